Context: an optimization exercise on an open-source flow, tuned for small area. The choices shown serve that exercise and are no tape-out recipe. In this exercise RTL edits were held to simulation tests only and were not proved equivalent to the original. Order is by start time. A run may have started before the one above it ended, and the first run may already hold edits. Some runs may be left out. An edit can pass the tests and still lose a function that they never use. The clock port is modelled as an ideal driver; clocking choices that lean on that would not hold on a real chip.

--- run.sh ---
#!/bin/bash
# synth_recipe.tcl (not shown) runs the flow's synth.tcl, then flattens the netlist and writes it again
# the make line also repeats each setting of config.mk as NAME=value (left out here)
make -C /OpenROAD-flow-scripts/flow DESIGN_CONFIG=/design/flow/config.mk WORK_HOME=/design/flow/orfs CLKGATE_MAP_FILE= SYNTH_SCRIPT=/design/flow/synth_recipe.tcl finish
--- config.mk ---
export PLATFORM = sky130hd
export DESIGN_NAME = firp
export DESIGN_NICKNAME = firp
export VERILOG_FILES = /design/flow/design.v
export SDC_FILE = /design/flow/constraint.sdc
export NUM_CORES = 4
export LEC_CHECK = 0
export CAP_MARGIN = 20
export CORE_MARGIN = 2
export CORE_UTILIZATION = 40
export SLEW_MARGIN = 20
--- constraint.sdc ---
create_clock -name core_clock -period 20.0 [get_ports {clock}]
set_input_delay 4.0000 -clock core_clock [delete_from_list [all_inputs] [get_ports {clock}]]
set_output_delay 4.0000 -clock core_clock [all_outputs]
set_load 0.01 [all_outputs]
--- design.v ---
`timescale 1ns / 1ps
module firp(
  input clock,
  input reset,
  output done,
  input start,
  input wire[15:0] input_sample,
  output [15:0] output_sample2);
parameter N = 19;
wire [15:0] coeffs[18:0];
reg [15:0] holderBefore[18:0];
integer i;
wire signed [16:0] saveSum;
wire signed [15:0] a,b;
wire [15:0] coeff;
wire signed [32:0] savemulti;
reg signed [32:0] final_acc;
wire signed [32:0] output_sample;
reg [3:0] j;
reg busy;
reg done_r;
reg [15:0] out_r;
wire [32:0] tmp;
    assign coeffs[0]=26;
    assign coeffs[1]=270;
    assign coeffs[2]=963;
    assign coeffs[3]=2424;
    assign coeffs[4]=4869;
    assign coeffs[5]=8259;
    assign coeffs[6]=12194;
    assign coeffs[7]=15948;
    assign coeffs[8]=18666;
    assign coeffs[9]=19660;
    assign coeffs[10]=18666;
    assign coeffs[11]=15948;
    assign coeffs[12]=12194;
	 assign coeffs[13]=8259;
	 assign coeffs[14]=4869;
	 assign coeffs[15]=2424;
	 assign coeffs[16]=963;
	 assign coeffs[17]=270;
	 assign coeffs[18]=26;
assign a = holderBefore[j];
assign b = (j == 4'd9) ? 16'd0 : holderBefore[5'd18 - j];
assign coeff = coeffs[j];
Adder A(.a(a),.b(b),.s(saveSum));
Adder2 B(.a(savemulti),.b(final_acc),.s(output_sample));
multiplier M(.b(saveSum),.a(coeff),.p(savemulti));
assign done = done_r;
always @(posedge clock or posedge reset)
begin
    if(reset)
        begin
				for(i=0;i<19;i=i+1) begin
					holderBefore[i] <= 0;
				end
				final_acc <= 0;
				j <= 0;
				busy <= 0;
				done_r <= 0;
				out_r <= 0;
        end
    else begin
        done_r <= 0;
        if(!busy) begin
            if(start) begin  
				for(i=18;i>0;i=i-1) begin
					holderBefore[i] <= holderBefore[i-1];
				end
                holderBefore[0]     <= input_sample;
                busy <= 1;
                j <= 0;
                final_acc <= 0;
            end
        end
		else begin
            final_acc <= output_sample;
            j <= j + 4'd1;
            if(j == 4'd9) begin
                busy <= 0;
                done_r <= 1;
                out_r <= tmp[32:17];
            end
		end
    end
end
assign tmp=RoundOuput(output_sample[32:0]);
assign output_sample2 = out_r;
function [32:0] RoundOuput;
		input reg [32:0] din;
		RoundOuput= ( din + 33'b0_0000_0000_0000_0001_0000_0000_0000_0000);
endfunction
endmodule
`timescale 1ns / 1ps
module Adder(input signed [15:0] a, input signed [15:0] b, output signed [16:0] s);
    assign s = a + b;
endmodule
module Adder2(input signed [32:0] a, input signed [32:0] b, output signed [32:0] s);
    assign s = a + b;
endmodule
module multiplier(input signed [16:0] b, input [15:0] a, output signed [32:0] p);
    assign p = b * $signed({1'b0, a});
endmodule
==> summary.md, run 1 <==
The destination of the worst register-to-register timing path was out_r[12]. The initial detailed-routing violation count is 2481. Entering global routing, the biggest net connects 215 pins. The height of the die works out to 277 µm. The delay of the slowest critical-path stage works out to 0.93 ns. Data arrives at the worst endpoint at 14.37 ns.

For this run, the total global-route usage over all layers was measured as 24.4%. After synthesis, the cell types taking the most area are dfrtp_1, fa_1, mux2_2, inv_1, ha_1. In the final design database the tool counted 3340 nets. Detailed placement finished with a half-perimeter wire length of 65300 µm. The run finished with no timing, DRC or antenna violations.

Clock tree synthesis inserted a total of 43 buffers. After detailed routing, the number of vias per cell comes to 5.95. The synthesized design contains 359 register bits. The biggest area consumer among synthesized cells is dfrtp_1. In this run the post-CTS setup repair buffer count came out at 0. The fraction of layout instances using a drive strength above 1 is 16.5%. The most frequent cell after synthesis was inv_1.

Final sum of negative setup slack: 0 ns. The number of hold buffers added after CTS is 0, and the actual transition at the worst max-transition pin is 1.33 ns. For the remaining global-route overflow, the log shows 0. The reg-to-reg startpoint was j[3]. TritonCTS built the clock tree. 36 I/O pins were placed. The most used flip-flop cell after synthesis is dfrtp_1. The hold violation total from the final report was 0; the share of the cycle needed by the critical path after routing was 69.4%. The end of the critical path is out_r[12]. The layout overhead on the synthesized area is 10.3%. STA classifies the critical path endpoint as a flip-flop. The first-pass detailed-route iteration total came out at 6. On the critical path, the stage with the largest delay is an instance of nor2b_1. Each instance of the synthesized netlist takes up on average 10.1 µm². The tools report the startpoint class of the critical path as a flip-flop. The setup check on the worst reg-to-reg path leaves a slack of 6.12 ns. After synthesis, flip-flops and latches occupy 30.2% of the total area. The synthesized design devotes to its leading area cell type 30.2% of total area. In the final routed layout, each cell accounts on average for 23.7 µm.

The critical path's most frequent cell was fa_1. The tools report the startpoint of the tightest hold check path as out_r[9]. At the placement stage, the worst setup path has a slack of 6.53 ns. The biggest fanout along the worst timing path is 33, and the shortest period the worst path allows is 13.88 ns.

The number of max-slew violations in the final report was 0. The critical path starts at j[3]. For this block, the routed nets add up to 92900 µm of wire. Die footprint: 76600 µm².

The first global-routing pass estimated 146000 µm of wire. The clock drives 359 sinks. In this run the worst hold path is classified as reg2reg. Of all flip-flops after synthesis, the portion carrying an async set or reset was 100%. The number of flops mapped to enable cells by yosys came out at 0. For the upper clock frequency limit, the log shows 0.0721 GHz.

In the synthesized netlist, the cells that appear most often are inv_1, dfrtp_1, mux2_2. For the layout filler cell count, the log shows 7044. The area of the placeable core is 74100 µm², and the number of distinct standard cells referenced by the synthesized netlist is 79. Floorplan die width: 277 µm. The total nets after synthesis is 3379, and the number of warnings issued by yosys is 2. The logs give 3 for the maximum number of buffers from clock root to sink and 2 for the level count of the clock H-tree.

The synthesized cell area was 29800 µm². The setup path with the least slack is of type reg2reg. Once placement completed, the tool counted placed cells totaling 3834.

After layout, the worst setup slack is 6.12 ns. The routed layout has 23300 vias. The tools report the final-report setup violation count as 0. In this run the tool buffered the top-level ports with 35 buffer cells. Number of global-route vias before repair: 24200.

The logs give 3916 for the filler-free cell count of the finished design and 0 for the initial antenna violation count. The tightest hold path in the finished design has a slack of 0.480 ns. At the end of routability-driven placement, the weighted congestion stood at 0.907.

Setup repair after global routing left no endpoint under its margin. For this configuration, the core starts out at a cell density of 40.2%. The clock reaches the later pin of the worst-skew pair after 0.61 ns.

The remaining routing DRC violations is 0, and the number of cells upsized or downsized after cts is 0. The tree is rooted in a clkbuf_16. In this run the remaining antenna-violating nets after routing total 0. The clock transition at the register clock pins on the worst setup and hold paths after CTS was 0.06 ns; the clock tree skew after final layout was 0.0234 ns.

The depth of the worst register-to-register path was 46; the required arrival time at the worst endpoint was 20.49 ns. The worst slew margin relative to its limit was 11.1%; the cell count after synthesis was 2951. In this run the core area contains 100 standard-cell rows. The count of maximum capacitance violations came out at 0.
## placed cells by master, fill, tap and decap left out, types with 9 or more instances in the layout
cell type,instances
a41oi_1,13
a222oi_1,44
xor2_1,16
a21oi_1,54
nand3_1,47
buf_4,56
and3_1,19
nor3_1,50
a2111oi_0,18
xnor2_1,46
and2_1,25
a211oi_1,9
or3_1,14
o21ai_0,51
a21o_1,18
a22oi_1,123
nor2_1,191
nand4_1,16
nor2b_1,16
mux2_2,309
nand2b_1,17
or2_2,9
o31ai_1,18
fa_1,292
a31oi_1,21
a221oi_1,28
ha_1,117
clkbuf_16,43
clkdlybuf4s50_1,35
inv_1,408
dfrtp_1,359
a22o_1,46
nand2_1,247
## through the flow
stage                     instance area (µm²)  utilization (%)
final                                   32800             44.3
after CTS                               32700             44.2
after detailed placement                31200             42.1
after floorplan                         29800                -
after global routing                    32800             44.3
after global placement                  31200             42.1
## state kept, by name, summed over array words and instances (netlist names)
register / count
holderBefore: 304
busy: 1
done_r: 1
out_r: 16
final_acc: 33
j: 4
## final cells by class
type	instances	area, µm²	area share, %
Antenna cell	1	2.50	0.00763
Clock buffer	55	1200	3.66
Clock inverter	24	349	1.06
Inverter	411	1550	4.73
Multi-Input combinational cell	2001	18600	56.8
Sequential cell	359	8980	27.4
Tap cell	969	1210	3.70
Timing Repair Buffer	96	877	2.67
## worst min path at each step
stage / slack (ns) / end / cells after the start
2_1_floorplan: 0.47 / final_acc[0] / 1
3_3_place_gp: 0.46 / out_r[2] / 2
3_5_place_dp: 0.47 / out_r[11] / 2
4_1_cts: 0.48 / out_r[11] / 2
5_1_grt: 0.51 / out_r[2] / 2
6_report: 0.48 / out_r[9] / 2
## layer usage
metal  GRT usage, %  vias to the layer above  routed length [µm]
met5              0                        -                   0
met1           33.3                    11800               39100
li1               -                    10100                   -
met4           9.04                        0                3850
met3           5.07                      278                7990
met2           38.5                     1116               42000
## worst max-delay path: cells and delay by family (launching register included)
| kind | cells | cell delay [ns] |
|---|---|---|
| AOI/OAI and AO/OA | 18 | 4.79 |
| xor gates and xnor gates | 1 | 0.13 |
| adders and majority gates | 9 | 3.94 |
| buffers and inverters | 6 | 0.86 |
| DFF | 1 | 0.33 |
| muxes | 1 | 0.28 |
| and+or+nand+nor | 11 | 3.39 |
## logic make-up (layout without fill, tap and decap cells)
family	after synthesis	count (layout)	share of synthesized area, %
and+or+nand+nor	689	689	10.5
buffers and inverters	591	586	7.46
AOI/OAI and AO/OA	528	528	13.6
adders and majority gates	409	409	24.6
DFF	359	359	30.2
muxes	312	312	11.8
xor gates and xnor gates	63	63	1.88
other	0	1	0
Power of run 1 is not shown: default switching activity piles up to over one toggle a cycle in this logic, so the estimate is an artifact.
==> run 2, diff against run 1 <==
==> design.v (replaced) <==
`timescale 1ns / 1ps
module firp(
  input clock,
  input reset,
  output done,
  input start,
  input wire [15:0] input_sample,
  output [15:0] output_sample2);
reg  [3:0]  ph;
reg         pend;      
reg         act;       
reg         last;      
reg         fresh;     
reg  [15:0] C;         
reg  [15:0] W [0:17];  
reg  [8:0]  cy;        
reg  [16:0] acc;       
wire win   = act | (pend & (ph == 4'd0));
wire ready = ~pend & ~act;
wire take  = start & ready;
wire is15  = (ph == 4'd15);
wire en = win & ~fresh;
wire z  = win & fresh & is15;
wire [17:0] t;
wire        c0 = win & C[ph];
genvar k;
generate
  for (k = 0; k < 18; k = k + 1) begin : g_tap
    assign t[k] = (W[k][0] & en) | z;
  end
endgenerate
wire [8:0] pa = {t[7:0], c0};
wire [8:0] pb = {t[9], t[10], t[11], t[12], t[13], t[14], t[15], t[16], t[17]};
wire [8:0] ps, pc;
genvar p;
generate
  for (p = 0; p < 9; p = p + 1) begin : g_pre
    fa3 u_pre (.a(pa[p]), .b(pb[p]), .c(cy[p]), .s(ps[p]), .co(pc[p]));
  end
endgenerate
wire       mid = t[8];
wire s1, c2;
ha2 u_s1 (.a(acc[1]), .b(ps[0]), .s(s1), .co(c2));
wire s3, c4;
fa3 u_s3 (.a(s1), .b(~ps[1]), .c(ps[5]), .s(s3), .co(c4));
wire s5, c6;
fa3 u_s5 (.a(acc[2]), .b(ps[2]), .c(ps[4]), .s(s5), .co(c6));
wire s7, c8;
ha2 u_s7 (.a(~ps[7]), .b(mid), .s(s7), .co(c8));
wire s9, c10;
fa3 u_s9 (.a(acc[3]), .b(ps[0]), .c(~ps[3]), .s(s9), .co(c10));
wire s11, c12;
fa3 u_s11 (.a(ps[8]), .b(mid), .c(last), .s(s11), .co(c12));
wire s13, c14;
fa3 u_s13 (.a(acc[4]), .b(ps[0]), .c(ps[1]), .s(s13), .co(c14));
wire s15, c16;
ha2 u_s15 (.a(ps[7]), .b(last), .s(s15), .co(c16));
wire s17, c18;
fa3 u_s17 (.a(acc[5]), .b(ps[6]), .c(~ps[8]), .s(s17), .co(c18));
wire s19, c20;
fa3 u_s19 (.a(acc[6]), .b(~ps[2]), .c(ps[5]), .s(s19), .co(c20));
wire s21, c22;
ha2 u_s21 (.a(acc[7]), .b(~ps[3]), .s(s21), .co(c22));
wire s23, c24;
ha2 u_s23 (.a(acc[8]), .b(ps[1]), .s(s23), .co(c24));
wire s25, c26;
fa3 u_s25 (.a(acc[9]), .b(ps[3]), .c(ps[4]), .s(s25), .co(c26));
wire s27, c28;
ha2 u_s27 (.a(acc[11]), .b(ps[3]), .s(s27), .co(c28));
wire s29, c30;
ha2 u_s29 (.a(acc[12]), .b(ps[4]), .s(s29), .co(c30));
wire s31, c32;
ha2 u_s31 (.a(acc[14]), .b(ps[6]), .s(s31), .co(c32));
wire s33, c34;
ha2 u_s33 (.a(acc[0]), .b(~ps[2]), .s(s33), .co(c34));
wire s35, c36;
fa3 u_s35 (.a(s3), .b(ps[6]), .c(ps[8]), .s(s35), .co(c36));
wire s37, c38;
fa3 u_s37 (.a(s5), .b(s7), .c(c2), .s(s37), .co(c38));
wire s39, c40;
fa3 u_s39 (.a(s9), .b(s11), .c(c6), .s(s39), .co(c40));
wire s41, c42;
fa3 u_s41 (.a(s13), .b(s15), .c(c10), .s(s41), .co(c42));
wire s43, c44;
fa3 u_s43 (.a(s17), .b(last), .c(c14), .s(s43), .co(c44));
wire s45, c46;
fa3 u_s45 (.a(s19), .b(ps[7]), .c(mid), .s(s45), .co(c46));
wire s47, c48;
fa3 u_s47 (.a(s21), .b(~ps[6]), .c(mid), .s(s47), .co(c48));
wire s49, c50;
fa3 u_s49 (.a(s23), .b(ps[4]), .c(ps[8]), .s(s49), .co(c50));
wire s51, c52;
fa3 u_s51 (.a(s25), .b(~ps[7]), .c(last), .s(s51), .co(c52));
wire s53, c54;
fa3 u_s53 (.a(acc[10]), .b(ps[2]), .c(mid), .s(s53), .co(c54));
wire s55, c56;
fa3 u_s55 (.a(s27), .b(ps[8]), .c(mid), .s(s55), .co(c56));
wire s57, c58;
fa3 u_s57 (.a(s29), .b(~ps[6]), .c(last), .s(s57), .co(c58));
wire s59, c60;
fa3 u_s59 (.a(acc[13]), .b(ps[5]), .c(last), .s(s59), .co(c60));
wire s61, c62;
fa3 u_s61 (.a(s31), .b(ps[7]), .c(ps[8]), .s(s61), .co(c62));
wire s63, c64;
ha2 u_s63 (.a(acc[15]), .b(last), .s(s63), .co(c64));
wire s65, c66;
ha2 u_s65 (.a(s33), .b(ps[4]), .s(s65), .co(c66));
wire s67, c68;
fa3 u_s67 (.a(s35), .b(last), .c(c34), .s(s67), .co(c68));
wire s69, c70;
fa3 u_s69 (.a(s37), .b(c4), .c(c36), .s(s69), .co(c70));
wire s71, c72;
fa3 u_s71 (.a(s39), .b(c8), .c(c38), .s(s71), .co(c72));
wire s73, c74;
fa3 u_s73 (.a(s41), .b(c12), .c(c40), .s(s73), .co(c74));
wire s75, c76;
fa3 u_s75 (.a(s43), .b(c16), .c(c42), .s(s75), .co(c76));
wire s77, c78;
fa3 u_s77 (.a(s45), .b(c18), .c(c44), .s(s77), .co(c78));
wire s79, c80;
fa3 u_s79 (.a(s47), .b(c20), .c(c46), .s(s79), .co(c80));
wire s81, c82;
fa3 u_s81 (.a(s49), .b(c22), .c(c48), .s(s81), .co(c82));
wire s83, c84;
fa3 u_s83 (.a(s51), .b(c24), .c(c50), .s(s83), .co(c84));
wire s85, c86;
fa3 u_s85 (.a(s53), .b(c26), .c(c52), .s(s85), .co(c86));
wire s87, c88;
fa3 u_s87 (.a(s55), .b(last), .c(c54), .s(s87), .co(c88));
wire s89, c90;
fa3 u_s89 (.a(s57), .b(c28), .c(c56), .s(s89), .co(c90));
wire s91, c92;
fa3 u_s91 (.a(s59), .b(c30), .c(c58), .s(s91), .co(c92));
wire s93, c94;
fa3 u_s93 (.a(s61), .b(mid), .c(c60), .s(s93), .co(c94));
wire s95, c96;
fa3 u_s95 (.a(s63), .b(c32), .c(c62), .s(s95), .co(c96));
wire s97, c98;
ha2 u_s97 (.a(acc[16]), .b(c64), .s(s97), .co(c98));
wire s99, c100;
ha2 u_s99 (.a(s65), .b(ps[5]), .s(s99), .co(c100));
wire s101, c102;
fa3 u_s101 (.a(s67), .b(c66), .c(c100), .s(s101), .co(c102));
wire s103, c104;
fa3 u_s103 (.a(s69), .b(c68), .c(c102), .s(s103), .co(c104));
wire s105, c106;
fa3 u_s105 (.a(s71), .b(c70), .c(c104), .s(s105), .co(c106));
wire s107, c108;
fa3 u_s107 (.a(s73), .b(c72), .c(c106), .s(s107), .co(c108));
wire s109, c110;
fa3 u_s109 (.a(s75), .b(c74), .c(c108), .s(s109), .co(c110));
wire s111, c112;
fa3 u_s111 (.a(s77), .b(c76), .c(c110), .s(s111), .co(c112));
wire s113, c114;
fa3 u_s113 (.a(s79), .b(c78), .c(c112), .s(s113), .co(c114));
wire s115, c116;
fa3 u_s115 (.a(s81), .b(c80), .c(c114), .s(s115), .co(c116));
wire s117, c118;
fa3 u_s117 (.a(s83), .b(c82), .c(c116), .s(s117), .co(c118));
wire s119, c120;
fa3 u_s119 (.a(s85), .b(c84), .c(c118), .s(s119), .co(c120));
wire s121, c122;
fa3 u_s121 (.a(s87), .b(c86), .c(c120), .s(s121), .co(c122));
wire s123, c124;
fa3 u_s123 (.a(s89), .b(c88), .c(c122), .s(s123), .co(c124));
wire s125, c126;
fa3 u_s125 (.a(s91), .b(c90), .c(c124), .s(s125), .co(c126));
wire s127, c128;
fa3 u_s127 (.a(s93), .b(c92), .c(c126), .s(s127), .co(c128));
wire s129, c130;
fa3 u_s129 (.a(s95), .b(c94), .c(c128), .s(s129), .co(c130));
wire s131, c132;
fa3 u_s131 (.a(s97), .b(c96), .c(c130), .s(s131), .co(c132));
wire s133, c134;
ha2 u_s133 (.a(c98), .b(c132), .s(s133), .co(c134));
wire [17:0] s = {s133, s131, s129, s127, s125, s123, s121, s119, s117, s115, s113, s111, s109, s107, s105, s103, s101, s99};
assign output_sample2 = s[16:1];
assign done = last;
integer i;
always @(posedge clock) begin
  for (i = 0; i < 18; i = i + 1)
    W[i] <= {win ? (i == 0 ? c0 : t[i-1]) : W[i][0], W[i][15:1]};
  cy  <= pc;
  acc <= win ? s[17:1] : 17'd4975;
  if (take) C <= {~input_sample[15], input_sample[14:0]};
end
always @(posedge clock or posedge reset) begin
  if (reset) begin
    ph    <= 4'd0;
    pend  <= 1'b0;
    act   <= 1'b0;
    last  <= 1'b0;
    fresh <= 1'b1;
  end else begin
    ph    <= ph + 4'd1;
    pend  <= take | (pend & (ph != 4'd0));
    act   <= win & ~is15;
    last  <= win & is15;
    if (win & is15) fresh <= 1'b0;
  end
end
endmodule
`timescale 1ns / 1ps
module fa3(input a, input b, input c, output s, output co);
    assign s  = a ^ b ^ c;
    assign co = (a & b) | (a & c) | (b & c);
endmodule
module ha2(input a, input b, output s, output co);
    assign s  = a ^ b;
    assign co = a & b;
endmodule
--- a/config.mk
+++ b/config.mk
@@ -10,2 +10,4 @@
 export CORE_UTILIZATION = 40
 export SLEW_MARGIN = 20
+export SYNTH_HIERARCHICAL = 1
+export SYNTH_MINIMUM_KEEP_SIZE = 0
==> summary.md, run 2 <==
The flow ran to the end and the layout has no timing, DRC or antenna violations. The remaining global-route overflow was 0 (unchanged). The run gives 11.80 ns (-2.57 ns) as the arrival time reported for the critical path endpoint. The register with the most flip-flops in the final layout is W. The biggest fanout along the worst timing path came out at 7 (-79%). The number of flops mapped to enable cells by yosys is 16 (+16). The flip-flop count of the largest register, all copies and words added works out to 288 (-5.3%). The initial detailed-routing violation count is 162 (-93%). The actual transition at the worst max-transition pin works out to 0.873 ns (-0.460 ns). The maximum number of buffers from clock root to sink was 3 (unchanged); the HPWL reported at the end of detailed placement was 8130 µm (-88%). The startpoint class of the critical path was a flip-flop.

The cell count after synthesis was 534 (-82%). Mean post-synth cell area: 17.5 µm² (+73%). The number of hold buffers added after CTS came out at 0 (unchanged). The compound-gate portion of the synthesized area works out to 3.73% (-9.8 points). For the number of warnings issued by yosys, the log shows 8 (+6). Combinational family with the most area after synthesis: adder cells.

The xor and xnor fraction of the mapped netlist area came out at 0.188% (-1.7 points). By area the synthesized netlist is led by dfxtp_1, fa_1, edfxtp_1, ha_1, dfrtp_1. On the critical path, the stage with the largest delay is an instance of fa_1. For the number of distinct standard cells referenced by the synthesized netlist, the log shows 29 (-63%).

Level count of the clock H-tree: 1 (-1). The count of maximum capacitance violations was 0 (unchanged). The number of ports placed on the die boundary is 36 (unchanged). The first-pass detailed-route iteration total was 4 (-2); the number of global-route vias before repair was 4121 (-83%). The detailed-route wire length is 12700 µm (-86%), and the fraction of layout instances using a drive strength above 1 is 12.5% (-4.0 points). The tools report the later-pin clock latency in the skew report as 0.56 ns (-0.05 ns).

The final sum of negative setup slack came out at 0 ns (unchanged). The share of flip-flops with an asynchronous set or reset after synthesis was 2.37% (-98 points). In the layout the commonest cells are dfxtp_1, fa_1, clkdlybuf4s50_1, clkbuf_16, a21o_1. The mux share of post-synthesis cell area is 1.29% (-11 points).

The number of antenna diodes is 0 (-1), and the number of buffer cells added on primary ports is 35 (unchanged). TritonCTS built the clock tree. The run gives 11000 µm² (-67%) as the post-route standard cell area excluding fillers.

The placed cell area is 9890 µm² (-68%). The tools report the clock tree skew after final layout as 0.0149 ns (-0.00847 ns). In this design, the largest share of critical-path delay is due to adder cells. The shortest period the worst path allows was 15.80 ns (+1.92 ns). The run gives 0 (unchanged) as the number of cells upsized or downsized after cts. The remaining routing DRC violations is 0 (unchanged), and the number of logic stages on the critical path including buffering is 26 (-43%). Worst slew margin relative to its limit: 41.7% (+31 points). Setup repair after global routing left no endpoint under its margin. Part of the Yosys area used for sequential elements: 74.7% (+45 points). Yosys instantiated no cell more often than dfxtp_1. Depth of the worst register-to-register path: 27 (-41%).

The largest registers in the layout are W x288, acc x17, C x16. By count the netlist is led by dfxtp_1, fa_1, a21o_1. The count of nets left with antenna violations after detail routing is 0 (unchanged). The total nets after synthesis came out at 631 (-81%).

The library cell used most frequently in the layout, excluding fill and tap cells, is dfxtp_1. The upper clock frequency limit was 0.0633 GHz (-12%). The initial antenna violation count was 0 (unchanged). The run gives 0.737 (-19%) as the final RePlAce weighted congestion.

The tools report the die footprint as 24500 µm² (-68%). The area fraction in and, or, nand and nor cells after synthesis is 1.81% (-8.7 points), and the fraction of post-synthesis cell area in the top cell type by area is 67.4% (+37 points). The number of storage elements in the synthesis netlist is 338 (-5.8%).

The number of nets in the layout is 672 (-80%). The height of the die came out at 157 µm (-43%). The run gives 0 (unchanged) as the count of buffers added by post-CTS timing repair for setup. The root buffer selected by CTS is clkbuf_16. For the required arrival time at the worst endpoint, the log shows 16.00 ns (-4.49 ns).

For the CTS buffer count, the log shows 31 (-28%). Critical path's most frequent cell: fa_1. The primary flip-flop cell chosen by synthesis mapping is dfxtp_1. The hold-critical path depth was 0 (-2); the hold violation total from the final report was 0 (unchanged). Number of max-slew violations in the final report: 0 (unchanged).

The clock transition at the register clock pins on the worst setup and hold paths after CTS works out to 0.06 ns (about the same). The worst setup path is of the reg2out kind. The share of synthesized cell area in full adder, half adder and majority cells was 15.5% (-9.1 points). The floorplan die width is 157 µm (-43%), and the maximum number of pins on one net before global-route repair is 38 (-82%).

Of all cell types, the one taking the most synthesized area is dfxtp_1. The routed wirelength normalized by instance count is 13.9 µm (-41%). Type of the most critical hold path: reg2reg. The overall track demand over capacity in global routing was 10.9% (-13 points). The synthesized cell area was 9320 µm² (-69%). Worst path buffer plus inverter count: 1 (-5).

The share of the cycle needed by the critical path after routing was 79.0% (+9.6 points). The tools report the kind of end point of the critical path as an output pin. The starting density of the core is 40.9% (+0.76 points). The run gives 3775 (-84%) as the vias after detailed routing. The run gives 22800 µm² (-69%) as the area of the placeable core. The tools report the floorplan row count as 55 (-45%).

The final-report setup violation count was 0 (unchanged); the first-pass GRT wire length was 21000 µm (-86%). The run gives 338 (-5.8%) as the number of sinks handled by clock tree synthesis. Relative to the synthesized area, the layout overhead comes to 17.7%. The delay of the slowest critical-path stage is 0.71 ns (-0.22 ns), and the final hold slack is 0.319 ns (-0.161 ns). The average via count per standard cell is 4.14 (-30%).
run 2: cell types whose count changed after synthesis, sizes merged, moves of 101 or more:
cell | before | now
inv | 410 | 11
dfrtp | 359 | 7
dfxtp | 0 | 314
mux2 | 309 | 1
nand2 | 247 | 1
fa | 292 | 62
nor2 | 195 | 3
clkbuf | 176 | 0
a22oi | 123 | 0
ha | 117 | 16
run 2: per-layer routing:
layer	wire length, µm	part of all wire (%)	up-vias	GRT usage (%)
met5	0	0	-	0
met4	334	2.6	0	3.54
met3	555	4.4	31	2.66
met2	5290	42	78	16.0
met1	6480	51	1859	16.0
li1	-	-	1807	-
run 2: logic make-up after synthesis:
kind of cell / after synthesis
flip-flops: 338
AO/OA/AOI/OAI: 40
adder cells (fa/ha/maj): 78
AND/OR/NAND/NOR: 28
multiplexers: 7
XOR/XNOR: 2
buffers and inverters: 41
run 2: area by class of cell:
type	instances	area (µm²)
clock inverters	19	198
inverters	11	41.3
clock buffers	38	883
flip-flops and latches	338	6970
well taps	313	392
repair buffers	38	373
fillers	1937	11800
multi-input cells	155	2120
run 2: worst paths after layout:
| kind | to | slack, ns | start |
|---|---|---|---|
| min reg2reg | W[2][3] | 0.32 | W[2][4] |
| min in group asynchronous | last | 3.73 | reset |
| max reg2reg | acc[16] | 8.91 | ph[0] |
| max | output_sample2[15] | 4.20 | ph[0] |
| max in group asynchronous | fresh | 15.99 | reset |
| min | W[2][3] | 0.32 | W[2][4] |
run 2: per-stage QoR:
stage               utilization, %  std cells  setup WS, ns
floorplan                        -        534          5.73
global placement              43.4        855          4.81
detailed placement            43.4        855          4.72
CTS                           48.2        912          4.10
global route                  48.2        912          3.73
finish                        48.2        912          4.20
run 2: modules after synthesis (local to each module, per instance):
| module | cells inside | cell area (µm²) | copies in the design | flops+latches |
|---|---|---|---|---|
| fa3 | 1 | 20.0 | 62 | 0 |
| firp | 458 | 7910 | 1 | 338 |
| ha2 | 1 | 12.5 | 14 | 0 |
Power of run 2 is not shown: the default activity estimate is doubtful for this run.
==> run 3, diff against run 2 <==
==> design.v (replaced) <==
`timescale 1ns / 1ps
module firp(
  input clock,
  input reset,
  output done,
  input start,
  input wire [15:0] input_sample,
  output [15:0] output_sample2);
reg  [3:0]  ph;
reg         pend;      
reg         act;       
reg         last;      
reg         fresh;     
reg  [15:0] C;         
reg  [15:0] W [0:17];  
reg  [8:0]  cy;        
reg  [16:0] acc;       
wire win   = act | (pend & (ph == 4'd0));
wire ready = ~pend & ~act;
wire take  = start & ready;
wire is15  = (ph == 4'd15);
wire en = win & ~fresh;
wire z  = win & fresh & is15;
wire [17:0] t;
wire        c0 = win & C[ph];
genvar k;
generate
  for (k = 0; k < 18; k = k + 1) begin : g_tap
    assign t[k] = (W[k][0] & en) | z;
  end
endgenerate
wire [8:0] pa = {t[7:0], c0};
wire [8:0] pb = {t[9], t[10], t[11], t[12], t[13], t[14], t[15], t[16], t[17]};
wire [8:0] ps, pc;
genvar p;
generate
  for (p = 0; p < 9; p = p + 1) begin : g_pre
    fa3 u_pre (.a(pa[p]), .b(pb[p]), .c(cy[p]), .s(ps[p]), .co(pc[p]));
  end
endgenerate
wire       mid = t[8];
wire s4, c4;
fa3 u_4 (.a(acc[0]), .b(~ps[2]), .c(ps[4]), .s(s4), .co(c4));
wire s7, c7;
ha2 u_7 (.a(~ps[5]), .b(s4), .s(s7), .co(c7));
wire s14, c14;
fa3 u_14 (.a(acc[1]), .b(ps[0]), .c(~ps[1]), .s(s14), .co(c14));
wire s17, c17;
fa3 u_17 (.a(ps[6]), .b(ps[8]), .c(c4), .s(s17), .co(c17));
wire s20, c20;
fa3 u_20 (.a(s14), .b(c7), .c(s17), .s(s20), .co(c20));
wire s29, c29;
fa3 u_29 (.a(acc[2]), .b(ps[2]), .c(ps[4]), .s(s29), .co(c29));
wire s32, c32;
fa3 u_32 (.a(ps[5]), .b(~ps[7]), .c(~mid), .s(s32), .co(c32));
wire s35, c35;
fa3 u_35 (.a(c14), .b(s29), .c(s32), .s(s35), .co(c35));
wire s38, c38;
fa3 u_38 (.a(c17), .b(s35), .c(c20), .s(s38), .co(c38));
wire s45, c45;
fa3 u_45 (.a(acc[3]), .b(~ps[0]), .c(~ps[3]), .s(s45), .co(c45));
wire s48, c48;
fa3 u_48 (.a(ps[8]), .b(c29), .c(c32), .s(s48), .co(c48));
wire s51, c51;
fa3 u_51 (.a(s45), .b(c35), .c(s48), .s(s51), .co(c51));
wire s54, c54;
ha2 u_54 (.a(s51), .b(c38), .s(s54), .co(c54));
wire s60, c60;
fa3 u_60 (.a(acc[4]), .b(ps[1]), .c(ps[7]), .s(s60), .co(c60));
wire s63, c63;
fa3 u_63 (.a(mid), .b(c45), .c(s60), .s(s63), .co(c63));
wire s66, c66;
fa3 u_66 (.a(c48), .b(s63), .c(c51), .s(s66), .co(c66));
wire s69, c69;
ha2 u_69 (.a(s66), .b(c54), .s(s69), .co(c69));
wire s76, c76;
fa3 u_76 (.a(acc[5]), .b(ps[0]), .c(ps[6]), .s(s76), .co(c76));
wire s79, c79;
fa3 u_79 (.a(~ps[8]), .b(last), .c(c60), .s(s79), .co(c79));
wire s82, c82;
fa3 u_82 (.a(s76), .b(c63), .c(s79), .s(s82), .co(c82));
wire s85, c85;
fa3 u_85 (.a(s82), .b(c66), .c(c69), .s(s85), .co(c85));
wire s93, c93;
fa3 u_93 (.a(acc[6]), .b(~ps[2]), .c(ps[5]), .s(s93), .co(c93));
wire s96, c96;
fa3 u_96 (.a(ps[7]), .b(~mid), .c(c76), .s(s96), .co(c96));
wire s99, c99;
fa3 u_99 (.a(s93), .b(c79), .c(s96), .s(s99), .co(c99));
wire s102, c102;
fa3 u_102 (.a(c82), .b(s99), .c(c85), .s(s102), .co(c102));
wire s109, c109;
fa3 u_109 (.a(acc[7]), .b(~ps[3]), .c(~ps[6]), .s(s109), .co(c109));
wire s112, c112;
fa3 u_112 (.a(last), .b(c93), .c(s109), .s(s112), .co(c112));
wire s115, c115;
fa3 u_115 (.a(c96), .b(s112), .c(c99), .s(s115), .co(c115));
wire s118, c118;
ha2 u_118 (.a(s115), .b(c102), .s(s118), .co(c118));
wire s126, c126;
fa3 u_126 (.a(acc[8]), .b(ps[1]), .c(ps[4]), .s(s126), .co(c126));
wire s129, c129;
fa3 u_129 (.a(ps[8]), .b(mid), .c(last), .s(s129), .co(c129));
wire s132, c132;
fa3 u_132 (.a(c109), .b(s126), .c(s129), .s(s132), .co(c132));
wire s135, c135;
fa3 u_135 (.a(c112), .b(s132), .c(c115), .s(s135), .co(c135));
wire s138, c138;
ha2 u_138 (.a(s135), .b(c118), .s(s138), .co(c138));
wire s144, c144;
fa3 u_144 (.a(acc[9]), .b(ps[3]), .c(ps[4]), .s(s144), .co(c144));
wire s147, c147;
fa3 u_147 (.a(~ps[7]), .b(c126), .c(c129), .s(s147), .co(c147));
wire s150, c150;
fa3 u_150 (.a(s144), .b(c132), .c(s147), .s(s150), .co(c150));
wire s153, c153;
fa3 u_153 (.a(s150), .b(c135), .c(c138), .s(s153), .co(c153));
wire s159, c159;
fa3 u_159 (.a(acc[10]), .b(ps[2]), .c(~mid), .s(s159), .co(c159));
wire s162, c162;
fa3 u_162 (.a(c144), .b(s159), .c(c147), .s(s162), .co(c162));
wire s165, c165;
fa3 u_165 (.a(c150), .b(s162), .c(c153), .s(s165), .co(c165));
wire s171, c171;
fa3 u_171 (.a(acc[11]), .b(ps[3]), .c(ps[8]), .s(s171), .co(c171));
wire s174, c174;
fa3 u_174 (.a(c159), .b(s171), .c(c162), .s(s174), .co(c174));
wire s177, c177;
ha2 u_177 (.a(s174), .b(c165), .s(s177), .co(c177));
wire s184, c184;
fa3 u_184 (.a(acc[12]), .b(ps[4]), .c(~ps[6]), .s(s184), .co(c184));
wire s187, c187;
fa3 u_187 (.a(mid), .b(last), .c(c171), .s(s187), .co(c187));
wire s190, c190;
fa3 u_190 (.a(s184), .b(s187), .c(c174), .s(s190), .co(c190));
wire s193, c193;
ha2 u_193 (.a(s190), .b(c177), .s(s193), .co(c193));
wire s198, c198;
fa3 u_198 (.a(acc[13]), .b(ps[5]), .c(last), .s(s198), .co(c198));
wire s201, c201;
fa3 u_201 (.a(c184), .b(s198), .c(c187), .s(s201), .co(c201));
wire s204, c204;
fa3 u_204 (.a(s201), .b(c190), .c(c193), .s(s204), .co(c204));
wire s212, c212;
fa3 u_212 (.a(acc[14]), .b(ps[6]), .c(ps[7]), .s(s212), .co(c212));
wire s215, c215;
fa3 u_215 (.a(ps[8]), .b(mid), .c(c198), .s(s215), .co(c215));
wire s218, c218;
fa3 u_218 (.a(s212), .b(s215), .c(c201), .s(s218), .co(c218));
wire s221, c221;
ha2 u_221 (.a(s218), .b(c204), .s(s221), .co(c221));
wire s225, c225;
fa3 u_225 (.a(acc[15]), .b(last), .c(c212), .s(s225), .co(c225));
wire s228, c228;
fa3 u_228 (.a(c215), .b(s225), .c(c218), .s(s228), .co(c228));
wire s231, c231;
ha2 u_231 (.a(s228), .b(c221), .s(s231), .co(c231));
wire s234, c234;
fa3 u_234 (.a(acc[16]), .b(c225), .c(c228), .s(s234), .co(c234));
wire s237, c237;
ha2 u_237 (.a(s234), .b(c231), .s(s237), .co(c237));
wire s239 = c234 ^ c237;
wire [17:0] s = {s239, s237, s231, s221, s204, s193, s177, s165, s153, s138, s118, s102, s85, s69, s54, s38, s20, s7};
assign output_sample2 = s[16:1];
assign done = last;
integer i;
always @(posedge clock) begin
  for (i = 0; i < 18; i = i + 1)
    W[i] <= {win ? (i == 0 ? c0 : t[i-1]) : W[i][0], W[i][15:1]};
  cy  <= pc;
  acc <= win ? s[17:1] : 17'd6076;
  if (take) C <= {~input_sample[15], input_sample[14:0]};
end
always @(posedge clock or posedge reset) begin
  if (reset) begin
    ph    <= 4'd0;
    pend  <= 1'b0;
    act   <= 1'b0;
    last  <= 1'b0;
    fresh <= 1'b1;
  end else begin
    ph    <= ph + 4'd1;
    pend  <= take | (pend & (ph != 4'd0));
    act   <= win & ~is15;
    last  <= win & is15;
    if (win & is15) fresh <= 1'b0;
  end
end
endmodule
`timescale 1ns / 1ps
module fa3(input a, input b, input c, output s, output co);
    assign s  = a ^ b ^ c;
    assign co = (a & b) | (a & c) | (b & c);
endmodule
module ha2(input a, input b, output s, output co);
    assign s  = a ^ b;
    assign co = a & b;
endmodule
--- a/config.mk
+++ b/config.mk
@@ -8,5 +8,8 @@
 export CAP_MARGIN = 20
 export CORE_MARGIN = 2
-export CORE_UTILIZATION = 40
+export CORE_UTILIZATION = 65
+export CTS_BUF_LIST = sky130_fd_sc_hd__clkbuf_16
+export CTS_CLUSTER_DIAMETER = 150
+export CTS_CLUSTER_SIZE = 32
 export SLEW_MARGIN = 20
 export SYNTH_HIERARCHICAL = 1
==> summary.md, run 3 <==
The cell count after synthesis was 531 (-0.56%). The combinational family with the most area after synthesis was adder cells. Endpoint with the worst hold slack: W[10][9]. The number of buffer cells added on primary ports was 35 (unchanged); the overall track demand over capacity in global routing was 17.9% (+6.9 points). The delay of the slowest critical-path stage works out to 0.80 ns (+0.09 ns). The run gives 20200 µm (-3.7%) as the first-pass GRT wire length. The number of hold buffers added after CTS came out at 0 (unchanged).

The worst hold path begins at W[10][10]. The CTS buffer count came out at 14 (-55%). The tools report the initial antenna violation count as 0 (unchanged). The worst path buffer plus inverter count is 4 (+3). The number of storage elements in the synthesis netlist works out to 338 (unchanged).

Number of nets in the layout: 644 (-4.2%). Synthesized cell area: 9200 µm² (-1.4%). The setup slack of the most critical reg-to-reg path was 11.32 ns (+2.41 ns).

The run gives 36 (unchanged) as the number of ports placed on the die boundary. The logs give 13800 µm² (-39%) for the area of the placeable core and 1 (unchanged) for the level count of the clock H-tree. Hold-critical path depth: 0 (unchanged). The largest total area in the synthesized netlist belongs to dfxtp_1. The tools report the startpoint class of the critical path as a flip-flop.

The run gives 0.0744 GHz (+18%) as the upper clock frequency limit. The mux share of post-synthesis cell area works out to 1.21% (-0.077 points). TritonCTS built the clock tree. Clock transition at the register clock pins on the worst setup and hold paths after CTS: 0.11 ns (+0.05 ns). First-pass detailed-route iteration total: 4 (unchanged). The vias after detailed routing is 3612 (-4.3%), and the HPWL reported at the end of detailed placement is 7990 µm (-1.8%). The flip-flop count of the largest register, all copies and words added is 288 (unchanged).

The clock tree skew after final layout came out at 0.0148 ns (-0.000148 ns). The critical setup path kind is reg2out. The actual transition at the worst max-transition pin was 1.02 ns (+0.149 ns); the maximum number of pins on one net before global-route repair was 39 (+2.6%).

The top register by number of flip-flops was W. The share of the cycle needed by the critical path after routing works out to 67.2% (-12 points). Count of nets left with antenna violations after detail routing: 0 (unchanged). The tightest min-delay check is of the reg2reg type. Routed wirelength normalized by instance count: 16.9 µm (+22%). The library cell used most frequently in the layout, excluding fill and tap cells, is dfxtp_1. The share of synthesized cell area in full adder, half adder and majority cells works out to 14.5% (-0.98 points).

The run gives 163 (+0.62%) as the initial detailed-routing violation count. For the total nets after synthesis, the log shows 621 (-1.6%). The run finished with no timing, DRC or antenna violations. The mean post-synth cell area is 17.3 µm² (-0.81%), and the number of antenna diodes is 0 (unchanged). The count of maximum capacitance violations was 0 (unchanged).

The tools report the final-report setup violation count as 0 (unchanged). From synthesis to final layout, the design area changed by 9.02%. The height of the die was 123 µm (-22%); the later-pin clock latency in the skew report was 0.48 ns (-0.08 ns). The required arrival time at the worst endpoint was 16.00 ns (about the same).

Among all cell types in the netlist, the one instantiated most often is dfxtp_1. For the floorplan row count, the log shows 43 (-22%). The part of the Yosys area used for sequential elements is 75.8% (+1.0 points). Setup repair after global routing left no endpoint under its margin. The xor and xnor fraction of the mapped netlist area was 0.286% (+0.098 points); the floorplan die width was 123 µm (-22%). The number of flops mapped to enable cells by yosys is 16 (unchanged). The compound-gate portion of the synthesized area is 3.81% (+0.079 points), and the layout filler cell count is 823 (-58%). The tools report the number of max-slew violations in the final report as 0 (unchanged). Dominant delay contributor by cell family on the critical path: adder cells. The largest registers in the layout are W x288, acc x17, C x16.

Number of distinct standard cells referenced by the synthesized netlist: 32 (+10%). The worst setup path is captured at an output pin. Sorting the synthesized cells by area gives the leading types as dfxtp_1, fa_1, edfxtp_1, dfrtp_1, a221o_1. The tools report the reg-to-reg startpoint as ph[0].

The arrival time reported for the critical path endpoint was 9.43 ns (-2.37 ns); the fraction of post-synthesis cell area in the top cell type by area was 68.4% (+0.94 points). The remaining global-route overflow is 0 (unchanged). The run gives 0 ns (unchanged) as the final sum of negative setup slack. The number of global-route vias before repair is 3872 (-6.0%). The shortest period the worst path allows is 13.43 ns (-2.37 ns), and the die footprint is 15100 µm² (-38%). Ranked by instance count, the synthesized netlist is headed by dfxtp_1, fa_1, a21o_1. Root buffer selected by CTS: clkbuf_16. The starting density of the core came out at 66.5% (+26 points). The detailed-route wire length was 12500 µm (-1.4%). The tools report the remaining routing DRC violations as 0 (unchanged).

The library cells used most frequently in the layout, excluding fill and tap cells, are dfxtp_1, fa_1, clkdlybuf4s50_1, a21o_1. The average via count per standard cell came out at 4.89 (+18%). The number of cells upsized or downsized after cts is 0 (unchanged). The share of flip-flops with an asynchronous set or reset after synthesis is 2.37% (unchanged), and the final hold slack is 0.324 ns (+0.00464 ns). The cell with the largest stage delay on the worst path was a31oi_4. The hold violation total from the final report is 0 (unchanged), and the biggest fanout along the worst timing path is 38 (+31).

The area fraction in and, or, nand and nor cells after synthesis works out to 1.80% (-0.016 points). The count of buffers added by post-CTS timing repair for setup was 0 (unchanged); the maximum number of buffers from clock root to sink was 3 (unchanged). The depth of the worst register-to-register path came out at 27 (unchanged). In the synthesized netlist the dominant register cell turns out to be dfxtp_1. Number of sinks handled by clock tree synthesis: 338 (unchanged). The fraction of layout instances using a drive strength above 1 came out at 6.63% (-5.9 points). The run gives 72.5% (+24 points) as the post-route core utilization. The final RePlAce weighted congestion came out at 0.847 (+15%). In this run the critical register-to-register path is captured at acc[15]. The number of warnings issued by yosys is 8 (unchanged), and the worst slew margin relative to its limit is 31.9% (-9.8 points).
## run 3: cell count changes in the layout (fill, tap and decap cells not counted), sizes merged, moves of 2 or more
cell | before | now
clkbuf | 38 | 15
clkinv | 8 | 0
ha | 16 | 12
fa | 62 | 59
bufinv | 2 | 0
mux2 | 1 | 3
mux2i | 3 | 1
o22ai | 0 | 2
## run 3: worst max path at each step
| stage | slack [ns] | endpoint | cells after the start | startpoint |
|---|---|---|---|---|
| after global placement | 7.20 | output_sample2[15] | 27 | ph[0] |
| after CTS | 6.47 | output_sample2[15] | 26 | ph[0] |
| after floorplan | 8.54 | output_sample2[15] | 28 | ph[1] |
| after detailed placement | 7.06 | output_sample2[15] | 26 | ph[0] |
| final | 6.57 | output_sample2[15] | 27 | ph[0] |
| after global routing | 6.01 | output_sample2[15] | 26 | ph[0] |
## run 3: final cells by class
type                       count  area (µm²)  share of cell area (%)
sequential                   338        6970                    69.5
multi-input combinational    150        2010                    20.1
clock buffer                  15         375                    3.74
timing repair buffer          37         365                    3.64
tap                          180         225                    2.25
inverter                      13        48.8                   0.487
clock inverter                 5        31.3                   0.312
## run 3: per-stage QoR
| stage | instance area (µm²) | setup WS (ns) | instances |
|---|---|---|---|
| 3_5_place_dp | 9610 | 7.06 | 718 |
| 6_report | 10000 | 6.57 | 738 |
| 3_3_place_gp | 9610 | 7.20 | 718 |
| 2_1_floorplan | 9200 | 8.54 | 531 |
| 5_1_grt | 10000 | 6.01 | 738 |
| 4_1_cts | 10000 | 6.47 | 738 |
## run 3: worst register-to-register path: stages, from the launching register on
cell	delay, ns
dfrtp_1	0.57
inv_1	0.11
ha_1	0.26
a31oi_4	0.80
nor2_2	0.03
buf_4	0.28
a21o_1	0.24
fa_1	0.65
inv_1	0.12
fa_1	0.43
fa_1	0.46
fa_1	0.39
fa_1	0.38
ha_1	0.19
ha_1	0.19
fa_1	0.39
fa_1	0.38
ha_1	0.19
ha_1	0.19
fa_1	0.39
fa_1	0.38
ha_1	0.19
ha_1	0.19
fa_1	0.37
ha_1	0.20
ha_1	0.18
ha_1	0.28
nor2b_1	0.13
## run 3: kinds of logic (layout without fill, tap and decap cells)
kind of cell / after synthesis / after routing
xor+xnor: 3 / 3
simple gates: 27 / 27
compound gates: 42 / 42
mux: 7 / 7
fa+ha+maj: 71 / 71
flops: 338 / 338
buf+inv: 43 / 70
## run 3: per-layer routing
| layer | GRT usage, % | up-vias | part of all wire (%) |
|---|---|---|---|
| met5 | 0 | - | 0 |
| met4 | 3.74 | 0 | 1.2 |
| met3 | 2.35 | 16 | 2.3 |
| met2 | 29.4 | 43 | 49 |
| met1 | 25.9 | 1818 | 48 |
| li1 | - | 1735 | - |
## run 3: modules after synthesis (local to each module, per instance)
module | area (µm²) | cells inside
firp | 7890 | 462
fa3 | 20.0 | 1
ha2 | 12.5 | 1
Power of run 3 is not shown: the default activity estimate is doubtful for this run.
==> run 4, diff against run 3 <==
--- a/config.mk
+++ b/config.mk
@@ -9,7 +9,7 @@
 export CORE_MARGIN = 2
 export CORE_UTILIZATION = 65
-export CTS_BUF_LIST = sky130_fd_sc_hd__clkbuf_16
-export CTS_CLUSTER_DIAMETER = 150
-export CTS_CLUSTER_SIZE = 32
+export CTS_BUF_LIST = sky130_fd_sc_hd__clkbuf_8
+export CTS_CLUSTER_DIAMETER = 100
+export CTS_CLUSTER_SIZE = 17
 export SLEW_MARGIN = 20
 export SYNTH_HIERARCHICAL = 1
==> summary.md, run 4 <==
For the number of max-slew violations in the final report, the log shows 0 (unchanged). The biggest area consumer among synthesized cells is dfxtp_1. The biggest fanout along the worst timing path is 38 (unchanged).

The root buffer selected by CTS is clkbuf_8. The layout filler cell count was 855 (+3.9%). Initial antenna violation count: 0 (unchanged).

The startpoint identified for the worst hold timing path is W[17][9]. Fraction of post-synthesis cell area in the top cell type by area: 68.4% (unchanged). The count of buffers added by post-CTS timing repair for setup came out at 0 (unchanged). For the count of maximum capacitance violations, the log shows 0 (unchanged).

The destination of the worst register-to-register timing path is acc[15]. For the maximum number of pins on one net before global-route repair, the log shows 39 (unchanged). Number of distinct standard cells referenced by the synthesized netlist: 32 (unchanged). The number of nets in the layout is 653 (+1.4%).

The number of buffer cells added on primary ports was 35 (unchanged). The most frequent cell after synthesis was dfxtp_1. The most common library cell in the layout ignoring fill and taps was dfxtp_1.

The remaining routing DRC violations was 0 (unchanged). The share of flip-flops with an asynchronous set or reset after synthesis is 2.37% (unchanged). For the CTS buffer count, the log shows 23 (+9).

The number of hold buffers added after CTS was 0 (unchanged); the number of flops mapped to enable cells by yosys was 16 (unchanged). For the number of sinks handled by clock tree synthesis, the log shows 338 (unchanged). The initial detailed-routing violation count was 140 (-14%). Delay of the slowest critical-path stage: 0.81 ns (about the same). TritonCTS built the clock tree. Setup repair after global routing left no endpoint under its margin. The run gives 6.55 ns (-0.0193 ns) as the post-route worst setup slack.

The top register by number of flip-flops is W. Among all flip-flop cells after synthesis, the most frequent one is dfxtp_1. The run gives 9.45 ns (+0.02 ns) as the arrival time reported for the critical path endpoint. The final-report setup violation count is 0 (unchanged). Depth of the worst register-to-register path: 26 (-3.7%). The run gives 13800 µm² (unchanged) as the area of the placeable core. STA classifies the critical path startpoint as a flip-flop. The vias after detailed routing is 3636 (+0.66%), and the overall track demand over capacity in global routing is 17.1% (-0.74 points). The hold violation total from the final report was 0 (unchanged).

The first-pass detailed-route iteration total was 4 (unchanged). The routed wirelength normalized by instance count is 15.8 µm (-6.7%). The required arrival time at the worst endpoint was 16.00 ns (about the same); the upper clock frequency limit was 0.0743 GHz (-0.14%). The remaining global-route overflow is 0 (unchanged). The startpoint identified for the worst register-to-register timing path is ph[0]. The tightest min-delay check is of the reg2reg type. The run gives 15100 µm² (unchanged) as the die footprint. Starting density of the core: 66.5% (unchanged).

Dominant delay contributor by cell family on the critical path: adder cells. The height of the die works out to 123 µm (unchanged). The average via count per standard cell was 4.86 (-0.68%).

Relative to the synthesized area, the layout overhead comes to 8.48%. Worst slack after detailed placement: 7.06 ns (unchanged). The tools report the level count of the clock H-tree as 1 (unchanged). The clock transition at the register clock pins on the worst setup and hold paths after CTS works out to 0.12 ns (about the same). Endpoint with the worst hold slack: W[17][8].

The floorplan die width came out at 123 µm (unchanged). Among the stages of the critical path, the cell type that occurs most often is fa_1. The logs give 11.35 ns (+0.03 ns) for the setup slack of the most critical reg-to-reg path and 9200 µm² (unchanged) for the synthesized cell area.

The number of antenna diodes was 0 (unchanged). STA classifies the critical path endpoint as an output pin. In the final layout, the registers with the most flip-flops are W x288, acc x17, C x16. The clock tree skew after final layout came out at 0.0263 ns (+0.0116 ns).

Share of the cycle needed by the critical path after routing: 67.3% (+0.097 points). The actual transition at the worst max-transition pin was 1.03 ns (+0.00810 ns); the cell count after synthesis was 531 (unchanged). For the number of cells upsized or downsized after cts, the log shows 0 (unchanged). For the first-pass GRT wire length, the log shows 19500 µm (-3.9%). The fraction of layout instances using a drive strength above 1 is 8.10% (+1.5 points), and the part of the Yosys area used for sequential elements is 75.8% (unchanged).

The library cells used most frequently in the layout, excluding fill and tap cells, are dfxtp_1, fa_1, clkdlybuf4s50_1, clkbuf_8, a21o_1. The slowest stage of the critical path belongs to the cell a31oi_4. The mean post-synth cell area is 17.3 µm² (unchanged), and the number of storage elements in the synthesis netlist is 338 (unchanged). The final sum of negative setup slack is 0 ns (unchanged). The logs give 7990 µm (unchanged) for the HPWL reported at the end of detailed placement and 31.4% (-0.54 points) for the worst slew margin relative to its limit.

After synthesis, the most frequently instantiated cells are dfxtp_1, fa_1, a21o_1. Sorting the synthesized cells by area gives the leading types as dfxtp_1, fa_1, edfxtp_1, dfrtp_1, a221o_1. Hold-critical path depth: 0 (unchanged). For the final RePlAce weighted congestion, the log shows 0.847 (unchanged). The shortest period the worst path allows is 13.45 ns (+0.0193 ns). The floorplan row count is 43 (unchanged), and the flip-flop count of the largest register, all copies and words added is 288 (unchanged).

The number of global-route vias before repair was 3831 (-1.1%). For the detailed-route wire length, the log shows 11800 µm (-5.4%). The run gives 0 (unchanged) as the count of nets left with antenna violations after detail routing.

The worst path buffer plus inverter count was 4 (unchanged). The tools report the later-pin clock latency in the skew report as 0.54 ns (+0.06 ns). The tools report the maximum number of buffers from clock root to sink as 3 (unchanged). The flow ran to the end and the layout has no timing, DRC or antenna violations. The run gives 621 (unchanged) as the total nets after synthesis. Number of warnings issued by yosys: 8 (unchanged). The critical path is of the reg2out type. The run gives 36 (unchanged) as the number of ports placed on the die boundary.
==> run 4: logic make-up (layout without fill, tap and decap cells) <==
| logic type | count (synthesis) | in the layout | synth area share [%] |
|---|---|---|---|
| DFF | 338 | 338 | 75.8 |
| adders and majority gates | 71 | 71 | 14.5 |
| muxes | 7 | 7 | 1.21 |
| and+or+nand+nor | 27 | 27 | 1.80 |
| buffers and inverters | 43 | 80 | 2.64 |
| xor gates and xnor gates | 3 | 3 | 0.286 |
| AOI/OAI and AO/OA | 42 | 42 | 3.81 |
==> run 4: cell type report <==
| cell class | instances | area, µm² | area share (%) |
|---|---|---|---|
| Clock buffer | 24 | 330 | 3.31 |
| Clock inverter | 6 | 26.3 | 0.263 |
| Inverter | 13 | 48.8 | 0.489 |
| Multi-Input combinational cell | 150 | 2010 | 20.2 |
| Sequential cell | 338 | 6970 | 69.9 |
| Tap cell | 180 | 225 | 2.26 |
| Timing Repair Buffer | 37 | 365 | 3.66 |
==> run 4: worst max-delay path by stage <==
stage	startpoint	slack (ns)	cells past startpoint	endpoint
5_1_grt	ph[0]	5.94	26	output_sample2[15]
3_5_place_dp	ph[0]	7.06	26	output_sample2[15]
2_1_floorplan	ph[1]	8.54	28	output_sample2[15]
4_1_cts	ph[0]	6.42	26	output_sample2[15]
6_report	ph[0]	6.55	26	output_sample2[15]
3_3_place_gp	ph[0]	7.20	27	output_sample2[15]
==> run 4: modules after synthesis (local to each module, per instance) <==
module / copies in the design / cell area [µm²] / flip-flops and latches / cells inside
fa3: 59 / 20.0 / 0 / 1
firp: 1 / 7890 / 338 / 462
ha2: 10 / 12.5 / 0 / 1
==> run 4: per-layer routing <==
metal | track usage, % | wire length, µm | vias up
li1 | - | - | 1749
met1 | 24.8 | 5750 | 1804
met2 | 26.8 | 5400 | 58
met3 | 2.95 | 348 | 25
met4 | 5.32 | 300 | 0
met5 | 0 | 0 | -
==> run 4: worst register-to-register path: stages (launching register included) <==
cell and delay [ns]:
dfrtp_1 0.54, inv_1 0.11, ha_1 0.25, a31oi_4 0.81, nor2_2 0.03, buf_4 0.28
a21o_1 0.24, fa_1 0.67, inv_1 0.14, fa_1 0.50, fa_1 0.40, fa_1 0.43
fa_1 0.45, ha_1 0.22, fa_1 0.38, fa_1 0.38, ha_1 0.19, ha_1 0.19
fa_1 0.39, fa_1 0.38, ha_1 0.19, ha_1 0.19, fa_1 0.37, ha_1 0.20
ha_1 0.18, ha_1 0.28, nor2b_1 0.13
==> run 4: stage by stage <==
stage	cells	hold slack, ns	utilization (%)	instance area [µm²]
after CTS	748	0.312	72.1	9970
after global routing	748	0.322	72.1	9970
final	748	0.319	72.1	9970
after detailed placement	718	0.312	69.5	9610
after global placement	718	0.310	69.5	9610
after floorplan	531	0.310	-	9200
Power of run 4 is not shown: the default activity estimate is doubtful for this run.
==> run 5, diff against run 4 <==
==> flow/run.sh (new file) <==
#!/bin/bash
# The standard layout (bash standard.sh) with two changes:
#  - ports get the smallest buffer (buf_1) instead of the delay buffer that
#    buffer_ports picks by default; every port is still buffered;
#  - clock tree: clkbuf_8 buffers, sink clusters of at most 17 flip-flops,
#    and no dummy loads.
# make's full output goes to flow_make.log here; each ORFS step also keeps its
# own log under orfs/logs/.
set -euo pipefail
export BUFFER_PORTS_ARGS="-buffer_cell sky130_fd_sc_hd__buf_1"
export CTS_ARGS="-sink_clustering_enable -repair_clock_nets -sink_clustering_size 17 -sink_clustering_max_diameter 100 -buf_list sky130_fd_sc_hd__clkbuf_8 -dont_use_dummy_load"
bash standard.sh > flow_make.log 2>&1
==> standard.sh (new file) <==
#!/bin/bash
# synth_recipe.tcl (not shown) runs the flow's synth.tcl, then flattens the netlist and writes it again
# the make line also repeats each setting of config.mk as NAME=value (left out here)
make -C /OpenROAD-flow-scripts/flow DESIGN_CONFIG=/design/flow/config.mk WORK_HOME=/design/flow/orfs CLKGATE_MAP_FILE= SYNTH_SCRIPT=/design/flow/synth_recipe.tcl "${@:-finish}"
--- a/config.mk
+++ b/config.mk
@@ -9,7 +9,4 @@
 export CORE_MARGIN = 2
 export CORE_UTILIZATION = 65
-export CTS_BUF_LIST = sky130_fd_sc_hd__clkbuf_8
-export CTS_CLUSTER_DIAMETER = 100
-export CTS_CLUSTER_SIZE = 17
 export SLEW_MARGIN = 20
 export SYNTH_HIERARCHICAL = 1
removed: run.sh
==> summary.md, run 5 <==
The floorplan row count was 43 (unchanged); the actual transition at the worst max-transition pin was 0.980 ns (-0.0499 ns). The starting density of the core is 66.5% (unchanged), and the floorplan die width is 123 µm (unchanged). The tools report the count of buffers added by post-CTS timing repair for setup as 0 (unchanged). After synthesis, the largest family of logic cells by area is adder cells. The tools report the final-report setup violation count as 0 (unchanged). The flow ran to the end and the layout has no timing, DRC or antenna violations.

Setup repair after global routing left no endpoint under its margin. The logs give 1 (unchanged) for the level count of the clock H-tree and 0 (unchanged) for the number of antenna diodes. Leaving out fill and tap cells, the most frequent cell in the layout is dfxtp_1. The mean post-synth cell area was 17.3 µm² (unchanged); the number of max-slew violations in the final report was 0 (unchanged).

Part of the Yosys area used for sequential elements: 75.8% (unchanged). After synthesis, the cell types taking the most area are dfxtp_1, fa_1, edfxtp_1, dfrtp_1, a221o_1. The number of sinks handled by clock tree synthesis is 338 (unchanged), and the upper clock frequency limit is 0.0767 GHz (+3.2%). The run gives 16.5% (-0.68 points) as the overall track demand over capacity in global routing.

The final RePlAce weighted congestion came out at 0.820 (-3.2%). For the die footprint, the log shows 15100 µm² (unchanged). The fraction of layout instances using a drive strength above 1 came out at 7.84% (-0.26 points). For the clock tree skew after final layout, the log shows 0.0250 ns (-0.00134 ns). The critical path in this run is classified as reg2out. The logs give 11400 µm (-3.2%) for the detailed-route wire length and 0 (unchanged) for the hold violation total from the final report. The routed wirelength normalized by instance count works out to 15.4 µm (-2.3%).

The count of nets left with antenna violations after detail routing was 0 (unchanged); the initial detailed-routing violation count was 172 (+23%). The fraction of post-synthesis cell area in the top cell type by area came out at 68.4% (unchanged). Leaving out fill and tap cells, the most frequent cells in the layout are dfxtp_1, fa_1, buf_1, clkbuf_8, a21o_1. The tree is rooted in a clkbuf_8. The area fraction in and, or, nand and nor cells after synthesis is 1.80% (unchanged). For the total nets after synthesis, the log shows 621 (unchanged). The commonest cells after synthesis are dfxtp_1, fa_1, a21o_1. The logs give 741 (-0.94%) for the filler-free cell count of the finished design and 18700 µm (-3.8%) for the first-pass GRT wire length. The number of flops mapped to enable cells by yosys is 16 (unchanged).

The worst setup path is launched from a flip-flop. For the HPWL reported at the end of detailed placement, the log shows 7680 µm (-3.9%). The primary flip-flop cell chosen by synthesis mapping is dfxtp_1. For the worst slew margin relative to its limit, the log shows 34.7% (+3.3 points).

Placed cell count: 718 (unchanged). The type of the most critical hold path is reg2reg. For the number of distinct standard cells referenced by the synthesized netlist, the log shows 32 (unchanged). CTS buffer count: 23 (unchanged). The share of the cycle needed by the critical path after routing was 65.2% (-2.1 points). The shortest period the worst path allows works out to 13.04 ns (-0.412 ns). The run gives 3681 (-3.9%) as the number of global-route vias before repair.

The synthesized cell area is 9200 µm² (unchanged). The arrival time reported for the critical path endpoint came out at 9.04 ns (-0.41 ns). The average via count per standard cell came out at 4.87 (+0.25%). In the final layout, the registers with the most flip-flops are W x288, acc x17, C x16. For the post-route core utilization, the log shows 70.3% (-1.9 points).

The tools report the remaining routing DRC violations as 0 (unchanged). The synthesized design spends more area on one cell type than any other, namely dfxtp_1. The most frequent cell after synthesis is dfxtp_1. The final hold slack is 0.318 ns (-0.000960 ns), and the number of hold buffers added after CTS is 0 (unchanged). The logs give 0 (unchanged) for the initial antenna violation count and 8 (unchanged) for the number of warnings issued by yosys.

For the vias after detailed routing, the log shows 3611 (-0.69%). First-pass detailed-route iteration total: 4 (unchanged). The compound-gate portion of the synthesized area came out at 3.81% (unchanged). The tools report the maximum number of buffers from clock root to sink as 3 (unchanged). The number of storage elements in the synthesis netlist was 338 (unchanged). The height of the die came out at 123 µm (unchanged). Mux share of post-synthesis cell area: 1.21% (unchanged). The worst setup path is captured at an output pin. The logs give 0 (unchanged) for the number of cells upsized or downsized after cts and 876 (+2.5%) for the layout filler cell count. Number of ports placed on the die boundary: 36 (unchanged). The clock transition at the register clock pins on the worst setup and hold paths after CTS works out to 0.12 ns (about the same). The layout overhead on the synthesized area was 5.66%. The maximum number of pins on one net before global-route repair came out at 39 (unchanged). The cell count after synthesis came out at 531 (unchanged).

Number of buffer cells added on primary ports: 35 (unchanged). The later-pin clock latency in the skew report was 0.52 ns (-0.02 ns). The area of the placeable core is 13800 µm² (unchanged), and the share of synthesized cell area in full adder, half adder and majority cells is 14.5% (unchanged). TritonCTS built the clock tree.

The remaining global-route overflow was 0 (unchanged). The biggest fanout along the worst timing path is 38 (unchanged), and the final sum of negative setup slack is 0 ns (unchanged). The tools report the count of maximum capacitance violations as 0 (unchanged). The number of nets in the layout is 653 (unchanged), and the xor and xnor fraction of the mapped netlist area is 0.286% (unchanged). The run gives 16.00 ns (about the same) as the required arrival time at the worst endpoint.

The share of flip-flops with an asynchronous set or reset after synthesis is 2.37% (unchanged). The flip-flop count of the largest register, all copies and words added is 288 (unchanged). The top register by number of flip-flops is W.
==> run 5: changes by cell type in the layout (fill, tap and decap cells not counted), sizes merged <==
cell and delta:
clkbuf -1, clkinvlp -1, inv -5, buf +35, clkdlybuf4s50 -35
==> run 5: per-stage QoR <==
stage               setup slack (ns)  instance area [µm²]
global route                    6.42                 9720
global placement                7.59                 9390
floorplan                       8.54                 9200
finish                          6.96                 9720
detailed placement              7.43                 9390
CTS                             6.85                 9710
==> run 5: path summary, 6_finish.rpt <==
kind / end / cells after the start / slack (ns) / startpoint
max: output_sample2[15] / 27 / 6.96 / ph[0]
min: W[3][0] / 0 / 0.32 / W[3][1]
max reg2reg: acc[16] / 28 / 11.37 / ph[0]
min reg2reg: W[3][0] / 0 / 0.32 / W[3][1]
max in group asynchronous: fresh / 2 / 16.30 / reset
min in group asynchronous: ph[1] / 2 / 3.41 / reset
==> run 5: worst max-delay path, stage by stage, from the launching register on <==
cell and delay [ns]:
dfrtp_1 0.55, inv_1 0.12, ha_1 0.26, a31oi_4 0.77
nor2_2 0.03, buf_4 0.28, a21o_1 0.24, fa_1 0.64
inv_1 0.12, fa_1 0.43, fa_1 0.47, fa_1 0.40
fa_1 0.37, ha_1 0.19, ha_1 0.19, fa_1 0.38
fa_1 0.38, ha_1 0.19, ha_1 0.20, fa_1 0.38
fa_1 0.37, ha_1 0.20, ha_1 0.19, fa_1 0.36
ha_1 0.19, ha_1 0.18, ha_1 0.28, buf_1 0.16
==> run 5: layout make-up <==
class	count	area, µm²	share of cell area (%)
Multi-Input combinational cell	150	2010	20.7
Tap cell	180	225	2.32
Sequential cell	338	6970	71.7
Clock buffer	23	317	3.26
Inverter	13	48.8	0.502
Timing Repair Buffer	37	146	1.51
==> run 5: modules after synthesis, one instance, submodules excluded <==
module	times used	cells
fa3	59	1
firp	1	462
ha2	10	1
==> run 5: routing by layer <==
| layer | track usage [%] | wire length (µm) | vias up |
|---|---|---|---|
| met1 | 24.1 | 5580 | 1784 |
| met5 | 0 | 0 | - |
| li1 | - | - | 1744 |
| met4 | 4.96 | 255 | 0 |
| met2 | 25.5 | 5200 | 60 |
| met3 | 3.04 | 391 | 23 |
==> run 5: logic make-up (layout without fill, tap and decap cells) <==
| kind of cell | Yosys count | in the layout |
|---|---|---|
| muxes | 7 | 7 |
| AOI/OAI and AO/OA | 42 | 42 |
| and+or+nand+nor | 27 | 27 |
| DFF | 338 | 338 |
| buffers and inverters | 43 | 73 |
| xor gates and xnor gates | 3 | 3 |
| adders and majority gates | 71 | 71 |
Power of run 5 is not shown: the default activity estimate is doubtful for this run.
==> run 6, diff against run 5 <==
==> flow/run.sh (replaced) <==
#!/bin/bash
# The standard layout (bash standard.sh) with two changes:
#  - ports get the smallest buffer (buf_1) instead of the delay buffer that
#    buffer_ports picks by default; every port is still buffered;
#  - clock tree: clkbuf_8 buffers, sink clusters of at most 20 flip-flops,
#    and no dummy loads.
# make's full output goes to flow_make.log here; each ORFS step also keeps its
# own log under orfs/logs/.
set -euo pipefail
export BUFFER_PORTS_ARGS="-buffer_cell sky130_fd_sc_hd__buf_1"
export CTS_ARGS="-sink_clustering_enable -repair_clock_nets -sink_clustering_size 20 -sink_clustering_max_diameter 100 -buf_list sky130_fd_sc_hd__clkbuf_8 -dont_use_dummy_load"
bash standard.sh > flow_make.log 2>&1
--- a/config.mk
+++ b/config.mk
@@ -8,5 +8,5 @@
 export CAP_MARGIN = 20
 export CORE_MARGIN = 2
-export CORE_UTILIZATION = 65
+export CORE_UTILIZATION = 85
 export SLEW_MARGIN = 20
 export SYNTH_HIERARCHICAL = 1
==> summary.md, run 6 <==
The first error in the log reads "Error: detail_place.tcl, 38 bad optional access". Height of the die: 108 µm (-12%). The commonest cells after synthesis are dfxtp_1, fa_1, a21o_1. In the synthesized netlist the dominant register cell turns out to be dfxtp_1. For the number of ports placed on the die boundary, the log shows 36 (unchanged). The number of buffer cells added on primary ports works out to 35 (unchanged). For the total nets after synthesis, the log shows 621 (unchanged). It got as far as detailed placement and failed there. The logs give 0.798 (-2.7%) for the final RePlAce weighted congestion and 32 (unchanged) for the number of distinct standard cells referenced by the synthesized netlist.

The synthesized cell area was 9200 µm² (unchanged). The number of flops mapped to enable cells by yosys was 16 (unchanged). Of all cell types, the one taking the most synthesized area is dfxtp_1. The starting density of the core was 88.3% (+22 points); the number of warnings issued by yosys was 8 (unchanged).

The share of flip-flops with an asynchronous set or reset after synthesis came out at 2.37% (unchanged). The floorplan die width came out at 108 µm (-12%). For the floorplan row count, the log shows 37 (-14%). The most common cell in the synthesized netlist is dfxtp_1. Fraction of post-synthesis cell area in the top cell type by area: 68.4% (unchanged). The part of the Yosys area used for sequential elements came out at 75.8% (unchanged). The run stopped with a tool error. The cell count after synthesis was 531 (unchanged). The number of storage elements in the synthesis netlist was 338 (unchanged); the mean post-synth cell area was 17.3 µm² (unchanged).

By area the synthesized netlist is led by dfxtp_1, fa_1, edfxtp_1, dfrtp_1, a221o_1.
-- run 6: cell counts after synthesis --
No cell type changed its count.
-- run 6: Yosys stat by module (local to each module, per instance) --
| module | flip-flops and latches | cells | cell area, µm² |
|---|---|---|---|
| ha2 | 0 | 1 | 12.5 |
| firp | 338 | 462 | 7890 |
| fa3 | 0 | 1 | 20.0 |
-- run 6: through the flow --
stage	hold WS [ns]	setup WS, ns	cell area (µm²)	cells
floorplan	0.310	8.54	9200	531
global placement	0.311	7.65	9340	674
-- run 6: how the worst min path moves through the flow --
stage / end / slack, ns / depth (start not counted)
2_1_floorplan: W[0][0] / 0.31 / 0
3_3_place_gp: W[5][0] / 0.31 / 0
-- run 6: logic make-up after synthesis --
family | after synthesis | synth area share (%)
adders and majority gates | 71 | 14.5
buffers and inverters | 43 | 2.64
xor gates and xnor gates | 3 | 0.286
AOI/OAI and AO/OA | 42 | 3.81
and+or+nand+nor | 27 | 1.80
DFF | 338 | 75.8
muxes | 7 | 1.21
==> run 7, diff against run 6 <==
==> flow/run.sh (replaced) <==
#!/bin/bash
# The standard layout (bash standard.sh) with two changes:
#  - ports get the smallest buffer (buf_1) instead of the delay buffer that
#    buffer_ports picks by default; every port is still buffered;
#  - clock tree: clkbuf_4 and clkbuf_8 buffers, sink clusters of at most 12 flip-flops,
#    and no dummy loads.
# make's full output goes to flow_make.log here; each ORFS step also keeps its
# own log under orfs/logs/.
set -euo pipefail
export BUFFER_PORTS_ARGS="-buffer_cell sky130_fd_sc_hd__buf_1"
export CTS_ARGS='-sink_clustering_enable -repair_clock_nets -sink_clustering_size 12 -sink_clustering_max_diameter 60 -buf_list {sky130_fd_sc_hd__clkbuf_4 sky130_fd_sc_hd__clkbuf_8} -dont_use_dummy_load'
bash standard.sh > flow_make.log 2>&1
--- a/config.mk
+++ b/config.mk
@@ -8,5 +8,5 @@
 export CAP_MARGIN = 20
 export CORE_MARGIN = 2
-export CORE_UTILIZATION = 85
+export CORE_UTILIZATION = 75
 export SLEW_MARGIN = 20
 export SYNTH_HIERARCHICAL = 1
==> summary.md, run 7 <==
The first routing iteration left 288 violations. The share of the cycle needed by the critical path after routing came out at 64.9%. Initial antenna violation count: 0.

Destination of the worst register-to-register timing path: acc[16]. The worst setup path is captured at an output pin. Dividing the detail-routed via count by the number of cells gives 5.43. Critical path's most frequent cell: fa_1. In the final layout, the share of cells above drive strength 1 is 9.77%. The height of the die was 115 µm (+6.2%). Grouping stages by cell kind, the critical path spends the most delay in adder cells.

The final sum of negative setup slack came out at 0 ns. The routed design has 16100 µm of wire. The number of buffer cells added on primary ports is 35 (unchanged).

The top cell types in the final layout, fill and taps aside, are dfxtp_1, fa_1, buf_1, clkbuf_8, a21o_1. Along the worst path, the maximum fanout reaches 36. Yosys attributes the largest share of cell area to dfxtp_1, fa_1, edfxtp_1, dfrtp_1, a221o_1. The die footprint was 13200 µm². The largest registers in the layout are W x288, acc x17, C x16. After detailed routing, the average wire length per cell comes to 22.3 µm. The fraction of post-synthesis cell area in the top cell type by area works out to 68.4% (unchanged). At the pin with the least slew margin, the transition time is 0.850 ns. The cell count after synthesis came out at 531 (unchanged). Setup repair after global routing left no endpoint under its margin. The shortest period the worst path allows is 12.99 ns. The flip-flop count of the largest register, all copies and words added was 288; the share of flip-flops with an asynchronous set or reset after synthesis was 2.37% (unchanged).

Cell with the largest stage delay on the worst path: fa_1. The area growth from synthesis to layout is 7.16%. For the number of cells upsized or downsized after cts, the log shows 0. Post-CTS timing repair inserted 0 buffers for setup.

TritonCTS built the clock tree. The root buffer selected by CTS is clkbuf_8. The most frequent cell after synthesis is dfxtp_1.

The number of hold buffers added after CTS was 0; the delay of the slowest critical-path stage was 0.71 ns. The run finished with no timing, DRC or antenna violations. The setup slack of the most critical reg-to-reg path is 11.32 ns, and the final-report setup violation count is 0. For the worst setup path, the data required time is 16.00 ns. The number of flops mapped to enable cells by yosys works out to 16 (unchanged). Across the run, the number of max-cap violations was 0. The run gives 32 (unchanged) as the number of distinct standard cells referenced by the synthesized netlist. The tools report the final RePlAce weighted congestion as 0.827 (+3.6%).

The vias after detailed routing is 3909. Endpoint with the worst hold slack: W[11][4]. Remaining routing DRC violations: 0. The part of the Yosys area used for sequential elements came out at 75.8% (unchanged). For the maximum number of buffers from clock root to sink, the log shows 3. Later-pin clock latency in the skew report: 0.51 ns. The worst hold path begins at W[11][5]. The pre-antenna-repair detailed-routing pass consisted of 4 iterations. The number of nets in the layout was 665; the floorplan row count was 40 (+8.1%).

By count the netlist is led by dfxtp_1, fa_1, a21o_1. The number of warnings issued by yosys is 8 (unchanged), and the clock transition at the register clock pins on the worst setup and hold paths after CTS is 0.08 ns. The floorplan die width works out to 115 µm (+6.2%). More flip-flops sit in one register than any other, and that register is W. For the CTS buffer count, the log shows 34. For this run, the total global-route usage over all layers was measured as 26.3%. Data on the critical path arrives at its endpoint at 8.99 ns.

Between clock sinks in the finished design, the worst skew comes to 0.0236 ns. The tools report the number of antenna diodes as 0. The setup path with the least slack is of type reg2out. The path class of the tightest hold or removal check is reg2reg. The primary flip-flop cell chosen by synthesis mapping was dfxtp_1. Summed over all instances, the cell type with the most area after synthesis is dfxtp_1. The number of cells on the worst reg-to-reg path is 27. In this run the remaining antenna-violating nets after routing total 0. The first-pass GRT wire length was 25000 µm. For the remaining global-route overflow, the log shows 0. The number of global-route vias before repair came out at 4348.

Entering global routing, the biggest net connects 39 pins. For the number of ports placed on the die boundary, the log shows 36 (unchanged). The core region is 12000 µm². The number of max-slew violations in the final report was 0. The number of sinks handled by clock tree synthesis was 338; the number of storage elements in the synthesis netlist was 338 (unchanged).

The hold violation total from the final report is 0. For the starting density of the core, the log shows 76.6% (-12 points). The synthesized cell area came out at 9200 µm² (unchanged). The worst hold path was traced through 0 stages. Based on the critical path, the design can be clocked at up to 0.0770 GHz. The worst slew margin relative to its limit is 43.3%, and the worst path buffer plus inverter count is 4.

Mean post-synth cell area: 17.3 µm² (unchanged). Most common library cell in the layout ignoring fill and taps: dfxtp_1. Once detailed placement completed, the half-perimeter wirelength came to 9640 µm. The worst setup path is launched from a flip-flop. The startpoint identified for the worst register-to-register timing path is ph[0].

The level count of the clock H-tree was 2. The total nets after synthesis was 621 (unchanged).
## run 7: cell counts after synthesis
Identical to the previous run, type by type.
## run 7: cell families (layout without fill, tap and decap cells)
| family | count (synthesis) | in the layout | synth area share (%) |
|---|---|---|---|
| buffers and inverters | 43 | 85 | 2.64 |
| adders and majority gates | 71 | 71 | 14.5 |
| AOI/OAI and AO/OA | 42 | 42 | 3.81 |
| and+or+nand+nor | 27 | 27 | 1.80 |
| xor gates and xnor gates | 3 | 3 | 0.286 |
| muxes | 7 | 7 | 1.21 |
| DFF | 338 | 338 | 75.8 |
## run 7: worst max-delay path by stage
| stage | startpoint | endpoint | slack, ns | cells after the start |
|---|---|---|---|---|
| after floorplan | ph[1] | output_sample2[15] | 8.54 | 28 |
| after global placement | ph[0] | output_sample2[15] | 7.60 | 26 |
| after detailed placement | ph[0] | output_sample2[15] | 7.23 | 26 |
| after CTS | ph[0] | output_sample2[15] | 6.59 | 26 |
| after global routing | ph[0] | output_sample2[15] | 6.68 | 26 |
| final | ph[0] | output_sample2[15] | 7.01 | 26 |
## run 7: cell type report
type	count	area (µm²)
multi-input combinational	150	2010
clock buffer	34	468
inverter	13	48.8
tap	147	184
fill	519	2160
sequential	338	6970
timing repair buffer	38	174
## run 7: through the flow
stage               hold WS [ns]  utilization [%]  cells  setup WS [ns]  cell area [µm²]
floorplan                  0.310                -    531           8.54             9200
global placement           0.310             77.9    685           7.60             9350
detailed placement         0.312             77.9    685           7.23             9350
CTS                        0.318             81.8    719           6.59             9820
global route               0.309             82.0    720           6.68             9850
finish                     0.318             82.0    720           7.01             9850
## run 7: worst register-to-register path, stage by stage, from the launching register on
cell and delay (ns):
dfrtp_1 0.60, inv_1 0.12, ha_1 0.26, a31oi_4 0.45
nor2_2 0.07, buf_4 0.27, a21o_1 0.25, fa_1 0.71
inv_1 0.15, fa_1 0.49, fa_1 0.40, fa_1 0.44
fa_1 0.45, ha_1 0.22, fa_1 0.39, fa_1 0.38
ha_1 0.19, ha_1 0.20, fa_1 0.38, fa_1 0.38
ha_1 0.20, ha_1 0.21, fa_1 0.39, ha_1 0.22
ha_1 0.21, ha_1 0.24, xnor2_1 0.24, nor2_1 0.07
## run 7: per-layer routing
| metal | vias up | global-route usage (%) | share of wire, % |
|---|---|---|---|
| met5 | - | 0 | 0 |
| met4 | 0 | 7.31 | 2.2 |
| met3 | 26 | 5.35 | 5.3 |
| met2 | 141 | 45.5 | 53 |
| met1 | 1972 | 34.5 | 40 |
| li1 | 1770 | - | - |
## run 7: modules after synthesis (local to each module, per instance)
module / flip-flops and latches / cells
ha2: 0 / 1
fa3: 0 / 1
firp: 338 / 462
Power of run 7 is not shown: the default activity estimate is doubtful for this run.
==> run 8, diff against run 7 <==
==> design.v (replaced) <==
`timescale 1ns / 1ps
module firp(
  input clock,
  input reset,
  output done,
  input start,
  input wire [15:0] input_sample,
  output [15:0] output_sample2);
reg  [3:0]  ph;
reg         pend;      
reg         act;       
reg         last;      
reg         fresh;     
reg  [15:0] C;         
reg  [15:0] W [0:17];  
reg  [8:0]  cy;        
reg  [16:0] acc;       
wire win   = act | (pend & (ph == 4'd0));
wire ready = ~pend & ~act;
wire take  = start & ready;
wire is15  = (ph == 4'd15);
wire en = win & ~fresh;
wire z  = win & fresh & is15;
wire [17:0] t;
wire        c0 = win & C[ph];
genvar k;
generate
  for (k = 0; k < 18; k = k + 1) begin : g_tap
    assign t[k] = (W[k][0] & en) | z;
  end
endgenerate
wire [8:0] pa = {t[7:0], c0};
wire [8:0] pb = {t[9], t[10], t[11], t[12], t[13], t[14], t[15], t[16], t[17]};
wire [8:0] ps, pc;
genvar p;
generate
  for (p = 0; p < 9; p = p + 1) begin : g_pre
    fa3 u_pre (.a(pa[p]), .b(pb[p]), .c(cy[p]), .s(ps[p]), .co(pc[p]));
  end
endgenerate
wire       mid = t[8];
wire s4, c4;
fa3 u_4 (.a(acc[0]), .b(~ps[2]), .c(ps[4]), .s(s4), .co(c4));
wire s7, c7;
ha2 u_7 (.a(~ps[5]), .b(s4), .s(s7), .co(c7));
wire s14, c14;
fa3 u_14 (.a(acc[1]), .b(ps[0]), .c(~ps[1]), .s(s14), .co(c14));
wire s17, c17;
fa3 u_17 (.a(ps[6]), .b(ps[8]), .c(c4), .s(s17), .co(c17));
wire s20, c20;
fa3 u_20 (.a(s14), .b(c7), .c(s17), .s(s20), .co(c20));
wire s29, c29;
fa3 u_29 (.a(acc[2]), .b(ps[2]), .c(ps[4]), .s(s29), .co(c29));
wire s32, c32;
fa3 u_32 (.a(ps[5]), .b(~ps[7]), .c(~mid), .s(s32), .co(c32));
wire s35, c35;
fa3 u_35 (.a(c14), .b(s29), .c(s32), .s(s35), .co(c35));
wire s38, c38;
fa3 u_38 (.a(c17), .b(s35), .c(c20), .s(s38), .co(c38));
wire s45, c45;
fa3 u_45 (.a(acc[3]), .b(ps[0]), .c(~ps[3]), .s(s45), .co(c45));
wire s48, c48;
fa3 u_48 (.a(~ps[8]), .b(c29), .c(c32), .s(s48), .co(c48));
wire s51, c51;
fa3 u_51 (.a(s45), .b(c35), .c(s48), .s(s51), .co(c51));
wire s54, c54;
ha2 u_54 (.a(s51), .b(c38), .s(s54), .co(c54));
wire s62, c62;
fa3 u_62 (.a(acc[4]), .b(ps[0]), .c(ps[1]), .s(s62), .co(c62));
wire s65, c65;
fa3 u_65 (.a(ps[7]), .b(~ps[8]), .c(mid), .s(s65), .co(c65));
wire s68, c68;
fa3 u_68 (.a(c45), .b(s62), .c(s65), .s(s68), .co(c68));
wire s71, c71;
fa3 u_71 (.a(c48), .b(s68), .c(c51), .s(s71), .co(c71));
wire s74, c74;
ha2 u_74 (.a(s71), .b(c54), .s(s74), .co(c74));
wire s78, c78;
fa3 u_78 (.a(acc[5]), .b(~ps[6]), .c(c62), .s(s78), .co(c78));
wire s81, c81;
fa3 u_81 (.a(c65), .b(c68), .c(s78), .s(s81), .co(c81));
wire s84, c84;
fa3 u_84 (.a(s81), .b(c71), .c(c74), .s(s84), .co(c84));
wire s93, c93;
fa3 u_93 (.a(acc[6]), .b(~ps[2]), .c(ps[5]), .s(s93), .co(c93));
wire s96, c96;
fa3 u_96 (.a(~ps[6]), .b(ps[7]), .c(~mid), .s(s96), .co(c96));
wire s99, c99;
fa3 u_99 (.a(s93), .b(s96), .c(c78), .s(s99), .co(c99));
wire s102, c102;
fa3 u_102 (.a(c81), .b(s99), .c(c84), .s(s102), .co(c102));
wire s107, c107;
fa3 u_107 (.a(acc[7]), .b(~ps[3]), .c(c93), .s(s107), .co(c107));
wire s110, c110;
fa3 u_110 (.a(c96), .b(s107), .c(c99), .s(s110), .co(c110));
wire s113, c113;
ha2 u_113 (.a(s110), .b(c102), .s(s113), .co(c113));
wire s120, c120;
fa3 u_120 (.a(acc[8]), .b(ps[1]), .c(~ps[4]), .s(s120), .co(c120));
wire s123, c123;
fa3 u_123 (.a(ps[8]), .b(mid), .c(s120), .s(s123), .co(c123));
wire s126, c126;
fa3 u_126 (.a(c107), .b(s123), .c(c110), .s(s126), .co(c126));
wire s129, c129;
ha2 u_129 (.a(s126), .b(c113), .s(s129), .co(c129));
wire s134, c134;
fa3 u_134 (.a(acc[9]), .b(ps[3]), .c(~ps[7]), .s(s134), .co(c134));
wire s137, c137;
fa3 u_137 (.a(c120), .b(s134), .c(c123), .s(s137), .co(c137));
wire s140, c140;
fa3 u_140 (.a(s137), .b(c126), .c(c129), .s(s140), .co(c140));
wire s147, c147;
fa3 u_147 (.a(acc[10]), .b(ps[2]), .c(ps[4]), .s(s147), .co(c147));
wire s150, c150;
fa3 u_150 (.a(~mid), .b(c134), .c(s147), .s(s150), .co(c150));
wire s153, c153;
fa3 u_153 (.a(s150), .b(c137), .c(c140), .s(s153), .co(c153));
wire s159, c159;
fa3 u_159 (.a(acc[11]), .b(~ps[3]), .c(ps[8]), .s(s159), .co(c159));
wire s162, c162;
fa3 u_162 (.a(c147), .b(s159), .c(c150), .s(s162), .co(c162));
wire s165, c165;
ha2 u_165 (.a(s162), .b(c153), .s(s165), .co(c165));
wire s172, c172;
fa3 u_172 (.a(acc[12]), .b(ps[3]), .c(ps[4]), .s(s172), .co(c172));
wire s175, c175;
fa3 u_175 (.a(ps[6]), .b(mid), .c(c159), .s(s175), .co(c175));
wire s178, c178;
fa3 u_178 (.a(s172), .b(s175), .c(c162), .s(s178), .co(c178));
wire s181, c181;
ha2 u_181 (.a(s178), .b(c165), .s(s181), .co(c181));
wire s186, c186;
fa3 u_186 (.a(acc[13]), .b(ps[5]), .c(~ps[6]), .s(s186), .co(c186));
wire s189, c189;
fa3 u_189 (.a(c172), .b(s186), .c(c175), .s(s189), .co(c189));
wire s192, c192;
fa3 u_192 (.a(s189), .b(c178), .c(c181), .s(s192), .co(c192));
wire s200, c200;
fa3 u_200 (.a(acc[14]), .b(~ps[6]), .c(ps[7]), .s(s200), .co(c200));
wire s203, c203;
fa3 u_203 (.a(ps[8]), .b(mid), .c(c186), .s(s203), .co(c203));
wire s206, c206;
fa3 u_206 (.a(s200), .b(s203), .c(c189), .s(s206), .co(c206));
wire s209, c209;
ha2 u_209 (.a(s206), .b(c192), .s(s209), .co(c209));
wire s213, c213;
fa3 u_213 (.a(acc[15]), .b(ps[6]), .c(c200), .s(s213), .co(c213));
wire s216, c216;
fa3 u_216 (.a(c203), .b(s213), .c(c206), .s(s216), .co(c216));
wire s219, c219;
ha2 u_219 (.a(s216), .b(c209), .s(s219), .co(c219));
wire s222, c222;
fa3 u_222 (.a(acc[16]), .b(c213), .c(c216), .s(s222), .co(c222));
wire s225, c225;
ha2 u_225 (.a(s222), .b(c219), .s(s225), .co(c225));
wire s227 = c222 ^ c225;
wire [17:0] s = {s227, s225, s219, s209, s192, s181, s165, s153, s140, s129, s113, s102, s84, s74, s54, s38, s20, s7};
assign output_sample2 = s[16:1];
assign done = last;
integer i;
always @(posedge clock) begin
  for (i = 0; i < 18; i = i + 1)
    W[i] <= {win ? (i == 0 ? c0 : t[i-1]) : W[i][0], W[i][15:1]};
  cy  <= pc;
  acc <= win ? s[17:1] : 17'd28812;
  if (take) C <= {~input_sample[15], input_sample[14:0]};
end
always @(posedge clock or posedge reset) begin
  if (reset) begin
    ph    <= 4'd0;
    pend  <= 1'b0;
    act   <= 1'b0;
    last  <= 1'b0;
    fresh <= 1'b1;
  end else begin
    ph    <= ph + 4'd1;
    pend  <= take | (pend & (ph != 4'd0));
    act   <= win & ~is15;
    last  <= win & is15;
    if (win & is15) fresh <= 1'b0;
  end
end
endmodule
`timescale 1ns / 1ps
module fa3(input a, input b, input c, output s, output co);
    assign s  = a ^ b ^ c;
    assign co = (a & b) | (a & c) | (b & c);
endmodule
module ha2(input a, input b, output s, output co);
    assign s  = a ^ b;
    assign co = a & b;
endmodule
==> flow/run.sh (replaced) <==
#!/bin/bash
# The standard layout (bash standard.sh) with two changes:
#  - ports get the smallest buffer (buf_1) instead of the delay buffer that
#    buffer_ports picks by default; every port is still buffered;
#  - clock tree: clkbuf_8 buffers, sink clusters of at most 17 flip-flops,
#    and no dummy loads.
# make's full output goes to flow_make.log here; each ORFS step also keeps its
# own log under orfs/logs/.
set -euo pipefail
export BUFFER_PORTS_ARGS="-buffer_cell sky130_fd_sc_hd__buf_1"
export CTS_ARGS="-sink_clustering_enable -repair_clock_nets -sink_clustering_size 17 -sink_clustering_max_diameter 100 -buf_list sky130_fd_sc_hd__clkbuf_8 -dont_use_dummy_load"
bash standard.sh > flow_make.log 2>&1
--- a/config.mk
+++ b/config.mk
@@ -8,5 +8,5 @@
 export CAP_MARGIN = 20
 export CORE_MARGIN = 2
-export CORE_UTILIZATION = 75
+export CORE_UTILIZATION = 65
 export SLEW_MARGIN = 20
 export SYNTH_HIERARCHICAL = 1
==> summary.md, run 8 <==
The run finished with no timing, DRC or antenna violations. The run gives 66.1% (-10 points) as the starting density of the core. Part of the Yosys area used for sequential elements: 76.3% (+0.50 points). The critical setup path kind was reg2out.

The number of buffer cells added on primary ports was 35 (unchanged); the actual transition at the worst max-transition pin was 1.04 ns (+0.187 ns). The library cells used most frequently in the layout, excluding fill and tap cells, are dfxtp_1, fa_1, buf_1, clkbuf_8, a21o_1. The required arrival time at the worst endpoint was 16.00 ns (about the same); the global-route met2 utilization was 24.2% (-21 points). The maximum number of buffers from clock root to sink is 3 (unchanged). The root buffer cell chosen for the clock tree is clkbuf_8.

The number of global-route vias before repair was 3682 (-15%); the mean post-synth cell area was 17.3 µm² (about the same). The tools report the final hold slack as 0.324 ns (+0.00665 ns). The logs give 0 (unchanged) for the initial antenna violation count and 8 (unchanged) for the number of warnings issued by yosys. The total nets after synthesis is 615 (-0.97%). The number of nets in the layout was 647 (-2.7%). The count of nets left with antenna violations after detail routing is 0 (unchanged), and the number of sinks handled by clock tree synthesis is 338 (unchanged). The number of flops mapped to enable cells by yosys works out to 16 (unchanged). The area growth from synthesis to layout is 5.70%. The HPWL reported at the end of detailed placement is 7570 µm (-21%), and the die footprint is 15000 µm² (+14%). The most used flip-flop cell after synthesis is dfxtp_1. The first-pass detailed-route iteration total came out at 6 (+2). Of all cell types, the one taking the most synthesized area is dfxtp_1. The library cell used most frequently in the layout, excluding fill and tap cells, is dfxtp_1. The run gives 9330 µm² (-0.20%) as the placed cell area. In the post-synthesis netlist, the cell with the most instances is dfxtp_1.

For the number of cells upsized or downsized after cts, the log shows 0 (unchanged). The height of the die was 123 µm (+6.8%). Ranked by instance count, the synthesized netlist is headed by dfxtp_1, fa_1, a21o_1. The number of hold buffers added after CTS was 0 (unchanged). The run gives 11200 µm (-31%) as the detailed-route wire length. The share of the cycle needed by the critical path after routing is 65.2% (+0.30 points), and the share of flip-flops with an asynchronous set or reset after synthesis is 2.37% (unchanged). The tools report the post-route standard cell area excluding fillers as 9660 µm² (-2.0%). The tools report the final RePlAce weighted congestion as 0.787 (-4.9%). The clock tree skew after final layout was 0.0173 ns (-0.00623 ns); the final sum of negative setup slack was 0 ns (unchanged). The number of antenna diodes came out at 0 (unchanged). The tools report the synthesized cell area as 9140 µm² (-0.65%).

The logs give 140 (-51%) for the initial detailed-routing violation count and 16.0% (-10 points) for the overall track demand over capacity in global routing. The biggest fanout along the worst timing path is 38 (+5.6%), and the number of ports placed on the die boundary is 36 (unchanged). The area of the placeable core came out at 13800 µm² (+15%). The tools report the later-pin clock latency in the skew report as 0.52 ns (about the same).

The fraction of post-synthesis cell area in the top cell type by area works out to 68.8% (+0.45 points). The flip-flop count of the largest register, all copies and words added works out to 288 (unchanged). The cell count after synthesis came out at 528 (-0.56%). The hold violation total from the final report is 0 (unchanged). The shortest period the worst path allows was 13.05 ns (+0.0605 ns).

More flip-flops sit in one register than any other, and that register is W. The CTS buffer count is 23 (-32%). The post-route worst setup slack was 6.95 ns (-0.0605 ns). The highest-utilization routing layer at the global route stage is met2.

Average via count per standard cell: 4.83 (-11%). In the final layout, the registers with the most flip-flops are W x288, acc x17, C x16. The number of storage elements in the synthesis netlist was 338 (unchanged).

The run gives 7.44 ns (+0.217 ns) as the worst slack after detailed placement. The logs give 0.0767 GHz (-0.46%) for the upper clock frequency limit and 0 (unchanged) for the remaining global-route overflow. Final-report setup violation count: 0 (unchanged). The worst setup path is launched from a flip-flop. Floorplan row count: 43 (+7.5%). The global routing usage on met1 came out at 23.8% (-11 points). First-pass GRT wire length: 18300 µm (-27%). Routed wirelength normalized by instance count: 15.1 µm (-32%).

The tools report the kind of end point of the critical path as an output pin. Clock transition at the register clock pins on the worst setup and hold paths after CTS: 0.09 ns (about the same). The remaining routing DRC violations is 0 (unchanged).

The run gives 3567 (-8.7%) as the vias after detailed routing. The run gives 32 (unchanged) as the number of distinct standard cells referenced by the synthesized netlist. The count of maximum capacitance violations is 0 (unchanged). The min-delay analysis places its worst path in the category reg2reg. The number of max-slew violations in the final report is 0 (unchanged), and the global-route met3 utilization is 3.07% (-2.3 points). The maximum number of pins on one net before global-route repair was 39 (unchanged); the fraction of layout instances using a drive strength above 1 was 7.35% (-2.4 points). For the count of buffers added by post-CTS timing repair for setup, the log shows 0 (unchanged). TritonCTS built the clock tree.

The floorplan die width came out at 123 µm (+6.8%). Setup repair after global routing left no endpoint under its margin. The worst slew margin relative to its limit came out at 30.8% (-12 points). After synthesis, the cell types taking the most area are dfxtp_1, fa_1, edfxtp_1, dfrtp_1, a221o_1.

Arrival time reported for the critical path endpoint: 9.05 ns (+0.06 ns). Level count of the clock H-tree: 1 (-1).
run 8: cell count changes in the layout (fill, tap and decap cells not counted):
cell	delta
fa_1	-3
buf_16	-1
clkbuf_8	-11
nor2b_1	+3
or2_2	-3
run 8: final timing paths:
kind / from / endpoint / slack (ns) / depth (start not counted)
max: ph[0] / output_sample2[15] / 6.95 / 26
min: W[7][11] / W[7][10] / 0.32 / 0
max reg2reg: ph[0] / acc[16] / 11.31 / 27
min reg2reg: W[7][11] / W[7][10] / 0.32 / 0
max in group asynchronous: reset / fresh / 16.32 / 2
min in group asynchronous: reset / ph[2] / 3.39 / 2
run 8: critical path, stage by stage, from the launching register on:
cell     delay (ns)
dfrtp_1        0.53
inv_1          0.11
ha_1           0.26
a31oi_4        0.81
nor2_2         0.02
buf_4          0.27
a21o_1         0.24
fa_1           0.70
inv_1          0.14
fa_1           0.49
fa_1           0.40
fa_1           0.42
fa_1           0.44
ha_1           0.22
fa_1           0.39
fa_1           0.38
ha_1           0.20
ha_1           0.19
fa_1           0.37
fa_1           0.37
ha_1           0.19
ha_1           0.19
fa_1           0.36
ha_1           0.19
ha_1           0.18
ha_1           0.28
buf_1          0.16
run 8: final cells by class:
class / instances / area, µm²
Clock buffer: 23 / 317
Fill cell: 900 / 4170
Inverter: 13 / 48.8
Multi-Input combinational cell: 147 / 1950
Sequential cell: 338 / 6970
Tap cell: 180 / 225
Timing Repair Buffer: 37 / 146
run 8: logic make-up after synthesis:
group / synth area share [%]
buffers and inverters: 2.66
muxes: 1.22
and+or+nand+nor: 1.81
adders and majority gates: 13.9
AOI/OAI and AO/OA: 3.84
DFF: 76.3
xor gates and xnor gates: 0.288
run 8: per-layer routing:
metal | vias up | wire length, µm
met2 | 55 | 5090
met5 | - | 0
met1 | 1757 | 5460
met3 | 20 | 393
met4 | 0 | 226
li1 | 1735 | -
run 8: Yosys stat by module, one instance, submodules excluded:
module / cells inside / area, µm² / flip-flops and latches
firp: 462 / 7890 / 338
fa3: 1 / 20.0 / 0
ha2: 1 / 12.5 / 0
run 8: stage by stage:
step | util (%) | instances
2_1_floorplan | - | 528
3_3_place_gp | 67.5 | 715
3_5_place_dp | 67.5 | 715
4_1_cts | 69.8 | 738
5_1_grt | 69.8 | 738
6_report | 69.8 | 738
Power of run 8 is not shown: the default activity estimate is doubtful for this run.
==> run 9, diff against run 8 <==
==> flow/run.sh (replaced) <==
#!/bin/bash
# The standard layout (bash standard.sh) with two changes:
#  - ports get the smallest buffer (buf_1) instead of the delay buffer that
#    buffer_ports picks by default; every port is still buffered;
#  - clock tree: clkbuf_8 buffers, sink clusters of at most 18 flip-flops,
#    and no dummy loads.
# make's full output goes to flow_make.log here; each ORFS step also keeps its
# own log under orfs/logs/.
set -euo pipefail
export BUFFER_PORTS_ARGS="-buffer_cell sky130_fd_sc_hd__buf_1"
export CTS_ARGS="-sink_clustering_enable -repair_clock_nets -sink_clustering_size 18 -sink_clustering_max_diameter 100 -buf_list sky130_fd_sc_hd__clkbuf_8 -dont_use_dummy_load"
bash standard.sh > flow_make.log 2>&1
--- a/config.mk
+++ b/config.mk
@@ -8,5 +8,5 @@
 export CAP_MARGIN = 20
 export CORE_MARGIN = 2
-export CORE_UTILIZATION = 65
+export CORE_UTILIZATION = 70
 export SLEW_MARGIN = 20
 export SYNTH_HIERARCHICAL = 1
==> summary.md, run 9 <==
The flow ran to the end and the layout has no timing, DRC or antenna violations. The share of flip-flops with an asynchronous set or reset after synthesis is 2.37% (unchanged). The delay of the slowest critical-path stage was 0.81 ns (about the same); the count of buffers added by post-CTS timing repair for setup was 0 (unchanged).

The tools report the kind of end point of the critical path as an output pin. For the starting density of the core, the log shows 72.1% (+6.0 points). The number of buffer cells added on primary ports is 35 (unchanged), and the worst slew margin relative to its limit is 30.9% (+0.033 points). For the detailed-route wire length, the log shows 11800 µm (+5.6%).

For the number of distinct standard cells referenced by the synthesized netlist, the log shows 32 (unchanged). The height of the die came out at 118 µm (-3.5%). In the final layout, the registers with the most flip-flops are W x288, acc x17, C x16.

The run gives 7790 µm (+2.8%) as the HPWL reported at the end of detailed placement. The count of maximum capacitance violations was 0 (unchanged); the filler-free cell count of the finished design was 729 (-1.2%). The clock transition at the register clock pins on the worst setup and hold paths after CTS came out at 0.10 ns (about the same).

For the setup slack of the most critical reg-to-reg path, the log shows 11.25 ns (-0.06 ns). The count of nets left with antenna violations after detail routing was 0 (unchanged). The mux share of post-synthesis cell area is 1.22% (unchanged), and the average via count per standard cell is 4.88 (+0.87%). The critical path is of the reg2out type. Xor and xnor fraction of the mapped netlist area: 0.288% (unchanged). The flip-flop count of the largest register, all copies and words added came out at 288 (unchanged). The required arrival time at the worst endpoint is 16.00 ns (about the same). The tools report the upper clock frequency limit as 0.0758 GHz (-1.1%). The most frequent cell after synthesis is dfxtp_1. The run gives 76.3% (unchanged) as the part of the Yosys area used for sequential elements. Remaining routing DRC violations: 0 (unchanged). Fraction of layout instances using a drive strength above 1: 7.18% (-0.17 points). The startpoint class of the critical path was a flip-flop. The initial detailed-routing violation count is 203 (+45%), and the arrival time reported for the critical path endpoint is 9.19 ns (+0.14 ns). Area of the placeable core: 12700 µm² (-8.4%). The area fraction in and, or, nand and nor cells after synthesis is 1.81% (unchanged).

CTS buffer count: 22 (-4.3%). TritonCTS built the clock tree. The first-pass detailed-route iteration total was 4 (-2).

The number of cells upsized or downsized after cts was 0 (unchanged). The run gives 0.862 (+9.5%) as the final RePlAce weighted congestion. The depth of the worst register-to-register path came out at 26 (-3.7%).

The number of storage elements in the synthesis netlist was 338 (unchanged); the initial antenna violation count was 0 (unchanged). The floorplan row count is 41 (-4.7%), and the number of global-route vias before repair is 3826 (+3.9%). The tools report the total nets after synthesis as 615 (unchanged). The actual transition at the worst max-transition pin came out at 1.04 ns (-0.000497 ns). The hold violation total from the final report is 0 (unchanged), and the hold-critical path depth is 0 (unchanged). The run gives 0.0363 ns (+0.0190 ns) as the clock tree skew after final layout.

The tools report the startpoint of the tightest hold check path as W[11][2]. The level count of the clock H-tree was 1 (unchanged); the number of flops mapped to enable cells by yosys was 16 (unchanged). Ranked by total cell area, the synthesized netlist is headed by dfxtp_1, fa_1, edfxtp_1, dfrtp_1, a221o_1. The routed wirelength normalized by instance count is 16.2 µm (+6.9%). The number of nets in the layout is 646 (-0.15%). The slowest stage of the critical path is the a31oi_4 cell. The floorplan die width was 118 µm (-3.5%); the final-report setup violation count was 0 (unchanged). The tools report the number of max-slew violations in the final report as 0 (unchanged). The tools report the placed cell count as 707 (-1.1%).

Number of hold buffers added after CTS: 0 (unchanged). The shortest period the worst path allows was 13.19 ns (+0.148 ns); the later-pin clock latency in the skew report was 0.53 ns (about the same). Root buffer selected by CTS: clkbuf_8.

The fraction of post-synthesis cell area in the top cell type by area came out at 68.8% (unchanged). The maximum number of pins on one net before global-route repair is 39 (unchanged), and the remaining global-route overflow is 0 (unchanged). For the vias after detailed routing, the log shows 3554 (-0.36%). In the synthesized netlist, the cells that appear most often are dfxtp_1, fa_1, a21o_1. The layout filler cell count came out at 750 (-17%). The mean post-synth cell area is 17.3 µm² (unchanged). Combinational family with the most area after synthesis: adder cells.

For the number of sinks handled by clock tree synthesis, the log shows 338 (unchanged). Primary flip-flop cell chosen by synthesis mapping: dfxtp_1. For the number of antenna diodes, the log shows 0 (unchanged).

The logs give 0 ns (unchanged) for the final sum of negative setup slack and 19700 µm (+8.0%) for the first-pass GRT wire length. The library cells used most frequently in the layout, excluding fill and tap cells, are dfxtp_1, fa_1, buf_1, clkbuf_8, a21o_1. The most common library cell in the layout ignoring fill and taps is dfxtp_1. The tools report the endpoint with the worst hold slack as W[11][1]. The biggest fanout along the worst timing path works out to 38 (unchanged). The worst register-to-register path begins at ph[0]. The share of synthesized cell area in full adder, half adder and majority cells came out at 13.9% (unchanged). The run gives 9140 µm² (unchanged) as the synthesized cell area. On the critical path the largest part of the delay comes from adder cells. Setup repair after global routing left no endpoint under its margin. Overall track demand over capacity in global routing: 18.3% (+2.3 points). For the maximum number of buffers from clock root to sink, the log shows 3 (unchanged). The layout overhead on the synthesized area was 5.44%.

The share of the cycle needed by the critical path after routing was 66.0% (+0.74 points). The cell that appears most often on the critical path is fa_1. The worst register-to-register path ends at acc[15].

The type of the most critical hold path is reg2reg. The number of ports placed on the die boundary came out at 36 (unchanged). The die footprint was 14000 µm² (-6.9%); the worst path buffer plus inverter count was 4 (unchanged).

The top register by number of flip-flops is W. The biggest area consumer among synthesized cells is dfxtp_1. The number of warnings issued by yosys is 8 (unchanged), and the cell count after synthesis is 528 (unchanged). The compound-gate portion of the synthesized area is 3.84% (unchanged).
run 9: cell counts after synthesis:
No cell type changed its count.
run 9: cell families after synthesis:
logic type | Yosys count
flip-flops | 338
adder cells (fa/ha/maj) | 68
buffers and inverters | 43
AO/OA/AOI/OAI | 42
AND/OR/NAND/NOR | 27
multiplexers | 7
XOR/XNOR | 3
run 9: how the worst max path moves through the flow:
stage	startpoint	endpoint	slack, ns	depth (start not counted)
detailed placement	ph[0]	output_sample2[15]	7.30	26
global placement	ph[0]	output_sample2[15]	7.52	26
floorplan	ph[1]	output_sample2[15]	8.54	28
finish	ph[0]	output_sample2[15]	6.81	26
global route	ph[0]	output_sample2[15]	6.22	26
CTS	ph[0]	output_sample2[15]	6.70	26
run 9: final cells by class:
type | instances | area [µm²] | area share (%)
Sequential cell | 338 | 6970 | 72.3
Tap cell | 172 | 215 | 2.23
Inverter | 13 | 48.8 | 0.507
Timing Repair Buffer | 37 | 146 | 1.52
Clock buffer | 22 | 303 | 3.14
Multi-Input combinational cell | 147 | 1950 | 20.3
run 9: stage by stage:
| stage | setup slack, ns | hold WS [ns] | instance area, µm² | utilization (%) |
|---|---|---|---|---|
| finish | 6.81 | 0.315 | 9630 | 76.0 |
| global route | 6.22 | 0.314 | 9630 | 76.0 |
| detailed placement | 7.30 | 0.312 | 9320 | 73.6 |
| CTS | 6.70 | 0.315 | 9630 | 76.0 |
| floorplan | 8.54 | 0.310 | 9140 | - |
| global placement | 7.52 | 0.310 | 9320 | 73.6 |
run 9: modules after synthesis (local to each module, per instance):
module  cell area [µm²]  flip-flops and latches
fa3                20.0                       0
firp               7890                     338
ha2                12.5                       0
run 9: layer usage:
metal | vias to the layer above | part of all wire [%] | global-route usage [%]
met1 | 1754 | 47 | 26.1
met4 | 0 | 2.0 | 6.25
met5 | - | 0 | 0
met2 | 53 | 48 | 28.8
li1 | 1729 | - | -
met3 | 18 | 3.6 | 3.33
Power of run 9 is not shown: the default activity estimate is doubtful for this run.
==> run 10, diff against run 9 <==
--- a/design.v
+++ b/design.v
@@ -10,12 +10,13 @@
 reg         pend;      
 reg         act;       
-reg         last;      
 reg         fresh;     
 reg  [15:0] C;         
 reg  [15:0] W [0:17];  
-reg  [8:0]  cy;        
+reg  [8:0]  cyn;       
 reg  [16:0] acc;       
-wire win   = act | (pend & (ph == 4'd0));
-wire ready = ~pend & ~act;
+wire ph0   = (ph == 4'd0);
+wire last  = act & ph0;                   
+wire win   = (act & ~ph0) | (pend & ph0);
+wire ready = ~pend & (~act | ph0);
 wire take  = start & ready;
 wire is15  = (ph == 4'd15);
@@ -30,20 +31,24 @@
   end
 endgenerate
-wire [8:0] pa = {t[7:0], c0};
-wire [8:0] pb = {t[9], t[10], t[11], t[12], t[13], t[14], t[15], t[16], t[17]};
-wire [8:0] ps, pc;
+wire [17:0] tn  = ~t;
+wire        c0n = ~c0;
+wire [8:0] pa = {tn[7:0], c0n};
+wire [8:0] pb = {tn[9], tn[10], tn[11], tn[12], tn[13], tn[14], tn[15], tn[16], tn[17]};
+wire [8:0] psn, pcn;
 genvar p;
 generate
   for (p = 0; p < 9; p = p + 1) begin : g_pre
-    fa3 u_pre (.a(pa[p]), .b(pb[p]), .c(cy[p]), .s(ps[p]), .co(pc[p]));
+    fa3 u_pre (.a(pa[p]), .b(pb[p]), .c(cyn[p]), .s(psn[p]), .co(pcn[p]));
   end
 endgenerate
-wire       mid = t[8];
+wire [8:0] ps   = ~psn;
+wire       midn = tn[8];
+wire       mid  = ~midn;
 wire s4, c4;
-fa3 u_4 (.a(acc[0]), .b(~ps[2]), .c(ps[4]), .s(s4), .co(c4));
+fa3 u_4 (.a(acc[0]), .b(psn[2]), .c(ps[4]), .s(s4), .co(c4));
 wire s7, c7;
-ha2 u_7 (.a(~ps[5]), .b(s4), .s(s7), .co(c7));
+ha2 u_7 (.a(psn[5]), .b(s4), .s(s7), .co(c7));
 wire s14, c14;
-fa3 u_14 (.a(acc[1]), .b(ps[0]), .c(~ps[1]), .s(s14), .co(c14));
+fa3 u_14 (.a(acc[1]), .b(ps[0]), .c(psn[1]), .s(s14), .co(c14));
 wire s17, c17;
 fa3 u_17 (.a(ps[6]), .b(ps[8]), .c(c4), .s(s17), .co(c17));
@@ -53,5 +58,5 @@
 fa3 u_29 (.a(acc[2]), .b(ps[2]), .c(ps[4]), .s(s29), .co(c29));
 wire s32, c32;
-fa3 u_32 (.a(ps[5]), .b(~ps[7]), .c(~mid), .s(s32), .co(c32));
+fa3 u_32 (.a(ps[5]), .b(psn[7]), .c(midn), .s(s32), .co(c32));
 wire s35, c35;
 fa3 u_35 (.a(c14), .b(s29), .c(s32), .s(s35), .co(c35));
@@ -59,7 +64,7 @@
 fa3 u_38 (.a(c17), .b(s35), .c(c20), .s(s38), .co(c38));
 wire s45, c45;
-fa3 u_45 (.a(acc[3]), .b(ps[0]), .c(~ps[3]), .s(s45), .co(c45));
+fa3 u_45 (.a(acc[3]), .b(ps[0]), .c(psn[3]), .s(s45), .co(c45));
 wire s48, c48;
-fa3 u_48 (.a(~ps[8]), .b(c29), .c(c32), .s(s48), .co(c48));
+fa3 u_48 (.a(psn[8]), .b(c29), .c(c32), .s(s48), .co(c48));
 wire s51, c51;
 fa3 u_51 (.a(s45), .b(c35), .c(s48), .s(s51), .co(c51));
@@ -69,5 +74,5 @@
 fa3 u_62 (.a(acc[4]), .b(ps[0]), .c(ps[1]), .s(s62), .co(c62));
 wire s65, c65;
-fa3 u_65 (.a(ps[7]), .b(~ps[8]), .c(mid), .s(s65), .co(c65));
+fa3 u_65 (.a(ps[7]), .b(psn[8]), .c(mid), .s(s65), .co(c65));
 wire s68, c68;
 fa3 u_68 (.a(c45), .b(s62), .c(s65), .s(s68), .co(c68));
@@ -77,5 +82,5 @@
 ha2 u_74 (.a(s71), .b(c54), .s(s74), .co(c74));
 wire s78, c78;
-fa3 u_78 (.a(acc[5]), .b(~ps[6]), .c(c62), .s(s78), .co(c78));
+fa3 u_78 (.a(acc[5]), .b(psn[6]), .c(c62), .s(s78), .co(c78));
 wire s81, c81;
 fa3 u_81 (.a(c65), .b(c68), .c(s78), .s(s81), .co(c81));
@@ -83,7 +88,7 @@
 fa3 u_84 (.a(s81), .b(c71), .c(c74), .s(s84), .co(c84));
 wire s93, c93;
-fa3 u_93 (.a(acc[6]), .b(~ps[2]), .c(ps[5]), .s(s93), .co(c93));
+fa3 u_93 (.a(acc[6]), .b(psn[2]), .c(ps[5]), .s(s93), .co(c93));
 wire s96, c96;
-fa3 u_96 (.a(~ps[6]), .b(ps[7]), .c(~mid), .s(s96), .co(c96));
+fa3 u_96 (.a(psn[6]), .b(ps[7]), .c(midn), .s(s96), .co(c96));
 wire s99, c99;
 fa3 u_99 (.a(s93), .b(s96), .c(c78), .s(s99), .co(c99));
@@ -91,5 +96,5 @@
 fa3 u_102 (.a(c81), .b(s99), .c(c84), .s(s102), .co(c102));
 wire s107, c107;
-fa3 u_107 (.a(acc[7]), .b(~ps[3]), .c(c93), .s(s107), .co(c107));
+fa3 u_107 (.a(acc[7]), .b(psn[3]), .c(c93), .s(s107), .co(c107));
 wire s110, c110;
 fa3 u_110 (.a(c96), .b(s107), .c(c99), .s(s110), .co(c110));
@@ -97,5 +102,5 @@
 ha2 u_113 (.a(s110), .b(c102), .s(s113), .co(c113));
 wire s120, c120;
-fa3 u_120 (.a(acc[8]), .b(ps[1]), .c(~ps[4]), .s(s120), .co(c120));
+fa3 u_120 (.a(acc[8]), .b(ps[1]), .c(psn[4]), .s(s120), .co(c120));
 wire s123, c123;
 fa3 u_123 (.a(ps[8]), .b(mid), .c(s120), .s(s123), .co(c123));
@@ -105,5 +110,5 @@
 ha2 u_129 (.a(s126), .b(c113), .s(s129), .co(c129));
 wire s134, c134;
-fa3 u_134 (.a(acc[9]), .b(ps[3]), .c(~ps[7]), .s(s134), .co(c134));
+fa3 u_134 (.a(acc[9]), .b(ps[3]), .c(psn[7]), .s(s134), .co(c134));
 wire s137, c137;
 fa3 u_137 (.a(c120), .b(s134), .c(c123), .s(s137), .co(c137));
@@ -113,9 +118,9 @@
 fa3 u_147 (.a(acc[10]), .b(ps[2]), .c(ps[4]), .s(s147), .co(c147));
 wire s150, c150;
-fa3 u_150 (.a(~mid), .b(c134), .c(s147), .s(s150), .co(c150));
+fa3 u_150 (.a(midn), .b(c134), .c(s147), .s(s150), .co(c150));
 wire s153, c153;
 fa3 u_153 (.a(s150), .b(c137), .c(c140), .s(s153), .co(c153));
 wire s159, c159;
-fa3 u_159 (.a(acc[11]), .b(~ps[3]), .c(ps[8]), .s(s159), .co(c159));
+fa3 u_159 (.a(acc[11]), .b(psn[3]), .c(ps[8]), .s(s159), .co(c159));
 wire s162, c162;
 fa3 u_162 (.a(c147), .b(s159), .c(c150), .s(s162), .co(c162));
@@ -131,5 +136,5 @@
 ha2 u_181 (.a(s178), .b(c165), .s(s181), .co(c181));
 wire s186, c186;
-fa3 u_186 (.a(acc[13]), .b(ps[5]), .c(~ps[6]), .s(s186), .co(c186));
+fa3 u_186 (.a(acc[13]), .b(ps[5]), .c(psn[6]), .s(s186), .co(c186));
 wire s189, c189;
 fa3 u_189 (.a(c172), .b(s186), .c(c175), .s(s189), .co(c189));
@@ -137,5 +142,5 @@
 fa3 u_192 (.a(s189), .b(c178), .c(c181), .s(s192), .co(c192));
 wire s200, c200;
-fa3 u_200 (.a(acc[14]), .b(~ps[6]), .c(ps[7]), .s(s200), .co(c200));
+fa3 u_200 (.a(acc[14]), .b(psn[6]), .c(ps[7]), .s(s200), .co(c200));
 wire s203, c203;
 fa3 u_203 (.a(ps[8]), .b(mid), .c(c186), .s(s203), .co(c203));
@@ -162,5 +167,5 @@
   for (i = 0; i < 18; i = i + 1)
     W[i] <= {win ? (i == 0 ? c0 : t[i-1]) : W[i][0], W[i][15:1]};
-  cy  <= pc;
+  cyn <= pcn;
   acc <= win ? s[17:1] : 17'd28812;
   if (take) C <= {~input_sample[15], input_sample[14:0]};
@@ -171,11 +176,9 @@
     pend  <= 1'b0;
     act   <= 1'b0;
-    last  <= 1'b0;
     fresh <= 1'b1;
   end else begin
     ph    <= ph + 4'd1;
-    pend  <= take | (pend & (ph != 4'd0));
-    act   <= win & ~is15;
-    last  <= win & is15;
+    pend  <= take | (pend & ~ph0);
+    act   <= win;
     if (win & is15) fresh <= 1'b0;
   end
==> summary.md, run 10 <==
The startpoint class of the critical path is a flip-flop. The tools report the final sum of negative setup slack as 0 ns (unchanged). The critical setup path kind is reg2out. The run gives 0 (unchanged) as the initial antenna violation count. The level count of the clock H-tree is 1 (unchanged), and the part of the Yosys area used for sequential elements is 76.2% (-0.12 points). The remaining global-route overflow was 0 (unchanged). The area of the placeable core came out at 12700 µm² (unchanged).

The share of the cycle needed by the critical path after routing is 64.9% (-1.1 points), and the number of storage elements in the synthesis netlist is 337 (-0.30%). The average via count per standard cell works out to 4.98 (+2.2%). The count of buffers added by post-CTS timing repair for setup is 0 (unchanged), and the number of buffer cells added on primary ports is 35 (unchanged). The largest registers in the layout are W x288, acc x17, C x16. In the post-synthesis netlist, the cell with the most instances is dfxtp_1. Kind of end point of the critical path: an output pin. The run gives 193 (-4.9%) as the initial detailed-routing violation count. The post-route worst setup slack was 7.02 ns (+0.215 ns). The logs give 8560 µm (+10%) for the HPWL reported at the end of detailed placement and 16.00 ns (about the same) for the required arrival time at the worst endpoint. The final-report setup violation count was 0 (unchanged).

Setup repair after global routing left no endpoint under its margin. The share of flip-flops with an asynchronous set or reset after synthesis is 2.08% (-0.29 points). Flip-flop count of the largest register, all copies and words added: 288 (unchanged). The remaining routing DRC violations was 0 (unchanged).

The mean post-synth cell area came out at 17.3 µm² (about the same). Leaving out fill and tap cells, the most frequent cell in the layout is dfxtp_1. The vias after detailed routing came out at 3648 (+2.6%). More flip-flops sit in one register than any other, and that register is W. The shortest period the worst path allows came out at 12.98 ns (-0.215 ns). The logs give 3 (unchanged) for the maximum number of buffers from clock root to sink and 614 (-0.16%) for the total nets after synthesis.

After synthesis, the most frequently instantiated cells are dfxtp_1, fa_1, a21oi_1. TritonCTS built the clock tree. Synthesized cell area: 9120 µm² (-0.21%).

The number of flops mapped to enable cells by yosys came out at 16 (unchanged). The actual transition at the worst max-transition pin works out to 0.758 ns (-0.279 ns). For the number of nets in the layout, the log shows 649 (+0.46%).

The number of sinks handled by clock tree synthesis is 337 (-0.30%). The synthesized design spends more area on one cell type than any other, namely dfxtp_1. The worst slew margin relative to its limit is 49.4% (+19 points). Leaving out fill and tap cells, the most frequent cells in the layout are dfxtp_1, fa_1, buf_1, clkbuf_8, a21oi_1. The maximum number of pins on one net before global-route repair was 37 (-5.1%); the biggest fanout along the worst timing path was 36 (-5.3%). Die footprint: 14000 µm² (-0.19%). The starting density of the core came out at 71.9% (-0.15 points). The number of warnings issued by yosys was 8 (unchanged). The run gives 75.8% (-0.20 points) as the post-route core utilization. The tools report the number of ports placed on the die boundary as 36 (unchanged). The routed wirelength normalized by instance count came out at 17.3 µm (+7.1%).

The clock tree skew after final layout is 0.0501 ns (+0.0138 ns). The height of the die came out at 118 µm (about the same). The floorplan row count is 41 (unchanged), and the CTS buffer count is 22 (unchanged). The root buffer selected by CTS was clkbuf_8. The later-pin clock latency in the skew report was 0.55 ns (+0.02 ns). The fraction of post-synthesis cell area in the top cell type by area works out to 69.0% (+0.14 points).

The cell count after synthesis came out at 527 (-0.19%). The logs give 0 (unchanged) for the hold violation total from the final report and 12700 µm (+7.5%) for the detailed-route wire length. Yosys attributes the largest share of cell area to dfxtp_1, fa_1, edfxtp_1, a221o_1, dfrtp_1.

The flow ran to the end and the layout has no timing, DRC or antenna violations. The tools report the number of hold buffers added after CTS as 0 (unchanged). Type of the most critical hold path: reg2reg.

The primary flip-flop cell chosen by synthesis mapping was dfxtp_1. The clock transition at the register clock pins on the worst setup and hold paths after CTS works out to 0.10 ns (about the same). The layout overhead on the synthesized area was 5.38% (about the same); the upper clock frequency limit was 0.0770 GHz (+1.7%). Number of global-route vias before repair: 4075 (+6.5%). The tools report the worst slack after detailed placement as 7.14 ns (-0.156 ns). Overall track demand over capacity in global routing: 19.8% (+1.5 points).

The fraction of layout instances using a drive strength above 1 was 7.50% (+0.32 points); the number of antenna diodes was 0 (unchanged). The first-pass GRT wire length is 21100 µm (+6.8%). The arrival time reported for the critical path endpoint was 8.98 ns (-0.21 ns). The logs give 0 (unchanged) for the count of nets left with antenna violations after detail routing and 0 (unchanged) for the count of maximum capacitance violations. First-pass detailed-route iteration total: 4 (unchanged).

The number of max-slew violations in the final report is 0 (unchanged). For the number of distinct standard cells referenced by the synthesized netlist, the log shows 32 (unchanged). The number of cells upsized or downsized after cts was 0 (unchanged); the floorplan die width was 118 µm (about the same). The final RePlAce weighted congestion was 0.826 (-4.2%).
-- run 10: area by class of cell --
class                           instances  area (µm²)
Clock buffer                           22         303
Fill cell                             755        3060
Inverter                               16        60.1
Multi-Input combinational cell        147        1910
Sequential cell                       337        6940
Tap cell                              172         215
Timing Repair Buffer                   38         174
-- run 10: logic make-up after synthesis --
group	share of synthesized area [%]
xor gates and xnor gates	0.288
AOI/OAI and AO/OA	3.29
and+or+nand+nor	1.95
adders and majority gates	13.9
muxes	1.47
buffers and inverters	2.90
DFF	76.2
-- run 10: modules after synthesis, one instance, submodules excluded --
module | cell area [µm²] | times used | flops+latches | cells
fa3 | 20.0 | 56 | 0 | 1
firp | 7870 | 1 | 337 | 461
ha2 | 12.5 | 10 | 0 | 1
-- run 10: routing by layer --
| metal | wire length, µm | global-route usage (%) | vias up |
|---|---|---|---|
| met5 | 0 | 0 | - |
| met4 | 328 | 6.17 | 0 |
| met3 | 483 | 3.97 | 26 |
| met2 | 6040 | 31.6 | 77 |
| met1 | 5840 | 27.8 | 1809 |
| li1 | - | - | 1736 |
-- run 10: final timing paths --
check	startpoint	endpoint	slack, ns	cells past startpoint
max	ph[1]	output_sample2[15]	7.02	26
min	W[0][8]	W[0][7]	0.31	0
max reg2reg	ph[1]	acc[14]	11.47	25
min reg2reg	W[0][8]	W[0][7]	0.31	0
max in group asynchronous	reset	fresh	16.40	2
min in group asynchronous	reset	ph[2]	3.33	2
-- run 10: metrics by stage --
stage,std cells,hold slack (ns),cell area (µm²)
global placement,709,0.310,9280
global route,732,0.322,9610
detailed placement,709,0.312,9280
floorplan,527,0.310,9120
CTS,731,0.312,9580
finish,732,0.312,9610
-- run 10: worst max-delay path, stage by stage, from the launching register on --
cell and delay (ns):
dfrtp_1 0.56, inv_1 0.08, ha_1 0.19, nor3b_4 0.17
mux2i_4 0.28, nor2_4 0.62, a21oi_1 0.21, fa_1 0.66
inv_1 0.11, fa_1 0.50, fa_1 0.43, fa_1 0.41
fa_1 0.44, ha_1 0.22, fa_1 0.38, fa_1 0.40
ha_1 0.19, ha_1 0.19, fa_1 0.41, fa_1 0.38
ha_1 0.20, ha_1 0.20, fa_1 0.37, ha_1 0.20
ha_1 0.19, ha_1 0.28, buf_1 0.15
Power of run 10 is not shown: the default activity estimate is doubtful for this run.
==> run 11, diff against run 10 <==
==> flow/run.sh (replaced) <==
#!/bin/bash
# The standard layout (bash standard.sh) with three changes:
#  - ports get the smallest buffer (buf_1) instead of the delay buffer that
#    buffer_ports picks by default; every port is still buffered;
#  - clock tree: clkbuf_8 buffers, sink clusters of at most 19 flip-flops,
#    and no dummy loads;
#  - after global routing, repair_timing -recover_power 100 downsizes gates
#    that have timing slack to spare (ORFS's RECOVER_POWER knob).
# make's full output goes to flow_make.log here; each ORFS step also keeps its
# own log under orfs/logs/.
set -euo pipefail
export BUFFER_PORTS_ARGS="-buffer_cell sky130_fd_sc_hd__buf_1"
export CTS_ARGS="-sink_clustering_enable -repair_clock_nets -sink_clustering_size 19 -sink_clustering_max_diameter 100 -buf_list sky130_fd_sc_hd__clkbuf_8 -dont_use_dummy_load"
export RECOVER_POWER=100
bash standard.sh > flow_make.log 2>&1
==> summary.md, run 11 <==
For the CTS buffer count, the log shows 21 (-4.5%). The mean post-synth cell area is 17.3 µm² (unchanged). Number of flops mapped to enable cells by yosys: 16 (unchanged). The worst setup path is of the reg2out kind. After detailed routing, no signal wire sits above met4. The maximum number of pins on one net before global-route repair is 37 (unchanged). TritonCTS built the clock tree. Ranked by instance count, the synthesized netlist is headed by dfxtp_1, fa_1, a21oi_1. The final RePlAce weighted congestion is 0.826 (unchanged), and the floorplan die width is 118 µm (unchanged). Fraction of post-synthesis cell area in the top cell type by area: 69.0% (unchanged).

Initial antenna violation count: 0 (unchanged). The run did not pass the layout checks because of capacitance limit, slew limit. Relative to the synthesized area, the layout overhead comes to 4.84%. Cell with the largest stage delay on the worst path: nor2_1. The root buffer selected by CTS was clkbuf_8. The routed wirelength normalized by instance count was 16.9 µm (-2.2%); the number of hold buffers added after CTS was 0 (unchanged).

The height of the die is 118 µm (unchanged), and the cell count after synthesis is 527 (unchanged). The run gives 402 µm (-17%) as the detailed-routed wire length on met3. For the number of distinct standard cells referenced by the synthesized netlist, the log shows 32 (unchanged). The die footprint came out at 14000 µm² (unchanged). STA classifies the critical path endpoint as an output pin. The startpoint class of the critical path is a flip-flop. The dominant delay contributor by cell family on the critical path was adder cells. Worst slew margin relative to its limit: -44.1% (-93 points). The clock tree skew after final layout is 0.0410 ns (-0.00916 ns).

The vias after detailed routing was 3592 (-1.5%); the first-pass detailed-route iteration total was 5 (+1). The remaining global-route overflow was 0 (unchanged); the number of nets in the layout was 648 (-0.15%). Actual transition at the worst max-transition pin: 2.15 ns (+1.40 ns). The run gives 76.2% (unchanged) as the part of the Yosys area used for sequential elements. For the first-pass GRT wire length, the log shows 20900 µm (-0.75%). Leaving out fill and tap cells, the most frequent cells in the layout are dfxtp_1, fa_1, buf_1, clkbuf_8, a21oi_1.

The maximum number of buffers from clock root to sink is 3 (unchanged). Number of ports placed on the die boundary: 36 (unchanged). The count of maximum capacitance violations is 1 (+1), and the final sum of negative setup slack is 0 ns (unchanged).

The tools report the number of warnings issued by yosys as 8 (unchanged). In the final layout, the registers with the most flip-flops are W x288, acc x17, C x16. The run gives 337 (unchanged) as the number of sinks handled by clock tree synthesis. The hold violation total from the final report is 0 (unchanged), and the upper clock frequency limit is 0.0689 GHz (-11%). The number of buffer cells added on primary ports was 35 (unchanged); the fraction of layout instances using a drive strength above 1 was 6.62% (-0.88 points). The average via count per standard cell is 4.91 (-1.4%), and the count of buffers added by post-CTS timing repair for setup is 0 (unchanged).

The share of flip-flops with an asynchronous set or reset after synthesis is 2.08% (unchanged). The share of the cycle needed by the critical path after routing is 72.6% (+7.7 points), and the detailed-route wire length is 12400 µm (-2.4%). For the floorplan row count, the log shows 41 (unchanged). The delay of the slowest critical-path stage was 1.71 ns (+1.05 ns); the number of max-slew violations in the final report was 37 (+37). Synthesized cell area: 9120 µm² (unchanged).

In the synthesized netlist the dominant register cell turns out to be dfxtp_1. Setup repair after global routing left no endpoint under its margin. The cell that appears most often on the critical path is fa_1. Level count of the clock H-tree: 1 (unchanged).

The worst path buffer plus inverter count was 3 (unchanged); the overall track demand over capacity in global routing was 19.5% (-0.28 points). The tightest min-delay check is of the reg2reg type. The run finished, with violations left. The later-pin clock latency in the skew report is 0.53 ns (-0.02 ns), and the shortest period the worst path allows is 14.52 ns (+1.54 ns). The tools report the remaining routing DRC violations as 0 (unchanged). The clock transition at the register clock pins on the worst setup and hold paths after CTS is 0.10 ns (about the same). Biggest area consumer among synthesized cells: dfxtp_1.

The initial detailed-routing violation count was 225 (+17%). For the count of nets left with antenna violations after detail routing, the log shows 0 (unchanged). The tools report the layout filler cell count as 766 (+1.5%). The area of the placeable core was 12700 µm² (unchanged).

The number of antenna diodes is 0 (unchanged), and the HPWL reported at the end of detailed placement is 8560 µm (unchanged). The number of storage elements in the synthesis netlist was 337 (unchanged); the number of cells upsized or downsized after cts was 0 (unchanged). The required arrival time at the worst endpoint is 16.00 ns (about the same), and the biggest fanout along the worst timing path is 36 (unchanged). Total nets after synthesis: 614 (unchanged).

Leaving out fill and tap cells, the most frequent cell in the layout is dfxtp_1. The met2 wire length is 5820 µm (-3.7%). For the starting density of the core, the log shows 71.9% (unchanged). The arrival time reported for the critical path endpoint is 10.52 ns (+1.54 ns), and the number of global-route vias before repair is 4025 (-1.2%). Sorting the synthesized cells by area gives the leading types as dfxtp_1, fa_1, edfxtp_1, a221o_1, dfrtp_1.

For the final-report setup violation count, the log shows 0 (unchanged). The most frequent cell after synthesis was dfxtp_1. W holds more flip-flops than any other register. The met1 wire length is 5870 µm (+0.43%). The flip-flop count of the largest register, all copies and words added is 288 (unchanged).
## run 11: worst register-to-register path: stages (launching register included)
cell     delay [ns]
dfrtp_1        0.44
inv_1          0.16
ha_1           0.17
nor3b_1        0.41
mux2i_1        0.42
nor2_1         1.71
a21oi_1        0.32
fa_1           0.72
inv_1          0.12
fa_1           0.50
fa_1           0.43
fa_1           0.41
fa_1           0.44
ha_1           0.22
fa_1           0.38
fa_1           0.40
ha_1           0.19
ha_1           0.19
fa_1           0.41
fa_1           0.38
ha_1           0.20
ha_1           0.20
fa_1           0.37
ha_1           0.20
ha_1           0.29
or2_2          0.29
## run 11: final timing paths
check / to / depth (start not counted) / slack (ns) / start
min in group asynchronous: ph[1] / 2 / 3.36 / reset
max in group asynchronous: fresh / 2 / 16.36 / reset
max: output_sample2[15] / 26 / 5.48 / ph[0]
min: W[14][2] / 0 / 0.32 / W[14][3]
min reg2reg: W[14][2] / 0 / 0.32 / W[14][3]
max reg2reg: acc[14] / 25 / 9.91 / ph[0]
## run 11: kinds of logic after synthesis
kind of cell / Yosys count / share of synthesized area [%]
XOR/XNOR: 3 / 0.288
multiplexers: 8 / 1.47
AO/OA/AOI/OAI: 41 / 3.29
buffers and inverters: 43 / 2.90
AND/OR/NAND/NOR: 27 / 1.95
adder cells (fa/ha/maj): 68 / 13.9
flip-flops: 337 / 76.2
## run 11: layer usage
metal | up-vias | track usage, %
met3 | 24 | 3.29
met1 | 1762 | 28.1
met4 | 0 | 4.89
met5 | - | 0
met2 | 72 | 31.5
li1 | 1734 | -
## run 11: Yosys stat by module (local to each module, per instance)
module  cells inside  area [µm²]  times used
firp             461        7870           1
ha2                1        12.5          10
fa3                1        20.0          56
## run 11: area by class of cell
class,count,area (µm²),share of cell area [%]
clock buffer,21,289,3.02
inverter,16,60.1,0.628
tap,172,215,2.25
timing repair buffer,38,170,1.78
multi-input combinational,147,1880,19.7
sequential,337,6940,72.6
## run 11: per-stage QoR
stage	area, µm²	setup slack, ns	hold WS, ns	cells	utilization (%)
final	9560	5.48	0.319	731	75.4
after global routing	9560	4.77	0.315	731	75.4
after floorplan	9120	8.31	0.310	527	-
after global placement	9280	7.35	0.310	709	73.2
after detailed placement	9280	7.14	0.312	709	73.2
after CTS	9570	6.53	0.310	730	75.5
Power of run 11 is not shown: the default activity estimate is doubtful for this run.
==> run 12, diff against run 11 <==
==> flow/run.sh (replaced) <==
#!/bin/bash
# The standard layout (bash standard.sh) with two changes:
#  - ports get the smallest buffer (buf_1) instead of the delay buffer that
#    buffer_ports picks by default; every port is still buffered;
#  - clock tree: clkbuf_8 buffers, sink clusters of at most 19 flip-flops,
#    and no dummy loads.
# make's full output goes to flow_make.log here; each ORFS step also keeps its
# own log under orfs/logs/.
set -euo pipefail
export BUFFER_PORTS_ARGS="-buffer_cell sky130_fd_sc_hd__buf_1"
export CTS_ARGS="-sink_clustering_enable -repair_clock_nets -sink_clustering_size 19 -sink_clustering_max_diameter 100 -buf_list sky130_fd_sc_hd__clkbuf_8 -dont_use_dummy_load"
bash standard.sh > flow_make.log 2>&1
==> summary.md, run 12 <==
The height of the die is 118 µm (unchanged), and the area fraction in and, or, nand and nor cells after synthesis is 1.95% (unchanged). The number of flops mapped to enable cells by yosys was 16 (unchanged). The fraction of layout instances using a drive strength above 1 was 7.33% (+0.72 points). Startpoint class of the critical path: a flip-flop. The fraction of post-synthesis cell area in the top cell type by area works out to 69.0% (unchanged). By count the netlist is led by dfxtp_1, fa_1, a21oi_1. The run gives 0 (unchanged) as the hold violation total from the final report.

Setup repair after global routing left no endpoint under its margin. The cell count after synthesis came out at 527 (unchanged). Shortest period the worst path allows: 12.96 ns (-1.56 ns). The tools report the count of nets left with antenna violations after detail routing as 0 (unchanged). For the final RePlAce weighted congestion, the log shows 0.826 (unchanged). The largest registers in the layout are W x288, acc x17, C x16. Leaving out fill and tap cells, the most frequent cells in the layout are dfxtp_1, fa_1, buf_1, clkbuf_8, a21oi_1. The final sum of negative setup slack is 0 ns (unchanged), and the part of the Yosys area used for sequential elements is 76.2% (unchanged).

The required arrival time at the worst endpoint was 16.00 ns (about the same). Most common library cell in the layout ignoring fill and taps: dfxtp_1. Floorplan die width: 118 µm (unchanged). The remaining routing DRC violations was 0 (unchanged).

The flow ran to the end and the layout has no timing, DRC or antenna violations. Following the worst setup path forward leads to its endpoint at output_sample2[15]. The average via count per standard cell was 4.93 (+0.31%). Top register by number of flip-flops: W.

For the setup slack of the most critical reg-to-reg path, the log shows 11.47 ns (+1.56 ns). In the post-synthesis netlist, the biggest area contributors are dfxtp_1, fa_1, edfxtp_1, a221o_1, dfrtp_1. Number of antenna diodes: 0 (unchanged). The xor and xnor fraction of the mapped netlist area is 0.288% (unchanged), and the number of distinct standard cells referenced by the synthesized netlist is 32 (unchanged). The clock transition at the register clock pins on the worst setup and hold paths after CTS came out at 0.10 ns (about the same). Final-report setup violation count: 0 (unchanged). The number of max-slew violations in the final report was 0 (-100%); the overall track demand over capacity in global routing was 19.5% (unchanged).

The kind of end point of the critical path was an output pin. For the first-pass detailed-route iteration total, the log shows 5 (unchanged). The critical setup path kind is reg2out.

Cell with the largest stage delay on the worst path: fa_1. The share of flip-flops with an asynchronous set or reset after synthesis came out at 2.08% (unchanged). The initial antenna violation count was 0 (unchanged). The count of buffers added by post-CTS timing repair for setup is 0 (unchanged), and the routed wirelength normalized by instance count is 16.9 µm (-0.19%). The later-pin clock latency in the skew report is 0.53 ns (about the same), and the depth of the worst register-to-register path is 25 (unchanged). For the CTS buffer count, the log shows 21 (unchanged). The number of ports placed on the die boundary came out at 36 (unchanged).

Clock tree skew after final layout: 0.0430 ns (+0.00206 ns). The floorplan row count was 41 (unchanged); the mean post-synth cell area was 17.3 µm² (unchanged). Remaining global-route overflow: 0 (unchanged). The primary flip-flop cell chosen by synthesis mapping is dfxtp_1. The HPWL reported at the end of detailed placement came out at 8560 µm (unchanged). The tools report the beginning of the critical path as ph[1].

For the total nets after synthesis, the log shows 614 (unchanged). The area of the placeable core is 12700 µm² (unchanged), and the layout overhead on the synthesized area is 5.23%. Clock tree synthesis selected as its root buffer the cell clkbuf_8. The maximum number of pins on one net before global-route repair came out at 37 (unchanged). The reg-to-reg startpoint was ph[1]. The number of buffer cells added on primary ports was 35 (unchanged). Combinational family with the most area after synthesis: adder cells. The vias after detailed routing was 3603 (+0.31%); the arrival time reported for the critical path endpoint was 8.96 ns (-1.56 ns). The compound-gate portion of the synthesized area came out at 3.29% (unchanged). The number of storage elements in the synthesis netlist was 337 (unchanged). The biggest fanout along the worst timing path is 36 (unchanged), and the upper clock frequency limit is 0.0772 GHz (+12%). The run gives 1 (unchanged) as the level count of the clock H-tree. The run gives 0 (unchanged) as the number of hold buffers added after CTS. The type of the most critical hold path is reg2reg.

Flip-flop count of the largest register, all copies and words added: 288 (unchanged). The destination of the worst register-to-register timing path is acc[14]. The number of sinks handled by clock tree synthesis is 337 (unchanged). Biggest area consumer among synthesized cells: dfxtp_1. The delay of the slowest critical-path stage works out to 0.66 ns (-1.05 ns). The worst slew margin relative to its limit came out at 49.1% (+93 points). The most frequent cell after synthesis is dfxtp_1. The initial detailed-routing violation count is 238 (+5.8%).

Counting stages on the worst path, the most repeated cell is fa_1. The share of synthesized cell area in full adder, half adder and majority cells was 13.9% (unchanged); the maximum number of buffers from clock root to sink was 3 (unchanged). The first-pass GRT wire length is 20900 µm (unchanged). The die footprint was 14000 µm² (unchanged); the synthesized cell area was 9120 µm² (unchanged). The run gives 71.9% (unchanged) as the starting density of the core.

The number of cells upsized or downsized after cts was 0 (unchanged). The detailed-route wire length is 12400 µm (-0.19%), and the actual transition at the worst max-transition pin is 0.762 ns (-1.39 ns). The number of warnings issued by yosys came out at 8 (unchanged). The mux share of post-synthesis cell area is 1.47% (unchanged).

The count of maximum capacitance violations came out at 0 (-1). The share of the cycle needed by the critical path after routing is 64.8% (-7.8 points). For the number of nets in the layout, the log shows 648 (unchanged). TritonCTS built the clock tree.

The number of global-route vias before repair was 4025 (unchanged).
==> run 12: cell types whose count changed in the layout (fill, tap and decap cells not counted), sizes merged <==
cell / delta
clkbuf: -1
buf: +1
==> run 12: per-stage QoR <==
step	setup WS [ns]	utilization, %	instance area, µm²	hold WS, ns	cells
after floorplan	8.31	-	9120	0.310	527
after global placement	7.35	73.2	9280	0.310	709
after detailed placement	7.14	73.2	9280	0.312	709
after CTS	6.53	75.5	9570	0.310	730
after global routing	6.56	75.7	9590	0.315	731
final	7.04	75.7	9590	0.318	731
==> run 12: final cells by class <==
cell class / instances / area, µm²
clock buffers: 21 / 289
well taps: 172 / 215
fillers: 759 / 3080
inverters: 16 / 60.1
repair buffers: 38 / 174
flip-flops and latches: 337 / 6940
multi-input cells: 147 / 1910
==> run 12: cell families after synthesis <==
family,Yosys count
compound gates,41
xor+xnor,3
fa+ha+maj,68
buf+inv,43
flops,337
mux,8
simple gates,27
==> run 12: worst min path at each step <==
stage                   from  slack (ns)       end  cells after the start
detailed placement  W[3][15]        0.31  W[3][14]                      0
finish              W[14][3]        0.32  W[14][2]                      0
global route         W[0][8]        0.32   W[0][7]                      0
floorplan            W[0][1]        0.31   W[0][0]                      0
global placement    W[14][1]        0.31  W[14][0]                      0
CTS                  W[4][7]        0.31   W[4][6]                      0
==> run 12: layer usage <==
| metal | track usage (%) | wire, µm | up-vias | share of wire, % |
|---|---|---|---|---|
| li1 | - | - | 1734 | - |
| met1 | 28.1 | 5830 | 1776 | 47 |
| met4 | 4.89 | 303 | 0 | 2.5 |
| met2 | 31.5 | 5810 | 71 | 47 |
| met3 | 3.29 | 425 | 22 | 3.4 |
| met5 | 0 | 0 | - | 0 |
==> run 12: Yosys stat by module, one instance, submodules excluded <==
| module | flip-flops and latches | times used |
|---|---|---|
| fa3 | 0 | 56 |
| firp | 337 | 1 |
| ha2 | 0 | 10 |
==> run 12: worst max-delay path: cells and delay by family, from the launching register on <==
kind	cells	cell delay (ns)
AOI/OAI and AO/OA	1	0.21
adders and majority gates	19	6.25
and+or+nand+nor	2	0.79
muxes	1	0.27
buffers and inverters	3	0.34
DFF	1	0.55
Power of run 12 is not shown: the default activity estimate is doubtful for this run.
==> run 13, diff against run 12 <==
--- a/config.mk
+++ b/config.mk
@@ -6,8 +6,8 @@
 export NUM_CORES = 4
 export LEC_CHECK = 0
-export CAP_MARGIN = 20
+export CAP_MARGIN = 0
 export CORE_MARGIN = 2
 export CORE_UTILIZATION = 70
-export SLEW_MARGIN = 20
+export SLEW_MARGIN = 0
 export SYNTH_HIERARCHICAL = 1
 export SYNTH_MINIMUM_KEEP_SIZE = 0
==> summary.md, run 13 <==
The logs give 12400 µm (about the same) for the detailed-route wire length and 8560 µm (unchanged) for the HPWL reported at the end of detailed placement. The vias after detailed routing is 3588 (-0.42%), and the area of the placeable core is 12700 µm² (unchanged). The critical path is of the reg2out type. TritonCTS built the clock tree. The run gives 76.2% (unchanged) as the part of the Yosys area used for sequential elements. The overall track demand over capacity in global routing was 19.5% (unchanged); the storage element area was 6940 µm² (unchanged). The number of cells upsized or downsized after cts was 0 (unchanged). The routed wirelength normalized by instance count is 16.9 µm (+0.15%). The number of antenna diodes was 0 (unchanged). The delay of the slowest critical-path stage was 0.98 ns (+0.32 ns); the shortest period the worst path allows was 13.44 ns (+0.483 ns). The flip-flop count of the largest register, all copies and words added works out to 288 (unchanged). The tools report the number of ports placed on the die boundary as 36 (unchanged).

The worst slack after detailed placement is 7.14 ns (unchanged), and the level count of the clock H-tree is 1 (unchanged). The cell with the largest stage delay on the worst path was mux2i_4. The post-route worst setup slack was 6.56 ns (-0.483 ns).

The run gives 0.0744 GHz (-3.6%) as the upper clock frequency limit. The logs give 21 (unchanged) for the CTS buffer count and 730 (-0.14%) for the filler-free cell count of the finished design. The tools report the die footprint as 14000 µm² (unchanged). The final hold slack came out at 0.316 ns (-0.00218 ns). The tools report the kind of end point of the critical path as an output pin.

Yosys instantiated no cell more often than dfxtp_1. The tools report the number of max-slew violations in the final report as 0 (unchanged). CTS placed an instance of clkbuf_8 at the clock tree root. The number of hold buffers added after CTS is 0 (unchanged). The arrival time reported for the critical path endpoint was 9.44 ns (+0.48 ns); the layout filler cell count was 765 (+0.79%).

The tools report the required arrival time at the worst endpoint as 16.00 ns (about the same). The run gives 1910 µm² (unchanged) as the combined area of the multi-input logic cells. The most used flip-flop cell after synthesis is dfxtp_1. The later-pin clock latency in the skew report is 0.53 ns (about the same), and the actual transition at the worst max-transition pin is 1.14 ns (+0.376 ns).

The count of nets left with antenna violations after detail routing is 0 (unchanged), and the average via count per standard cell is 4.92 (-0.28%). The final-report setup violation count was 0 (unchanged). The clock tree skew after final layout is 0.0417 ns (-0.00133 ns), and the height of the die is 118 µm (unchanged). The floorplan die width was 118 µm (unchanged). Yosys attributes the largest share of cell area to dfxtp_1, fa_1, edfxtp_1, a221o_1, dfrtp_1. The number of buffer cells added on primary ports is 35 (unchanged). Counting instances in the post-synthesis netlist gives the leading cell types as dfxtp_1, fa_1, a21oi_1. The initial antenna violation count came out at 0 (unchanged).

The number of global-route vias before repair is 4025 (unchanged). The hold violation total from the final report came out at 0 (unchanged). The total nets after synthesis was 614 (unchanged). Top register by number of flip-flops: W. The largest registers in the layout are W x288, acc x17, C x16. The number of storage elements in the synthesis netlist is 337 (unchanged).

In the layout the commonest cells are dfxtp_1, fa_1, buf_1, clkbuf_8, a21oi_1. Leaving out fill and tap cells, the most frequent cell in the layout is dfxtp_1. The critical path's most frequent cell is fa_1. The run gives 4 (-1) as the first-pass detailed-route iteration total.

For the synthesized cell area, the log shows 9120 µm² (unchanged). The share of flip-flops with an asynchronous set or reset after synthesis was 2.08% (unchanged). The tools report the maximum number of pins on one net before global-route repair as 37 (unchanged). The biggest area consumer among synthesized cells is dfxtp_1. Setup repair after global routing left no endpoint under its margin. The maximum number of buffers from clock root to sink is 3 (unchanged), and the initial detailed-routing violation count is 223 (-6.3%). The cell count after synthesis was 527 (unchanged); the number of warnings issued by yosys was 8 (unchanged).

The tools report the final RePlAce weighted congestion as 0.826 (unchanged). The run gives 0 ns (unchanged) as the final sum of negative setup slack. First-pass GRT wire length: 20900 µm (unchanged). The type of the most critical hold path is reg2reg. The starting density of the core came out at 71.9% (unchanged). The fraction of layout instances using a drive strength above 1 is 7.17% (-0.17 points). Number of sinks handled by clock tree synthesis: 337 (unchanged).

The run gives 0 (unchanged) as the remaining global-route overflow. The count of maximum capacitance violations was 0 (unchanged); the share of the cycle needed by the critical path after routing was 67.2% (+2.4 points). The mean post-synth cell area was 17.3 µm² (unchanged). Startpoint class of the critical path: a flip-flop. The placed cell count is 709 (unchanged), and the number of flops mapped to enable cells by yosys is 16 (unchanged).

The remaining routing DRC violations was 0 (unchanged); the count of buffers added by post-CTS timing repair for setup was 0 (unchanged). The worst slew margin relative to its limit was 22.5% (-27 points); the floorplan row count was 41 (unchanged). Number of nets in the layout: 647 (-0.15%).

The flow ran to the end and the layout has no timing, DRC or antenna violations. Compared with the post-synthesis result, the final layout area differs by 4.93%. Fraction of post-synthesis cell area in the top cell type by area: 69.0% (unchanged).

The biggest fanout along the worst timing path was 36 (unchanged); the number of distinct standard cells referenced by the synthesized netlist was 32 (unchanged). The clock transition at the register clock pins on the worst setup and hold paths after CTS is 0.10 ns (about the same).
[run 13: cell count changes in the layout (fill, tap and decap cells not counted), sizes merged]
| cell | previous run | this run |
|---|---|---|
| buf | 38 | 37 |
[run 13: worst max-delay path: cells and delay by family (launching register included)]
family / cells / cell delay (ns)
mux: 1 / 0.98
simple gates: 2 / 0.63
compound gates: 1 / 0.31
fa+ha+maj: 19 / 6.05
flops: 1 / 0.45
buf+inv: 3 / 0.51
[run 13: path summary, 6_finish.rpt]
check,from,to,slack [ns],cells after the start
worst max-delay path,ph[0],output_sample2[15],6.56,26
worst min-delay path,W[14][3],W[14][2],0.32,0
worst max register to register,ph[0],acc[16],10.96,27
worst min register to register,W[14][3],W[14][2],0.32,0
max in group asynchronous,reset,fresh,16.35,2
min in group asynchronous,reset,ph[1],3.36,2
[run 13: routing by layer]
layer,routed length [µm],part of all wire [%],vias up,global-route usage [%]
met5,0,0,-,0
met4,271,2.2,0,4.89
met3,407,3.3,20,3.29
met2,5820,47,61,31.5
met1,5870,47,1775,28.1
li1,-,-,1732,-
[run 13: area by class of cell]
type	count	share of cell area [%]
Tap cell	172	2.25
Inverter	16	0.628
Sequential cell	337	72.6
Multi-Input combinational cell	147	20.0
Timing Repair Buffer	37	1.53
Clock buffer	21	3.02
[run 13: kinds of logic after synthesis]
logic type	count (synthesis)	share of synthesized area, %
compound gates	41	3.29
xor+xnor	3	0.288
fa+ha+maj	68	13.9
buf+inv	43	2.90
flops	337	76.2
mux	8	1.47
simple gates	27	1.95
[run 13: through the flow]
step / util (%) / area (µm²)
after detailed placement: 73.2 / 9280
final: 75.5 / 9570
after global routing: 75.5 / 9570
after CTS: 75.5 / 9570
after floorplan: - / 9120
after global placement: 73.2 / 9280
[run 13: Yosys stat by module (local to each module, per instance)]
module,flops+latches,cells
ha2,0,1
fa3,0,1
firp,337,461
Power of run 13 is not shown: the default activity estimate is doubtful for this run.
==> run 14, diff against run 13 <==
--- a/design.v
+++ b/design.v
@@ -46,45 +46,44 @@
 wire       mid  = ~midn;
 wire s4, c4;
-fa3 u_4 (.a(acc[0]), .b(psn[2]), .c(ps[4]), .s(s4), .co(c4));
-wire s7, c7;
-ha2 u_7 (.a(psn[5]), .b(s4), .s(s7), .co(c7));
-wire s14, c14;
-fa3 u_14 (.a(acc[1]), .b(ps[0]), .c(psn[1]), .s(s14), .co(c14));
-wire s17, c17;
-fa3 u_17 (.a(ps[6]), .b(ps[8]), .c(c4), .s(s17), .co(c17));
-wire s20, c20;
-fa3 u_20 (.a(s14), .b(c7), .c(s17), .s(s20), .co(c20));
-wire s29, c29;
-fa3 u_29 (.a(acc[2]), .b(ps[2]), .c(ps[4]), .s(s29), .co(c29));
-wire s32, c32;
-fa3 u_32 (.a(ps[5]), .b(psn[7]), .c(midn), .s(s32), .co(c32));
-wire s35, c35;
-fa3 u_35 (.a(c14), .b(s29), .c(s32), .s(s35), .co(c35));
-wire s38, c38;
-fa3 u_38 (.a(c17), .b(s35), .c(c20), .s(s38), .co(c38));
-wire s45, c45;
-fa3 u_45 (.a(acc[3]), .b(ps[0]), .c(psn[3]), .s(s45), .co(c45));
-wire s48, c48;
-fa3 u_48 (.a(psn[8]), .b(c29), .c(c32), .s(s48), .co(c48));
-wire s51, c51;
-fa3 u_51 (.a(s45), .b(c35), .c(s48), .s(s51), .co(c51));
-wire s54, c54;
-ha2 u_54 (.a(s51), .b(c38), .s(s54), .co(c54));
-wire s62, c62;
-fa3 u_62 (.a(acc[4]), .b(ps[0]), .c(ps[1]), .s(s62), .co(c62));
-wire s65, c65;
-fa3 u_65 (.a(ps[7]), .b(psn[8]), .c(mid), .s(s65), .co(c65));
-wire s68, c68;
-fa3 u_68 (.a(c45), .b(s62), .c(s65), .s(s68), .co(c68));
-wire s71, c71;
-fa3 u_71 (.a(c48), .b(s68), .c(c51), .s(s71), .co(c71));
-wire s74, c74;
-ha2 u_74 (.a(s71), .b(c54), .s(s74), .co(c74));
+fa3 u_4 (.a(acc[0]), .b(ps[2]), .c(ps[4]), .s(s4), .co(c4));
+wire c7 = ps[5] & s4;
+wire s16, c16;
+fa3 u_16 (.a(acc[1]), .b(ps[0]), .c(psn[1]), .s(s16), .co(c16));
+wire s19, c19;
+fa3 u_19 (.a(ps[2]), .b(ps[5]), .c(ps[6]), .s(s19), .co(c19));
+wire s22, c22;
+fa3 u_22 (.a(psn[8]), .b(c4), .c(s16), .s(s22), .co(c22));
+wire s25, c25;
+fa3 u_25 (.a(s19), .b(c7), .c(s22), .s(s25), .co(c25));
+wire s33, c33;
+fa3 u_33 (.a(acc[2]), .b(ps[4]), .c(psn[7]), .s(s33), .co(c33));
+wire s36, c36;
+fa3 u_36 (.a(psn[8]), .b(mid), .c(c16), .s(s36), .co(c36));
+wire s39, c39;
+fa3 u_39 (.a(c19), .b(s33), .c(c22), .s(s39), .co(c39));
+wire s42, c42;
+fa3 u_42 (.a(s36), .b(c25), .c(s39), .s(s42), .co(c42));
+wire s49, c49;
+fa3 u_49 (.a(acc[3]), .b(psn[0]), .c(psn[3]), .s(s49), .co(c49));
+wire s52, c52;
+fa3 u_52 (.a(mid), .b(c33), .c(s49), .s(s52), .co(c52));
+wire s55, c55;
+fa3 u_55 (.a(c36), .b(s52), .c(c39), .s(s55), .co(c55));
+wire s58, c58;
+ha2 u_58 (.a(c42), .b(s55), .s(s58), .co(c58));
+wire s64, c64;
+fa3 u_64 (.a(acc[4]), .b(ps[1]), .c(ps[7]), .s(s64), .co(c64));
+wire s67, c67;
+fa3 u_67 (.a(psn[8]), .b(c49), .c(s64), .s(s67), .co(c67));
+wire s70, c70;
+fa3 u_70 (.a(c52), .b(s67), .c(c55), .s(s70), .co(c70));
+wire s73, c73;
+ha2 u_73 (.a(c58), .b(s70), .s(s73), .co(c73));
 wire s78, c78;
-fa3 u_78 (.a(acc[5]), .b(psn[6]), .c(c62), .s(s78), .co(c78));
+fa3 u_78 (.a(acc[5]), .b(ps[0]), .c(psn[6]), .s(s78), .co(c78));
 wire s81, c81;
-fa3 u_81 (.a(c65), .b(c68), .c(s78), .s(s81), .co(c81));
+fa3 u_81 (.a(c64), .b(s78), .c(c67), .s(s81), .co(c81));
 wire s84, c84;
-fa3 u_84 (.a(s81), .b(c71), .c(c74), .s(s84), .co(c84));
+fa3 u_84 (.a(s81), .b(c70), .c(c73), .s(s84), .co(c84));
 wire s93, c93;
 fa3 u_93 (.a(acc[6]), .b(psn[2]), .c(ps[5]), .s(s93), .co(c93));
@@ -92,11 +91,11 @@
 fa3 u_96 (.a(psn[6]), .b(ps[7]), .c(midn), .s(s96), .co(c96));
 wire s99, c99;
-fa3 u_99 (.a(s93), .b(s96), .c(c78), .s(s99), .co(c99));
+fa3 u_99 (.a(c78), .b(s93), .c(s96), .s(s99), .co(c99));
 wire s102, c102;
-fa3 u_102 (.a(c81), .b(s99), .c(c84), .s(s102), .co(c102));
+fa3 u_102 (.a(s99), .b(c81), .c(c84), .s(s102), .co(c102));
 wire s107, c107;
 fa3 u_107 (.a(acc[7]), .b(psn[3]), .c(c93), .s(s107), .co(c107));
 wire s110, c110;
-fa3 u_110 (.a(c96), .b(s107), .c(c99), .s(s110), .co(c110));
+fa3 u_110 (.a(c96), .b(c99), .c(s107), .s(s110), .co(c110));
 wire s113, c113;
 ha2 u_113 (.a(s110), .b(c102), .s(s113), .co(c113));
@@ -116,29 +115,29 @@
 fa3 u_140 (.a(s137), .b(c126), .c(c129), .s(s140), .co(c140));
 wire s147, c147;
-fa3 u_147 (.a(acc[10]), .b(ps[2]), .c(ps[4]), .s(s147), .co(c147));
+fa3 u_147 (.a(acc[10]), .b(ps[2]), .c(psn[4]), .s(s147), .co(c147));
 wire s150, c150;
-fa3 u_150 (.a(midn), .b(c134), .c(s147), .s(s150), .co(c150));
+fa3 u_150 (.a(mid), .b(c134), .c(s147), .s(s150), .co(c150));
 wire s153, c153;
 fa3 u_153 (.a(s150), .b(c137), .c(c140), .s(s153), .co(c153));
-wire s159, c159;
-fa3 u_159 (.a(acc[11]), .b(psn[3]), .c(ps[8]), .s(s159), .co(c159));
-wire s162, c162;
-fa3 u_162 (.a(c147), .b(s159), .c(c150), .s(s162), .co(c162));
-wire s165, c165;
-ha2 u_165 (.a(s162), .b(c153), .s(s165), .co(c165));
-wire s172, c172;
-fa3 u_172 (.a(acc[12]), .b(ps[3]), .c(ps[4]), .s(s172), .co(c172));
-wire s175, c175;
-fa3 u_175 (.a(ps[6]), .b(mid), .c(c159), .s(s175), .co(c175));
-wire s178, c178;
-fa3 u_178 (.a(s172), .b(s175), .c(c162), .s(s178), .co(c178));
-wire s181, c181;
-ha2 u_181 (.a(s178), .b(c165), .s(s181), .co(c181));
+wire s161, c161;
+fa3 u_161 (.a(acc[11]), .b(ps[3]), .c(psn[4]), .s(s161), .co(c161));
+wire s164, c164;
+fa3 u_164 (.a(ps[8]), .b(mid), .c(c147), .s(s164), .co(c164));
+wire s167, c167;
+fa3 u_167 (.a(s161), .b(c150), .c(s164), .s(s167), .co(c167));
+wire s170, c170;
+ha2 u_170 (.a(s167), .b(c153), .s(s170), .co(c170));
+wire s174, c174;
+fa3 u_174 (.a(acc[12]), .b(ps[6]), .c(c161), .s(s174), .co(c174));
+wire s177, c177;
+fa3 u_177 (.a(c164), .b(s174), .c(c167), .s(s177), .co(c177));
+wire s180, c180;
+ha2 u_180 (.a(s177), .b(c170), .s(s180), .co(c180));
 wire s186, c186;
-fa3 u_186 (.a(acc[13]), .b(ps[5]), .c(psn[6]), .s(s186), .co(c186));
+fa3 u_186 (.a(acc[13]), .b(ps[4]), .c(ps[5]), .s(s186), .co(c186));
 wire s189, c189;
-fa3 u_189 (.a(c172), .b(s186), .c(c175), .s(s189), .co(c189));
+fa3 u_189 (.a(psn[6]), .b(s186), .c(c174), .s(s189), .co(c189));
 wire s192, c192;
-fa3 u_192 (.a(s189), .b(c178), .c(c181), .s(s192), .co(c192));
+fa3 u_192 (.a(s189), .b(c177), .c(c180), .s(s192), .co(c192));
 wire s200, c200;
 fa3 u_200 (.a(acc[14]), .b(psn[6]), .c(ps[7]), .s(s200), .co(c200));
@@ -160,5 +159,5 @@
 ha2 u_225 (.a(s222), .b(c219), .s(s225), .co(c225));
 wire s227 = c222 ^ c225;
-wire [17:0] s = {s227, s225, s219, s209, s192, s181, s165, s153, s140, s129, s113, s102, s84, s74, s54, s38, s20, s7};
+wire [17:0] s = {s227, s225, s219, s209, s192, s180, s170, s153, s140, s129, s113, s102, s84, s73, s58, s42, s25, 1'b0};
 assign output_sample2 = s[16:1];
 assign done = last;
==> summary.md, run 14 <==
The run gives 613 (-0.16%) as the total nets after synthesis. The tools report the number of ports placed on the die boundary as 36 (unchanged). Dominant delay contributor by cell family on the critical path: adder cells. The cell with the largest stage delay on the worst path is mux2i_4. The worst path buffer plus inverter count was 3 (unchanged). The shortest period the worst path allows was 13.48 ns (+0.0346 ns); the final RePlAce weighted congestion was 0.844 (+2.3%). The run gives 11100 µm (-10%) as the detailed-route wire length.

For the die footprint, the log shows 13900 µm² (about the same). The biggest fanout along the worst timing path was 36 (unchanged). The depth of the worst register-to-register path was 27 (unchanged). Ranked by total cell area, the synthesized netlist is headed by dfxtp_1, fa_1, edfxtp_1, a221o_1, dfrtp_1. The actual transition at the worst max-transition pin came out at 1.06 ns (-0.0756 ns).

The most frequent cell after synthesis is dfxtp_1. The root buffer cell chosen for the clock tree is clkbuf_8. In the final layout, the registers with the most flip-flops are W x288, acc x17, C x16. In this run the critical register-to-register path is captured at acc[15]. The initial detailed-routing violation count was 139 (-38%); the remaining routing DRC violations was 0 (unchanged). The number of antenna diodes was 0 (unchanged); the fraction of layout instances using a drive strength above 1 was 7.17% (unchanged). The routed wirelength normalized by instance count was 15.2 µm (-10%). The average via count per standard cell is 4.90 (-0.33%), and the maximum number of buffers from clock root to sink is 3 (unchanged).

The maximum number of pins on one net before global-route repair came out at 37 (unchanged). The mean post-synth cell area came out at 17.3 µm² (about the same). The most used flip-flop cell after synthesis is dfxtp_1. Ranked by instance count, the synthesized netlist is headed by dfxtp_1, fa_1, a21oi_1. The run gives 0 (unchanged) as the remaining global-route overflow. Leaving out fill and tap cells, the most frequent cells in the layout are dfxtp_1, fa_1, buf_1, clkbuf_8, a21oi_1.

The post-route core utilization is 75.4% (about the same), and the delay of the slowest critical-path stage is 0.92 ns (-0.06 ns). The final sum of negative setup slack was 0 ns (unchanged). The CTS buffer count was 21 (unchanged); the number of buffer cells added on primary ports was 35 (unchanged). The vias after detailed routing is 3576 (-0.33%). The xor and xnor fraction of the mapped netlist area was 0.288% (about the same). The critical setup path kind is reg2out. The reg-to-reg startpoint was ph[1]. The number of cells upsized or downsized after cts came out at 0 (unchanged).

By area, the combinational part of the netlist is dominated by adder cells. The later-pin clock latency in the skew report is 0.54 ns (about the same), and the number of flops mapped to enable cells by yosys is 16 (unchanged). The run gives 10.90 ns (-0.06 ns) as the setup slack of the most critical reg-to-reg path.

Height of the die: 118 µm (about the same). The floorplan row count is 41 (unchanged). The share of synthesized cell area in full adder, half adder and majority cells is 13.8% (-0.13 points). The worst slew margin relative to its limit was 27.7% (+5.2 points); the first-pass GRT wire length was 18700 µm (-11%). The tightest min-delay check is of the reg2reg type. Share of flip-flops with an asynchronous set or reset after synthesis: 2.08% (unchanged).

For the synthesized cell area, the log shows 9110 µm² (about the same). The logs give 12700 µm² (unchanged) for the area of the placeable core and 0 (unchanged) for the count of buffers added by post-CTS timing repair for setup. The final-report setup violation count came out at 0 (unchanged). The number of max-slew violations in the final report was 0 (unchanged); the arrival time reported for the critical path endpoint was 9.48 ns (+0.04 ns). The biggest area consumer among synthesized cells is dfxtp_1. The tools report the number of sinks handled by clock tree synthesis as 337 (unchanged). The logs give 0 (unchanged) for the initial antenna violation count and 3785 (-6.0%) for the number of global-route vias before repair.

The number of nets in the layout was 646 (-0.15%); the fraction of post-synthesis cell area in the top cell type by area was 69.0% (about the same). The tools report the count of nets left with antenna violations after detail routing as 0 (unchanged). Upper clock frequency limit: 0.0742 GHz (-0.26%). The hold-critical path depth was 0 (unchanged); the part of the Yosys area used for sequential elements was 76.2% (about the same). Hold violation total from the final report: 0 (unchanged). Setup repair after global routing left no endpoint under its margin. TritonCTS built the clock tree. The number of storage elements in the synthesis netlist is 337 (unchanged). The number of distinct standard cells referenced by the synthesized netlist was 32 (unchanged); the share of the cycle needed by the critical path after routing was 67.4% (+0.17 points). The count of maximum capacitance violations is 0 (unchanged). The clock tree skew after final layout is 0.0518 ns (+0.0101 ns), and the starting density of the core is 71.9% (about the same). The path with the worst hold slack has its endpoint at W[10][2].

The overall track demand over capacity in global routing is 17.1% (-2.4 points), and the number of hold buffers added after CTS is 0 (unchanged). The HPWL reported at the end of detailed placement was 7570 µm (-12%); the floorplan die width was 118 µm (about the same). The area fraction in and, or, nand and nor cells after synthesis is 2.02% (+0.070 points).

The flip-flop count of the largest register, all copies and words added is 288 (unchanged), and the compound-gate portion of the synthesized area is 3.30% (about the same). The cell count after synthesis was 527 (unchanged); the required arrival time at the worst endpoint was 16.00 ns (about the same). The layout overhead on the synthesized area is 4.93% (about the same).

The tools report the first-pass detailed-route iteration total as 4 (unchanged). The number of warnings issued by yosys came out at 8 (unchanged). The most common library cell in the layout ignoring fill and taps was dfxtp_1. The tools report the level count of the clock H-tree as 1 (unchanged).

W holds more flip-flops than any other register. The kind of end point of the critical path was an output pin. The clock transition at the register clock pins on the worst setup and hold paths after CTS came out at 0.11 ns (about the same).

The run finished with no timing, DRC or antenna violations. The worst setup path is launched from a flip-flop. The mux share of post-synthesis cell area was 1.47% (about the same). The worst hold path begins at W[10][3]. Among the stages of the critical path, the cell type that occurs most often is fa_1.
==> run 14: changes by cell type in the layout (fill, tap and decap cells not counted), sizes merged <==
cell   previous run  this run
nor2b            10        11
ha               12        11
==> run 14: area by class of cell <==
type                       instances  area (µm²)
sequential                       337        6940
fill                             821        3110
multi-input combinational        147        1910
clock buffer                      21         289
tap                              172         215
timing repair buffer              37         146
inverter                          16        60.1
==> run 14: kinds of logic (layout without fill, tap and decap cells) <==
kind of cell	count (synthesis)	count (layout)
AO/OA/AOI/OAI	41	41
XOR/XNOR	3	3
AND/OR/NAND/NOR	28	28
buffers and inverters	43	74
flip-flops	337	337
multiplexers	8	8
adder cells (fa/ha/maj)	67	67
==> run 14: Yosys stat by module, one instance, submodules excluded <==
module	copies in the design	cells
fa3	56	1
firp	1	462
ha2	9	1
==> run 14: worst reg2reg max path, stage by stage (launching register included) <==
cell and delay [ns]:
dfrtp_1 0.51, inv_1 0.10, ha_1 0.15, nor3b_4 0.26, mux2i_4 0.92, nor2_4 0.34, a21oi_1 0.30, fa_1 0.49
inv_1 0.14, fa_1 0.46, fa_1 0.40, fa_1 0.39, fa_1 0.40, fa_1 0.44, ha_1 0.20, fa_1 0.37
fa_1 0.38, ha_1 0.19, ha_1 0.18, fa_1 0.39, fa_1 0.38, ha_1 0.19, ha_1 0.19, fa_1 0.37
ha_1 0.21, ha_1 0.19, ha_1 0.28, nor2b_1 0.13
==> run 14: metal layers <==
metal,global-route usage (%),wire length (µm)
met5,0,0
met4,4.82,230
met3,3.29,449
met2,26.1,4880
met1,25.6,5540
==> run 14: per-stage QoR <==
step	std cells	cell area, µm²	setup slack (ns)	hold slack (ns)
global placement	709	9270	7.19	0.310
floorplan	527	9110	8.09	0.310
finish	730	9560	6.52	0.298
global route	730	9560	5.94	0.295
CTS	730	9560	6.43	0.299
detailed placement	709	9270	7.04	0.312
==> run 14: how the worst max path moves through the flow <==
stage                     slack, ns  start  cells past startpoint                 end
after detailed placement       7.04  ph[1]                     27  output_sample2[15]
final                          6.52  ph[1]                     27  output_sample2[15]
after CTS                      6.43  ph[1]                     27  output_sample2[15]
after global placement         7.19  ph[1]                     27  output_sample2[15]
after global routing           5.94  ph[1]                     27  output_sample2[15]
after floorplan                8.09  ph[1]                     29  output_sample2[15]
Power of run 14 is not shown: the default activity estimate is doubtful for this run.
==> run 15, diff against run 14 <==
==> flow/run.sh (replaced) <==
#!/bin/bash
# The standard layout (bash standard.sh) with two changes:
#  - ports get the smallest buffer (buf_1) instead of the delay buffer that
#    buffer_ports picks by default; every port is still buffered;
#  - clock tree: clkbuf_8 buffers, sink clusters of at most 21 flip-flops within 45 um,
#    and no dummy loads.
# make's full output goes to flow_make.log here; each ORFS step also keeps its
# own log under orfs/logs/.
set -euo pipefail
export BUFFER_PORTS_ARGS="-buffer_cell sky130_fd_sc_hd__buf_1"
export CTS_ARGS="-sink_clustering_enable -repair_clock_nets -sink_clustering_size 21 -sink_clustering_max_diameter 45 -buf_list sky130_fd_sc_hd__clkbuf_8 -dont_use_dummy_load"
bash standard.sh > flow_make.log 2>&1
==> summary.md, run 15 <==
The number of max-slew violations in the final report is 0 (unchanged), and the routed wirelength normalized by instance count is 15.3 µm (+0.68%). The critical path in this run is classified as reg2out. The run gives 0.0743 GHz (+0.18%) as the upper clock frequency limit. Sorting the synthesized cells by area gives the leading types as dfxtp_1, fa_1, edfxtp_1, a221o_1, dfrtp_1. The logs give 16.00 ns (about the same) for the required arrival time at the worst endpoint and 28.6% (+0.91 points) for the worst slew margin relative to its limit. Fraction of layout instances using a drive strength above 1: 7.66% (+0.50 points).

The logs give 733 (+0.41%) for the filler-free cell count of the finished design and 0 (unchanged) for the number of cells upsized or downsized after cts. The HPWL reported at the end of detailed placement was 7570 µm (unchanged). In the synthesized netlist the dominant register cell turns out to be dfxtp_1.

The level count of the clock H-tree was 1 (unchanged); the height of the die was 118 µm (unchanged). The number of flops mapped to enable cells by yosys came out at 16 (unchanged). The number of distinct standard cells referenced by the synthesized netlist came out at 32 (unchanged). The number of ports placed on the die boundary is 36 (unchanged). The library cell used most frequently in the layout, excluding fill and tap cells, is dfxtp_1. The post-route worst setup slack was 6.55 ns (+0.0247 ns); the number of sinks handled by clock tree synthesis was 337 (unchanged).

The hold violation total from the final report was 0 (unchanged); the average via count per standard cell was 4.94 (+0.93%). The count of buffers added by post-CTS timing repair for setup is 0 (unchanged), and the remaining routing DRC violations is 0 (unchanged). The worst path buffer plus inverter count came out at 3 (unchanged). The tools report the later-pin clock latency in the skew report as 0.56 ns (+0.02 ns).

The mean post-synth cell area was 17.3 µm² (unchanged); the depth of the worst register-to-register path was 27 (unchanged). Setup repair after global routing left no endpoint under its margin. The overall track demand over capacity in global routing is 17.3% (+0.18 points), and the biggest fanout along the worst timing path is 36 (unchanged).

The initial antenna violation count is 0 (unchanged). The share of flip-flops with an asynchronous set or reset after synthesis is 2.08% (unchanged). Compared with the post-synthesis result, the final layout area differs by 5.38%. The arrival time reported for the critical path endpoint was 9.45 ns (-0.03 ns); the share of the cycle needed by the critical path after routing was 67.3% (-0.12 points). The clock transition at the register clock pins on the worst setup and hold paths after CTS was 0.09 ns (-0.02 ns). The initial detailed-routing violation count is 167 (+20%), and the synthesized cell area is 9110 µm² (unchanged). The number of storage elements in the synthesis netlist is 337 (unchanged). For the maximum number of buffers from clock root to sink, the log shows 3 (unchanged). The tools report the cell count after synthesis as 527 (unchanged). In the final layout, the registers with the most flip-flops are W x288, acc x17, C x16. The run gives 0 (unchanged) as the number of hold buffers added after CTS. The number of nets in the layout is 649 (+0.46%), and the fraction of post-synthesis cell area in the top cell type by area is 69.0% (unchanged).

The tools report the end of the critical path as output_sample2[15]. The actual transition at the worst max-transition pin was 1.05 ns (-0.0133 ns). The tools report the CTS buffer count as 24 (+14%). dfxtp_1 is the most common cell in the netlist.

The delay of the slowest critical-path stage came out at 0.91 ns (about the same). Kind of end point of the critical path: an output pin. Root buffer selected by CTS: clkbuf_8.

The number of antenna diodes came out at 0 (unchanged). The floorplan die width is 118 µm (unchanged), and the setup slack of the most critical reg-to-reg path is 10.95 ns (+0.05 ns). The min-delay analysis places its worst path in the category reg2reg. The number of buffer cells added on primary ports was 35 (unchanged).

Leaving out fill and tap cells, the most frequent cells in the layout are dfxtp_1, fa_1, buf_1, clkbuf_8, a21oi_1. The number of warnings issued by yosys was 8 (unchanged). The shortest period the worst path allows was 13.45 ns (-0.0247 ns). The tools report the first-pass GRT wire length as 18700 µm (+0.33%). The starting density of the core was 71.9% (unchanged); the vias after detailed routing was 3624 (+1.3%). The count of nets left with antenna violations after detail routing came out at 0 (unchanged). The first-pass detailed-route iteration total was 4 (unchanged). For the final sum of negative setup slack, the log shows 0 ns (unchanged). The final-report setup violation count came out at 0 (unchanged). The run gives 0.844 (unchanged) as the final RePlAce weighted congestion.

Top register by number of flip-flops: W. The area of the placeable core was 12700 µm² (unchanged); the clock tree skew after final layout was 0.0906 ns (+0.0388 ns). The placed cell count came out at 709 (unchanged). The dominant delay contributor by cell family on the critical path is adder cells. The worst setup path is launched from a flip-flop. For the remaining global-route overflow, the log shows 0 (unchanged). The reg-to-reg startpoint is ph[1]. The floorplan row count was 41 (unchanged). The largest total area in the synthesized netlist belongs to dfxtp_1. The die footprint was 13900 µm² (unchanged). The worst slack after detailed placement is 7.04 ns (unchanged). The run gives 3766 (-0.50%) as the number of global-route vias before repair. The beginning of the critical path was ph[1]. The tools report the total nets after synthesis as 613 (unchanged). The flip-flop count of the largest register, all copies and words added was 288 (unchanged); the count of maximum capacitance violations was 0 (unchanged).

The run finished with no timing, DRC or antenna violations. The commonest cells after synthesis are dfxtp_1, fa_1, a21oi_1. TritonCTS built the clock tree. The maximum number of pins on one net before global-route repair is 37 (unchanged), and the number of logic stages on the critical path including buffering is 27 (unchanged). Destination of the worst register-to-register timing path: acc[15]. Part of the Yosys area used for sequential elements: 76.2% (unchanged). The slowest stage of the critical path is the mux2i_4 cell.

Counting stages on the worst path, the most repeated cell is fa_1. The run gives 11200 µm (+1.1%) as the detailed-route wire length.
-- run 15: changes by cell type in the layout (fill, tap and decap cells not counted), sizes merged --
| cell | previous run | this run |
|---|---|---|
| clkbuf | 21 | 24 |
-- run 15: metrics by stage --
stage	hold slack, ns	utilization (%)	area, µm²
after floorplan	0.310	-	9110
after global placement	0.310	73.2	9270
after detailed placement	0.312	73.2	9270
after CTS	0.281	75.8	9600
after global routing	0.289	75.8	9600
final	0.290	75.8	9600
-- run 15: logic make-up after synthesis --
kind of cell               synth area share [%]
AOI/OAI and AO/OA                          3.30
and+or+nand+nor                            2.02
xor gates and xnor gates                  0.288
DFF                                        76.2
adders and majority gates                  13.8
buffers and inverters                      2.90
muxes                                      1.47
-- run 15: worst min path at each step --
stage                          end  slack (ns)  startpoint  depth (start not counted)
final                     W[13][1]        0.29    W[13][2]                          0
after global routing      W[13][1]        0.29    W[13][2]                          0
after CTS                 W[13][1]        0.28    W[13][2]                          0
after detailed placement  W[6][12]        0.31    W[6][13]                          0
after global placement    W[13][3]        0.31    W[13][4]                          0
after floorplan            W[0][0]        0.31     W[0][1]                          0
-- run 15: layout make-up --
type	count	area, µm²
fillers	807	3070
multi-input cells	147	1910
clock buffers	24	330
inverters	16	60.1
flip-flops and latches	337	6940
repair buffers	37	146
well taps	172	215
-- run 15: modules after synthesis (local to each module, per instance) --
module	times used	cell area [µm²]	flops+latches
fa3	56	20.0	0
ha2	9	12.5	0
firp	1	7880	337
-- run 15: per-layer routing --
metal,track usage (%),wire [µm],vias up
met2,26.2,5040,77
met3,3.49,436,27
met5,0,0,-
li1,-,-,1735
met1,25.6,5410,1785
met4,5.72,337,0
Power of run 15 is not shown: the default activity estimate is doubtful for this run.
==> run 16, diff against run 15 <==
==> flow/run.sh (replaced) <==
#!/bin/bash
# The standard layout (bash standard.sh) with two changes:
#  - ports get the smallest buffer (buf_1) instead of the delay buffer that
#    buffer_ports picks by default; every port is still buffered;
#  - clock tree: clkbuf_16 at the sink clusters (at most 34 flip-flops), clkbuf_4 above,
#    and no dummy loads.
# make's full output goes to flow_make.log here; each ORFS step also keeps its
# own log under orfs/logs/.
set -euo pipefail
export BUFFER_PORTS_ARGS="-buffer_cell sky130_fd_sc_hd__buf_1"
export CTS_ARGS='-sink_clustering_enable -repair_clock_nets -sink_clustering_size 34 -sink_clustering_max_diameter 100 -buf_list {sky130_fd_sc_hd__clkbuf_16} -sink_clustering_buffer sky130_fd_sc_hd__clkbuf_16 -root_buf sky130_fd_sc_hd__clkbuf_4 -tree_buf sky130_fd_sc_hd__clkbuf_4 -dont_use_dummy_load'
bash standard.sh > flow_make.log 2>&1
==> summary.md, run 16 <==
The first-pass GRT wire length came out at 19100 µm (+1.8%). The biggest area contributor in the post-synthesis netlist is dfxtp_1. The biggest fanout along the worst timing path is 36 (unchanged), and the number of hold buffers added after CTS is 0 (unchanged). Overall track demand over capacity in global routing: 17.7% (+0.41 points).

For the layout filler cell count, the log shows 812 (+0.62%). The run finished with no timing, DRC or antenna violations. The upper clock frequency limit is 0.0736 GHz (-1.0%), and the combined area of the multi-input logic cells is 1910 µm² (unchanged).

For the required arrival time at the worst endpoint, the log shows 16.00 ns (about the same). The library cells used most frequently in the layout, excluding fill and tap cells, are dfxtp_1, fa_1, buf_1, a21oi_1, a221o_1. The logs give 76.2% (unchanged) for the part of the Yosys area used for sequential elements and 11800 µm (+4.9%) for the detailed-route wire length.

The worst path buffer plus inverter count is 3 (unchanged). The number of storage elements in the synthesis netlist is 337 (unchanged), and the count of maximum capacitance violations is 0 (unchanged). The run gives 0.844 (unchanged) as the final RePlAce weighted congestion. The number of flops mapped to enable cells by yosys came out at 16 (unchanged). The tools report the startpoint class of the critical path as a flip-flop. The library cell used most frequently in the layout, excluding fill and tap cells, is dfxtp_1. The routed wirelength normalized by instance count was 16.3 µm (+6.5%).

The number of cells upsized or downsized after cts came out at 0 (unchanged). The logs give 0 ns (unchanged) for the final sum of negative setup slack and 0 (unchanged) for the remaining global-route overflow. The maximum number of pins on one net before global-route repair was 37 (unchanged); the clock tree skew after final layout was 0.0695 ns (-0.0211 ns). The number of ports placed on the die boundary was 36 (unchanged). The initial detailed-routing violation count is 140 (-16%), and the die footprint is 13900 µm² (unchanged). The depth of the worst register-to-register path is 27 (unchanged). For the total nets after synthesis, the log shows 613 (unchanged).

Placed cell area: 9270 µm² (unchanged). The storage element area was 6940 µm² (unchanged); the level count of the clock H-tree was 1 (unchanged). For the number of global-route vias before repair, the log shows 3730 (-0.96%). Critical path's most frequent cell: fa_1.

The initial antenna violation count is 0 (unchanged), and the count of buffers added by post-CTS timing repair for setup is 0 (unchanged). The flip-flop count of the largest register, all copies and words added was 288 (unchanged); the clock transition at the register clock pins on the worst setup and hold paths after CTS was 0.11 ns (+0.02 ns). On the critical path, the stage with the largest delay is an instance of mux2i_4. STA classifies the critical path endpoint as an output pin. Number of logic stages on the critical path including buffering: 27 (unchanged).

The dominant delay contributor by cell family on the critical path is adder cells. The tools report the cell count after synthesis as 527 (unchanged). By area the synthesized netlist is led by dfxtp_1, fa_1, edfxtp_1, a221o_1, dfrtp_1.

The CTS buffer count came out at 13 (-46%). The logs give 8 (unchanged) for the number of warnings issued by yosys and 0 (unchanged) for the hold violation total from the final report. The count of nets left with antenna violations after detail routing was 0 (unchanged); the height of the die was 118 µm (unchanged). The actual transition at the worst max-transition pin was 1.06 ns (+0.0138 ns).

The most frequent cell after synthesis is dfxtp_1. The number of nets in the layout was 638 (-1.7%); the number of antenna diodes was 0 (unchanged). The type of the most critical hold path was reg2reg. The run gives 0 (unchanged) as the remaining routing DRC violations. Number of max-slew violations in the final report: 0 (unchanged).

The floorplan die width was 118 µm (unchanged). The run gives 4 (unchanged) as the first-pass detailed-route iteration total. The average via count per standard cell was 4.95 (+0.21%); the synthesized cell area was 9110 µm² (unchanged). Arrival time reported for the critical path endpoint: 9.59 ns (+0.14 ns). The number of buffer cells added on primary ports came out at 35 (unchanged). The root buffer cell chosen for the clock tree is clkbuf_4.

Critical setup path kind: reg2out. The number of sinks handled by clock tree synthesis came out at 337 (unchanged). The tools report the later-pin clock latency in the skew report as 0.62 ns (+0.06 ns). The tools report the HPWL reported at the end of detailed placement as 7570 µm (unchanged).

Maximum number of buffers from clock root to sink: 3 (unchanged). From synthesis to final layout, the design area changed by 4.75%. Hold-critical path depth: 0 (unchanged).

Ranked by flip-flop count, first place goes to W. Setup repair after global routing left no endpoint under its margin. The share of flip-flops with an asynchronous set or reset after synthesis was 2.08% (unchanged). The fraction of layout instances using a drive strength above 1 was 5.82% (-1.8 points).

TritonCTS built the clock tree. The tools report the post-route standard cell area excluding fillers as 9540 µm² (-0.60%). Fraction of post-synthesis cell area in the top cell type by area: 69.0% (unchanged).

Share of the cycle needed by the critical path after routing: 68.0% (+0.70 points). The worst slew margin relative to its limit came out at 27.6% (-0.94 points). The delay of the slowest critical-path stage was 0.92 ns (about the same). The primary flip-flop cell chosen by synthesis mapping is dfxtp_1. The mean post-synth cell area is 17.3 µm² (unchanged), and the final-report setup violation count is 0 (unchanged). The tools report the number of distinct standard cells referenced by the synthesized netlist as 32 (unchanged). The starting density of the core is 71.9% (unchanged), and the shortest period the worst path allows is 13.59 ns (+0.140 ns).

The logs give 3577 (-1.3%) for the vias after detailed routing and 12700 µm² (unchanged) for the area of the placeable core. The floorplan row count was 41 (unchanged). The largest registers in the layout are W x288, acc x17, C x16. Ranked by instance count, the synthesized netlist is headed by dfxtp_1, fa_1, a21oi_1.
## run 16: cell counts after synthesis
Identical to the previous run, type by type.
## run 16: metal layers
layer	global-route usage [%]	vias up	routed length [µm]
met2	28.5	61	5470
met3	2.52	14	356
met4	3.77	0	198
met5	0	-	0
li1	-	1720	-
met1	26.2	1782	5750
## run 16: per-module statistics from Yosys, one instance, submodules excluded
module	area (µm²)	flops+latches	cells inside	times used
fa3	20.0	0	1	56
firp	7880	337	462	1
ha2	12.5	0	1	9
## run 16: per-stage QoR
stage	hold slack, ns	utilization, %	instances	worst slack (ns)
after global routing	0.290	75.3	722	5.84
after detailed placement	0.312	73.2	709	7.04
after CTS	0.279	75.3	722	6.32
final	0.284	75.3	722	6.41
after floorplan	0.310	-	527	8.09
after global placement	0.310	73.2	709	7.19
## run 16: worst register-to-register path: stages, from the launching register on
cell and delay, ns:
dfrtp_1 0.52, inv_1 0.10, ha_1 0.15, nor3b_4 0.26, mux2i_4 0.92, nor2_4 0.35, a21oi_1 0.30, fa_1 0.49
inv_1 0.14, fa_1 0.46, fa_1 0.40, fa_1 0.39, fa_1 0.40, fa_1 0.44, ha_1 0.20, fa_1 0.37
fa_1 0.38, ha_1 0.19, ha_1 0.18, fa_1 0.39, fa_1 0.38, ha_1 0.19, ha_1 0.19, fa_1 0.37
ha_1 0.21, ha_1 0.19, ha_1 0.28, nor2b_1 0.13
## run 16: cells by family (layout without fill, tap and decap cells)
group | count (synthesis) | count (layout) | share of synthesized area [%]
AO/OA/AOI/OAI | 41 | 41 | 3.30
XOR/XNOR | 3 | 3 | 0.288
adder cells (fa/ha/maj) | 67 | 67 | 13.8
buffers and inverters | 43 | 66 | 2.90
flip-flops | 337 | 337 | 76.2
multiplexers | 8 | 8 | 1.47
AND/OR/NAND/NOR | 28 | 28 | 2.02
## run 16: path summary, 6_finish.rpt
kind	from	endpoint	slack [ns]
max in group asynchronous	reset	fresh	16.39
worst max-delay path	ph[1]	output_sample2[15]	6.41
min in group asynchronous	reset	ph[2]	3.27
worst min-delay path	W[13][5]	W[13][4]	0.28
worst min register to register	W[13][5]	W[13][4]	0.28
worst max register to register	ph[1]	acc[15]	10.87
## run 16: area by class of cell
class                   count  area share, %
clock buffers              13           2.86
repair buffers             37           1.53
well taps                 172           2.26
inverters                  16          0.629
flip-flops and latches    337           72.8
multi-input cells         147           20.0
Power of run 16 is not shown: the default activity estimate is doubtful for this run.
==> run 17, diff against run 16 <==
--- a/flow/run.sh
+++ b/flow/run.sh
@@ -9,4 +9,4 @@
 set -euo pipefail
 export BUFFER_PORTS_ARGS="-buffer_cell sky130_fd_sc_hd__buf_1"
-export CTS_ARGS='-sink_clustering_enable -repair_clock_nets -sink_clustering_size 34 -sink_clustering_max_diameter 100 -buf_list {sky130_fd_sc_hd__clkbuf_16} -sink_clustering_buffer sky130_fd_sc_hd__clkbuf_16 -root_buf sky130_fd_sc_hd__clkbuf_4 -tree_buf sky130_fd_sc_hd__clkbuf_4 -dont_use_dummy_load'
+export CTS_ARGS='-sink_clustering_enable -repair_clock_nets -sink_clustering_size 34 -sink_clustering_max_diameter 70 -buf_list {sky130_fd_sc_hd__clkbuf_16} -sink_clustering_buffer sky130_fd_sc_hd__clkbuf_16 -root_buf sky130_fd_sc_hd__clkbuf_4 -tree_buf sky130_fd_sc_hd__clkbuf_4 -dont_use_dummy_load'
 bash standard.sh > flow_make.log 2>&1
==> summary.md, run 17 <==
Delay of the slowest critical-path stage: 0.91 ns (about the same). Leaving out fill and tap cells, the most frequent cell in the layout is dfxtp_1. The clock transition at the register clock pins on the worst setup and hold paths after CTS works out to 0.11 ns (about the same).

The remaining routing DRC violations came out at 0 (unchanged). After synthesis, the largest family of logic cells by area is adder cells. The remaining global-route overflow is 0 (unchanged), and the shortest period the worst path allows is 13.59 ns (-0.000160 ns).

The number of warnings issued by yosys was 8 (unchanged). The detailed-route wire length was 11500 µm (-2.7%). Relative to the synthesized area, the layout overhead comes to 5.03%. The flow ran to the end and the layout has no timing, DRC or antenna violations.

The layout filler cell count was 804 (-0.99%). The beginning of the critical path was ph[1]. For the die footprint, the log shows 13900 µm² (unchanged).

The type of the most critical hold path is reg2reg. Starting density of the core: 71.9% (unchanged). In this run the clock root is driven by a clkbuf_4. The setup path with the least slack is of type reg2out. In the layout the commonest cells are dfxtp_1, fa_1, buf_1, a21oi_1, a221o_1.

The compound-gate portion of the synthesized area works out to 3.30% (unchanged). Mean post-synth cell area: 17.3 µm² (unchanged). CTS buffer count: 14 (+1). The storage element area is 6940 µm² (unchanged). Setup repair after global routing left no endpoint under its margin. The average via count per standard cell works out to 4.90 (-1.0%). The tools report the startpoint of the tightest hold check path as W[8][10]. The worst slew margin relative to its limit was 28.7% (+1.0 points). In this run the critical register-to-register path is launched from ph[1].

The run gives 0 (unchanged) as the count of buffers added by post-CTS timing repair for setup. The cell count after synthesis is 527 (unchanged), and the placed cell count is 709 (unchanged). The run gives 37 (unchanged) as the maximum number of pins on one net before global-route repair. The HPWL reported at the end of detailed placement was 7570 µm (unchanged); the share of flip-flops with an asynchronous set or reset after synthesis was 2.08% (unchanged). The run gives 723 (+0.14%) as the filler-free cell count of the finished design. Number of cells upsized or downsized after cts: 0 (unchanged).

Floorplan row count: 41 (unchanged). The number of buffer cells added on primary ports was 35 (unchanged). Counting instances in the post-synthesis netlist gives the leading cell types as dfxtp_1, fa_1, a21oi_1. The number of flops mapped to enable cells by yosys is 16 (unchanged), and the number of antenna diodes is 0 (unchanged). The run gives 0.63 ns (about the same) as the later-pin clock latency in the skew report. The fraction of layout instances using a drive strength above 1 is 5.99% (+0.17 points). Routed wirelength normalized by instance count: 15.8 µm (-2.8%).

The run gives 1 (unchanged) as the level count of the clock H-tree. For the initial detailed-routing violation count, the log shows 146 (+4.3%). The fraction of post-synthesis cell area in the top cell type by area was 69.0% (unchanged). Final hold slack: 0.303 ns (+0.0190 ns). The worst setup path is captured at an output pin. For the number of max-slew violations in the final report, the log shows 0 (unchanged).

Global-route met2 utilization: 27.9% (-0.54 points). The share of the cycle needed by the critical path after routing is 68.0% (about the same), and the mux share of post-synthesis cell area is 1.47% (unchanged). The initial antenna violation count is 0 (unchanged), and the height of the die is 118 µm (unchanged).

The final RePlAce weighted congestion was 0.844 (unchanged); the global-route met3 utilization was 2.66% (+0.15 points). Maximum number of buffers from clock root to sink: 3 (unchanged). The critical path's most frequent cell was fa_1. The run gives 12700 µm² (unchanged) as the area of the placeable core. The top register by number of flip-flops is W. Xor and xnor fraction of the mapped netlist area: 0.288% (unchanged). The required arrival time at the worst endpoint is 16.00 ns (about the same), and the share of synthesized cell area in full adder, half adder and majority cells is 13.8% (unchanged).

Synthesized cell area: 9110 µm² (unchanged). The largest registers in the layout are W x288, acc x17, C x16. The biggest fanout along the worst timing path was 36 (unchanged); the number of storage elements in the synthesis netlist was 337 (unchanged). The startpoint class of the critical path was a flip-flop. The vias after detailed routing is 3545 (-0.89%). The global routing stage identified its most utilized layer as met2. The actual transition at the worst max-transition pin was 1.05 ns (-0.0153 ns). The flip-flop count of the largest register, all copies and words added is 288 (unchanged), and the clock tree skew after final layout is 0.0532 ns (-0.0162 ns). The upper clock frequency limit came out at 0.0736 GHz (about the same).

Ranked by total cell area, the synthesized netlist is headed by dfxtp_1, fa_1, edfxtp_1, a221o_1, dfrtp_1. The number of sinks handled by clock tree synthesis came out at 337 (unchanged). The biggest area consumer among synthesized cells is dfxtp_1. The combined area of the multi-input logic cells is 1910 µm² (unchanged).

The overall track demand over capacity in global routing was 17.6% (-0.15 points). Number of ports placed on the die boundary: 36 (unchanged). The first-pass detailed-route iteration total was 4 (unchanged).

The run gives 613 (unchanged) as the total nets after synthesis. Arrival time reported for the critical path endpoint: 9.59 ns (about the same). The count of maximum capacitance violations was 0 (unchanged); the final sum of negative setup slack was 0 ns (unchanged). The global routing usage on met1 is 25.9% (-0.30 points). The number of hold buffers added after CTS is 0 (unchanged), and the first-pass GRT wire length is 19000 µm (-0.10%).

The primary flip-flop cell chosen by synthesis mapping was dfxtp_1. The hold violation total from the final report is 0 (unchanged), and the floorplan die width is 118 µm (unchanged). The count of nets left with antenna violations after detail routing is 0 (unchanged), and the area fraction in and, or, nand and nor cells after synthesis is 2.02% (unchanged).

The logs give 76.2% (unchanged) for the part of the Yosys area used for sequential elements and 3756 (+0.70%) for the number of global-route vias before repair. By instance count, the leading cell after synthesis is dfxtp_1. The number of distinct standard cells referenced by the synthesized netlist came out at 32 (unchanged).

The cell with the largest stage delay on the worst path was mux2i_4. TritonCTS built the clock tree. The run gives 639 (+0.16%) as the number of nets in the layout. For the final-report setup violation count, the log shows 0 (unchanged).
## run 17: cell counts after synthesis
No cell type changed its count.
## run 17: modules after synthesis (local to each module, per instance)
module,flops+latches,cells inside,copies in the design,cell area [µm²]
ha2,0,1,9,12.5
firp,337,462,1,7880
fa3,0,1,56,20.0
## run 17: metal layers
layer	vias up	routed length, µm
met1	1758	5560
met5	-	0
li1	1718	-
met2	53	5310
met4	0	246
met3	16	338
## run 17: path summary, 6_finish.rpt
check,endpoint,slack [ns],cells past startpoint
setup / recovery,output_sample2[15],6.41,27
hold / removal,W[8][9],0.30,0
setup reg to reg,acc[15],10.87,27
hold reg to reg,W[8][9],0.30,0
max in group asynchronous,fresh,16.44,2
min in group asynchronous,ph[2],3.27,2
## run 17: worst max-delay path: cells and delay by family (launching register included)
| kind | cells | cell delay, ns |
|---|---|---|
| adder cells (fa/ha/maj) | 20 | 6.25 |
| multiplexers | 1 | 0.91 |
| AND/OR/NAND/NOR | 2 | 0.59 |
| flip-flops | 1 | 0.52 |
| buffers and inverters | 3 | 0.39 |
| AO/OA/AOI/OAI | 1 | 0.30 |
## run 17: kinds of logic (layout without fill, tap and decap cells)
| kind of cell | count (synthesis) | count (layout) |
|---|---|---|
| adder cells (fa/ha/maj) | 67 | 67 |
| XOR/XNOR | 3 | 3 |
| flip-flops | 337 | 337 |
| buffers and inverters | 43 | 67 |
| AND/OR/NAND/NOR | 28 | 28 |
| AO/OA/AOI/OAI | 41 | 41 |
| multiplexers | 8 | 8 |
## run 17: cell type report
class                      count  share of cell area (%)
clock buffer                  14                    3.11
timing repair buffer          37                    1.53
multi-input combinational    147                    19.9
inverter                      16                   0.628
sequential                   337                    72.6
tap                          172                    2.25
## run 17: through the flow
| step | util [%] | area [µm²] | setup slack, ns |
|---|---|---|---|
| 2_1_floorplan | - | 9110 | 8.09 |
| 3_3_place_gp | 73.2 | 9270 | 7.19 |
| 3_5_place_dp | 73.2 | 9270 | 7.04 |
| 4_1_cts | 75.5 | 9570 | 6.30 |
| 5_1_grt | 75.5 | 9570 | 5.82 |
| 6_report | 75.5 | 9570 | 6.41 |
Power of run 17 is not shown: the default activity estimate is doubtful for this run.
==> run 18, diff against run 17 <==
--- a/flow/run.sh
+++ b/flow/run.sh
@@ -9,4 +9,4 @@
 set -euo pipefail
 export BUFFER_PORTS_ARGS="-buffer_cell sky130_fd_sc_hd__buf_1"
-export CTS_ARGS='-sink_clustering_enable -repair_clock_nets -sink_clustering_size 34 -sink_clustering_max_diameter 70 -buf_list {sky130_fd_sc_hd__clkbuf_16} -sink_clustering_buffer sky130_fd_sc_hd__clkbuf_16 -root_buf sky130_fd_sc_hd__clkbuf_4 -tree_buf sky130_fd_sc_hd__clkbuf_4 -dont_use_dummy_load'
+export CTS_ARGS='-sink_clustering_enable -repair_clock_nets -sink_clustering_size 34 -sink_clustering_max_diameter 100 -buf_list {sky130_fd_sc_hd__clkbuf_16} -sink_clustering_buffer sky130_fd_sc_hd__clkbuf_16 -root_buf sky130_fd_sc_hd__clkbuf_4 -tree_buf sky130_fd_sc_hd__clkbuf_4 -dont_use_dummy_load'
 bash standard.sh > flow_make.log 2>&1
--- a/config.mk
+++ b/config.mk
@@ -8,5 +8,5 @@
 export CAP_MARGIN = 0
 export CORE_MARGIN = 2
-export CORE_UTILIZATION = 70
+export CORE_UTILIZATION = 75
 export SLEW_MARGIN = 0
 export SYNTH_HIERARCHICAL = 1
==> summary.md, run 18 <==
The flow ran to the end and the layout has no timing, DRC or antenna violations. The floorplan die width works out to 114 µm (-3.3%). The maximum number of buffers from clock root to sink was 3 (unchanged); the detailed-route wire length was 12900 µm (+13%). Yosys instantiated no cell more often than dfxtp_1. Critical path's most frequent cell: fa_1.

The flip-flop count of the largest register, all copies and words added came out at 288 (unchanged). The shortest period the worst path allows came out at 13.83 ns (+0.238 ns). The starting density of the core is 76.5% (+4.6 points), and the number of sinks handled by clock tree synthesis is 337 (unchanged). The storage element area was 6940 µm² (unchanged); the hold-critical path depth was 0 (unchanged). The overall track demand over capacity in global routing was 21.5% (+3.9 points).

The tools report the final-report setup violation count as 0 (unchanged). Setup repair after global routing left no endpoint under its margin. Maximum number of pins on one net before global-route repair: 37 (unchanged). The run gives 3922 (+4.4%) as the number of global-route vias before repair. The top cell types in the final layout, fill and taps aside, are dfxtp_1, fa_1, buf_1, a21oi_1, a221o_1.

The tools report the filler-free cell count of the finished design as 698 (-3.5%). The level count of the clock H-tree is 1 (unchanged). Clock transition at the register clock pins on the worst setup and hold paths after CTS: 0.12 ns (about the same). The hold violation total from the final report is 0 (unchanged), and the number of distinct standard cells referenced by the synthesized netlist is 32 (unchanged).

The tools report the HPWL reported at the end of detailed placement as 8750 µm (+16%). The CTS buffer count is 13 (-1), and the delay of the slowest critical-path stage is 0.96 ns (+0.05 ns). The number of warnings issued by yosys is 8 (unchanged).

The cell with the largest stage delay on the worst path is mux2i_4. The logs give 142 (-2.7%) for the initial detailed-routing violation count and 1 (+1) for the initial antenna violation count. The number of nets in the layout is 638 (-0.16%). The logs give 0 (unchanged) for the count of maximum capacitance violations and 36 (unchanged) for the number of ports placed on the die boundary.

The upper clock frequency limit was 0.0723 GHz (-1.7%). The height of the die was 114 µm (-3.3%). The area fraction in and, or, nand and nor cells after synthesis was 2.02% (unchanged). The worst setup path is of the reg2out kind. The clock tree skew after final layout is 0.0603 ns (+0.00708 ns).

The combined area of the multi-input logic cells was 1910 µm² (unchanged). Ranked by total cell area, the synthesized netlist is headed by dfxtp_1, fa_1, edfxtp_1, a221o_1, dfrtp_1. In this run the clock root is driven by a clkbuf_4. The layout filler cell count was 650 (-19%); the compound-gate portion of the synthesized area was 3.30% (unchanged). The number of hold buffers added after CTS is 0 (unchanged), and the actual transition at the worst max-transition pin is 1.10 ns (+0.0553 ns). The share of synthesized cell area in full adder, half adder and majority cells came out at 13.8% (unchanged). The tools report the startpoint class of the critical path as a flip-flop. First-pass GRT wire length: 21000 µm (+10%). The mean post-synth cell area was 17.3 µm² (unchanged).

The average via count per standard cell works out to 5.21 (+6.3%). The type of the most critical hold path is reg2reg. The mux share of post-synthesis cell area works out to 1.47% (unchanged).

The part of the Yosys area used for sequential elements is 76.2% (unchanged). The later-pin clock latency in the skew report is 0.61 ns (-0.02 ns). The logs give 684 (-3.5%) for the placed cell count and 24.9% (-3.8 points) for the worst slew margin relative to its limit.

For the floorplan row count, the log shows 40 (-2.4%). Of all cell types, the one taking the most synthesized area is dfxtp_1. The largest registers in the layout are W x288, acc x17, C x16. The run gives 527 (unchanged) as the cell count after synthesis. The synthesized cell area was 9110 µm² (unchanged). The share of flip-flops with an asynchronous set or reset after synthesis came out at 2.08% (unchanged).

Among all flip-flop cells after synthesis, the most frequent one is dfxtp_1. The post-route standard cell area excluding fillers is 9510 µm² (-0.56%). The routed wirelength normalized by instance count was 18.5 µm (+17%). STA classifies the critical path endpoint as an output pin. The remaining routing DRC violations is 0 (unchanged), and the final sum of negative setup slack is 0 ns (unchanged). The number of cells upsized or downsized after cts is 0 (unchanged), and the number of max-slew violations in the final report is 0 (unchanged). The biggest fanout along the worst timing path was 36 (unchanged).

By count the netlist is led by dfxtp_1, fa_1, a21oi_1. The placed cell area is 9240 µm² (-0.34%), and the vias after detailed routing is 3639 (+2.7%). The number of buffer cells added on primary ports came out at 35 (unchanged). The count of buffers added by post-CTS timing repair for setup was 0 (unchanged); the remaining global-route overflow was 0 (unchanged).

The setup slack of the most critical reg-to-reg path came out at 10.61 ns (-0.26 ns). The library cell used most frequently in the layout, excluding fill and tap cells, is dfxtp_1. The layout overhead on the synthesized area is 4.44%, and the post-route core utilization is 79.9% (+4.4 points). The number of flops mapped to enable cells by yosys came out at 16 (unchanged). The number of storage elements in the synthesis netlist is 337 (unchanged).

The depth of the worst register-to-register path came out at 27 (unchanged). TritonCTS built the clock tree. For the arrival time reported for the critical path endpoint, the log shows 9.83 ns (+0.24 ns). The share of the cycle needed by the critical path after routing was 69.1% (+1.2 points); the first-pass detailed-route iteration total was 4 (unchanged). Total nets after synthesis: 613 (unchanged). The required arrival time at the worst endpoint is 16.00 ns (about the same). For the final RePlAce weighted congestion, the log shows 0.821 (-2.8%).

The fraction of post-synthesis cell area in the top cell type by area was 69.0% (unchanged). The count of nets left with antenna violations after detail routing came out at 0 (unchanged). After synthesis, the largest family of logic cells by area is adder cells. The top register by number of flip-flops is W. The fraction of layout instances using a drive strength above 1 was 5.82% (-0.17 points); the die footprint was 13000 µm² (-6.4%). The tools report the area of the placeable core as 11900 µm² (-6.0%). The xor and xnor fraction of the mapped netlist area is 0.288% (unchanged).
==> run 18: stage by stage <==
stage | hold WS (ns) | setup slack (ns)
3_5_place_dp | 0.312 | 6.82
5_1_grt | 0.289 | 5.74
4_1_cts | 0.282 | 6.10
6_report | 0.289 | 6.17
3_3_place_gp | 0.310 | 7.22
2_1_floorplan | 0.310 | 8.09
==> run 18: cell families after synthesis <==
group                      after synthesis
AOI/OAI and AO/OA                       41
muxes                                    8
xor gates and xnor gates                 3
buffers and inverters                   43
adders and majority gates               67
and+or+nand+nor                         28
DFF                                    337
==> run 18: per-layer routing <==
metal,routed length [µm],vias to the layer above,track usage (%)
met2,6610,67,36.9
met1,5710,1837,29.6
met4,252,0,4.96
li1,-,1717,-
met5,0,-,0
met3,364,18,3.07
==> run 18: worst paths after layout <==
check | start | to
worst max-delay path | ph[1] | output_sample2[15]
worst min-delay path | W[2][2] | W[2][1]
worst max register to register | ph[1] | acc[15]
worst min register to register | W[2][2] | W[2][1]
max in group asynchronous | reset | fresh
min in group asynchronous | reset | ph[1]
==> run 18: worst max-delay path: cells and delay by family (launching register included) <==
kind,cells,cell delay (ns)
buffers and inverters,3,0.43
DFF,1,0.54
muxes,1,0.96
AOI/OAI and AO/OA,1,0.31
and+or+nand+nor,2,0.65
adders and majority gates,20,6.33
==> run 18: final cells by class <==
class                      count  area share (%)
inverter                      16           0.631
clock buffer                  13            2.87
antenna                        1          0.0263
multi-input combinational    147            20.0
timing repair buffer          37            1.54
sequential                   337            73.0
tap                          147            1.93
==> run 18: modules after synthesis, one instance, submodules excluded <==
module  flops+latches  times used  area, µm²  cells inside
ha2                 0           9       12.5             1
firp              337           1       7880           462
fa3                 0          56       20.0             1
Power of run 18 is not shown: the default activity estimate is doubtful for this run.
==> run 19, diff against run 18 <==
==> flow/run.sh (replaced) <==
#!/bin/bash
# The standard layout (bash standard.sh) with two changes:
#  - ports get the smallest buffer (buf_1) instead of the delay buffer that
#    buffer_ports picks by default; every port is still buffered;
#  - clock tree: clkbuf_16 at the sink clusters (at most 34 flip-flops), clkbuf_2 above,
#    and no dummy loads.
# make's full output goes to flow_make.log here; each ORFS step also keeps its
# own log under orfs/logs/.
set -euo pipefail
export BUFFER_PORTS_ARGS="-buffer_cell sky130_fd_sc_hd__buf_1"
export CTS_ARGS='-sink_clustering_enable -repair_clock_nets -sink_clustering_size 34 -sink_clustering_max_diameter 100 -buf_list {sky130_fd_sc_hd__clkbuf_16} -sink_clustering_buffer sky130_fd_sc_hd__clkbuf_16 -root_buf sky130_fd_sc_hd__clkbuf_2 -tree_buf sky130_fd_sc_hd__clkbuf_2 -dont_use_dummy_load'
bash standard.sh > flow_make.log 2>&1
==> summary.md, run 19 <==
HPWL reported at the end of detailed placement: 8750 µm (unchanged). The depth of the worst register-to-register path came out at 27 (unchanged). The number of hold buffers added after CTS came out at 0 (unchanged).

The final RePlAce weighted congestion was 0.821 (unchanged). The tools report the layout filler cell count as 654 (+0.62%). The storage element area is 6940 µm² (unchanged), and the number of warnings issued by yosys is 8 (unchanged). The overall track demand over capacity in global routing is 21.5% (+0.070 points), and the number of nets in the layout is 638 (unchanged). The arrival time reported for the critical path endpoint is 9.97 ns (+0.14 ns), and the synthesized cell area is 9110 µm² (unchanged). The fraction of post-synthesis cell area in the top cell type by area came out at 69.0% (unchanged). The run gives 3933 (+0.28%) as the number of global-route vias before repair. The tools report the level count of the clock H-tree as 1 (unchanged).

Root buffer selected by CTS: clkbuf_2. The part of the Yosys area used for sequential elements is 76.2% (unchanged), and the hold violation total from the final report is 0 (unchanged). The tools report the global routing usage on met1 as 29.6% (-0.038 points). The number of storage elements in the synthesis netlist is 337 (unchanged), and the upper clock frequency limit is 0.0716 GHz (-1.0%).

Clock tree skew after final layout: 0.110 ns (+0.0493 ns). Final-report setup violation count: 0 (unchanged). The average via count per standard cell was 5.23 (+0.33%). The number of ports placed on the die boundary was 36 (unchanged); the actual transition at the worst max-transition pin was 1.11 ns (+0.00898 ns). The largest registers in the layout are W x288, acc x17, C x16. Initial detailed-routing violation count: 134 (-5.6%). The tools report the count of buffers added by post-CTS timing repair for setup as 0 (unchanged). For the number of sinks handled by clock tree synthesis, the log shows 337 (unchanged). The detailed-route wire length came out at 13000 µm (+0.41%). For the number of distinct standard cells referenced by the synthesized netlist, the log shows 32 (unchanged). The biggest fanout along the worst timing path was 36 (unchanged). Maximum number of pins on one net before global-route repair: 37 (unchanged). The share of flip-flops with an asynchronous set or reset after synthesis is 2.08% (unchanged). The first-pass detailed-route iteration total came out at 4 (unchanged). The die footprint is 13000 µm² (unchanged). Yosys attributes the largest share of cell area to dfxtp_1, fa_1, edfxtp_1, a221o_1, dfrtp_1. The layout overhead on the synthesized area was 4.35% (about the same). The cell count after synthesis is 527 (unchanged), and the floorplan die width is 114 µm (unchanged). The mean post-synth cell area was 17.3 µm² (unchanged); the flip-flop count of the largest register, all copies and words added was 288 (unchanged). The first-pass GRT wire length was 21100 µm (+0.23%). The count of maximum capacitance violations was 0 (unchanged); the combined area of the multi-input logic cells was 1910 µm² (unchanged). The hold-critical path depth was 0 (unchanged); the number of flops mapped to enable cells by yosys was 16 (unchanged). The library cell used most frequently in the layout, excluding fill and tap cells, is dfxtp_1. Type of the most critical hold path: reg2reg.

The biggest area consumer among synthesized cells is dfxtp_1. The floorplan row count was 40 (unchanged); the clock transition at the register clock pins on the worst setup and hold paths after CTS was 0.12 ns (about the same). The primary flip-flop cell chosen by synthesis mapping was dfxtp_1. Kind of end point of the critical path: an output pin.

The remaining global-route overflow was 0 (unchanged). Global-route met3 utilization: 3.39% (+0.32 points). In this run the most used layer during global routing was met2. Counting flops per register, the top entry is W.

Total nets after synthesis: 613 (unchanged). The worst setup path is launched from a flip-flop. The initial antenna violation count is 1 (unchanged), and the global-route met2 utilization is 37.1% (+0.12 points). The maximum number of buffers from clock root to sink came out at 3 (unchanged). The fraction of layout instances using a drive strength above 1 came out at 5.82% (unchanged). The CTS buffer count came out at 13 (unchanged).

By instance count, the leading cell after synthesis is dfxtp_1. The height of the die is 114 µm (unchanged). Routed wirelength normalized by instance count: 18.6 µm (+0.41%).

TritonCTS built the clock tree. The number of buffer cells added on primary ports is 35 (unchanged). The required arrival time at the worst endpoint was 16.00 ns (about the same). The area of the placeable core came out at 11900 µm² (unchanged). The library cells used most frequently in the layout, excluding fill and tap cells, are dfxtp_1, fa_1, buf_1, a21oi_1, a221o_1. The shortest period the worst path allows is 13.97 ns (+0.143 ns), and the count of nets left with antenna violations after detail routing is 0 (unchanged).

Number of cells upsized or downsized after cts: 0 (unchanged). The final sum of negative setup slack is 0 ns (unchanged), and the share of the cycle needed by the critical path after routing is 69.9% (+0.72 points). The remaining routing DRC violations is 0 (unchanged).

The flow ran to the end and the layout has no timing, DRC or antenna violations. The critical setup path kind was reg2out. The number of max-slew violations in the final report was 0 (unchanged); the starting density of the core was 76.5% (unchanged).

The later-pin clock latency in the skew report was 0.74 ns (+0.13 ns). The tools report the worst slew margin relative to its limit as 24.3% (-0.61 points). The run gives 3651 (+0.33%) as the vias after detailed routing. Setup repair after global routing left no endpoint under its margin. Sorting the synthesized cells by how often they occur yields dfxtp_1, fa_1, a21oi_1.
[run 19: cell counts after synthesis]
Identical to the previous run, type by type.
[run 19: critical path, stage by stage (launching register included)]
cell and delay [ns]:
dfrtp_1 0.54, inv_1 0.13, ha_1 0.15, nor3b_4 0.31
mux2i_4 0.97, nor2_4 0.35, a21oi_1 0.31, fa_1 0.49
inv_1 0.14, fa_1 0.45, fa_1 0.41, fa_1 0.40
fa_1 0.41, fa_1 0.45, ha_1 0.21, fa_1 0.37
fa_1 0.38, ha_1 0.20, ha_1 0.20, fa_1 0.40
fa_1 0.39, ha_1 0.19, ha_1 0.19, fa_1 0.37
ha_1 0.19, ha_1 0.19, ha_1 0.29, buf_1 0.15
[run 19: kinds of logic after synthesis]
group | share of synthesized area [%]
muxes | 1.47
AOI/OAI and AO/OA | 3.30
adders and majority gates | 13.8
xor gates and xnor gates | 0.288
and+or+nand+nor | 2.02
DFF | 76.2
buffers and inverters | 2.90
[run 19: area by class of cell]
class | instances | share of cell area, %
multi-input cells | 147 | 20.0
diodes | 1 | 0.0263
well taps | 147 | 1.93
repair buffers | 37 | 1.54
flip-flops and latches | 337 | 73.0
clock buffers | 13 | 2.79
inverters | 16 | 0.632
[run 19: worst paths after layout]
check	startpoint	end	slack [ns]
worst max-delay path	ph[1]	output_sample2[15]	6.03
max in group asynchronous	reset	act	16.54
worst min register to register	W[2][2]	W[2][1]	0.23
worst max register to register	ph[1]	acc[15]	10.55
min in group asynchronous	reset	ph[1]	3.15
worst min-delay path	W[2][2]	W[2][1]	0.23
[run 19: metrics by stage]
step	hold WS [ns]	setup slack, ns	util, %	instances	cell area, µm²
2_1_floorplan	0.310	8.09	-	527	9110
3_3_place_gp	0.310	7.22	77.6	684	9240
3_5_place_dp	0.312	6.82	77.6	684	9240
4_1_cts	0.227	5.94	79.8	697	9500
5_1_grt	0.231	5.57	79.8	698	9510
6_report	0.234	6.03	79.8	698	9510
[run 19: per-layer routing]
| metal | vias up | share of wire [%] |
|---|---|---|
| li1 | 1717 | - |
| met1 | 1830 | 43 |
| met2 | 80 | 51 |
| met3 | 24 | 3.9 |
| met4 | 0 | 2.0 |
| met5 | - | 0 |
[run 19: Yosys stat by module, one instance, submodules excluded]
module,cells inside,flops+latches,area [µm²],times used
ha2,1,0,12.5,9
firp,462,337,7880,1
fa3,1,0,20.0,56
Power of run 19 is not shown: the default activity estimate is doubtful for this run.
==> run 20, diff against run 19 <==
--- a/design.v
+++ b/design.v
@@ -21,6 +21,4 @@
 wire take  = start & ready;
 wire is15  = (ph == 4'd15);
-wire en = win & ~fresh;
-wire z  = win & fresh & is15;
 wire [17:0] t;
 wire        c0 = win & C[ph];
@@ -28,5 +26,5 @@
 generate
   for (k = 0; k < 18; k = k + 1) begin : g_tap
-    assign t[k] = (W[k][0] & en) | z;
+    assign t[k] = W[k][0] & win;
   end
 endgenerate
@@ -165,5 +163,5 @@
 always @(posedge clock) begin
   for (i = 0; i < 18; i = i + 1)
-    W[i] <= {win ? (i == 0 ? c0 : t[i-1]) : W[i][0], W[i][15:1]};
+    W[i] <= {fresh ? is15 : win ? (i == 0 ? c0 : t[i-1]) : W[i][0], W[i][15:1]};
   cyn <= pcn;
   acc <= win ? s[17:1] : 17'd28812;
@@ -180,5 +178,5 @@
     pend  <= take | (pend & ~ph0);
     act   <= win;
-    if (win & is15) fresh <= 1'b0;
+    if (is15) fresh <= 1'b0;
   end
 end
==> flow/run.sh (replaced) <==
#!/bin/bash
# The standard layout (bash standard.sh) with two changes:
#  - ports get the smallest buffer (buf_1) instead of the delay buffer that
#    buffer_ports picks by default; every port is still buffered;
#  - clock tree: clkbuf_8 buffers, sink clusters of at most 18 flip-flops,
#    and no dummy loads.
# make's full output goes to flow_make.log here; each ORFS step also keeps its
# own log under orfs/logs/.
set -euo pipefail
export BUFFER_PORTS_ARGS="-buffer_cell sky130_fd_sc_hd__buf_1"
export CTS_ARGS="-sink_clustering_enable -repair_clock_nets -sink_clustering_size 18 -sink_clustering_max_diameter 100 -buf_list sky130_fd_sc_hd__clkbuf_8 -dont_use_dummy_load"
bash standard.sh > flow_make.log 2>&1
--- a/config.mk
+++ b/config.mk
@@ -8,5 +8,5 @@
 export CAP_MARGIN = 0
 export CORE_MARGIN = 2
-export CORE_UTILIZATION = 75
+export CORE_UTILIZATION = 70
 export SLEW_MARGIN = 0
 export SYNTH_HIERARCHICAL = 1
==> summary.md, run 20 <==
Setup repair after global routing left no endpoint under its margin. The layout overhead on the synthesized area works out to 5.30%. The reg-to-reg startpoint is ph[0]. The critical path's most frequent cell is fa_1. The run finished with no timing, DRC or antenna violations. The share of flip-flops with an asynchronous set or reset after synthesis works out to 2.08% (unchanged). For the filler-free cell count of the finished design, the log shows 745 (+6.7%).

The required arrival time at the worst endpoint is 16.00 ns (about the same). The hold-critical path depth works out to 0 (unchanged). Startpoint of the tightest hold check path: W[6][1]. The worst path buffer plus inverter count works out to 4 (+1).

The mean post-synth cell area came out at 16.7 µm² (-3.1%). Combinational family with the most area after synthesis: adder cells. For the overall track demand over capacity in global routing, the log shows 18.7% (-2.8 points).

The final-report setup violation count was 0 (unchanged); the HPWL reported at the end of detailed placement was 8460 µm (-3.4%). For the cell count after synthesis, the log shows 541 (+2.7%). Startpoint class of the critical path: a flip-flop. The number of hold buffers added after CTS is 0 (unchanged). The top register by number of flip-flops is W. By area the synthesized netlist is led by dfxtp_1, fa_1, edfxtp_1, a21oi_1, dfrtp_1. In this run the critical register-to-register path is captured at acc[16]. The logs give 37 (unchanged) for the maximum number of pins on one net before global-route repair and 0 (unchanged) for the count of maximum capacitance violations. The run gives 41 (+2.5%) as the floorplan row count.

The clock transition at the register clock pins on the worst setup and hold paths after CTS was 0.11 ns (about the same). The share of the cycle needed by the critical path after routing was 67.0% (-2.9 points). The setup path with the least slack is of type reg2out. Broken down by cell family, the worst path's largest delay share belongs to adder cells. The fraction of layout instances using a drive strength above 1 works out to 5.76% (-0.059 points). Count of buffers added by post-CTS timing repair for setup: 0 (unchanged). The logs give 13900 µm² (+6.3%) for the die footprint and 76.6% (+0.42 points) for the part of the Yosys area used for sequential elements.

The final sum of negative setup slack is 0 ns (unchanged). The clock tree skew after final layout was 0.0727 ns (-0.0369 ns); the share of synthesized cell area in full adder, half adder and majority cells was 13.9% (+0.076 points). The number of storage elements in the synthesis netlist was 337 (unchanged); the number of sinks handled by clock tree synthesis was 337 (unchanged). Final hold slack: 0.265 ns (+0.0304 ns).

The remaining routing DRC violations came out at 0 (unchanged). The run gives 71.8% (-4.7 points) as the starting density of the core. The final RePlAce weighted congestion came out at 0.833 (+1.5%). The path class of the tightest hold or removal check is reg2reg.

The initial antenna violation count is 1 (unchanged). The total nets after synthesis is 627 (+2.3%). The placed cell count came out at 723 (+5.7%).

The mux share of post-synthesis cell area works out to 1.44% (-0.033 points). The run gives 0.0747 GHz (+4.3%) as the upper clock frequency limit. The delay of the slowest critical-path stage was 0.91 ns (-0.06 ns); the level count of the clock H-tree was 1 (unchanged). Number of warnings issued by yosys: 8 (unchanged). The depth of the worst register-to-register path is 28 (+3.7%), and the number of logic stages on the critical path including buffering is 27 (unchanged).

In the final layout, the registers with the most flip-flops are W x288, acc x17, C x16. The flip-flop count of the largest register, all copies and words added is 288 (unchanged), and the number of nets in the layout is 661 (+3.6%). Height of the die: 118 µm (+3.1%). The tools report the detailed-route wire length as 12300 µm (-5.7%).

TritonCTS built the clock tree. Following the worst setup path forward leads to its endpoint at output_sample2[15]. The cell with the largest stage delay on the worst path was mux2i_2. The most frequent cell after synthesis was dfxtp_1. The logs give 0 (unchanged) for the count of nets left with antenna violations after detail routing and 0.55 ns (-0.19 ns) for the later-pin clock latency in the skew report. The routed wirelength normalized by instance count is 16.4 µm (-12%), and the setup slack of the most critical reg-to-reg path is 10.95 ns (+0.40 ns). For the number of distinct standard cells referenced by the synthesized netlist, the log shows 31 (-3.1%). Maximum number of buffers from clock root to sink: 3 (unchanged).

The synthesized cell area was 9060 µm² (-0.55%); the first-pass detailed-route iteration total was 4 (unchanged). The remaining global-route overflow was 0 (unchanged). Among all flip-flop cells after synthesis, the most frequent one is dfxtp_1.

The first-pass GRT wire length is 20100 µm (-4.5%), and the biggest fanout along the worst timing path is 36 (unchanged). Leaving out fill and tap cells, the most frequent cell in the layout is dfxtp_1. The fraction of post-synthesis cell area in the top cell type by area came out at 69.4% (+0.38 points). The area of the placeable core was 12600 µm² (+5.9%); the shortest period the worst path allows was 13.39 ns (-0.581 ns). For the post-route core utilization, the log shows 75.6% (-4.2 points). Clock tree synthesis selected as its root buffer the cell clkbuf_8.

Hold violation total from the final report: 0 (unchanged). Leaving out fill and tap cells, the most frequent cells in the layout are dfxtp_1, fa_1, a21oi_1, buf_1, clkbuf_8. Arrival time reported for the critical path endpoint: 9.39 ns (-0.58 ns).

The initial detailed-routing violation count was 181 (+35%); the number of antenna diodes was 0 (-1). The number of buffer cells added on primary ports was 35 (unchanged); the number of cells upsized or downsized after cts was 0 (unchanged). STA classifies the critical path endpoint as an output pin. The run gives 22 (+9) as the CTS buffer count. The number of flops mapped to enable cells by yosys is 16 (unchanged), and the area fraction in and, or, nand and nor cells after synthesis is 2.60% (+0.58 points). The run gives 0 (unchanged) as the number of max-slew violations in the final report.

Floorplan die width: 118 µm (+3.1%). The number of ports placed on the die boundary came out at 36 (unchanged). The compound-gate portion of the synthesized area was 2.22% (-1.1 points). By count the netlist is led by dfxtp_1, fa_1, a21oi_1. The worst slew margin relative to its limit was 28.3% (+4.0 points).

The largest total area in the synthesized netlist belongs to dfxtp_1. The average via count per standard cell was 4.90 (-6.3%). The critical path starts at ph[0]. The actual transition at the worst max-transition pin is 1.06 ns (-0.0567 ns). The vias after detailed routing was 3651 (unchanged); the number of global-route vias before repair was 3905 (-0.71%). The xor and xnor fraction of the mapped netlist area was 0.290% (+0.0016 points).
run 20: cell count changes after synthesis, moves of 5 or more:
cell | before | now
a21oi_1 | 19 | 36
a221o_1 | 17 | 0
and2_1 | 2 | 11
nand2_1 | 1 | 19
nand2b_1 | 2 | 7
nor2b_1 | 11 | 1
or2_2 | 6 | 0
run 20: logic make-up (layout without fill, tap and decap cells):
kind of cell / count (synthesis) / in the layout
multiplexers: 8 / 8
AND/OR/NAND/NOR: 43 / 43
flip-flops: 337 / 337
XOR/XNOR: 3 / 3
buffers and inverters: 44 / 76
adder cells (fa/ha/maj): 67 / 67
AO/OA/AOI/OAI: 39 / 39
run 20: worst register-to-register path: cells and delay by family (launching register included):
kind          cells  cell delay [ns]
xor+xnor          1             0.19
fa+ha+maj        20             6.19
buf+inv           3             0.70
flops             1             0.47
mux               1             0.91
simple gates      3             0.41
run 20: cell type report:
type | instances | area, µm²
clock buffers | 22 | 303
inverters | 17 | 77.6
flip-flops and latches | 337 | 6940
repair buffers | 37 | 146
well taps | 172 | 215
fillers | 749 | 3080
multi-input cells | 160 | 1860
run 20: Yosys stat by module (local to each module, per instance):
module | cells | flops+latches | times used
fa3 | 1 | 0 | 56
ha2 | 1 | 0 | 9
firp | 476 | 337 | 1
run 20: per-layer routing:
layer / GRT usage, % / routed length (µm) / vias to the layer above
li1: - / - / 1747
met1: 25.9 / 5570 / 1800
met2: 30.2 / 5750 / 71
met3: 3.88 / 548 / 31
met4: 5.95 / 365 / 2
met5: 0 / 13 / -
run 20: through the flow:
step	setup slack (ns)	instance area, µm²
floorplan	8.30	9060
global placement	7.38	9240
detailed placement	7.22	9240
CTS	6.56	9540
global route	6.10	9540
finish	6.61	9540
run 20: how the worst min path moves through the flow:
stage | end | slack, ns
floorplan | W[0][0] | 0.31
global placement | W[4][11] | 0.31
detailed placement | W[15][12] | 0.31
CTS | W[6][0] | 0.27
global route | W[6][0] | 0.26
finish | W[6][0] | 0.26
Power of run 20 is not shown: the default activity estimate is doubtful for this run.
==> run 21, diff against run 20 <==
==> flow/run.sh (replaced) <==
#!/bin/bash
# The standard layout (bash standard.sh) with two changes:
#  - ports get the smallest buffer (buf_1) instead of the delay buffer that
#    buffer_ports picks by default; every port is still buffered;
#  - clock tree: clkbuf_16 at the sink clusters (at most 32 flip-flops), clkbuf_2 above,
#    and no dummy loads.
# make's full output goes to flow_make.log here; each ORFS step also keeps its
# own log under orfs/logs/.
set -euo pipefail
export BUFFER_PORTS_ARGS="-buffer_cell sky130_fd_sc_hd__buf_1"
export CTS_ARGS='-sink_clustering_enable -repair_clock_nets -sink_clustering_size 32 -sink_clustering_max_diameter 100 -buf_list {sky130_fd_sc_hd__clkbuf_16} -sink_clustering_buffer sky130_fd_sc_hd__clkbuf_16 -root_buf sky130_fd_sc_hd__clkbuf_2 -tree_buf sky130_fd_sc_hd__clkbuf_2 -dont_use_dummy_load'
bash standard.sh > flow_make.log 2>&1
--- a/config.mk
+++ b/config.mk
@@ -8,5 +8,5 @@
 export CAP_MARGIN = 0
 export CORE_MARGIN = 2
-export CORE_UTILIZATION = 70
+export CORE_UTILIZATION = 75
 export SLEW_MARGIN = 0
 export SYNTH_HIERARCHICAL = 1
==> summary.md, run 21 <==
The run finished with no timing, DRC or antenna violations. The routed wirelength normalized by instance count came out at 22.3 µm (+36%). For the maximum number of buffers from clock root to sink, the log shows 3 (unchanged). Sorting the synthesized cells by how often they occur yields dfxtp_1, fa_1, a21oi_1. Final sum of negative setup slack: 0 ns (unchanged). Most frequent cell after synthesis: dfxtp_1. Counting flops per register, the top entry is W. The remaining global-route overflow came out at 0 (unchanged). The worst setup path is launched from a flip-flop. The starting density of the core is 76.1% (+4.3 points).

STA classifies the critical path endpoint as an output pin. The worst path buffer plus inverter count works out to 5 (+1). The most used flip-flop cell after synthesis is dfxtp_1. The number of distinct standard cells referenced by the synthesized netlist was 31 (unchanged); the initial detailed-routing violation count was 255 (+41%).

The logs give 0 (unchanged) for the remaining routing DRC violations and 0.822 (-1.4%) for the final RePlAce weighted congestion. The biggest fanout along the worst timing path was 36 (unchanged). The actual transition at the worst max-transition pin is 0.461 ns (-0.594 ns), and the number of storage elements in the synthesis netlist is 337 (unchanged). The floorplan die width came out at 114 µm (-3.3%). The share of the cycle needed by the critical path after routing was 66.9% (-0.11 points). Later-pin clock latency in the skew report: 0.81 ns (+0.26 ns). The average via count per standard cell is 5.40 (+10%), and the first-pass detailed-route iteration total is 15 (+11). The area of the placeable core was 11900 µm² (-5.6%); the number of buffer cells added on primary ports was 35 (unchanged). The run gives 0.163 ns (+0.0905 ns) as the clock tree skew after final layout.

The number of sinks handled by clock tree synthesis is 337 (unchanged). The logs give 76.6% (unchanged) for the part of the Yosys area used for sequential elements and 37 (unchanged) for the maximum number of pins on one net before global-route repair. The tools report the root buffer selected by CTS as clkbuf_2. Number of cells upsized or downsized after cts: 0 (unchanged). The count of buffers added by post-CTS timing repair for setup came out at 0 (unchanged). For the first-pass GRT wire length, the log shows 24900 µm (+24%). The count of nets left with antenna violations after detail routing is 0 (unchanged). The library cells used most frequently in the layout, excluding fill and tap cells, are dfxtp_1, fa_1, a21oi_1, buf_1, nand2_1. Ranked by total cell area, the synthesized netlist is headed by dfxtp_1, fa_1, edfxtp_1, a21oi_1, dfrtp_1. The critical setup path kind is reg2out. The initial antenna violation count was 1 (unchanged); the clock transition at the register clock pins on the worst setup and hold paths after CTS was 0.13 ns (+0.02 ns).

The final-report setup violation count is 0 (unchanged). Counting stages on the worst path, the most repeated cell is fa_1. The logs give 0 (unchanged) for the number of max-slew violations in the final report and 15900 µm (+30%) for the detailed-route wire length. The worst slew margin relative to its limit is 69.2% (+41 points).

The flip-flop count of the largest register, all copies and words added was 288 (unchanged). The total nets after synthesis is 627 (unchanged), and the shortest period the worst path allows is 13.37 ns (-0.0216 ns). The level count of the clock H-tree was 1 (unchanged).

The HPWL reported at the end of detailed placement is 10100 µm (+19%). The height of the die is 114 µm (-3.3%). The tools report the vias after detailed routing as 3857 (+5.6%). The share of flip-flops with an asynchronous set or reset after synthesis came out at 2.08% (unchanged). The fraction of post-synthesis cell area in the top cell type by area works out to 69.4% (unchanged).

The library cell used most frequently in the layout, excluding fill and tap cells, is dfxtp_1. For the number of warnings issued by yosys, the log shows 8 (unchanged). The mean post-synth cell area is 16.7 µm² (unchanged), and the upper clock frequency limit is 0.0748 GHz (+0.16%).

The hold violation total from the final report was 0 (unchanged). The run gives 541 (unchanged) as the cell count after synthesis. The run gives 16.00 ns (about the same) as the required arrival time at the worst endpoint. The path class of the tightest hold or removal check is reg2reg.

The count of maximum capacitance violations is 0 (unchanged), and the layout overhead on the synthesized area is 4.89%. The delay of the slowest critical-path stage was 0.71 ns (-0.20 ns). The number of ports placed on the die boundary is 36 (unchanged).

The run gives 14 (-36%) as the CTS buffer count. The number of global-route vias before repair was 4261 (+9.1%). The number of nets in the layout was 654 (-1.1%).

Biggest area consumer among synthesized cells: dfxtp_1. Number of hold buffers added after CTS: 0 (unchanged). The largest individual stage delay along the critical path comes from the cell fa_1.

The largest registers in the layout are W x288, acc x17, C x16. The arrival time reported for the critical path endpoint was 9.37 ns (-0.02 ns); the floorplan row count was 40 (-2.4%). The die footprint came out at 13000 µm² (-6.4%). On the critical path the largest part of the delay comes from adder cells. The synthesized cell area is 9060 µm² (unchanged).

Number of flops mapped to enable cells by yosys: 16 (unchanged). TritonCTS built the clock tree. The overall track demand over capacity in global routing was 26.5% (+7.8 points); the fraction of layout instances using a drive strength above 1 was 4.42% (-1.3 points). Setup repair after global routing left no endpoint under its margin.
run 21: path summary, 6_finish.rpt:
| kind | slack [ns] | from | endpoint | depth (start not counted) |
|---|---|---|---|---|
| setup / recovery | 6.63 | ph[1] | output_sample2[15] | 28 |
| hold / removal | 0.20 | W[0][1] | W[0][0] | 0 |
| setup reg to reg | 11.22 | ph[1] | acc[15] | 28 |
| hold reg to reg | 0.20 | W[0][1] | W[0][0] | 0 |
| max in group asynchronous | 16.46 | reset | fresh | 2 |
| min in group asynchronous | 3.11 | reset | ph[3] | 2 |
run 21: modules after synthesis, one instance, submodules excluded:
| module | cells inside | cell area [µm²] | times used | flops+latches |
|---|---|---|---|---|
| fa3 | 1 | 20.0 | 56 | 0 |
| firp | 476 | 7830 | 1 | 337 |
| ha2 | 1 | 12.5 | 9 | 0 |
run 21: worst register-to-register path: cells and delay by family, from the launching register on:
kind,cells,cell delay (ns)
fa+ha+maj,20,6.49
buf+inv,4,0.85
simple gates,3,0.55
flops,1,0.50
mux,1,0.13
run 21: metal layers:
metal  up-vias  share of wire, %  global-route usage [%]  routed length, µm
li1       1727                 -                       -                  -
met5         -                 0                       0                  0
met2       136                51                    44.7               8040
met3        44               4.2                    4.09                670
met4         0               3.3                    10.1                521
met1      1950                42                    35.6               6680
run 21: cell families (layout without fill, tap and decap cells):
logic type | after synthesis | in the layout | synth area share (%)
AOI/OAI and AO/OA | 39 | 39 | 2.22
xor gates and xnor gates | 3 | 3 | 0.290
adders and majority gates | 67 | 67 | 13.9
buffers and inverters | 44 | 69 | 2.93
DFF | 337 | 337 | 76.6
muxes | 8 | 8 | 1.44
other | 0 | 1 | 0
and+or+nand+nor | 43 | 43 | 2.60
run 21: final cells by class:
type	count	area, µm²
inverters	17	77.6
multi-input cells	160	1850
repair buffers	38	154
fillers	572	2410
flip-flops and latches	337	6940
well taps	147	184
clock buffers	14	290
diodes	1	2.50
run 21: stage by stage:
stage	util [%]	hold WS [ns]	setup WS, ns	area (µm²)	instances
2_1_floorplan	-	0.310	8.30	9060	541
3_3_place_gp	77.3	0.310	7.76	9210	699
6_report	79.8	0.203	6.63	9500	714
5_1_grt	79.8	0.156	6.24	9500	714
3_5_place_dp	77.3	0.312	7.52	9210	699
4_1_cts	79.8	0.161	6.53	9500	713
Power of run 21 is not shown: the default activity estimate is doubtful for this run.
==> run 22, diff against run 21 <==
==> flow/run.sh (replaced) <==
#!/bin/bash
# The standard layout (bash standard.sh) with three changes:
#  - ports get the smallest buffer (buf_1) instead of the delay buffer that
#    buffer_ports picks by default; every port is still buffered;
#  - clock tree: sink clusters of at most 32 flip-flops, clkbuf_16 buffers
#    above them, and no dummy loads;
#  - after CTS, flow/swap_clock.tcl turns the root buffer and the sink-cluster
#    buffers into inverters (two inversions on every clock path), then the
#    standard flow continues from the changed 4_cts.odb.
# make's full output goes to flow_make_cts.log and flow_make.log, the
# swap's to swap_clock.log, here; each ORFS step also keeps its
# own log under orfs/logs/.
set -euo pipefail
export BUFFER_PORTS_ARGS="-buffer_cell sky130_fd_sc_hd__buf_1"
export CTS_ARGS='-sink_clustering_enable -repair_clock_nets -sink_clustering_size 32 -sink_clustering_max_diameter 100 -buf_list {sky130_fd_sc_hd__clkbuf_16} -sink_clustering_buffer sky130_fd_sc_hd__clkbuf_16 -root_buf sky130_fd_sc_hd__clkbuf_16 -tree_buf sky130_fd_sc_hd__clkbuf_16 -dont_use_dummy_load'
bash standard.sh cts > flow_make_cts.log 2>&1
res=orfs/results/sky130hd/firp/base
ODB=$res/4_cts.odb SDC=$res/4_cts.sdc OUT_ODB=$res/4_cts.odb \
  openroad -no_splash -exit flow/swap_clock.tcl > swap_clock.log 2>&1
bash standard.sh > flow_make.log 2>&1
==> flow/swap_clock.tcl (new file) <==
# After CTS: the root buffer (clkbuf_16) becomes an inverter (clkinv_2) and each
# leaf buffer (clkbuf_16) becomes an inverter (inv_12), which drives as well at
# two thirds of the area. Every path from the clock port to a flip-flop passes
# the root, the middle buffers and one leaf: two inversions, so every flip-flop
# still sees the clock's rising edge. The middle buffers are clkbuf_16 (chosen
# in CTS) so that the leaf inverters get sharp input edges.
# usage: ODB=... SDC=... OUT_ODB=... openroad -exit swap_clock.tcl (FLOW_HOME set)
read_db $::env(ODB)
read_liberty $::env(FLOW_HOME)/platforms/sky130hd/lib/sky130_fd_sc_hd__tt_025C_1v80.lib
read_sdc $::env(SDC)
source $::env(FLOW_HOME)/platforms/sky130hd/setRC.tcl
set db [ord::get_db]
set block [ord::get_db_block]

proc replace_inst {inst mname inpin outpin} {
  global db block
  set master [$db findMaster $mname]
  set name [$inst getName]
  set loc [$inst getLocation]
  set orient [$inst getOrient]
  set oldm [$inst getMaster]
  set innet [[$inst findITerm A] getNet]
  set outnet [[$inst findITerm X] getNet]
  odb::dbInst_destroy $inst
  set ni [odb::dbInst_create $block $master $name]
  $ni setOrient $orient
  $ni setLocation [lindex $loc 0] [lindex $loc 1]
  $ni setPlacementStatus PLACED
  $ni setSourceType TIMING
  [$ni findITerm A] connect $innet
  [$ni findITerm $outpin] connect $outnet
  puts "replaced $name [$oldm getName] -> $mname"
}

# classify the clock buffers by what they drive
set root {}; set mids {}; set leaves {}
foreach inst [$block getInsts] {
  set m [[$inst getMaster] getName]
  if {![string match "sky130_fd_sc_hd__clkbuf_*" $m]} continue
  set out [[$inst findITerm X] getNet]
  set drives_ff 0; set drives_buf 0
  foreach it [$out getITerms] {
    if {[$it isOutputSignal]} continue
    set lm [[[$it getInst] getMaster] getName]
    if {[string match "*clkbuf*" $lm]} { set drives_buf 1 } else { set drives_ff 1 }
  }
  set in [[$inst findITerm A] getNet]
  set from_port [expr {[llength [$in getBTerms]] > 0}]
  if {$from_port} { lappend root $inst } elseif {$drives_ff} { lappend leaves $inst } else { lappend mids $inst }
}
puts "root [llength $root] mids [llength $mids] leaves [llength $leaves]"
if {[llength $root] != 1} { error "expected one root buffer" }
# every path: root -> (mids)* -> leaf; the inversions must be even on every path
foreach i $root { replace_inst $i sky130_fd_sc_hd__clkinv_2 A Y }
foreach i $leaves { replace_inst $i sky130_fd_sc_hd__inv_12 A Y }

add_global_connection -net {VDD} -inst_pattern {.*} -pin_pattern {VPWR} -power
add_global_connection -net {VDD} -inst_pattern {.*} -pin_pattern {VPB}
add_global_connection -net {VSS} -inst_pattern {.*} -pin_pattern {VGND} -ground
add_global_connection -net {VSS} -inst_pattern {.*} -pin_pattern {VNB}
global_connect
detailed_placement
check_placement -verbose
set_propagated_clock [all_clocks]
estimate_parasitics -placement
report_clock_skew
foreach inst [get_cells *] {
  set m [get_property $inst ref_name]
  if {[string match "*dfxtp*" $m] || [string match "*dfrtp*" $m] || [string match "*edfxtp*" $m] || [string match "*dfstp*" $m]} {
    set p [get_pins [get_full_name $inst]/CLK]
    lappend sl [get_property $p slew_max_rise] [get_property $p slew_max_fall]
  }
}
puts "max clk pin slew [tcl::mathfunc::max {*}$sl]"
report_worst_slack -min
report_worst_slack -max
if {[info exists ::env(OUT_ODB)]} { write_db $::env(OUT_ODB) }
==> summary.md, run 22 <==
The tools report the detailed-routed wire length on met3 as 743 µm (+11%). TritonCTS built the clock tree. The flow ran to the end and the layout has no timing, DRC or antenna violations. The logs give 8 (unchanged) for the number of warnings issued by yosys and 247 (-3.1%) for the initial detailed-routing violation count. The register with the most flip-flops in the final layout is W. The share of synthesized cell area in full adder, half adder and majority cells works out to 13.9% (unchanged). Synthesized cell area: 9060 µm² (unchanged).

The height of the die is 114 µm (unchanged), and the number of cells upsized or downsized after cts is 0 (unchanged). The run gives 0 (-1) as the number of antenna diodes. The tools report the met1 wire length as 6580 µm (-1.5%). The compound-gate portion of the synthesized area is 2.22% (unchanged). In the synthesized netlist the dominant register cell turns out to be dfxtp_1. The mean post-synth cell area was 16.7 µm² (unchanged); the maximum number of pins on one net before global-route repair was 37 (unchanged). Topmost layer with routed signal wires: met5. For the met2 wire length, the log shows 8070 µm (+0.41%). The number of hold buffers added after CTS was 0 (unchanged); the final-report setup violation count was 0 (unchanged).

The initial antenna violation count is 2 (+1), and the actual transition at the worst max-transition pin is 0.448 ns (-0.0132 ns). The tools report the number of max-slew violations in the final report as 0 (unchanged). The remaining routing DRC violations is 0 (unchanged), and the shortest period the worst path allows is 13.10 ns (-0.271 ns). The tools report the endpoint with the worst hold slack as W[0][0]. For the total nets after synthesis, the log shows 627 (unchanged). HPWL reported at the end of detailed placement: 10100 µm (unchanged). The number of global-route vias before repair is 4312 (+1.2%). In this run the critical register-to-register path is launched from ph[0].

The tools report the final RePlAce weighted congestion as 0.822 (unchanged). The mux share of post-synthesis cell area came out at 1.44% (unchanged). The number of sinks handled by clock tree synthesis came out at 337 (unchanged). The worst slew margin relative to its limit is 70.1% (+0.88 points). For this design, the slowest cell found on the critical path is fa_1. The share of flip-flops with an asynchronous set or reset after synthesis was 2.08% (unchanged); the first-pass GRT wire length was 25100 µm (+0.47%).

The floorplan row count is 40 (unchanged), and the clock transition at the register clock pins on the worst setup and hold paths after CTS is 0.11 ns (-0.02 ns). The min-delay analysis places its worst path in the category reg2reg. After synthesis, the cell types taking the most area are dfxtp_1, fa_1, edfxtp_1, a21oi_1, dfrtp_1.

The tools report the vias after detailed routing as 3885 (+0.73%). For the clock tree skew after final layout, the log shows 0.0706 ns (-0.0926 ns). The tools report the final sum of negative setup slack as 0 ns (unchanged). The delay of the slowest critical-path stage came out at 0.74 ns (+0.03 ns). In the post-synthesis netlist, the cell with the most instances is dfxtp_1.

The biggest area contributor in the post-synthesis netlist is dfxtp_1. For the cell count after synthesis, the log shows 541 (unchanged). The tools report the destination of the worst register-to-register timing path as acc[16]. The area of the placeable core was 11900 µm² (unchanged).

Fraction of post-synthesis cell area in the top cell type by area: 69.4% (unchanged). The number of flops mapped to enable cells by yosys is 16 (unchanged). Startpoint of the tightest hold check path: W[0][1].

The upper clock frequency limit is 0.0763 GHz (+2.1%). The kind of end point of the critical path is an output pin. The hold violation total from the final report is 0 (unchanged), and the number of ports placed on the die boundary is 36 (unchanged). Relative to the synthesized area, the layout overhead comes to 4.24%. The fraction of layout instances using a drive strength above 1 is 4.42% (unchanged). The remaining global-route overflow came out at 0 (unchanged). The hold-critical path depth was 0 (unchanged); the biggest fanout along the worst timing path was 36 (unchanged).

By count the netlist is led by dfxtp_1, fa_1, a21oi_1. The cell sitting at the root of the clock tree is a clkbuf_16. The detailed-route wire length was 16100 µm (+1.1%).

The routed wirelength normalized by instance count works out to 22.6 µm (+1.2%). In the final layout, the registers with the most flip-flops are W x288, acc x17, C x16. The tools report the final hold slack as 0.287 ns (+0.0846 ns).

Counting stages on the worst path, the most repeated cell is fa_1. Floorplan die width: 114 µm (unchanged). The critical setup path kind is reg2out.

The average via count per standard cell was 5.45 (+0.87%). The die footprint is 13000 µm² (unchanged). The run gives 26.6% (+0.10 points) as the overall track demand over capacity in global routing. The count of buffers added by post-CTS timing repair for setup came out at 0 (unchanged). First-pass detailed-route iteration total: 5 (-10). Required arrival time at the worst endpoint: 16.00 ns (about the same). The part of the Yosys area used for sequential elements came out at 76.6% (unchanged). The flip-flop count of the largest register, all copies and words added was 288 (unchanged); the share of the cycle needed by the critical path after routing was 65.5% (-1.4 points). Setup repair after global routing left no endpoint under its margin.

The maximum number of buffers from clock root to sink was 3 (unchanged); the later-pin clock latency in the skew report was 0.50 ns (-0.31 ns). The number of nets in the layout is 654 (unchanged). The tools report the startpoint class of the critical path as a flip-flop. The number of distinct standard cells referenced by the synthesized netlist is 31 (unchanged), and the count of maximum capacitance violations is 0 (unchanged). The count of nets left with antenna violations after detail routing is 0 (unchanged), and the arrival time reported for the critical path endpoint is 9.10 ns (-0.27 ns). The starting density of the core came out at 76.1% (unchanged). The combinational family with the most area after synthesis was adder cells. Number of buffer cells added on primary ports: 35 (unchanged). The CTS buffer count was 14 (unchanged); the setup slack of the most critical reg-to-reg path was 11.26 ns (+0.04 ns). Most common library cell in the layout ignoring fill and taps: dfxtp_1. The xor and xnor fraction of the mapped netlist area is 0.290% (unchanged).

Leaving out fill and tap cells, the most frequent cells in the layout are dfxtp_1, fa_1, a21oi_1, buf_1, nand2_1. The number of storage elements in the synthesis netlist is 337 (unchanged), and the area fraction in and, or, nand and nor cells after synthesis is 2.60% (unchanged). The tools report the level count of the clock H-tree as 1 (unchanged). The depth of the worst register-to-register path works out to 29 (+3.6%).
## run 22: cells by family (layout without fill, tap and decap cells)
kind of cell             count (synthesis)  count (layout)
flip-flops                             337             337
adder cells (fa/ha/maj)                 67              67
buffers and inverters                   44              69
AND/OR/NAND/NOR                         43              43
AO/OA/AOI/OAI                           39              39
multiplexers                             8               8
XOR/XNOR                                 3               3
## run 22: cell type report
class / count / area [µm²]
Timing Repair Buffer: 38 / 154
Clock buffer: 2 / 50.0
Multi-Input combinational cell: 160 / 1850
Fill cell: 585 / 2470
Tap cell: 147 / 184
Sequential cell: 337 / 6940
Clock inverter: 12 / 184
Inverter: 17 / 77.6
## run 22: worst max path at each step
stage | endpoint | slack (ns) | cells after the start | start
3_3_place_gp | output_sample2[15] | 7.76 | 28 | ph[0]
6_report | output_sample2[15] | 6.90 | 28 | ph[0]
2_1_floorplan | output_sample2[15] | 8.30 | 28 | ph[0]
5_1_grt | output_sample2[15] | 6.58 | 28 | ph[0]
4_1_cts | output_sample2[15] | 6.88 | 28 | ph[0]
3_5_place_dp | output_sample2[15] | 7.52 | 28 | ph[0]
## run 22: metrics by stage
stage	std cells	cell area [µm²]	setup slack [ns]	util [%]
after floorplan	541	9060	8.30	-
after global placement	699	9210	7.76	77.3
after detailed placement	699	9210	7.52	77.3
after CTS	713	9560	6.88	80.3
after global routing	713	9440	6.58	79.3
final	713	9440	6.90	79.3
## run 22: per-layer routing
metal | vias up | track usage, %
li1 | 1736 | -
met1 | 1950 | 34.7
met2 | 140 | 45.3
met3 | 55 | 4.89
met4 | 4 | 10.0
met5 | - | 0
## run 22: Yosys stat by module (local to each module, per instance)
module  flip-flops and latches  area [µm²]  copies in the design
ha2                          0        12.5                     9
firp                       337        7830                     1
fa3                          0        20.0                    56
## run 22: worst max-delay path: cells and delay by family, from the launching register on
kind,cells,cell delay [ns]
buf+inv,5,1.07
fa+ha+maj,20,6.52
simple gates,2,0.43
mux,1,0.13
flops,1,0.48
Power of run 22 is not shown: the default activity estimate is doubtful for this run.
==> run 23, diff against run 22 <==
--- a/flow/run.sh
+++ b/flow/run.sh
@@ -3,5 +3,5 @@
 #  - ports get the smallest buffer (buf_1) instead of the delay buffer that
 #    buffer_ports picks by default; every port is still buffered;
-#  - clock tree: sink clusters of at most 32 flip-flops, clkbuf_16 buffers
+#  - clock tree: sink clusters of at most 32 flip-flops, clkbuf_8 buffers
 #    above them, and no dummy loads;
 #  - after CTS, flow/swap_clock.tcl turns the root buffer and the sink-cluster
@@ -13,5 +13,5 @@
 set -euo pipefail
 export BUFFER_PORTS_ARGS="-buffer_cell sky130_fd_sc_hd__buf_1"
-export CTS_ARGS='-sink_clustering_enable -repair_clock_nets -sink_clustering_size 32 -sink_clustering_max_diameter 100 -buf_list {sky130_fd_sc_hd__clkbuf_16} -sink_clustering_buffer sky130_fd_sc_hd__clkbuf_16 -root_buf sky130_fd_sc_hd__clkbuf_16 -tree_buf sky130_fd_sc_hd__clkbuf_16 -dont_use_dummy_load'
+export CTS_ARGS='-sink_clustering_enable -repair_clock_nets -sink_clustering_size 32 -sink_clustering_max_diameter 100 -buf_list {sky130_fd_sc_hd__clkbuf_16} -sink_clustering_buffer sky130_fd_sc_hd__clkbuf_16 -root_buf sky130_fd_sc_hd__clkbuf_8 -tree_buf sky130_fd_sc_hd__clkbuf_8 -dont_use_dummy_load'
 bash standard.sh cts > flow_make_cts.log 2>&1
 res=orfs/results/sky130hd/firp/base
--- a/flow/swap_clock.tcl
+++ b/flow/swap_clock.tcl
@@ -1,7 +1,7 @@
-# After CTS: the root buffer (clkbuf_16) becomes an inverter (clkinv_2) and each
+# After CTS: the root buffer (clkbuf_8) becomes an inverter (clkinv_2) and each
 # leaf buffer (clkbuf_16) becomes an inverter (inv_12), which drives as well at
 # two thirds of the area. Every path from the clock port to a flip-flop passes
 # the root, the middle buffers and one leaf: two inversions, so every flip-flop
-# still sees the clock's rising edge. The middle buffers are clkbuf_16 (chosen
+# still sees the clock's rising edge. The middle buffers are clkbuf_8 (chosen
 # in CTS) so that the leaf inverters get sharp input edges.
 # usage: ODB=... SDC=... OUT_ODB=... openroad -exit swap_clock.tcl (FLOW_HOME set)
==> summary.md, run 23 <==
The run gives 9.10 ns (about the same) as the arrival time reported for the critical path endpoint. The clock transition at the register clock pins on the worst setup and hold paths after CTS is 0.13 ns (+0.02 ns), and the initial detailed-routing violation count is 296 (+20%). By area the synthesized netlist is led by dfxtp_1, fa_1, edfxtp_1, a21oi_1, dfrtp_1. The tools report the number of global-route vias before repair as 4247 (-1.5%).

The biggest area consumer among synthesized cells was dfxtp_1. The share of the cycle needed by the critical path after routing came out at 65.5% (about the same). Height of the die: 114 µm (unchanged). The shortest period the worst path allows works out to 13.10 ns (+0.00175 ns). The number of hold buffers added after CTS came out at 0 (unchanged). The number of nets in the layout was 654 (unchanged); the fraction of layout instances using a drive strength above 1 was 4.42% (unchanged). Ranked by flip-flop count, first place goes to W.

The logs give 0 (unchanged) for the final-report setup violation count and 76.1% (unchanged) for the starting density of the core. Actual transition at the worst max-transition pin: 0.489 ns (+0.0414 ns). The primary flip-flop cell chosen by synthesis mapping is dfxtp_1.

The largest registers in the layout are W x288, acc x17, C x16. The flip-flop count of the largest register, all copies and words added came out at 288 (unchanged). The run gives 14 (unchanged) as the CTS buffer count. Setup repair after global routing left no endpoint under its margin. The tree is rooted in a clkbuf_8. The fraction of post-synthesis cell area in the top cell type by area is 69.4% (unchanged), and the later-pin clock latency in the skew report is 0.54 ns (+0.04 ns). For the number of sinks handled by clock tree synthesis, the log shows 337 (unchanged). Startpoint class of the critical path: a flip-flop.

The logs give 0 (unchanged) for the count of maximum capacitance violations and 3 (unchanged) for the maximum number of buffers from clock root to sink. The number of distinct standard cells referenced by the synthesized netlist is 31 (unchanged). Synthesized cell area: 9060 µm² (unchanged). Dominant delay contributor by cell family on the critical path: adder cells. Worst path buffer plus inverter count: 5 (unchanged).

Count of nets left with antenna violations after detail routing: 0 (unchanged). The worst setup path is captured at an output pin. The tools report the maximum number of pins on one net before global-route repair as 37 (unchanged).

The tools report the floorplan row count as 40 (unchanged). The tools report the number of cells upsized or downsized after cts as 0 (unchanged). Yosys instantiated no cell more often than dfxtp_1. The delay of the slowest critical-path stage was 0.71 ns (-0.03 ns); the placed cell area was 9210 µm² (unchanged). The initial antenna violation count came out at 3 (+1). The tools report the number of warnings issued by yosys as 8 (unchanged).

Level count of the clock H-tree: 1 (unchanged). The share of flip-flops with an asynchronous set or reset after synthesis is 2.08% (unchanged). TritonCTS built the clock tree.

The clock tree skew after final layout came out at 0.110 ns (+0.0390 ns). The run finished with no timing, DRC or antenna violations. The layout overhead on the synthesized area was 4.02%; the worst slew margin relative to its limit was 67.4% (-2.7 points). The remaining routing DRC violations came out at 0 (unchanged). The number of buffer cells added on primary ports is 35 (unchanged), and the biggest fanout along the worst timing path is 36 (unchanged). The average via count per standard cell was 5.48 (+0.55%); the required arrival time at the worst endpoint was 16.00 ns (about the same).

The floorplan die width came out at 114 µm (unchanged). Number of max-slew violations in the final report: 0 (unchanged). The number of storage elements in the synthesis netlist was 337 (unchanged). Most common library cell in the layout ignoring fill and taps: dfxtp_1. The vias after detailed routing was 3912 (+0.69%).

The slowest stage of the critical path is the fa_1 cell. Leaving out fill and tap cells, the most frequent cells in the layout are dfxtp_1, fa_1, a21oi_1, buf_1, nand2_1. Sorting the synthesized cells by how often they occur yields dfxtp_1, fa_1, a21oi_1. Part of the Yosys area used for sequential elements: 76.6% (unchanged). The tools report the first-pass GRT wire length as 25200 µm (+0.36%).

The overall track demand over capacity in global routing is 27.0% (+0.35 points), and the count of buffers added by post-CTS timing repair for setup is 0 (unchanged). The final RePlAce weighted congestion is 0.822 (unchanged), and the upper clock frequency limit is 0.0763 GHz (about the same). Hold violation total from the final report: 0 (unchanged). The die footprint is 13000 µm² (unchanged).

The routed wirelength normalized by instance count was 22.8 µm (+0.87%). The critical path's most frequent cell is fa_1. The mean post-synth cell area was 16.7 µm² (unchanged); the number of ports placed on the die boundary was 36 (unchanged). The number of flops mapped to enable cells by yosys is 16 (unchanged). Critical setup path kind: reg2out. The tools report the detailed-route wire length as 16200 µm (+1.0%). The type of the most critical hold path is reg2reg. The logs give 627 (unchanged) for the total nets after synthesis and 11900 µm² (unchanged) for the area of the placeable core. The logs give 0 (unchanged) for the remaining global-route overflow and 9420 µm² (-0.21%) for the post-route standard cell area excluding fillers. The first-pass detailed-route iteration total was 5 (unchanged); the final sum of negative setup slack was 0 ns (unchanged). The run gives 541 (unchanged) as the cell count after synthesis. The HPWL reported at the end of detailed placement is 10100 µm (unchanged).
-- run 23: cell counts after synthesis --
No cell type changed its count.
-- run 23: logic make-up after synthesis --
logic type,Yosys count,share of synthesized area (%)
AOI/OAI and AO/OA,39,2.22
xor gates and xnor gates,3,0.290
adders and majority gates,67,13.9
buffers and inverters,44,2.93
DFF,337,76.6
muxes,8,1.44
and+or+nand+nor,43,2.60
-- run 23: modules after synthesis, one instance, submodules excluded --
module,flip-flops and latches,area (µm²)
fa3,0,20.0
ha2,0,12.5
firp,337,7830
-- run 23: metal layers --
metal  vias to the layer above  track usage (%)  wire [µm]
met2                       164             46.8       8370
met1                      1966             35.5       6580
met3                        44             4.84        766
met4                         4             7.72        506
li1                       1734                -          -
met5                         -                0         28
-- run 23: final timing paths --
| path | slack (ns) | start | cells past startpoint | endpoint |
|---|---|---|---|---|
| worst max-delay path | 6.90 | ph[1] | 28 | output_sample2[15] |
| worst min-delay path | 0.26 | W[10][13] | 0 | W[10][12] |
| worst max register to register | 11.25 | ph[1] | 28 | acc[15] |
| worst min register to register | 0.26 | W[10][13] | 0 | W[10][12] |
| max in group asynchronous | 16.24 | reset | 2 | fresh |
| min in group asynchronous | 3.38 | reset | 2 | ph[3] |
-- run 23: layout make-up --
type / instances / area, µm²
clock buffers: 2 / 27.5
flip-flops and latches: 337 / 6940
diodes: 1 / 2.50
clock inverters: 12 / 184
well taps: 147 / 184
fillers: 587 / 2490
multi-input cells: 160 / 1850
inverters: 17 / 77.6
repair buffers: 38 / 154
-- run 23: worst register-to-register path: cells and delay by family, from the launching register on --
kind	cells	cell delay, ns
multiplexers	1	0.12
buffers and inverters	4	0.85
AND/OR/NAND/NOR	3	0.59
adder cells (fa/ha/maj)	20	6.47
flip-flops	1	0.51
-- run 23: per-stage QoR --
stage	hold WS, ns	instances	utilization (%)	setup slack, ns
3_5_place_dp	0.312	699	77.3	7.52
4_1_cts	0.291	713	80.0	6.85
3_3_place_gp	0.310	699	77.3	7.76
6_report	0.259	714	79.1	6.90
5_1_grt	0.248	713	79.1	6.60
2_1_floorplan	0.310	541	-	8.30
Power of run 23 is not shown: the default activity estimate is doubtful for this run.
==> run 24, diff against run 23 <==
--- a/flow/run.sh
+++ b/flow/run.sh
@@ -3,5 +3,5 @@
 #  - ports get the smallest buffer (buf_1) instead of the delay buffer that
 #    buffer_ports picks by default; every port is still buffered;
-#  - clock tree: sink clusters of at most 32 flip-flops, clkbuf_8 buffers
+#  - clock tree: sink clusters of at most 32 flip-flops, clkbuf_16 buffers
 #    above them, and no dummy loads;
 #  - after CTS, flow/swap_clock.tcl turns the root buffer and the sink-cluster
@@ -13,5 +13,5 @@
 set -euo pipefail
 export BUFFER_PORTS_ARGS="-buffer_cell sky130_fd_sc_hd__buf_1"
-export CTS_ARGS='-sink_clustering_enable -repair_clock_nets -sink_clustering_size 32 -sink_clustering_max_diameter 100 -buf_list {sky130_fd_sc_hd__clkbuf_16} -sink_clustering_buffer sky130_fd_sc_hd__clkbuf_16 -root_buf sky130_fd_sc_hd__clkbuf_8 -tree_buf sky130_fd_sc_hd__clkbuf_8 -dont_use_dummy_load'
+export CTS_ARGS='-sink_clustering_enable -repair_clock_nets -sink_clustering_size 32 -sink_clustering_max_diameter 100 -buf_list {sky130_fd_sc_hd__clkbuf_16} -sink_clustering_buffer sky130_fd_sc_hd__clkbuf_16 -root_buf sky130_fd_sc_hd__clkbuf_16 -tree_buf sky130_fd_sc_hd__clkbuf_16 -dont_use_dummy_load'
 bash standard.sh cts > flow_make_cts.log 2>&1
 res=orfs/results/sky130hd/firp/base
--- a/flow/swap_clock.tcl
+++ b/flow/swap_clock.tcl
@@ -1,7 +1,7 @@
-# After CTS: the root buffer (clkbuf_8) becomes an inverter (clkinv_2) and each
+# After CTS: the root buffer (clkbuf_16) becomes an inverter (clkinv_2) and each
 # leaf buffer (clkbuf_16) becomes an inverter (inv_12), which drives as well at
 # two thirds of the area. Every path from the clock port to a flip-flop passes
 # the root, the middle buffers and one leaf: two inversions, so every flip-flop
-# still sees the clock's rising edge. The middle buffers are clkbuf_8 (chosen
+# still sees the clock's rising edge. The middle buffers are clkbuf_16 (chosen
 # in CTS) so that the leaf inverters get sharp input edges.
 # usage: ODB=... SDC=... OUT_ODB=... openroad -exit swap_clock.tcl (FLOW_HOME set)
--- a/config.mk
+++ b/config.mk
@@ -8,5 +8,5 @@
 export CAP_MARGIN = 0
 export CORE_MARGIN = 2
-export CORE_UTILIZATION = 75
+export CORE_UTILIZATION = 80
 export SLEW_MARGIN = 0
 export SYNTH_HIERARCHICAL = 1
==> summary.md, run 24 <==
The run stopped with a tool error. It got as far as clock tree synthesis and failed there. The tool reported: "[ERROR DPL-0033] detailed placement checks failed during check placement". In the synthesized netlist, the cells that appear most often are dfxtp_1, fa_1, a21oi_1. The total nets after synthesis came out at 627 (unchanged).

The number of buffer cells added on primary ports was 35 (unchanged). For the count of buffers added by post-CTS timing repair for setup, the log shows 0 (unchanged). The run gives 10900 µm (+7.8%) as the HPWL reported at the end of detailed placement.

The tree is rooted in a clkbuf_16. The number of ports placed on the die boundary is 36 (unchanged). The fraction of post-synthesis cell area in the top cell type by area is 69.4% (unchanged). The number of flops mapped to enable cells by yosys is 16 (unchanged), and the number of storage elements in the synthesis netlist is 337 (unchanged).

The CTS buffer count is 14 (unchanged). The level count of the clock H-tree was 1 (unchanged). The final RePlAce weighted congestion came out at 0.898 (+9.3%). The number of warnings issued by yosys was 8 (unchanged). Most frequent cell after synthesis: dfxtp_1. The most used flip-flop cell after synthesis is dfxtp_1. Of all cell types, the one taking the most synthesized area is dfxtp_1.

The synthesized cell area is 9060 µm² (unchanged). For the number of hold buffers added after CTS, the log shows 0 (unchanged). The share of flip-flops with an asynchronous set or reset after synthesis came out at 2.08% (unchanged). The floorplan row count is 38 (-5.0%), and the part of the Yosys area used for sequential elements is 76.6% (unchanged). The number of sinks handled by clock tree synthesis was 337 (unchanged).

The floorplan die width is 110 µm (-3.1%), and the cell count after synthesis is 541 (unchanged). The height of the die came out at 110 µm (-3.1%). The mean post-synth cell area was 16.7 µm² (unchanged); the number of cells upsized or downsized after cts was 0 (unchanged). The run gives 31 (unchanged) as the number of distinct standard cells referenced by the synthesized netlist. The starting density of the core was 82.8% (+6.8 points). In the post-synthesis netlist, the biggest area contributors are dfxtp_1, fa_1, edfxtp_1, a21oi_1, dfrtp_1. The maximum number of buffers from clock root to sink came out at 3 (unchanged).
[run 24: cell counts after synthesis]
No cell type changed its count.
[run 24: worst max-delay path by stage]
stage / cells after the start / from / to / slack [ns]
detailed placement: 28 / ph[0] / output_sample2[15] / 7.44
global placement: 28 / ph[0] / output_sample2[15] / 7.80
floorplan: 28 / ph[0] / output_sample2[15] / 8.30
[run 24: through the flow]
step	hold slack, ns	setup slack, ns	instances	util (%)	area, µm²
2_1_floorplan	0.310	8.30	541	-	9060
3_3_place_gp	0.310	7.80	692	84.1	9200
3_5_place_dp	0.312	7.44	692	84.1	9200
[run 24: cell families after synthesis]
kind of cell | Yosys count | share of synthesized area (%)
fa+ha+maj | 67 | 13.9
xor+xnor | 3 | 0.290
simple gates | 43 | 2.60
flops | 337 | 76.6
buf+inv | 44 | 2.93
compound gates | 39 | 2.22
mux | 8 | 1.44
[run 24: modules after synthesis (local to each module, per instance)]
module  times used  cells inside  area, µm²
ha2              9             1       12.5
firp             1           476       7830
fa3             56             1       20.0
==> run 25, diff against run 24 <==
--- a/flow/swap_clock.tcl
+++ b/flow/swap_clock.tcl
@@ -1,9 +1,2 @@
-# After CTS: the root buffer (clkbuf_16) becomes an inverter (clkinv_2) and each
-# leaf buffer (clkbuf_16) becomes an inverter (inv_12), which drives as well at
-# two thirds of the area. Every path from the clock port to a flip-flop passes
-# the root, the middle buffers and one leaf: two inversions, so every flip-flop
-# still sees the clock's rising edge. The middle buffers are clkbuf_16 (chosen
-# in CTS) so that the leaf inverters get sharp input edges.
-# usage: ODB=... SDC=... OUT_ODB=... openroad -exit swap_clock.tcl (FLOW_HOME set)
 read_db $::env(ODB)
 read_liberty $::env(FLOW_HOME)/platforms/sky130hd/lib/sky130_fd_sc_hd__tt_025C_1v80.lib
@@ -54,4 +47,12 @@
 foreach i $root { replace_inst $i sky130_fd_sc_hd__clkinv_2 A Y }
 foreach i $leaves { replace_inst $i sky130_fd_sc_hd__inv_12 A Y }
+foreach i $mids {
+  set n 0
+  foreach it [[[$i findITerm X] getNet] getITerms] { if {![$it isOutputSignal]} { incr n } }
+  if {$n <= 4} {
+    $i swapMaster [$db findMaster sky130_fd_sc_hd__clkbuf_8]
+    puts "resized [$i getName] (drives $n) -> sky130_fd_sc_hd__clkbuf_8"
+  }
+}
 
 add_global_connection -net {VDD} -inst_pattern {.*} -pin_pattern {VPWR} -power
--- a/config.mk
+++ b/config.mk
@@ -8,5 +8,5 @@
 export CAP_MARGIN = 0
 export CORE_MARGIN = 2
-export CORE_UTILIZATION = 80
+export CORE_UTILIZATION = 75
 export SLEW_MARGIN = 0
 export SYNTH_HIERARCHICAL = 1
==> summary.md, run 25 <==
The path class of the tightest hold or removal check is reg2reg. The fraction of layout instances using a drive strength above 1 works out to 4.42%. The library cells used most frequently in the layout, excluding fill and tap cells, are dfxtp_1, fa_1, a21oi_1, buf_1, nand2_1. Biggest area consumer among synthesized cells: dfxtp_1. Clock latency on the worst-skew pair, taken at its later pin, is 0.48 ns. The first routing iteration left 279 violations. Number of cells upsized or downsized after cts: 0 (unchanged). For this run, design rule violations remaining after detail routing come to 0.

The required arrival time at the worst endpoint is 16.00 ns. The cell with the largest stage delay on the worst path is fa_1. The xor and xnor fraction of the mapped netlist area was 0.290% (unchanged); the number of sinks handled by clock tree synthesis was 337 (unchanged).

The fraction of post-synthesis cell area in the top cell type by area came out at 69.4% (unchanged). The run finished with no timing, DRC or antenna violations. The critical path contains buffers and inverters numbering 5 combined. Leaving out fill and tap cells, the most frequent cell in the layout is dfxtp_1. The area of the placeable core came out at 11900 µm². Maximum number of buffers from clock root to sink: 3 (unchanged). Ranked by total cell area, the synthesized netlist is headed by dfxtp_1, fa_1, edfxtp_1, a21oi_1, dfrtp_1. The first global-routing pass estimated 25100 µm of wire. Number of global-route vias before repair: 4304.

Setup repair after global routing left no endpoint under its margin. The floorplan die width works out to 114 µm (+3.2%). The number of buffer cells added on primary ports came out at 35 (unchanged).

Once detail routing completed, the nets flagged for antenna violations numbered 0. The logs give 9.15 ns for the arrival time reported for the critical path endpoint and 0 for the hold violation total from the final report. The clock tree skew after final layout came out at 0.0297 ns. Across all layers, the routed design uses 3891 vias. The count of buffers added by post-CTS timing repair for setup is 0 (unchanged).

Summed over all layers, the routed wires come to 16100 µm. Based on the critical path, the design can be clocked at up to 0.0760 GHz. For the synthesized cell area, the log shows 9060 µm² (unchanged).

The mux share of post-synthesis cell area came out at 1.44% (unchanged). The repair_antennas step left the layout with diodes totalling 0. The floorplan row count was 40 (+5.3%); the actual transition at the worst max-transition pin was 0.452 ns. The final sum of negative setup slack was 0 ns.

The shortest period the worst path allows was 13.15 ns. Topmost layer with routed signal wires: met4. The share of synthesized cell area in full adder, half adder and majority cells is 13.9% (unchanged), and the count of maximum capacitance violations is 0.

The initial antenna violation count is 0. The run gives 14 (unchanged) as the CTS buffer count. The tools report the number of max-slew violations in the final report as 0. The remaining global-route overflow was 0; the detailed-routed wire length on met3 was 620 µm. For the storage element area, the log shows 6940 µm².

The routed design uses 8200 µm of met2 wire. Dominant delay contributor by cell family on the critical path: adder cells. The commonest cells after synthesis are dfxtp_1, fa_1, a21oi_1.

The final RePlAce weighted congestion is 0.822 (-8.5%). The die covers 13000 µm². The net count of the finished layout is 654.

Primary flip-flop cell chosen by synthesis mapping: dfxtp_1. Setup violations remaining at the end of the flow were counted as 0. In the final layout, the registers with the most flip-flops are W x288, acc x17, C x16. In this design, the stage delay of the slowest critical-path cell is 0.74 ns. The kind of end point of the critical path is an output pin.

After detailed routing, the average wire length per cell comes to 22.6 µm. Layout overhead on the synthesized area: 4.12%. The tools report the startpoint class of the critical path as a flip-flop.

The setup path with the least slack is of type reg2out. The register with the most flip-flops in the layout has 288 of them. The combinational family with the most area after synthesis is adder cells. The logs give 31 (unchanged) for the number of distinct standard cells referenced by the synthesized netlist and 69.8% for the worst slew margin relative to its limit. The number of warnings issued by yosys is 8 (unchanged), and the biggest fanout along the worst timing path is 36.

The first-pass detailed-route iteration total is 5, and the height of the die is 114 µm (+3.2%). The most frequent cell after synthesis is dfxtp_1. The cell count after synthesis came out at 541 (unchanged). The final critical path takes up 65.8% of the cycle. The number of ports placed on the die boundary was 36 (unchanged); the number of flops mapped to enable cells by yosys was 16 (unchanged). For the starting density of the core, the log shows 76.1% (-6.8 points).

The mean post-synth cell area came out at 16.7 µm² (unchanged). Number of hold buffers added after CTS: 0 (unchanged). For the HPWL reported at the end of detailed placement, the log shows 10100 µm (-7.2%).

The share of flip-flops with an asynchronous set or reset after synthesis works out to 2.08% (unchanged). The part of the Yosys area used for sequential elements was 76.6% (unchanged); the average via count per standard cell was 5.46. The run gives 1850 µm² as the combined area of the multi-input logic cells.

The number of storage elements in the synthesis netlist is 337 (unchanged). The compound-gate portion of the synthesized area was 2.22% (unchanged). The tools report the root buffer selected by CTS as clkbuf_16.

The area fraction in and, or, nand and nor cells after synthesis is 2.60% (unchanged). The critical path's most frequent cell was fa_1. The register with the most flip-flops in the final layout is W. The detailed router put a total of 6740 µm of wire on met1. Entering global routing, the biggest net connects 37 pins.

Global routing used 26.7% of the available tracks across all layers. The clock transition at the register clock pins on the worst setup and hold paths after CTS works out to 0.12 ns. TritonCTS built the clock tree. Total nets after synthesis: 627 (unchanged).

Level count of the clock H-tree: 1 (unchanged). After filler insertion, the fill cell instance count of the layout stands at 587.
## run 25: cell counts after synthesis
Identical to the previous run, type by type.
## run 25: logic make-up (layout without fill, tap and decap cells)
kind of cell / Yosys count / in the layout
DFF: 337 / 337
adders and majority gates: 67 / 67
buffers and inverters: 44 / 69
and+or+nand+nor: 43 / 43
AOI/OAI and AO/OA: 39 / 39
muxes: 8 / 8
xor gates and xnor gates: 3 / 3
## run 25: per-module statistics from Yosys, one instance, submodules excluded
| module | copies in the design | cells inside | flops+latches | area (µm²) |
|---|---|---|---|---|
| ha2 | 9 | 1 | 0 | 12.5 |
| fa3 | 56 | 1 | 0 | 20.0 |
| firp | 1 | 476 | 337 | 7830 |
## run 25: final timing paths
| path | start | to | slack [ns] | depth (start not counted) |
|---|---|---|---|---|
| max | ph[0] | output_sample2[15] | 6.85 | 28 |
| min | W[0][15] | W[0][14] | 0.32 | 0 |
| max reg2reg | ph[0] | acc[16] | 11.23 | 29 |
| min reg2reg | W[0][15] | W[0][14] | 0.32 | 0 |
| max in group asynchronous | reset | fresh | 16.25 | 2 |
| min in group asynchronous | reset | ph[1] | 3.44 | 2 |
## run 25: layout make-up
class                   count  share of cell area, %
clock buffers               2                  0.411
flip-flops and latches    337                   73.6
well taps                 147                   1.95
repair buffers             38                   1.63
clock inverters            12                   1.95
inverters                  17                  0.822
multi-input cells         160                   19.6
## run 25: metal layers
metal	track usage, %	vias up
li1	-	1737
met1	35.4	1973
met4	9.19	0
met2	45.8	134
met3	3.93	47
met5	0	-
## run 25: metrics by stage
step	util (%)	instances	hold slack [ns]	setup WS (ns)	area [µm²]
finish	79.2	713	0.321	6.85	9430
global route	79.2	713	0.323	6.56	9430
CTS	80.3	713	0.297	6.88	9560
detailed placement	77.3	699	0.312	7.52	9210
global placement	77.3	699	0.310	7.76	9210
floorplan	-	541	0.310	8.30	9060
Power of run 25 is not shown: the default activity estimate is doubtful for this run.

-- port drivers added, routing unchanged --
The flow's constraints put no driver on any port. The routed layouts listed below were extracted and timed again, unchanged, in two steps.
Step 1 assumes that a clkbuf_16 drives the clock port and a buf_2 every other input.
Step 2 also shifts input and output timing later by t, the mid clock arrival at the registers, as if the neighbouring blocks saw the same clock.
a / b / c = ideal / step 1 / step 2; a / b = the first two.
| run | t, ns | slack for setup (ns) | worst setup path at the end | clock arrival spread, ns | worst slew at a driven data input, ns |
|---|---|---|---|---|---|
| run 1 | 0.664 | 6.122 / 6.122 / 6.122 | register to register | 0.028 / 0.028 | 0.04 |
| run 2 | 0.593 | 4.197 / 4.155 / 4.748 | register to output | 0.015 / 0.015 | 0.03 |
| run 3 | 0.517 | 6.565 / 6.523 / 7.040 | register to output | 0.016 / 0.016 | 0.04 |
| run 4 | 0.567 | 6.546 / 6.510 / 7.076 | register to output | 0.027 / 0.027 | 0.04 |
| run 5 | 0.544 | 6.958 / 6.920 / 7.464 | register to output | 0.029 / 0.028 | 0.03 |
| run 7 | 0.538 | 7.014 / 6.976 / 7.514 | register to output | 0.025 / 0.025 | 0.04 |
| run 8 | 0.546 | 6.954 / 6.917 / 7.463 | register to output | 0.021 / 0.021 | 0.03 |
| run 9 | 0.551 | 6.806 / 6.766 / 7.317 | register to output | 0.038 / 0.038 | 0.04 |
| run 10 | 0.559 | 7.021 / 6.985 / 7.544 | register to output | 0.052 / 0.052 | 0.04 |
| run 11 | 0.544 | 5.479 / 5.443 / 5.987 | register to output | 0.041 / 0.042 | 0.04 |
| run 12 | 0.544 | 7.041 / 7.005 / 7.549 | register to output | 0.044 / 0.043 | 0.04 |
| run 13 | 0.544 | 6.558 / 6.522 / 7.066 | register to output | 0.042 / 0.042 | 0.04 |
| run 14 | 0.540 | 6.523 / 6.486 / 7.026 | register to output | 0.068 / 0.068 | 0.03 |
| run 15 | 0.552 | 6.548 / 6.511 / 7.063 | register to output | 0.093 / 0.093 | 0.03 |
| run 16 | 0.624 | 6.408 / 6.375 / 6.999 | register to output | 0.070 / 0.070 | 0.03 |
| run 17 | 0.640 | 6.408 / 6.374 / 7.014 | register to output | 0.054 / 0.054 | 0.03 |
| run 18 | 0.618 | 6.170 / 6.134 / 6.752 | register to output | 0.065 / 0.064 | 0.04 |
| run 19 | 0.722 | 6.027 / 5.991 / 6.713 | register to output | 0.113 / 0.113 | 0.03 |
| run 20 | 0.553 | 6.608 / 6.572 / 7.125 | register to output | 0.073 / 0.074 | 0.04 |
| run 21 | 0.764 | 6.630 / 6.596 / 7.360 | register to output | 0.164 / 0.163 | 0.05 |
| run 22 | 0.504 | 6.900 / 6.862 / 7.365 | register to output | 0.071 / 0.071 | 0.05 |
| run 23 | 0.520 | 6.899 / 6.865 / 7.385 | register to output | 0.110 / 0.110 | 0.05 |
| run 25 | 0.504 | 6.847 / 6.808 / 7.311 | register to output | 0.030 / 0.029 | 0.05 |
